What follows belongs to an exercise in optimizing a design on an open flow for small area and a short achievable clock period; a production flow would make more cautious choices.
Only simulation tests tie the RTL to the original design; equivalence was not proved.
The runs stand in the order in which they began. Some may have run side by side, so a run need not build on the results above it, and the first need not be the original design.
Not every run is shown, and edits may drop behaviour that the tests do not exercise.

File: design/flow/design.v
`timescale 1ns/100ps
module booth_enc(
	input  [32:0] b,
	output [16:0] neg,
	output [16:0] one,
	output [16:0] two
);
	genvar i;
	generate
		for (i = 0; i < 16; i = i + 1) begin : g_digit
			wire hi = b[2*i+1];
			wire md = b[2*i];
			wire lo = (i == 0) ? 1'b0 : b[(i == 0) ? 0 : 2*i-1];
			assign neg[i] = hi;
			assign one[i] = md ^ lo;
			assign two[i] = (hi & ~md & ~lo) | (~hi & md & lo);
		end
	endgenerate
	assign neg[16] = 1'b0;
	assign one[16] = b[31] & ~b[32];
	assign two[16] = 1'b0;
endmodule
module mult(
	input  [32:0] a_q,
	input  [16:0] neg_q,
	input  [16:0] one_q,
	input  [16:0] two_q,
	input         hi_q,
	output [39:0] x_n,
	output [39:0] y_n,
	output        cin_n
);
	wire pp1 = ((one_q[0] & a_q[0])) ^ neg_q[0];
	wire pp2 = ((one_q[0] & a_q[1]) | (two_q[0] & a_q[0])) ^ neg_q[0];
	wire pp3 = ((one_q[0] & a_q[2]) | (two_q[0] & a_q[1])) ^ neg_q[0];
	wire pp4 = ((one_q[0] & a_q[3]) | (two_q[0] & a_q[2])) ^ neg_q[0];
	wire pp5 = ((one_q[0] & a_q[4]) | (two_q[0] & a_q[3])) ^ neg_q[0];
	wire pp6 = ((one_q[0] & a_q[5]) | (two_q[0] & a_q[4])) ^ neg_q[0];
	wire pp7 = ((one_q[0] & a_q[6]) | (two_q[0] & a_q[5])) ^ neg_q[0];
	wire pp8 = ((one_q[0] & a_q[7]) | (two_q[0] & a_q[6])) ^ neg_q[0];
	wire pp9 = ((one_q[0] & a_q[8]) | (two_q[0] & a_q[7])) ^ neg_q[0];
	wire pp10 = ((one_q[0] & a_q[9]) | (two_q[0] & a_q[8])) ^ neg_q[0];
	wire pp11 = ((one_q[0] & a_q[10]) | (two_q[0] & a_q[9])) ^ neg_q[0];
	wire pp12 = ((one_q[0] & a_q[11]) | (two_q[0] & a_q[10])) ^ neg_q[0];
	wire pp13 = ((one_q[0] & a_q[12]) | (two_q[0] & a_q[11])) ^ neg_q[0];
	wire pp14 = ((one_q[0] & a_q[13]) | (two_q[0] & a_q[12])) ^ neg_q[0];
	wire pp15 = ((one_q[0] & a_q[14]) | (two_q[0] & a_q[13])) ^ neg_q[0];
	wire pp16 = ((one_q[0] & a_q[15]) | (two_q[0] & a_q[14])) ^ neg_q[0];
	wire pp17 = ((one_q[0] & a_q[16]) | (two_q[0] & a_q[15])) ^ neg_q[0];
	wire pp18 = ((one_q[0] & a_q[17]) | (two_q[0] & a_q[16])) ^ neg_q[0];
	wire pp19 = ((one_q[0] & a_q[18]) | (two_q[0] & a_q[17])) ^ neg_q[0];
	wire pp20 = ((one_q[0] & a_q[19]) | (two_q[0] & a_q[18])) ^ neg_q[0];
	wire pp21 = ((one_q[0] & a_q[20]) | (two_q[0] & a_q[19])) ^ neg_q[0];
	wire pp22 = ((one_q[0] & a_q[21]) | (two_q[0] & a_q[20])) ^ neg_q[0];
	wire pp23 = ((one_q[0] & a_q[22]) | (two_q[0] & a_q[21])) ^ neg_q[0];
	wire pp24 = ((one_q[0] & a_q[23]) | (two_q[0] & a_q[22])) ^ neg_q[0];
	wire pp25 = ((one_q[0] & a_q[24]) | (two_q[0] & a_q[23])) ^ neg_q[0];
	wire pp26 = ((one_q[0] & a_q[25]) | (two_q[0] & a_q[24])) ^ neg_q[0];
	wire pp27 = ((one_q[0] & a_q[26]) | (two_q[0] & a_q[25])) ^ neg_q[0];
	wire pp28 = ((one_q[0] & a_q[27]) | (two_q[0] & a_q[26])) ^ neg_q[0];
	wire pp29 = ((one_q[0] & a_q[28]) | (two_q[0] & a_q[27])) ^ neg_q[0];
	wire pp30 = ((one_q[0] & a_q[29]) | (two_q[0] & a_q[28])) ^ neg_q[0];
	wire pp31 = ((one_q[0] & a_q[30]) | (two_q[0] & a_q[29])) ^ neg_q[0];
	wire pp32 = ((one_q[0] & a_q[31]) | (two_q[0] & a_q[30])) ^ neg_q[0];
	wire pp33 = ((one_q[0] & a_q[32]) | (two_q[0] & a_q[31])) ^ neg_q[0];
	wire pp34 = ~(((one_q[0] & a_q[32]) | (two_q[0] & a_q[32])) ^ neg_q[0]);
	wire pp35 = ((one_q[1] & a_q[0])) ^ neg_q[1];
	wire pp36 = ((one_q[1] & a_q[1]) | (two_q[1] & a_q[0])) ^ neg_q[1];
	wire pp37 = ((one_q[1] & a_q[2]) | (two_q[1] & a_q[1])) ^ neg_q[1];
	wire pp38 = ((one_q[1] & a_q[3]) | (two_q[1] & a_q[2])) ^ neg_q[1];
	wire pp39 = ((one_q[1] & a_q[4]) | (two_q[1] & a_q[3])) ^ neg_q[1];
	wire pp40 = ((one_q[1] & a_q[5]) | (two_q[1] & a_q[4])) ^ neg_q[1];
	wire pp41 = ((one_q[1] & a_q[6]) | (two_q[1] & a_q[5])) ^ neg_q[1];
	wire pp42 = ((one_q[1] & a_q[7]) | (two_q[1] & a_q[6])) ^ neg_q[1];
	wire pp43 = ((one_q[1] & a_q[8]) | (two_q[1] & a_q[7])) ^ neg_q[1];
	wire pp44 = ((one_q[1] & a_q[9]) | (two_q[1] & a_q[8])) ^ neg_q[1];
	wire pp45 = ((one_q[1] & a_q[10]) | (two_q[1] & a_q[9])) ^ neg_q[1];
	wire pp46 = ((one_q[1] & a_q[11]) | (two_q[1] & a_q[10])) ^ neg_q[1];
	wire pp47 = ((one_q[1] & a_q[12]) | (two_q[1] & a_q[11])) ^ neg_q[1];
	wire pp48 = ((one_q[1] & a_q[13]) | (two_q[1] & a_q[12])) ^ neg_q[1];
	wire pp49 = ((one_q[1] & a_q[14]) | (two_q[1] & a_q[13])) ^ neg_q[1];
	wire pp50 = ((one_q[1] & a_q[15]) | (two_q[1] & a_q[14])) ^ neg_q[1];
	wire pp51 = ((one_q[1] & a_q[16]) | (two_q[1] & a_q[15])) ^ neg_q[1];
	wire pp52 = ((one_q[1] & a_q[17]) | (two_q[1] & a_q[16])) ^ neg_q[1];
	wire pp53 = ((one_q[1] & a_q[18]) | (two_q[1] & a_q[17])) ^ neg_q[1];
	wire pp54 = ((one_q[1] & a_q[19]) | (two_q[1] & a_q[18])) ^ neg_q[1];
	wire pp55 = ((one_q[1] & a_q[20]) | (two_q[1] & a_q[19])) ^ neg_q[1];
	wire pp56 = ((one_q[1] & a_q[21]) | (two_q[1] & a_q[20])) ^ neg_q[1];
	wire pp57 = ((one_q[1] & a_q[22]) | (two_q[1] & a_q[21])) ^ neg_q[1];
	wire pp58 = ((one_q[1] & a_q[23]) | (two_q[1] & a_q[22])) ^ neg_q[1];
	wire pp59 = ((one_q[1] & a_q[24]) | (two_q[1] & a_q[23])) ^ neg_q[1];
	wire pp60 = ((one_q[1] & a_q[25]) | (two_q[1] & a_q[24])) ^ neg_q[1];
	wire pp61 = ((one_q[1] & a_q[26]) | (two_q[1] & a_q[25])) ^ neg_q[1];
	wire pp62 = ((one_q[1] & a_q[27]) | (two_q[1] & a_q[26])) ^ neg_q[1];
	wire pp63 = ((one_q[1] & a_q[28]) | (two_q[1] & a_q[27])) ^ neg_q[1];
	wire pp64 = ((one_q[1] & a_q[29]) | (two_q[1] & a_q[28])) ^ neg_q[1];
	wire pp65 = ((one_q[1] & a_q[30]) | (two_q[1] & a_q[29])) ^ neg_q[1];
	wire pp66 = ((one_q[1] & a_q[31]) | (two_q[1] & a_q[30])) ^ neg_q[1];
	wire pp67 = ((one_q[1] & a_q[32]) | (two_q[1] & a_q[31])) ^ neg_q[1];
	wire pp68 = ~(((one_q[1] & a_q[32]) | (two_q[1] & a_q[32])) ^ neg_q[1]);
	wire pp69 = ((one_q[2] & a_q[0])) ^ neg_q[2];
	wire pp70 = ((one_q[2] & a_q[1]) | (two_q[2] & a_q[0])) ^ neg_q[2];
	wire pp71 = ((one_q[2] & a_q[2]) | (two_q[2] & a_q[1])) ^ neg_q[2];
	wire pp72 = ((one_q[2] & a_q[3]) | (two_q[2] & a_q[2])) ^ neg_q[2];
	wire pp73 = ((one_q[2] & a_q[4]) | (two_q[2] & a_q[3])) ^ neg_q[2];
	wire pp74 = ((one_q[2] & a_q[5]) | (two_q[2] & a_q[4])) ^ neg_q[2];
	wire pp75 = ((one_q[2] & a_q[6]) | (two_q[2] & a_q[5])) ^ neg_q[2];
	wire pp76 = ((one_q[2] & a_q[7]) | (two_q[2] & a_q[6])) ^ neg_q[2];
	wire pp77 = ((one_q[2] & a_q[8]) | (two_q[2] & a_q[7])) ^ neg_q[2];
	wire pp78 = ((one_q[2] & a_q[9]) | (two_q[2] & a_q[8])) ^ neg_q[2];
	wire pp79 = ((one_q[2] & a_q[10]) | (two_q[2] & a_q[9])) ^ neg_q[2];
	wire pp80 = ((one_q[2] & a_q[11]) | (two_q[2] & a_q[10])) ^ neg_q[2];
	wire pp81 = ((one_q[2] & a_q[12]) | (two_q[2] & a_q[11])) ^ neg_q[2];
	wire pp82 = ((one_q[2] & a_q[13]) | (two_q[2] & a_q[12])) ^ neg_q[2];
	wire pp83 = ((one_q[2] & a_q[14]) | (two_q[2] & a_q[13])) ^ neg_q[2];
	wire pp84 = ((one_q[2] & a_q[15]) | (two_q[2] & a_q[14])) ^ neg_q[2];
	wire pp85 = ((one_q[2] & a_q[16]) | (two_q[2] & a_q[15])) ^ neg_q[2];
	wire pp86 = ((one_q[2] & a_q[17]) | (two_q[2] & a_q[16])) ^ neg_q[2];
	wire pp87 = ((one_q[2] & a_q[18]) | (two_q[2] & a_q[17])) ^ neg_q[2];
	wire pp88 = ((one_q[2] & a_q[19]) | (two_q[2] & a_q[18])) ^ neg_q[2];
	wire pp89 = ((one_q[2] & a_q[20]) | (two_q[2] & a_q[19])) ^ neg_q[2];
	wire pp90 = ((one_q[2] & a_q[21]) | (two_q[2] & a_q[20])) ^ neg_q[2];
	wire pp91 = ((one_q[2] & a_q[22]) | (two_q[2] & a_q[21])) ^ neg_q[2];
	wire pp92 = ((one_q[2] & a_q[23]) | (two_q[2] & a_q[22])) ^ neg_q[2];
	wire pp93 = ((one_q[2] & a_q[24]) | (two_q[2] & a_q[23])) ^ neg_q[2];
	wire pp94 = ((one_q[2] & a_q[25]) | (two_q[2] & a_q[24])) ^ neg_q[2];
	wire pp95 = ((one_q[2] & a_q[26]) | (two_q[2] & a_q[25])) ^ neg_q[2];
	wire pp96 = ((one_q[2] & a_q[27]) | (two_q[2] & a_q[26])) ^ neg_q[2];
	wire pp97 = ((one_q[2] & a_q[28]) | (two_q[2] & a_q[27])) ^ neg_q[2];
	wire pp98 = ((one_q[2] & a_q[29]) | (two_q[2] & a_q[28])) ^ neg_q[2];
	wire pp99 = ((one_q[2] & a_q[30]) | (two_q[2] & a_q[29])) ^ neg_q[2];
	wire pp100 = ((one_q[2] & a_q[31]) | (two_q[2] & a_q[30])) ^ neg_q[2];
	wire pp101 = ((one_q[2] & a_q[32]) | (two_q[2] & a_q[31])) ^ neg_q[2];
	wire pp102 = ~(((one_q[2] & a_q[32]) | (two_q[2] & a_q[32])) ^ neg_q[2]);
	wire pp103 = ((one_q[3] & a_q[0])) ^ neg_q[3];
	wire pp104 = ((one_q[3] & a_q[1]) | (two_q[3] & a_q[0])) ^ neg_q[3];
	wire pp105 = ((one_q[3] & a_q[2]) | (two_q[3] & a_q[1])) ^ neg_q[3];
	wire pp106 = ((one_q[3] & a_q[3]) | (two_q[3] & a_q[2])) ^ neg_q[3];
	wire pp107 = ((one_q[3] & a_q[4]) | (two_q[3] & a_q[3])) ^ neg_q[3];
	wire pp108 = ((one_q[3] & a_q[5]) | (two_q[3] & a_q[4])) ^ neg_q[3];
	wire pp109 = ((one_q[3] & a_q[6]) | (two_q[3] & a_q[5])) ^ neg_q[3];
	wire pp110 = ((one_q[3] & a_q[7]) | (two_q[3] & a_q[6])) ^ neg_q[3];
	wire pp111 = ((one_q[3] & a_q[8]) | (two_q[3] & a_q[7])) ^ neg_q[3];
	wire pp112 = ((one_q[3] & a_q[9]) | (two_q[3] & a_q[8])) ^ neg_q[3];
	wire pp113 = ((one_q[3] & a_q[10]) | (two_q[3] & a_q[9])) ^ neg_q[3];
	wire pp114 = ((one_q[3] & a_q[11]) | (two_q[3] & a_q[10])) ^ neg_q[3];
	wire pp115 = ((one_q[3] & a_q[12]) | (two_q[3] & a_q[11])) ^ neg_q[3];
	wire pp116 = ((one_q[3] & a_q[13]) | (two_q[3] & a_q[12])) ^ neg_q[3];
	wire pp117 = ((one_q[3] & a_q[14]) | (two_q[3] & a_q[13])) ^ neg_q[3];
	wire pp118 = ((one_q[3] & a_q[15]) | (two_q[3] & a_q[14])) ^ neg_q[3];
	wire pp119 = ((one_q[3] & a_q[16]) | (two_q[3] & a_q[15])) ^ neg_q[3];
	wire pp120 = ((one_q[3] & a_q[17]) | (two_q[3] & a_q[16])) ^ neg_q[3];
	wire pp121 = ((one_q[3] & a_q[18]) | (two_q[3] & a_q[17])) ^ neg_q[3];
	wire pp122 = ((one_q[3] & a_q[19]) | (two_q[3] & a_q[18])) ^ neg_q[3];
	wire pp123 = ((one_q[3] & a_q[20]) | (two_q[3] & a_q[19])) ^ neg_q[3];
	wire pp124 = ((one_q[3] & a_q[21]) | (two_q[3] & a_q[20])) ^ neg_q[3];
	wire pp125 = ((one_q[3] & a_q[22]) | (two_q[3] & a_q[21])) ^ neg_q[3];
	wire pp126 = ((one_q[3] & a_q[23]) | (two_q[3] & a_q[22])) ^ neg_q[3];
	wire pp127 = ((one_q[3] & a_q[24]) | (two_q[3] & a_q[23])) ^ neg_q[3];
	wire pp128 = ((one_q[3] & a_q[25]) | (two_q[3] & a_q[24])) ^ neg_q[3];
	wire pp129 = ((one_q[3] & a_q[26]) | (two_q[3] & a_q[25])) ^ neg_q[3];
	wire pp130 = ((one_q[3] & a_q[27]) | (two_q[3] & a_q[26])) ^ neg_q[3];
	wire pp131 = ((one_q[3] & a_q[28]) | (two_q[3] & a_q[27])) ^ neg_q[3];
	wire pp132 = ((one_q[3] & a_q[29]) | (two_q[3] & a_q[28])) ^ neg_q[3];
	wire pp133 = ((one_q[3] & a_q[30]) | (two_q[3] & a_q[29])) ^ neg_q[3];
	wire pp134 = ((one_q[3] & a_q[31]) | (two_q[3] & a_q[30])) ^ neg_q[3];
	wire pp135 = ((one_q[3] & a_q[32]) | (two_q[3] & a_q[31])) ^ neg_q[3];
	wire pp136 = ~(((one_q[3] & a_q[32]) | (two_q[3] & a_q[32])) ^ neg_q[3]);
	wire pp137 = ((one_q[4] & a_q[0])) ^ neg_q[4];
	wire pp138 = ((one_q[4] & a_q[1]) | (two_q[4] & a_q[0])) ^ neg_q[4];
	wire pp139 = ((one_q[4] & a_q[2]) | (two_q[4] & a_q[1])) ^ neg_q[4];
	wire pp140 = ((one_q[4] & a_q[3]) | (two_q[4] & a_q[2])) ^ neg_q[4];
	wire pp141 = ((one_q[4] & a_q[4]) | (two_q[4] & a_q[3])) ^ neg_q[4];
	wire pp142 = ((one_q[4] & a_q[5]) | (two_q[4] & a_q[4])) ^ neg_q[4];
	wire pp143 = ((one_q[4] & a_q[6]) | (two_q[4] & a_q[5])) ^ neg_q[4];
	wire pp144 = ((one_q[4] & a_q[7]) | (two_q[4] & a_q[6])) ^ neg_q[4];
	wire pp145 = ((one_q[4] & a_q[8]) | (two_q[4] & a_q[7])) ^ neg_q[4];
	wire pp146 = ((one_q[4] & a_q[9]) | (two_q[4] & a_q[8])) ^ neg_q[4];
	wire pp147 = ((one_q[4] & a_q[10]) | (two_q[4] & a_q[9])) ^ neg_q[4];
	wire pp148 = ((one_q[4] & a_q[11]) | (two_q[4] & a_q[10])) ^ neg_q[4];
	wire pp149 = ((one_q[4] & a_q[12]) | (two_q[4] & a_q[11])) ^ neg_q[4];
	wire pp150 = ((one_q[4] & a_q[13]) | (two_q[4] & a_q[12])) ^ neg_q[4];
	wire pp151 = ((one_q[4] & a_q[14]) | (two_q[4] & a_q[13])) ^ neg_q[4];
	wire pp152 = ((one_q[4] & a_q[15]) | (two_q[4] & a_q[14])) ^ neg_q[4];
	wire pp153 = ((one_q[4] & a_q[16]) | (two_q[4] & a_q[15])) ^ neg_q[4];
	wire pp154 = ((one_q[4] & a_q[17]) | (two_q[4] & a_q[16])) ^ neg_q[4];
	wire pp155 = ((one_q[4] & a_q[18]) | (two_q[4] & a_q[17])) ^ neg_q[4];
	wire pp156 = ((one_q[4] & a_q[19]) | (two_q[4] & a_q[18])) ^ neg_q[4];
	wire pp157 = ((one_q[4] & a_q[20]) | (two_q[4] & a_q[19])) ^ neg_q[4];
	wire pp158 = ((one_q[4] & a_q[21]) | (two_q[4] & a_q[20])) ^ neg_q[4];
	wire pp159 = ((one_q[4] & a_q[22]) | (two_q[4] & a_q[21])) ^ neg_q[4];
	wire pp160 = ((one_q[4] & a_q[23]) | (two_q[4] & a_q[22])) ^ neg_q[4];
	wire pp161 = ((one_q[4] & a_q[24]) | (two_q[4] & a_q[23])) ^ neg_q[4];
	wire pp162 = ((one_q[4] & a_q[25]) | (two_q[4] & a_q[24])) ^ neg_q[4];
	wire pp163 = ((one_q[4] & a_q[26]) | (two_q[4] & a_q[25])) ^ neg_q[4];
	wire pp164 = ((one_q[4] & a_q[27]) | (two_q[4] & a_q[26])) ^ neg_q[4];
	wire pp165 = ((one_q[4] & a_q[28]) | (two_q[4] & a_q[27])) ^ neg_q[4];
	wire pp166 = ((one_q[4] & a_q[29]) | (two_q[4] & a_q[28])) ^ neg_q[4];
	wire pp167 = ((one_q[4] & a_q[30]) | (two_q[4] & a_q[29])) ^ neg_q[4];
	wire pp168 = ((one_q[4] & a_q[31]) | (two_q[4] & a_q[30])) ^ neg_q[4];
	wire pp169 = ((one_q[4] & a_q[32]) | (two_q[4] & a_q[31])) ^ neg_q[4];
	wire pp170 = ~(((one_q[4] & a_q[32]) | (two_q[4] & a_q[32])) ^ neg_q[4]);
	wire pp171 = ((one_q[5] & a_q[0])) ^ neg_q[5];
	wire pp172 = ((one_q[5] & a_q[1]) | (two_q[5] & a_q[0])) ^ neg_q[5];
	wire pp173 = ((one_q[5] & a_q[2]) | (two_q[5] & a_q[1])) ^ neg_q[5];
	wire pp174 = ((one_q[5] & a_q[3]) | (two_q[5] & a_q[2])) ^ neg_q[5];
	wire pp175 = ((one_q[5] & a_q[4]) | (two_q[5] & a_q[3])) ^ neg_q[5];
	wire pp176 = ((one_q[5] & a_q[5]) | (two_q[5] & a_q[4])) ^ neg_q[5];
	wire pp177 = ((one_q[5] & a_q[6]) | (two_q[5] & a_q[5])) ^ neg_q[5];
	wire pp178 = ((one_q[5] & a_q[7]) | (two_q[5] & a_q[6])) ^ neg_q[5];
	wire pp179 = ((one_q[5] & a_q[8]) | (two_q[5] & a_q[7])) ^ neg_q[5];
	wire pp180 = ((one_q[5] & a_q[9]) | (two_q[5] & a_q[8])) ^ neg_q[5];
	wire pp181 = ((one_q[5] & a_q[10]) | (two_q[5] & a_q[9])) ^ neg_q[5];
	wire pp182 = ((one_q[5] & a_q[11]) | (two_q[5] & a_q[10])) ^ neg_q[5];
	wire pp183 = ((one_q[5] & a_q[12]) | (two_q[5] & a_q[11])) ^ neg_q[5];
	wire pp184 = ((one_q[5] & a_q[13]) | (two_q[5] & a_q[12])) ^ neg_q[5];
	wire pp185 = ((one_q[5] & a_q[14]) | (two_q[5] & a_q[13])) ^ neg_q[5];
	wire pp186 = ((one_q[5] & a_q[15]) | (two_q[5] & a_q[14])) ^ neg_q[5];
	wire pp187 = ((one_q[5] & a_q[16]) | (two_q[5] & a_q[15])) ^ neg_q[5];
	wire pp188 = ((one_q[5] & a_q[17]) | (two_q[5] & a_q[16])) ^ neg_q[5];
	wire pp189 = ((one_q[5] & a_q[18]) | (two_q[5] & a_q[17])) ^ neg_q[5];
	wire pp190 = ((one_q[5] & a_q[19]) | (two_q[5] & a_q[18])) ^ neg_q[5];
	wire pp191 = ((one_q[5] & a_q[20]) | (two_q[5] & a_q[19])) ^ neg_q[5];
	wire pp192 = ((one_q[5] & a_q[21]) | (two_q[5] & a_q[20])) ^ neg_q[5];
	wire pp193 = ((one_q[5] & a_q[22]) | (two_q[5] & a_q[21])) ^ neg_q[5];
	wire pp194 = ((one_q[5] & a_q[23]) | (two_q[5] & a_q[22])) ^ neg_q[5];
	wire pp195 = ((one_q[5] & a_q[24]) | (two_q[5] & a_q[23])) ^ neg_q[5];
	wire pp196 = ((one_q[5] & a_q[25]) | (two_q[5] & a_q[24])) ^ neg_q[5];
	wire pp197 = ((one_q[5] & a_q[26]) | (two_q[5] & a_q[25])) ^ neg_q[5];
	wire pp198 = ((one_q[5] & a_q[27]) | (two_q[5] & a_q[26])) ^ neg_q[5];
	wire pp199 = ((one_q[5] & a_q[28]) | (two_q[5] & a_q[27])) ^ neg_q[5];
	wire pp200 = ((one_q[5] & a_q[29]) | (two_q[5] & a_q[28])) ^ neg_q[5];
	wire pp201 = ((one_q[5] & a_q[30]) | (two_q[5] & a_q[29])) ^ neg_q[5];
	wire pp202 = ((one_q[5] & a_q[31]) | (two_q[5] & a_q[30])) ^ neg_q[5];
	wire pp203 = ((one_q[5] & a_q[32]) | (two_q[5] & a_q[31])) ^ neg_q[5];
	wire pp204 = ~(((one_q[5] & a_q[32]) | (two_q[5] & a_q[32])) ^ neg_q[5]);
	wire pp205 = ((one_q[6] & a_q[0])) ^ neg_q[6];
	wire pp206 = ((one_q[6] & a_q[1]) | (two_q[6] & a_q[0])) ^ neg_q[6];
	wire pp207 = ((one_q[6] & a_q[2]) | (two_q[6] & a_q[1])) ^ neg_q[6];
	wire pp208 = ((one_q[6] & a_q[3]) | (two_q[6] & a_q[2])) ^ neg_q[6];
	wire pp209 = ((one_q[6] & a_q[4]) | (two_q[6] & a_q[3])) ^ neg_q[6];
	wire pp210 = ((one_q[6] & a_q[5]) | (two_q[6] & a_q[4])) ^ neg_q[6];
	wire pp211 = ((one_q[6] & a_q[6]) | (two_q[6] & a_q[5])) ^ neg_q[6];
	wire pp212 = ((one_q[6] & a_q[7]) | (two_q[6] & a_q[6])) ^ neg_q[6];
	wire pp213 = ((one_q[6] & a_q[8]) | (two_q[6] & a_q[7])) ^ neg_q[6];
	wire pp214 = ((one_q[6] & a_q[9]) | (two_q[6] & a_q[8])) ^ neg_q[6];
	wire pp215 = ((one_q[6] & a_q[10]) | (two_q[6] & a_q[9])) ^ neg_q[6];
	wire pp216 = ((one_q[6] & a_q[11]) | (two_q[6] & a_q[10])) ^ neg_q[6];
	wire pp217 = ((one_q[6] & a_q[12]) | (two_q[6] & a_q[11])) ^ neg_q[6];
	wire pp218 = ((one_q[6] & a_q[13]) | (two_q[6] & a_q[12])) ^ neg_q[6];
	wire pp219 = ((one_q[6] & a_q[14]) | (two_q[6] & a_q[13])) ^ neg_q[6];
	wire pp220 = ((one_q[6] & a_q[15]) | (two_q[6] & a_q[14])) ^ neg_q[6];
	wire pp221 = ((one_q[6] & a_q[16]) | (two_q[6] & a_q[15])) ^ neg_q[6];
	wire pp222 = ((one_q[6] & a_q[17]) | (two_q[6] & a_q[16])) ^ neg_q[6];
	wire pp223 = ((one_q[6] & a_q[18]) | (two_q[6] & a_q[17])) ^ neg_q[6];
	wire pp224 = ((one_q[6] & a_q[19]) | (two_q[6] & a_q[18])) ^ neg_q[6];
	wire pp225 = ((one_q[6] & a_q[20]) | (two_q[6] & a_q[19])) ^ neg_q[6];
	wire pp226 = ((one_q[6] & a_q[21]) | (two_q[6] & a_q[20])) ^ neg_q[6];
	wire pp227 = ((one_q[6] & a_q[22]) | (two_q[6] & a_q[21])) ^ neg_q[6];
	wire pp228 = ((one_q[6] & a_q[23]) | (two_q[6] & a_q[22])) ^ neg_q[6];
	wire pp229 = ((one_q[6] & a_q[24]) | (two_q[6] & a_q[23])) ^ neg_q[6];
	wire pp230 = ((one_q[6] & a_q[25]) | (two_q[6] & a_q[24])) ^ neg_q[6];
	wire pp231 = ((one_q[6] & a_q[26]) | (two_q[6] & a_q[25])) ^ neg_q[6];
	wire pp232 = ((one_q[6] & a_q[27]) | (two_q[6] & a_q[26])) ^ neg_q[6];
	wire pp233 = ((one_q[6] & a_q[28]) | (two_q[6] & a_q[27])) ^ neg_q[6];
	wire pp234 = ((one_q[6] & a_q[29]) | (two_q[6] & a_q[28])) ^ neg_q[6];
	wire pp235 = ((one_q[6] & a_q[30]) | (two_q[6] & a_q[29])) ^ neg_q[6];
	wire pp236 = ((one_q[6] & a_q[31]) | (two_q[6] & a_q[30])) ^ neg_q[6];
	wire pp237 = ((one_q[6] & a_q[32]) | (two_q[6] & a_q[31])) ^ neg_q[6];
	wire pp238 = ~(((one_q[6] & a_q[32]) | (two_q[6] & a_q[32])) ^ neg_q[6]);
	wire pp239 = ((one_q[7] & a_q[0])) ^ neg_q[7];
	wire pp240 = ((one_q[7] & a_q[1]) | (two_q[7] & a_q[0])) ^ neg_q[7];
	wire pp241 = ((one_q[7] & a_q[2]) | (two_q[7] & a_q[1])) ^ neg_q[7];
	wire pp242 = ((one_q[7] & a_q[3]) | (two_q[7] & a_q[2])) ^ neg_q[7];
	wire pp243 = ((one_q[7] & a_q[4]) | (two_q[7] & a_q[3])) ^ neg_q[7];
	wire pp244 = ((one_q[7] & a_q[5]) | (two_q[7] & a_q[4])) ^ neg_q[7];
	wire pp245 = ((one_q[7] & a_q[6]) | (two_q[7] & a_q[5])) ^ neg_q[7];
	wire pp246 = ((one_q[7] & a_q[7]) | (two_q[7] & a_q[6])) ^ neg_q[7];
	wire pp247 = ((one_q[7] & a_q[8]) | (two_q[7] & a_q[7])) ^ neg_q[7];
	wire pp248 = ((one_q[7] & a_q[9]) | (two_q[7] & a_q[8])) ^ neg_q[7];
	wire pp249 = ((one_q[7] & a_q[10]) | (two_q[7] & a_q[9])) ^ neg_q[7];
	wire pp250 = ((one_q[7] & a_q[11]) | (two_q[7] & a_q[10])) ^ neg_q[7];
	wire pp251 = ((one_q[7] & a_q[12]) | (two_q[7] & a_q[11])) ^ neg_q[7];
	wire pp252 = ((one_q[7] & a_q[13]) | (two_q[7] & a_q[12])) ^ neg_q[7];
	wire pp253 = ((one_q[7] & a_q[14]) | (two_q[7] & a_q[13])) ^ neg_q[7];
	wire pp254 = ((one_q[7] & a_q[15]) | (two_q[7] & a_q[14])) ^ neg_q[7];
	wire pp255 = ((one_q[7] & a_q[16]) | (two_q[7] & a_q[15])) ^ neg_q[7];
	wire pp256 = ((one_q[7] & a_q[17]) | (two_q[7] & a_q[16])) ^ neg_q[7];
	wire pp257 = ((one_q[7] & a_q[18]) | (two_q[7] & a_q[17])) ^ neg_q[7];
	wire pp258 = ((one_q[7] & a_q[19]) | (two_q[7] & a_q[18])) ^ neg_q[7];
	wire pp259 = ((one_q[7] & a_q[20]) | (two_q[7] & a_q[19])) ^ neg_q[7];
	wire pp260 = ((one_q[7] & a_q[21]) | (two_q[7] & a_q[20])) ^ neg_q[7];
	wire pp261 = ((one_q[7] & a_q[22]) | (two_q[7] & a_q[21])) ^ neg_q[7];
	wire pp262 = ((one_q[7] & a_q[23]) | (two_q[7] & a_q[22])) ^ neg_q[7];
	wire pp263 = ((one_q[7] & a_q[24]) | (two_q[7] & a_q[23])) ^ neg_q[7];
	wire pp264 = ((one_q[7] & a_q[25]) | (two_q[7] & a_q[24])) ^ neg_q[7];
	wire pp265 = ((one_q[7] & a_q[26]) | (two_q[7] & a_q[25])) ^ neg_q[7];
	wire pp266 = ((one_q[7] & a_q[27]) | (two_q[7] & a_q[26])) ^ neg_q[7];
	wire pp267 = ((one_q[7] & a_q[28]) | (two_q[7] & a_q[27])) ^ neg_q[7];
	wire pp268 = ((one_q[7] & a_q[29]) | (two_q[7] & a_q[28])) ^ neg_q[7];
	wire pp269 = ((one_q[7] & a_q[30]) | (two_q[7] & a_q[29])) ^ neg_q[7];
	wire pp270 = ((one_q[7] & a_q[31]) | (two_q[7] & a_q[30])) ^ neg_q[7];
	wire pp271 = ((one_q[7] & a_q[32]) | (two_q[7] & a_q[31])) ^ neg_q[7];
	wire pp272 = ~(((one_q[7] & a_q[32]) | (two_q[7] & a_q[32])) ^ neg_q[7]);
	wire pp273 = ((one_q[8] & a_q[0])) ^ neg_q[8];
	wire pp274 = ((one_q[8] & a_q[1]) | (two_q[8] & a_q[0])) ^ neg_q[8];
	wire pp275 = ((one_q[8] & a_q[2]) | (two_q[8] & a_q[1])) ^ neg_q[8];
	wire pp276 = ((one_q[8] & a_q[3]) | (two_q[8] & a_q[2])) ^ neg_q[8];
	wire pp277 = ((one_q[8] & a_q[4]) | (two_q[8] & a_q[3])) ^ neg_q[8];
	wire pp278 = ((one_q[8] & a_q[5]) | (two_q[8] & a_q[4])) ^ neg_q[8];
	wire pp279 = ((one_q[8] & a_q[6]) | (two_q[8] & a_q[5])) ^ neg_q[8];
	wire pp280 = ((one_q[8] & a_q[7]) | (two_q[8] & a_q[6])) ^ neg_q[8];
	wire pp281 = ((one_q[8] & a_q[8]) | (two_q[8] & a_q[7])) ^ neg_q[8];
	wire pp282 = ((one_q[8] & a_q[9]) | (two_q[8] & a_q[8])) ^ neg_q[8];
	wire pp283 = ((one_q[8] & a_q[10]) | (two_q[8] & a_q[9])) ^ neg_q[8];
	wire pp284 = ((one_q[8] & a_q[11]) | (two_q[8] & a_q[10])) ^ neg_q[8];
	wire pp285 = ((one_q[8] & a_q[12]) | (two_q[8] & a_q[11])) ^ neg_q[8];
	wire pp286 = ((one_q[8] & a_q[13]) | (two_q[8] & a_q[12])) ^ neg_q[8];
	wire pp287 = ((one_q[8] & a_q[14]) | (two_q[8] & a_q[13])) ^ neg_q[8];
	wire pp288 = ((one_q[8] & a_q[15]) | (two_q[8] & a_q[14])) ^ neg_q[8];
	wire pp289 = ((one_q[8] & a_q[16]) | (two_q[8] & a_q[15])) ^ neg_q[8];
	wire pp290 = ((one_q[8] & a_q[17]) | (two_q[8] & a_q[16])) ^ neg_q[8];
	wire pp291 = ((one_q[8] & a_q[18]) | (two_q[8] & a_q[17])) ^ neg_q[8];
	wire pp292 = ((one_q[8] & a_q[19]) | (two_q[8] & a_q[18])) ^ neg_q[8];
	wire pp293 = ((one_q[8] & a_q[20]) | (two_q[8] & a_q[19])) ^ neg_q[8];
	wire pp294 = ((one_q[8] & a_q[21]) | (two_q[8] & a_q[20])) ^ neg_q[8];
	wire pp295 = ((one_q[8] & a_q[22]) | (two_q[8] & a_q[21])) ^ neg_q[8];
	wire pp296 = ((one_q[8] & a_q[23]) | (two_q[8] & a_q[22])) ^ neg_q[8];
	wire pp297 = ((one_q[8] & a_q[24]) | (two_q[8] & a_q[23])) ^ neg_q[8];
	wire pp298 = ((one_q[8] & a_q[25]) | (two_q[8] & a_q[24])) ^ neg_q[8];
	wire pp299 = ((one_q[8] & a_q[26]) | (two_q[8] & a_q[25])) ^ neg_q[8];
	wire pp300 = ((one_q[8] & a_q[27]) | (two_q[8] & a_q[26])) ^ neg_q[8];
	wire pp301 = ((one_q[8] & a_q[28]) | (two_q[8] & a_q[27])) ^ neg_q[8];
	wire pp302 = ((one_q[8] & a_q[29]) | (two_q[8] & a_q[28])) ^ neg_q[8];
	wire pp303 = ((one_q[8] & a_q[30]) | (two_q[8] & a_q[29])) ^ neg_q[8];
	wire pp304 = ((one_q[8] & a_q[31]) | (two_q[8] & a_q[30])) ^ neg_q[8];
	wire pp305 = ((one_q[8] & a_q[32]) | (two_q[8] & a_q[31])) ^ neg_q[8];
	wire pp306 = ~(((one_q[8] & a_q[32]) | (two_q[8] & a_q[32])) ^ neg_q[8]);
	wire pp307 = ((one_q[9] & a_q[0])) ^ neg_q[9];
	wire pp308 = ((one_q[9] & a_q[1]) | (two_q[9] & a_q[0])) ^ neg_q[9];
	wire pp309 = ((one_q[9] & a_q[2]) | (two_q[9] & a_q[1])) ^ neg_q[9];
	wire pp310 = ((one_q[9] & a_q[3]) | (two_q[9] & a_q[2])) ^ neg_q[9];
	wire pp311 = ((one_q[9] & a_q[4]) | (two_q[9] & a_q[3])) ^ neg_q[9];
	wire pp312 = ((one_q[9] & a_q[5]) | (two_q[9] & a_q[4])) ^ neg_q[9];
	wire pp313 = ((one_q[9] & a_q[6]) | (two_q[9] & a_q[5])) ^ neg_q[9];
	wire pp314 = ((one_q[9] & a_q[7]) | (two_q[9] & a_q[6])) ^ neg_q[9];
	wire pp315 = ((one_q[9] & a_q[8]) | (two_q[9] & a_q[7])) ^ neg_q[9];
	wire pp316 = ((one_q[9] & a_q[9]) | (two_q[9] & a_q[8])) ^ neg_q[9];
	wire pp317 = ((one_q[9] & a_q[10]) | (two_q[9] & a_q[9])) ^ neg_q[9];
	wire pp318 = ((one_q[9] & a_q[11]) | (two_q[9] & a_q[10])) ^ neg_q[9];
	wire pp319 = ((one_q[9] & a_q[12]) | (two_q[9] & a_q[11])) ^ neg_q[9];
	wire pp320 = ((one_q[9] & a_q[13]) | (two_q[9] & a_q[12])) ^ neg_q[9];
	wire pp321 = ((one_q[9] & a_q[14]) | (two_q[9] & a_q[13])) ^ neg_q[9];
	wire pp322 = ((one_q[9] & a_q[15]) | (two_q[9] & a_q[14])) ^ neg_q[9];
	wire pp323 = ((one_q[9] & a_q[16]) | (two_q[9] & a_q[15])) ^ neg_q[9];
	wire pp324 = ((one_q[9] & a_q[17]) | (two_q[9] & a_q[16])) ^ neg_q[9];
	wire pp325 = ((one_q[9] & a_q[18]) | (two_q[9] & a_q[17])) ^ neg_q[9];
	wire pp326 = ((one_q[9] & a_q[19]) | (two_q[9] & a_q[18])) ^ neg_q[9];
	wire pp327 = ((one_q[9] & a_q[20]) | (two_q[9] & a_q[19])) ^ neg_q[9];
	wire pp328 = ((one_q[9] & a_q[21]) | (two_q[9] & a_q[20])) ^ neg_q[9];
	wire pp329 = ((one_q[9] & a_q[22]) | (two_q[9] & a_q[21])) ^ neg_q[9];
	wire pp330 = ((one_q[9] & a_q[23]) | (two_q[9] & a_q[22])) ^ neg_q[9];
	wire pp331 = ((one_q[9] & a_q[24]) | (two_q[9] & a_q[23])) ^ neg_q[9];
	wire pp332 = ((one_q[9] & a_q[25]) | (two_q[9] & a_q[24])) ^ neg_q[9];
	wire pp333 = ((one_q[9] & a_q[26]) | (two_q[9] & a_q[25])) ^ neg_q[9];
	wire pp334 = ((one_q[9] & a_q[27]) | (two_q[9] & a_q[26])) ^ neg_q[9];
	wire pp335 = ((one_q[9] & a_q[28]) | (two_q[9] & a_q[27])) ^ neg_q[9];
	wire pp336 = ((one_q[9] & a_q[29]) | (two_q[9] & a_q[28])) ^ neg_q[9];
	wire pp337 = ((one_q[9] & a_q[30]) | (two_q[9] & a_q[29])) ^ neg_q[9];
	wire pp338 = ((one_q[9] & a_q[31]) | (two_q[9] & a_q[30])) ^ neg_q[9];
	wire pp339 = ((one_q[9] & a_q[32]) | (two_q[9] & a_q[31])) ^ neg_q[9];
	wire pp340 = ~(((one_q[9] & a_q[32]) | (two_q[9] & a_q[32])) ^ neg_q[9]);
	wire pp341 = ((one_q[10] & a_q[0])) ^ neg_q[10];
	wire pp342 = ((one_q[10] & a_q[1]) | (two_q[10] & a_q[0])) ^ neg_q[10];
	wire pp343 = ((one_q[10] & a_q[2]) | (two_q[10] & a_q[1])) ^ neg_q[10];
	wire pp344 = ((one_q[10] & a_q[3]) | (two_q[10] & a_q[2])) ^ neg_q[10];
	wire pp345 = ((one_q[10] & a_q[4]) | (two_q[10] & a_q[3])) ^ neg_q[10];
	wire pp346 = ((one_q[10] & a_q[5]) | (two_q[10] & a_q[4])) ^ neg_q[10];
	wire pp347 = ((one_q[10] & a_q[6]) | (two_q[10] & a_q[5])) ^ neg_q[10];
	wire pp348 = ((one_q[10] & a_q[7]) | (two_q[10] & a_q[6])) ^ neg_q[10];
	wire pp349 = ((one_q[10] & a_q[8]) | (two_q[10] & a_q[7])) ^ neg_q[10];
	wire pp350 = ((one_q[10] & a_q[9]) | (two_q[10] & a_q[8])) ^ neg_q[10];
	wire pp351 = ((one_q[10] & a_q[10]) | (two_q[10] & a_q[9])) ^ neg_q[10];
	wire pp352 = ((one_q[10] & a_q[11]) | (two_q[10] & a_q[10])) ^ neg_q[10];
	wire pp353 = ((one_q[10] & a_q[12]) | (two_q[10] & a_q[11])) ^ neg_q[10];
	wire pp354 = ((one_q[10] & a_q[13]) | (two_q[10] & a_q[12])) ^ neg_q[10];
	wire pp355 = ((one_q[10] & a_q[14]) | (two_q[10] & a_q[13])) ^ neg_q[10];
	wire pp356 = ((one_q[10] & a_q[15]) | (two_q[10] & a_q[14])) ^ neg_q[10];
	wire pp357 = ((one_q[10] & a_q[16]) | (two_q[10] & a_q[15])) ^ neg_q[10];
	wire pp358 = ((one_q[10] & a_q[17]) | (two_q[10] & a_q[16])) ^ neg_q[10];
	wire pp359 = ((one_q[10] & a_q[18]) | (two_q[10] & a_q[17])) ^ neg_q[10];
	wire pp360 = ((one_q[10] & a_q[19]) | (two_q[10] & a_q[18])) ^ neg_q[10];
	wire pp361 = ((one_q[10] & a_q[20]) | (two_q[10] & a_q[19])) ^ neg_q[10];
	wire pp362 = ((one_q[10] & a_q[21]) | (two_q[10] & a_q[20])) ^ neg_q[10];
	wire pp363 = ((one_q[10] & a_q[22]) | (two_q[10] & a_q[21])) ^ neg_q[10];
	wire pp364 = ((one_q[10] & a_q[23]) | (two_q[10] & a_q[22])) ^ neg_q[10];
	wire pp365 = ((one_q[10] & a_q[24]) | (two_q[10] & a_q[23])) ^ neg_q[10];
	wire pp366 = ((one_q[10] & a_q[25]) | (two_q[10] & a_q[24])) ^ neg_q[10];
	wire pp367 = ((one_q[10] & a_q[26]) | (two_q[10] & a_q[25])) ^ neg_q[10];
	wire pp368 = ((one_q[10] & a_q[27]) | (two_q[10] & a_q[26])) ^ neg_q[10];
	wire pp369 = ((one_q[10] & a_q[28]) | (two_q[10] & a_q[27])) ^ neg_q[10];
	wire pp370 = ((one_q[10] & a_q[29]) | (two_q[10] & a_q[28])) ^ neg_q[10];
	wire pp371 = ((one_q[10] & a_q[30]) | (two_q[10] & a_q[29])) ^ neg_q[10];
	wire pp372 = ((one_q[10] & a_q[31]) | (two_q[10] & a_q[30])) ^ neg_q[10];
	wire pp373 = ((one_q[10] & a_q[32]) | (two_q[10] & a_q[31])) ^ neg_q[10];
	wire pp374 = ~(((one_q[10] & a_q[32]) | (two_q[10] & a_q[32])) ^ neg_q[10]);
	wire pp375 = ((one_q[11] & a_q[0])) ^ neg_q[11];
	wire pp376 = ((one_q[11] & a_q[1]) | (two_q[11] & a_q[0])) ^ neg_q[11];
	wire pp377 = ((one_q[11] & a_q[2]) | (two_q[11] & a_q[1])) ^ neg_q[11];
	wire pp378 = ((one_q[11] & a_q[3]) | (two_q[11] & a_q[2])) ^ neg_q[11];
	wire pp379 = ((one_q[11] & a_q[4]) | (two_q[11] & a_q[3])) ^ neg_q[11];
	wire pp380 = ((one_q[11] & a_q[5]) | (two_q[11] & a_q[4])) ^ neg_q[11];
	wire pp381 = ((one_q[11] & a_q[6]) | (two_q[11] & a_q[5])) ^ neg_q[11];
	wire pp382 = ((one_q[11] & a_q[7]) | (two_q[11] & a_q[6])) ^ neg_q[11];
	wire pp383 = ((one_q[11] & a_q[8]) | (two_q[11] & a_q[7])) ^ neg_q[11];
	wire pp384 = ((one_q[11] & a_q[9]) | (two_q[11] & a_q[8])) ^ neg_q[11];
	wire pp385 = ((one_q[11] & a_q[10]) | (two_q[11] & a_q[9])) ^ neg_q[11];
	wire pp386 = ((one_q[11] & a_q[11]) | (two_q[11] & a_q[10])) ^ neg_q[11];
	wire pp387 = ((one_q[11] & a_q[12]) | (two_q[11] & a_q[11])) ^ neg_q[11];
	wire pp388 = ((one_q[11] & a_q[13]) | (two_q[11] & a_q[12])) ^ neg_q[11];
	wire pp389 = ((one_q[11] & a_q[14]) | (two_q[11] & a_q[13])) ^ neg_q[11];
	wire pp390 = ((one_q[11] & a_q[15]) | (two_q[11] & a_q[14])) ^ neg_q[11];
	wire pp391 = ((one_q[11] & a_q[16]) | (two_q[11] & a_q[15])) ^ neg_q[11];
	wire pp392 = ((one_q[11] & a_q[17]) | (two_q[11] & a_q[16])) ^ neg_q[11];
	wire pp393 = ((one_q[11] & a_q[18]) | (two_q[11] & a_q[17])) ^ neg_q[11];
	wire pp394 = ((one_q[11] & a_q[19]) | (two_q[11] & a_q[18])) ^ neg_q[11];
	wire pp395 = ((one_q[11] & a_q[20]) | (two_q[11] & a_q[19])) ^ neg_q[11];
	wire pp396 = ((one_q[11] & a_q[21]) | (two_q[11] & a_q[20])) ^ neg_q[11];
	wire pp397 = ((one_q[11] & a_q[22]) | (two_q[11] & a_q[21])) ^ neg_q[11];
	wire pp398 = ((one_q[11] & a_q[23]) | (two_q[11] & a_q[22])) ^ neg_q[11];
	wire pp399 = ((one_q[11] & a_q[24]) | (two_q[11] & a_q[23])) ^ neg_q[11];
	wire pp400 = ((one_q[11] & a_q[25]) | (two_q[11] & a_q[24])) ^ neg_q[11];
	wire pp401 = ((one_q[11] & a_q[26]) | (two_q[11] & a_q[25])) ^ neg_q[11];
	wire pp402 = ((one_q[11] & a_q[27]) | (two_q[11] & a_q[26])) ^ neg_q[11];
	wire pp403 = ((one_q[11] & a_q[28]) | (two_q[11] & a_q[27])) ^ neg_q[11];
	wire pp404 = ((one_q[11] & a_q[29]) | (two_q[11] & a_q[28])) ^ neg_q[11];
	wire pp405 = ((one_q[11] & a_q[30]) | (two_q[11] & a_q[29])) ^ neg_q[11];
	wire pp406 = ((one_q[11] & a_q[31]) | (two_q[11] & a_q[30])) ^ neg_q[11];
	wire pp407 = ((one_q[11] & a_q[32]) | (two_q[11] & a_q[31])) ^ neg_q[11];
	wire pp408 = ~(((one_q[11] & a_q[32]) | (two_q[11] & a_q[32])) ^ neg_q[11]);
	wire pp409 = ((one_q[12] & a_q[0])) ^ neg_q[12];
	wire pp410 = ((one_q[12] & a_q[1]) | (two_q[12] & a_q[0])) ^ neg_q[12];
	wire pp411 = ((one_q[12] & a_q[2]) | (two_q[12] & a_q[1])) ^ neg_q[12];
	wire pp412 = ((one_q[12] & a_q[3]) | (two_q[12] & a_q[2])) ^ neg_q[12];
	wire pp413 = ((one_q[12] & a_q[4]) | (two_q[12] & a_q[3])) ^ neg_q[12];
	wire pp414 = ((one_q[12] & a_q[5]) | (two_q[12] & a_q[4])) ^ neg_q[12];
	wire pp415 = ((one_q[12] & a_q[6]) | (two_q[12] & a_q[5])) ^ neg_q[12];
	wire pp416 = ((one_q[12] & a_q[7]) | (two_q[12] & a_q[6])) ^ neg_q[12];
	wire pp417 = ((one_q[12] & a_q[8]) | (two_q[12] & a_q[7])) ^ neg_q[12];
	wire pp418 = ((one_q[12] & a_q[9]) | (two_q[12] & a_q[8])) ^ neg_q[12];
	wire pp419 = ((one_q[12] & a_q[10]) | (two_q[12] & a_q[9])) ^ neg_q[12];
	wire pp420 = ((one_q[12] & a_q[11]) | (two_q[12] & a_q[10])) ^ neg_q[12];
	wire pp421 = ((one_q[12] & a_q[12]) | (two_q[12] & a_q[11])) ^ neg_q[12];
	wire pp422 = ((one_q[12] & a_q[13]) | (two_q[12] & a_q[12])) ^ neg_q[12];
	wire pp423 = ((one_q[12] & a_q[14]) | (two_q[12] & a_q[13])) ^ neg_q[12];
	wire pp424 = ((one_q[12] & a_q[15]) | (two_q[12] & a_q[14])) ^ neg_q[12];
	wire pp425 = ((one_q[12] & a_q[16]) | (two_q[12] & a_q[15])) ^ neg_q[12];
	wire pp426 = ((one_q[12] & a_q[17]) | (two_q[12] & a_q[16])) ^ neg_q[12];
	wire pp427 = ((one_q[12] & a_q[18]) | (two_q[12] & a_q[17])) ^ neg_q[12];
	wire pp428 = ((one_q[12] & a_q[19]) | (two_q[12] & a_q[18])) ^ neg_q[12];
	wire pp429 = ((one_q[12] & a_q[20]) | (two_q[12] & a_q[19])) ^ neg_q[12];
	wire pp430 = ((one_q[12] & a_q[21]) | (two_q[12] & a_q[20])) ^ neg_q[12];
	wire pp431 = ((one_q[12] & a_q[22]) | (two_q[12] & a_q[21])) ^ neg_q[12];
	wire pp432 = ((one_q[12] & a_q[23]) | (two_q[12] & a_q[22])) ^ neg_q[12];
	wire pp433 = ((one_q[12] & a_q[24]) | (two_q[12] & a_q[23])) ^ neg_q[12];
	wire pp434 = ((one_q[12] & a_q[25]) | (two_q[12] & a_q[24])) ^ neg_q[12];
	wire pp435 = ((one_q[12] & a_q[26]) | (two_q[12] & a_q[25])) ^ neg_q[12];
	wire pp436 = ((one_q[12] & a_q[27]) | (two_q[12] & a_q[26])) ^ neg_q[12];
	wire pp437 = ((one_q[12] & a_q[28]) | (two_q[12] & a_q[27])) ^ neg_q[12];
	wire pp438 = ((one_q[12] & a_q[29]) | (two_q[12] & a_q[28])) ^ neg_q[12];
	wire pp439 = ((one_q[12] & a_q[30]) | (two_q[12] & a_q[29])) ^ neg_q[12];
	wire pp440 = ((one_q[12] & a_q[31]) | (two_q[12] & a_q[30])) ^ neg_q[12];
	wire pp441 = ((one_q[12] & a_q[32]) | (two_q[12] & a_q[31])) ^ neg_q[12];
	wire pp442 = ~(((one_q[12] & a_q[32]) | (two_q[12] & a_q[32])) ^ neg_q[12]);
	wire pp443 = ((one_q[13] & a_q[0])) ^ neg_q[13];
	wire pp444 = ((one_q[13] & a_q[1]) | (two_q[13] & a_q[0])) ^ neg_q[13];
	wire pp445 = ((one_q[13] & a_q[2]) | (two_q[13] & a_q[1])) ^ neg_q[13];
	wire pp446 = ((one_q[13] & a_q[3]) | (two_q[13] & a_q[2])) ^ neg_q[13];
	wire pp447 = ((one_q[13] & a_q[4]) | (two_q[13] & a_q[3])) ^ neg_q[13];
	wire pp448 = ((one_q[13] & a_q[5]) | (two_q[13] & a_q[4])) ^ neg_q[13];
	wire pp449 = ((one_q[13] & a_q[6]) | (two_q[13] & a_q[5])) ^ neg_q[13];
	wire pp450 = ((one_q[13] & a_q[7]) | (two_q[13] & a_q[6])) ^ neg_q[13];
	wire pp451 = ((one_q[13] & a_q[8]) | (two_q[13] & a_q[7])) ^ neg_q[13];
	wire pp452 = ((one_q[13] & a_q[9]) | (two_q[13] & a_q[8])) ^ neg_q[13];
	wire pp453 = ((one_q[13] & a_q[10]) | (two_q[13] & a_q[9])) ^ neg_q[13];
	wire pp454 = ((one_q[13] & a_q[11]) | (two_q[13] & a_q[10])) ^ neg_q[13];
	wire pp455 = ((one_q[13] & a_q[12]) | (two_q[13] & a_q[11])) ^ neg_q[13];
	wire pp456 = ((one_q[13] & a_q[13]) | (two_q[13] & a_q[12])) ^ neg_q[13];
	wire pp457 = ((one_q[13] & a_q[14]) | (two_q[13] & a_q[13])) ^ neg_q[13];
	wire pp458 = ((one_q[13] & a_q[15]) | (two_q[13] & a_q[14])) ^ neg_q[13];
	wire pp459 = ((one_q[13] & a_q[16]) | (two_q[13] & a_q[15])) ^ neg_q[13];
	wire pp460 = ((one_q[13] & a_q[17]) | (two_q[13] & a_q[16])) ^ neg_q[13];
	wire pp461 = ((one_q[13] & a_q[18]) | (two_q[13] & a_q[17])) ^ neg_q[13];
	wire pp462 = ((one_q[13] & a_q[19]) | (two_q[13] & a_q[18])) ^ neg_q[13];
	wire pp463 = ((one_q[13] & a_q[20]) | (two_q[13] & a_q[19])) ^ neg_q[13];
	wire pp464 = ((one_q[13] & a_q[21]) | (two_q[13] & a_q[20])) ^ neg_q[13];
	wire pp465 = ((one_q[13] & a_q[22]) | (two_q[13] & a_q[21])) ^ neg_q[13];
	wire pp466 = ((one_q[13] & a_q[23]) | (two_q[13] & a_q[22])) ^ neg_q[13];
	wire pp467 = ((one_q[13] & a_q[24]) | (two_q[13] & a_q[23])) ^ neg_q[13];
	wire pp468 = ((one_q[13] & a_q[25]) | (two_q[13] & a_q[24])) ^ neg_q[13];
	wire pp469 = ((one_q[13] & a_q[26]) | (two_q[13] & a_q[25])) ^ neg_q[13];
	wire pp470 = ((one_q[13] & a_q[27]) | (two_q[13] & a_q[26])) ^ neg_q[13];
	wire pp471 = ((one_q[13] & a_q[28]) | (two_q[13] & a_q[27])) ^ neg_q[13];
	wire pp472 = ((one_q[13] & a_q[29]) | (two_q[13] & a_q[28])) ^ neg_q[13];
	wire pp473 = ((one_q[13] & a_q[30]) | (two_q[13] & a_q[29])) ^ neg_q[13];
	wire pp474 = ((one_q[13] & a_q[31]) | (two_q[13] & a_q[30])) ^ neg_q[13];
	wire pp475 = ((one_q[13] & a_q[32]) | (two_q[13] & a_q[31])) ^ neg_q[13];
	wire pp476 = ~(((one_q[13] & a_q[32]) | (two_q[13] & a_q[32])) ^ neg_q[13]);
	wire pp477 = ((one_q[14] & a_q[0])) ^ neg_q[14];
	wire pp478 = ((one_q[14] & a_q[1]) | (two_q[14] & a_q[0])) ^ neg_q[14];
	wire pp479 = ((one_q[14] & a_q[2]) | (two_q[14] & a_q[1])) ^ neg_q[14];
	wire pp480 = ((one_q[14] & a_q[3]) | (two_q[14] & a_q[2])) ^ neg_q[14];
	wire pp481 = ((one_q[14] & a_q[4]) | (two_q[14] & a_q[3])) ^ neg_q[14];
	wire pp482 = ((one_q[14] & a_q[5]) | (two_q[14] & a_q[4])) ^ neg_q[14];
	wire pp483 = ((one_q[14] & a_q[6]) | (two_q[14] & a_q[5])) ^ neg_q[14];
	wire pp484 = ((one_q[14] & a_q[7]) | (two_q[14] & a_q[6])) ^ neg_q[14];
	wire pp485 = ((one_q[14] & a_q[8]) | (two_q[14] & a_q[7])) ^ neg_q[14];
	wire pp486 = ((one_q[14] & a_q[9]) | (two_q[14] & a_q[8])) ^ neg_q[14];
	wire pp487 = ((one_q[14] & a_q[10]) | (two_q[14] & a_q[9])) ^ neg_q[14];
	wire pp488 = ((one_q[14] & a_q[11]) | (two_q[14] & a_q[10])) ^ neg_q[14];
	wire pp489 = ((one_q[14] & a_q[12]) | (two_q[14] & a_q[11])) ^ neg_q[14];
	wire pp490 = ((one_q[14] & a_q[13]) | (two_q[14] & a_q[12])) ^ neg_q[14];
	wire pp491 = ((one_q[14] & a_q[14]) | (two_q[14] & a_q[13])) ^ neg_q[14];
	wire pp492 = ((one_q[14] & a_q[15]) | (two_q[14] & a_q[14])) ^ neg_q[14];
	wire pp493 = ((one_q[14] & a_q[16]) | (two_q[14] & a_q[15])) ^ neg_q[14];
	wire pp494 = ((one_q[14] & a_q[17]) | (two_q[14] & a_q[16])) ^ neg_q[14];
	wire pp495 = ((one_q[14] & a_q[18]) | (two_q[14] & a_q[17])) ^ neg_q[14];
	wire pp496 = ((one_q[14] & a_q[19]) | (two_q[14] & a_q[18])) ^ neg_q[14];
	wire pp497 = ((one_q[14] & a_q[20]) | (two_q[14] & a_q[19])) ^ neg_q[14];
	wire pp498 = ((one_q[14] & a_q[21]) | (two_q[14] & a_q[20])) ^ neg_q[14];
	wire pp499 = ((one_q[14] & a_q[22]) | (two_q[14] & a_q[21])) ^ neg_q[14];
	wire pp500 = ((one_q[14] & a_q[23]) | (two_q[14] & a_q[22])) ^ neg_q[14];
	wire pp501 = ((one_q[14] & a_q[24]) | (two_q[14] & a_q[23])) ^ neg_q[14];
	wire pp502 = ((one_q[14] & a_q[25]) | (two_q[14] & a_q[24])) ^ neg_q[14];
	wire pp503 = ((one_q[14] & a_q[26]) | (two_q[14] & a_q[25])) ^ neg_q[14];
	wire pp504 = ((one_q[14] & a_q[27]) | (two_q[14] & a_q[26])) ^ neg_q[14];
	wire pp505 = ((one_q[14] & a_q[28]) | (two_q[14] & a_q[27])) ^ neg_q[14];
	wire pp506 = ((one_q[14] & a_q[29]) | (two_q[14] & a_q[28])) ^ neg_q[14];
	wire pp507 = ((one_q[14] & a_q[30]) | (two_q[14] & a_q[29])) ^ neg_q[14];
	wire pp508 = ((one_q[14] & a_q[31]) | (two_q[14] & a_q[30])) ^ neg_q[14];
	wire pp509 = ((one_q[14] & a_q[32]) | (two_q[14] & a_q[31])) ^ neg_q[14];
	wire pp510 = ~(((one_q[14] & a_q[32]) | (two_q[14] & a_q[32])) ^ neg_q[14]);
	wire pp511 = ((one_q[15] & a_q[0])) ^ neg_q[15];
	wire pp512 = ((one_q[15] & a_q[1]) | (two_q[15] & a_q[0])) ^ neg_q[15];
	wire pp513 = ((one_q[15] & a_q[2]) | (two_q[15] & a_q[1])) ^ neg_q[15];
	wire pp514 = ((one_q[15] & a_q[3]) | (two_q[15] & a_q[2])) ^ neg_q[15];
	wire pp515 = ((one_q[15] & a_q[4]) | (two_q[15] & a_q[3])) ^ neg_q[15];
	wire pp516 = ((one_q[15] & a_q[5]) | (two_q[15] & a_q[4])) ^ neg_q[15];
	wire pp517 = ((one_q[15] & a_q[6]) | (two_q[15] & a_q[5])) ^ neg_q[15];
	wire pp518 = ((one_q[15] & a_q[7]) | (two_q[15] & a_q[6])) ^ neg_q[15];
	wire pp519 = ((one_q[15] & a_q[8]) | (two_q[15] & a_q[7])) ^ neg_q[15];
	wire pp520 = ((one_q[15] & a_q[9]) | (two_q[15] & a_q[8])) ^ neg_q[15];
	wire pp521 = ((one_q[15] & a_q[10]) | (two_q[15] & a_q[9])) ^ neg_q[15];
	wire pp522 = ((one_q[15] & a_q[11]) | (two_q[15] & a_q[10])) ^ neg_q[15];
	wire pp523 = ((one_q[15] & a_q[12]) | (two_q[15] & a_q[11])) ^ neg_q[15];
	wire pp524 = ((one_q[15] & a_q[13]) | (two_q[15] & a_q[12])) ^ neg_q[15];
	wire pp525 = ((one_q[15] & a_q[14]) | (two_q[15] & a_q[13])) ^ neg_q[15];
	wire pp526 = ((one_q[15] & a_q[15]) | (two_q[15] & a_q[14])) ^ neg_q[15];
	wire pp527 = ((one_q[15] & a_q[16]) | (two_q[15] & a_q[15])) ^ neg_q[15];
	wire pp528 = ((one_q[15] & a_q[17]) | (two_q[15] & a_q[16])) ^ neg_q[15];
	wire pp529 = ((one_q[15] & a_q[18]) | (two_q[15] & a_q[17])) ^ neg_q[15];
	wire pp530 = ((one_q[15] & a_q[19]) | (two_q[15] & a_q[18])) ^ neg_q[15];
	wire pp531 = ((one_q[15] & a_q[20]) | (two_q[15] & a_q[19])) ^ neg_q[15];
	wire pp532 = ((one_q[15] & a_q[21]) | (two_q[15] & a_q[20])) ^ neg_q[15];
	wire pp533 = ((one_q[15] & a_q[22]) | (two_q[15] & a_q[21])) ^ neg_q[15];
	wire pp534 = ((one_q[15] & a_q[23]) | (two_q[15] & a_q[22])) ^ neg_q[15];
	wire pp535 = ((one_q[15] & a_q[24]) | (two_q[15] & a_q[23])) ^ neg_q[15];
	wire pp536 = ((one_q[15] & a_q[25]) | (two_q[15] & a_q[24])) ^ neg_q[15];
	wire pp537 = ((one_q[15] & a_q[26]) | (two_q[15] & a_q[25])) ^ neg_q[15];
	wire pp538 = ((one_q[15] & a_q[27]) | (two_q[15] & a_q[26])) ^ neg_q[15];
	wire pp539 = ((one_q[15] & a_q[28]) | (two_q[15] & a_q[27])) ^ neg_q[15];
	wire pp540 = ((one_q[15] & a_q[29]) | (two_q[15] & a_q[28])) ^ neg_q[15];
	wire pp541 = ((one_q[15] & a_q[30]) | (two_q[15] & a_q[29])) ^ neg_q[15];
	wire pp542 = ((one_q[15] & a_q[31]) | (two_q[15] & a_q[30])) ^ neg_q[15];
	wire pp543 = ((one_q[15] & a_q[32]) | (two_q[15] & a_q[31])) ^ neg_q[15];
	wire pp544 = ~(((one_q[15] & a_q[32]) | (two_q[15] & a_q[32])) ^ neg_q[15]);
	wire pp545 = one_q[16] & a_q[0];
	wire pp546 = one_q[16] & a_q[1];
	wire pp547 = one_q[16] & a_q[2];
	wire pp548 = one_q[16] & a_q[3];
	wire pp549 = one_q[16] & a_q[4];
	wire pp550 = one_q[16] & a_q[5];
	wire pp551 = one_q[16] & a_q[6];
	wire pp552 = one_q[16] & a_q[7];
	wire pp553 = one_q[16] & a_q[8];
	wire pp554 = one_q[16] & a_q[9];
	wire pp555 = one_q[16] & a_q[10];
	wire pp556 = one_q[16] & a_q[11];
	wire pp557 = one_q[16] & a_q[12];
	wire pp558 = one_q[16] & a_q[13];
	wire pp559 = one_q[16] & a_q[14];
	wire pp560 = one_q[16] & a_q[15];
	wire pp561 = one_q[16] & a_q[16];
	wire pp562 = one_q[16] & a_q[17];
	wire pp563 = one_q[16] & a_q[18];
	wire pp564 = one_q[16] & a_q[19];
	wire pp565 = one_q[16] & a_q[20];
	wire pp566 = one_q[16] & a_q[21];
	wire pp567 = one_q[16] & a_q[22];
	wire pp568 = one_q[16] & a_q[23];
	wire pp569 = one_q[16] & a_q[24];
	wire pp570 = one_q[16] & a_q[25];
	wire pp571 = one_q[16] & a_q[26];
	wire pp572 = one_q[16] & a_q[27];
	wire pp573 = one_q[16] & a_q[28];
	wire pp574 = one_q[16] & a_q[29];
	wire pp575 = one_q[16] & a_q[30];
	wire pp576 = one_q[16] & a_q[31];
	wire s577 = neg_q[1] ^ pp3 ^ pp35;
	wire c578 = (neg_q[1] & pp3) | (neg_q[1] & pp35) | (pp3 & pp35);
	wire s579 = pp4 ^ pp36 ^ c578;
	wire c580 = (pp4 & pp36) | (pp4 & c578) | (pp36 & c578);
	wire s581 = neg_q[2] ^ pp5 ^ pp37;
	wire c582 = (neg_q[2] & pp5) | (neg_q[2] & pp37) | (pp5 & pp37);
	wire s583 = pp69 ^ s581 ^ c580;
	wire c584 = (pp69 & s581) | (pp69 & c580) | (s581 & c580);
	wire s585 = pp6 ^ pp38 ^ pp70;
	wire c586 = (pp6 & pp38) | (pp6 & pp70) | (pp38 & pp70);
	wire s587 = c582 ^ s585 ^ c584;
	wire c588 = (c582 & s585) | (c582 & c584) | (s585 & c584);
	wire s589 = neg_q[3] ^ pp7 ^ pp39;
	wire c590 = (neg_q[3] & pp7) | (neg_q[3] & pp39) | (pp7 & pp39);
	wire s591 = pp71 ^ pp103 ^ c586;
	wire c592 = (pp71 & pp103) | (pp71 & c586) | (pp103 & c586);
	wire s593 = s589 ^ s591 ^ c588;
	wire c594 = (s589 & s591) | (s589 & c588) | (s591 & c588);
	wire s595 = pp8 ^ pp40 ^ pp72;
	wire c596 = (pp8 & pp40) | (pp8 & pp72) | (pp40 & pp72);
	wire s597 = pp104 ^ c590 ^ s595;
	wire c598 = (pp104 & c590) | (pp104 & s595) | (c590 & s595);
	wire s599 = c592 ^ s597;
	wire c600 = c592 & s597;
	wire s601 = neg_q[4] ^ pp9 ^ pp41;
	wire c602 = (neg_q[4] & pp9) | (neg_q[4] & pp41) | (pp9 & pp41);
	wire s603 = pp73 ^ pp105 ^ pp137;
	wire c604 = (pp73 & pp105) | (pp73 & pp137) | (pp105 & pp137);
	wire s605 = c596 ^ s601 ^ s603;
	wire c606 = (c596 & s601) | (c596 & s603) | (s601 & s603);
	wire s607 = c598 ^ s605 ^ c600;
	wire c608 = (c598 & s605) | (c598 & c600) | (s605 & c600);
	wire s609 = pp10 ^ pp42 ^ pp74;
	wire c610 = (pp10 & pp42) | (pp10 & pp74) | (pp42 & pp74);
	wire s611 = pp106 ^ pp138 ^ c602;
	wire c612 = (pp106 & pp138) | (pp106 & c602) | (pp138 & c602);
	wire s613 = c604 ^ s609 ^ c606;
	wire c614 = (c604 & s609) | (c604 & c606) | (s609 & c606);
	wire s615 = s611 ^ s613 ^ c608;
	wire c616 = (s611 & s613) | (s611 & c608) | (s613 & c608);
	wire s617 = neg_q[5] ^ pp11 ^ pp43;
	wire c618 = (neg_q[5] & pp11) | (neg_q[5] & pp43) | (pp11 & pp43);
	wire s619 = pp75 ^ pp107 ^ pp139;
	wire c620 = (pp75 & pp107) | (pp75 & pp139) | (pp107 & pp139);
	wire s621 = pp171 ^ c610 ^ s617;
	wire c622 = (pp171 & c610) | (pp171 & s617) | (c610 & s617);
	wire s623 = s619 ^ c612 ^ s621;
	wire c624 = (s619 & c612) | (s619 & s621) | (c612 & s621);
	wire s625 = c614 ^ s623;
	wire c626 = c614 & s623;
	wire s627 = pp12 ^ pp44 ^ pp76;
	wire c628 = (pp12 & pp44) | (pp12 & pp76) | (pp44 & pp76);
	wire s629 = pp108 ^ pp140 ^ pp172;
	wire c630 = (pp108 & pp140) | (pp108 & pp172) | (pp140 & pp172);
	wire s631 = c618 ^ c620 ^ s627;
	wire c632 = (c618 & c620) | (c618 & s627) | (c620 & s627);
	wire s633 = s629 ^ c622 ^ s631;
	wire c634 = (s629 & c622) | (s629 & s631) | (c622 & s631);
	wire s635 = c624 ^ s633 ^ c626;
	wire c636 = (c624 & s633) | (c624 & c626) | (s633 & c626);
	wire s637 = neg_q[6] ^ pp13 ^ pp45;
	wire c638 = (neg_q[6] & pp13) | (neg_q[6] & pp45) | (pp13 & pp45);
	wire s639 = pp77 ^ pp109 ^ pp141;
	wire c640 = (pp77 & pp109) | (pp77 & pp141) | (pp109 & pp141);
	wire s641 = pp173 ^ pp205 ^ c628;
	wire c642 = (pp173 & pp205) | (pp173 & c628) | (pp205 & c628);
	wire s643 = c630 ^ s637 ^ s639;
	wire c644 = (c630 & s637) | (c630 & s639) | (s637 & s639);
	wire s645 = c632 ^ s641 ^ s643;
	wire c646 = (c632 & s641) | (c632 & s643) | (s641 & s643);
	wire s647 = c634 ^ s645;
	wire c648 = c634 & s645;
	wire s649 = pp14 ^ pp46 ^ pp78;
	wire c650 = (pp14 & pp46) | (pp14 & pp78) | (pp46 & pp78);
	wire s651 = pp110 ^ pp142 ^ pp174;
	wire c652 = (pp110 & pp142) | (pp110 & pp174) | (pp142 & pp174);
	wire s653 = pp206 ^ c638 ^ c640;
	wire c654 = (pp206 & c638) | (pp206 & c640) | (c638 & c640);
	wire s655 = s649 ^ s651 ^ c642;
	wire c656 = (s649 & s651) | (s649 & c642) | (s651 & c642);
	wire s657 = c644 ^ s653 ^ s655;
	wire c658 = (c644 & s653) | (c644 & s655) | (s653 & s655);
	wire s659 = c646 ^ c648 ^ s657;
	wire c660 = (c646 & c648) | (c646 & s657) | (c648 & s657);
	wire s661 = neg_q[7] ^ pp15 ^ pp47;
	wire c662 = (neg_q[7] & pp15) | (neg_q[7] & pp47) | (pp15 & pp47);
	wire s663 = pp79 ^ pp111 ^ pp143;
	wire c664 = (pp79 & pp111) | (pp79 & pp143) | (pp111 & pp143);
	wire s665 = pp175 ^ pp207 ^ pp239;
	wire c666 = (pp175 & pp207) | (pp175 & pp239) | (pp207 & pp239);
	wire s667 = c650 ^ c652 ^ s661;
	wire c668 = (c650 & c652) | (c650 & s661) | (c652 & s661);
	wire s669 = s663 ^ s665 ^ c654;
	wire c670 = (s663 & s665) | (s663 & c654) | (s665 & c654);
	wire s671 = s667 ^ c656 ^ s669;
	wire c672 = (s667 & c656) | (s667 & s669) | (c656 & s669);
	wire s673 = c658 ^ s671;
	wire c674 = c658 & s671;
	wire s675 = pp16 ^ pp48 ^ pp80;
	wire c676 = (pp16 & pp48) | (pp16 & pp80) | (pp48 & pp80);
	wire s677 = pp112 ^ pp144 ^ pp176;
	wire c678 = (pp112 & pp144) | (pp112 & pp176) | (pp144 & pp176);
	wire s679 = pp208 ^ pp240 ^ c662;
	wire c680 = (pp208 & pp240) | (pp208 & c662) | (pp240 & c662);
	wire s681 = c664 ^ c666 ^ s675;
	wire c682 = (c664 & c666) | (c664 & s675) | (c666 & s675);
	wire s683 = s677 ^ c668 ^ s679;
	wire c684 = (s677 & c668) | (s677 & s679) | (c668 & s679);
	wire s685 = s681 ^ c670 ^ s683;
	wire c686 = (s681 & c670) | (s681 & s683) | (c670 & s683);
	wire s687 = c672 ^ s685;
	wire c688 = c672 & s685;
	wire s689 = neg_q[8] ^ pp17 ^ pp49;
	wire c690 = (neg_q[8] & pp17) | (neg_q[8] & pp49) | (pp17 & pp49);
	wire s691 = pp81 ^ pp113 ^ pp145;
	wire c692 = (pp81 & pp113) | (pp81 & pp145) | (pp113 & pp145);
	wire s693 = pp177 ^ pp209 ^ pp241;
	wire c694 = (pp177 & pp209) | (pp177 & pp241) | (pp209 & pp241);
	wire s695 = pp273 ^ c676 ^ c678;
	wire c696 = (pp273 & c676) | (pp273 & c678) | (c676 & c678);
	wire s697 = s689 ^ s691 ^ s693;
	wire c698 = (s689 & s691) | (s689 & s693) | (s691 & s693);
	wire s699 = c680 ^ c682 ^ s695;
	wire c700 = (c680 & c682) | (c680 & s695) | (c682 & s695);
	wire s701 = s697 ^ c684 ^ s699;
	wire c702 = (s697 & c684) | (s697 & s699) | (c684 & s699);
	wire s703 = c686 ^ s701;
	wire c704 = c686 & s701;
	wire s705 = pp18 ^ pp50 ^ pp82;
	wire c706 = (pp18 & pp50) | (pp18 & pp82) | (pp50 & pp82);
	wire s707 = pp114 ^ pp146 ^ pp178;
	wire c708 = (pp114 & pp146) | (pp114 & pp178) | (pp146 & pp178);
	wire s709 = pp210 ^ pp242 ^ pp274;
	wire c710 = (pp210 & pp242) | (pp210 & pp274) | (pp242 & pp274);
	wire s711 = c690 ^ c692 ^ c694;
	wire c712 = (c690 & c692) | (c690 & c694) | (c692 & c694);
	wire s713 = s705 ^ s707 ^ s709;
	wire c714 = (s705 & s707) | (s705 & s709) | (s707 & s709);
	wire s715 = c696 ^ c698 ^ s711;
	wire c716 = (c696 & c698) | (c696 & s711) | (c698 & s711);
	wire s717 = s713 ^ c700 ^ s715;
	wire c718 = (s713 & c700) | (s713 & s715) | (c700 & s715);
	wire s719 = c702 ^ s717;
	wire c720 = c702 & s717;
	wire s721 = neg_q[9] ^ pp19 ^ pp51;
	wire c722 = (neg_q[9] & pp19) | (neg_q[9] & pp51) | (pp19 & pp51);
	wire s723 = pp83 ^ pp115 ^ pp147;
	wire c724 = (pp83 & pp115) | (pp83 & pp147) | (pp115 & pp147);
	wire s725 = pp179 ^ pp211 ^ pp243;
	wire c726 = (pp179 & pp211) | (pp179 & pp243) | (pp211 & pp243);
	wire s727 = pp275 ^ pp307 ^ c706;
	wire c728 = (pp275 & pp307) | (pp275 & c706) | (pp307 & c706);
	wire s729 = c708 ^ c710 ^ s721;
	wire c730 = (c708 & c710) | (c708 & s721) | (c710 & s721);
	wire s731 = s723 ^ s725 ^ c712;
	wire c732 = (s723 & s725) | (s723 & c712) | (s725 & c712);
	wire s733 = c714 ^ s727 ^ s729;
	wire c734 = (c714 & s727) | (c714 & s729) | (s727 & s729);
	wire s735 = c716 ^ s731 ^ s733;
	wire c736 = (c716 & s731) | (c716 & s733) | (s731 & s733);
	wire s737 = c718 ^ s735;
	wire c738 = c718 & s735;
	wire s739 = pp20 ^ pp52 ^ pp84;
	wire c740 = (pp20 & pp52) | (pp20 & pp84) | (pp52 & pp84);
	wire s741 = pp116 ^ pp148 ^ pp180;
	wire c742 = (pp116 & pp148) | (pp116 & pp180) | (pp148 & pp180);
	wire s743 = pp212 ^ pp244 ^ pp276;
	wire c744 = (pp212 & pp244) | (pp212 & pp276) | (pp244 & pp276);
	wire s745 = pp308 ^ c722 ^ c724;
	wire c746 = (pp308 & c722) | (pp308 & c724) | (c722 & c724);
	wire s747 = c726 ^ s739 ^ s741;
	wire c748 = (c726 & s739) | (c726 & s741) | (s739 & s741);
	wire s749 = s743 ^ c728 ^ c730;
	wire c750 = (s743 & c728) | (s743 & c730) | (c728 & c730);
	wire s751 = s745 ^ s747 ^ c732;
	wire c752 = (s745 & s747) | (s745 & c732) | (s747 & c732);
	wire s753 = c734 ^ s749 ^ s751;
	wire c754 = (c734 & s749) | (c734 & s751) | (s749 & s751);
	wire s755 = c736 ^ c738;
	wire c756 = c736 & c738;
	wire s757 = neg_q[10] ^ pp21 ^ pp53;
	wire c758 = (neg_q[10] & pp21) | (neg_q[10] & pp53) | (pp21 & pp53);
	wire s759 = pp85 ^ pp117 ^ pp149;
	wire c760 = (pp85 & pp117) | (pp85 & pp149) | (pp117 & pp149);
	wire s761 = pp181 ^ pp213 ^ pp245;
	wire c762 = (pp181 & pp213) | (pp181 & pp245) | (pp213 & pp245);
	wire s763 = pp277 ^ pp309 ^ pp341;
	wire c764 = (pp277 & pp309) | (pp277 & pp341) | (pp309 & pp341);
	wire s765 = c740 ^ c742 ^ c744;
	wire c766 = (c740 & c742) | (c740 & c744) | (c742 & c744);
	wire s767 = s757 ^ s759 ^ s761;
	wire c768 = (s757 & s759) | (s757 & s761) | (s759 & s761);
	wire s769 = s763 ^ c746 ^ c748;
	wire c770 = (s763 & c746) | (s763 & c748) | (c746 & c748);
	wire s771 = s765 ^ s767 ^ c750;
	wire c772 = (s765 & s767) | (s765 & c750) | (s767 & c750);
	wire s773 = s769 ^ c752 ^ s771;
	wire c774 = (s769 & c752) | (s769 & s771) | (c752 & s771);
	wire s775 = c754 ^ s773;
	wire c776 = c754 & s773;
	wire s777 = pp22 ^ pp54 ^ pp86;
	wire c778 = (pp22 & pp54) | (pp22 & pp86) | (pp54 & pp86);
	wire s779 = pp118 ^ pp150 ^ pp182;
	wire c780 = (pp118 & pp150) | (pp118 & pp182) | (pp150 & pp182);
	wire s781 = pp214 ^ pp246 ^ pp278;
	wire c782 = (pp214 & pp246) | (pp214 & pp278) | (pp246 & pp278);
	wire s783 = pp310 ^ pp342 ^ c758;
	wire c784 = (pp310 & pp342) | (pp310 & c758) | (pp342 & c758);
	wire s785 = c760 ^ c762 ^ c764;
	wire c786 = (c760 & c762) | (c760 & c764) | (c762 & c764);
	wire s787 = s777 ^ s779 ^ s781;
	wire c788 = (s777 & s779) | (s777 & s781) | (s779 & s781);
	wire s789 = c766 ^ c768 ^ s783;
	wire c790 = (c766 & c768) | (c766 & s783) | (c768 & s783);
	wire s791 = s785 ^ s787 ^ c770;
	wire c792 = (s785 & s787) | (s785 & c770) | (s787 & c770);
	wire s793 = s789 ^ c772 ^ s791;
	wire c794 = (s789 & c772) | (s789 & s791) | (c772 & s791);
	wire s795 = c774 ^ s793;
	wire c796 = c774 & s793;
	wire s797 = neg_q[11] ^ pp23 ^ pp55;
	wire c798 = (neg_q[11] & pp23) | (neg_q[11] & pp55) | (pp23 & pp55);
	wire s799 = pp87 ^ pp119 ^ pp151;
	wire c800 = (pp87 & pp119) | (pp87 & pp151) | (pp119 & pp151);
	wire s801 = pp183 ^ pp215 ^ pp247;
	wire c802 = (pp183 & pp215) | (pp183 & pp247) | (pp215 & pp247);
	wire s803 = pp279 ^ pp311 ^ pp343;
	wire c804 = (pp279 & pp311) | (pp279 & pp343) | (pp311 & pp343);
	wire s805 = pp375 ^ c778 ^ c780;
	wire c806 = (pp375 & c778) | (pp375 & c780) | (c778 & c780);
	wire s807 = c782 ^ s797 ^ s799;
	wire c808 = (c782 & s797) | (c782 & s799) | (s797 & s799);
	wire s809 = s801 ^ s803 ^ c784;
	wire c810 = (s801 & s803) | (s801 & c784) | (s803 & c784);
	wire s811 = c786 ^ c788 ^ s805;
	wire c812 = (c786 & c788) | (c786 & s805) | (c788 & s805);
	wire s813 = s807 ^ c790 ^ s809;
	wire c814 = (s807 & c790) | (s807 & s809) | (c790 & s809);
	wire s815 = s811 ^ c792 ^ s813;
	wire c816 = (s811 & c792) | (s811 & s813) | (c792 & s813);
	wire s817 = c794 ^ s815;
	wire c818 = c794 & s815;
	wire s819 = pp24 ^ pp56 ^ pp88;
	wire c820 = (pp24 & pp56) | (pp24 & pp88) | (pp56 & pp88);
	wire s821 = pp120 ^ pp152 ^ pp184;
	wire c822 = (pp120 & pp152) | (pp120 & pp184) | (pp152 & pp184);
	wire s823 = pp216 ^ pp248 ^ pp280;
	wire c824 = (pp216 & pp248) | (pp216 & pp280) | (pp248 & pp280);
	wire s825 = pp312 ^ pp344 ^ pp376;
	wire c826 = (pp312 & pp344) | (pp312 & pp376) | (pp344 & pp376);
	wire s827 = c798 ^ c800 ^ c802;
	wire c828 = (c798 & c800) | (c798 & c802) | (c800 & c802);
	wire s829 = c804 ^ s819 ^ s821;
	wire c830 = (c804 & s819) | (c804 & s821) | (s819 & s821);
	wire s831 = s823 ^ s825 ^ c806;
	wire c832 = (s823 & s825) | (s823 & c806) | (s825 & c806);
	wire s833 = c808 ^ s827 ^ s829;
	wire c834 = (c808 & s827) | (c808 & s829) | (s827 & s829);
	wire s835 = c810 ^ c812 ^ s831;
	wire c836 = (c810 & c812) | (c810 & s831) | (c812 & s831);
	wire s837 = s833 ^ c814 ^ s835;
	wire c838 = (s833 & c814) | (s833 & s835) | (c814 & s835);
	wire s839 = c816 ^ s837;
	wire c840 = c816 & s837;
	wire s841 = neg_q[12] ^ pp25 ^ pp57;
	wire c842 = (neg_q[12] & pp25) | (neg_q[12] & pp57) | (pp25 & pp57);
	wire s843 = pp89 ^ pp121 ^ pp153;
	wire c844 = (pp89 & pp121) | (pp89 & pp153) | (pp121 & pp153);
	wire s845 = pp185 ^ pp217 ^ pp249;
	wire c846 = (pp185 & pp217) | (pp185 & pp249) | (pp217 & pp249);
	wire s847 = pp281 ^ pp313 ^ pp345;
	wire c848 = (pp281 & pp313) | (pp281 & pp345) | (pp313 & pp345);
	wire s849 = pp377 ^ pp409 ^ c820;
	wire c850 = (pp377 & pp409) | (pp377 & c820) | (pp409 & c820);
	wire s851 = c822 ^ c824 ^ c826;
	wire c852 = (c822 & c824) | (c822 & c826) | (c824 & c826);
	wire s853 = s841 ^ s843 ^ s845;
	wire c854 = (s841 & s843) | (s841 & s845) | (s843 & s845);
	wire s855 = s847 ^ c828 ^ c830;
	wire c856 = (s847 & c828) | (s847 & c830) | (c828 & c830);
	wire s857 = s849 ^ s851 ^ s853;
	wire c858 = (s849 & s851) | (s849 & s853) | (s851 & s853);
	wire s859 = c832 ^ c834 ^ s855;
	wire c860 = (c832 & c834) | (c832 & s855) | (c834 & s855);
	wire s861 = s857 ^ c836 ^ s859;
	wire c862 = (s857 & c836) | (s857 & s859) | (c836 & s859);
	wire s863 = c838 ^ s861;
	wire c864 = c838 & s861;
	wire s865 = pp26 ^ pp58 ^ pp90;
	wire c866 = (pp26 & pp58) | (pp26 & pp90) | (pp58 & pp90);
	wire s867 = pp122 ^ pp154 ^ pp186;
	wire c868 = (pp122 & pp154) | (pp122 & pp186) | (pp154 & pp186);
	wire s869 = pp218 ^ pp250 ^ pp282;
	wire c870 = (pp218 & pp250) | (pp218 & pp282) | (pp250 & pp282);
	wire s871 = pp314 ^ pp346 ^ pp378;
	wire c872 = (pp314 & pp346) | (pp314 & pp378) | (pp346 & pp378);
	wire s873 = pp410 ^ c842 ^ c844;
	wire c874 = (pp410 & c842) | (pp410 & c844) | (c842 & c844);
	wire s875 = c846 ^ c848 ^ s865;
	wire c876 = (c846 & c848) | (c846 & s865) | (c848 & s865);
	wire s877 = s867 ^ s869 ^ s871;
	wire c878 = (s867 & s869) | (s867 & s871) | (s869 & s871);
	wire s879 = c850 ^ c852 ^ c854;
	wire c880 = (c850 & c852) | (c850 & c854) | (c852 & c854);
	wire s881 = s873 ^ s875 ^ s877;
	wire c882 = (s873 & s875) | (s873 & s877) | (s875 & s877);
	wire s883 = c856 ^ c858 ^ s879;
	wire c884 = (c856 & c858) | (c856 & s879) | (c858 & s879);
	wire s885 = s881 ^ c860 ^ s883;
	wire c886 = (s881 & c860) | (s881 & s883) | (c860 & s883);
	wire s887 = c862 ^ s885;
	wire c888 = c862 & s885;
	wire s889 = neg_q[13] ^ pp27 ^ pp59;
	wire c890 = (neg_q[13] & pp27) | (neg_q[13] & pp59) | (pp27 & pp59);
	wire s891 = pp91 ^ pp123 ^ pp155;
	wire c892 = (pp91 & pp123) | (pp91 & pp155) | (pp123 & pp155);
	wire s893 = pp187 ^ pp219 ^ pp251;
	wire c894 = (pp187 & pp219) | (pp187 & pp251) | (pp219 & pp251);
	wire s895 = pp283 ^ pp315 ^ pp347;
	wire c896 = (pp283 & pp315) | (pp283 & pp347) | (pp315 & pp347);
	wire s897 = pp379 ^ pp411 ^ pp443;
	wire c898 = (pp379 & pp411) | (pp379 & pp443) | (pp411 & pp443);
	wire s899 = c866 ^ c868 ^ c870;
	wire c900 = (c866 & c868) | (c866 & c870) | (c868 & c870);
	wire s901 = c872 ^ s889 ^ s891;
	wire c902 = (c872 & s889) | (c872 & s891) | (s889 & s891);
	wire s903 = s893 ^ s895 ^ s897;
	wire c904 = (s893 & s895) | (s893 & s897) | (s895 & s897);
	wire s905 = c874 ^ c876 ^ c878;
	wire c906 = (c874 & c876) | (c874 & c878) | (c876 & c878);
	wire s907 = s899 ^ s901 ^ s903;
	wire c908 = (s899 & s901) | (s899 & s903) | (s901 & s903);
	wire s909 = c880 ^ c882 ^ s905;
	wire c910 = (c880 & c882) | (c880 & s905) | (c882 & s905);
	wire s911 = s907 ^ c884 ^ s909;
	wire c912 = (s907 & c884) | (s907 & s909) | (c884 & s909);
	wire s913 = c886 ^ s911;
	wire c914 = c886 & s911;
	wire s915 = pp28 ^ pp60 ^ pp92;
	wire c916 = (pp28 & pp60) | (pp28 & pp92) | (pp60 & pp92);
	wire s917 = pp124 ^ pp156 ^ pp188;
	wire c918 = (pp124 & pp156) | (pp124 & pp188) | (pp156 & pp188);
	wire s919 = pp220 ^ pp252 ^ pp284;
	wire c920 = (pp220 & pp252) | (pp220 & pp284) | (pp252 & pp284);
	wire s921 = pp316 ^ pp348 ^ pp380;
	wire c922 = (pp316 & pp348) | (pp316 & pp380) | (pp348 & pp380);
	wire s923 = pp412 ^ pp444 ^ c890;
	wire c924 = (pp412 & pp444) | (pp412 & c890) | (pp444 & c890);
	wire s925 = c892 ^ c894 ^ c896;
	wire c926 = (c892 & c894) | (c892 & c896) | (c894 & c896);
	wire s927 = c898 ^ s915 ^ s917;
	wire c928 = (c898 & s915) | (c898 & s917) | (s915 & s917);
	wire s929 = s919 ^ s921 ^ c900;
	wire c930 = (s919 & s921) | (s919 & c900) | (s921 & c900);
	wire s931 = c902 ^ c904 ^ s923;
	wire c932 = (c902 & c904) | (c902 & s923) | (c904 & s923);
	wire s933 = s925 ^ s927 ^ c906;
	wire c934 = (s925 & s927) | (s925 & c906) | (s927 & c906);
	wire s935 = s929 ^ c908 ^ s931;
	wire c936 = (s929 & c908) | (s929 & s931) | (c908 & s931);
	wire s937 = c910 ^ s933 ^ s935;
	wire c938 = (c910 & s933) | (c910 & s935) | (s933 & s935);
	wire s939 = c912 ^ s937;
	wire c940 = c912 & s937;
	wire s941 = neg_q[14] ^ pp29 ^ pp61;
	wire c942 = (neg_q[14] & pp29) | (neg_q[14] & pp61) | (pp29 & pp61);
	wire s943 = pp93 ^ pp125 ^ pp157;
	wire c944 = (pp93 & pp125) | (pp93 & pp157) | (pp125 & pp157);
	wire s945 = pp189 ^ pp221 ^ pp253;
	wire c946 = (pp189 & pp221) | (pp189 & pp253) | (pp221 & pp253);
	wire s947 = pp285 ^ pp317 ^ pp349;
	wire c948 = (pp285 & pp317) | (pp285 & pp349) | (pp317 & pp349);
	wire s949 = pp381 ^ pp413 ^ pp445;
	wire c950 = (pp381 & pp413) | (pp381 & pp445) | (pp413 & pp445);
	wire s951 = pp477 ^ c916 ^ c918;
	wire c952 = (pp477 & c916) | (pp477 & c918) | (c916 & c918);
	wire s953 = c920 ^ c922 ^ s941;
	wire c954 = (c920 & c922) | (c920 & s941) | (c922 & s941);
	wire s955 = s943 ^ s945 ^ s947;
	wire c956 = (s943 & s945) | (s943 & s947) | (s945 & s947);
	wire s957 = s949 ^ c924 ^ c926;
	wire c958 = (s949 & c924) | (s949 & c926) | (c924 & c926);
	wire s959 = c928 ^ s951 ^ s953;
	wire c960 = (c928 & s951) | (c928 & s953) | (s951 & s953);
	wire s961 = s955 ^ c930 ^ c932;
	wire c962 = (s955 & c930) | (s955 & c932) | (c930 & c932);
	wire s963 = s957 ^ s959 ^ c934;
	wire c964 = (s957 & s959) | (s957 & c934) | (s959 & c934);
	wire s965 = c936 ^ s961 ^ s963;
	wire c966 = (c936 & s961) | (c936 & s963) | (s961 & s963);
	wire s967 = c938 ^ c940;
	wire c968 = c938 & c940;
	wire s969 = pp30 ^ pp62 ^ pp94;
	wire c970 = (pp30 & pp62) | (pp30 & pp94) | (pp62 & pp94);
	wire s971 = pp126 ^ pp158 ^ pp190;
	wire c972 = (pp126 & pp158) | (pp126 & pp190) | (pp158 & pp190);
	wire s973 = pp222 ^ pp254 ^ pp286;
	wire c974 = (pp222 & pp254) | (pp222 & pp286) | (pp254 & pp286);
	wire s975 = pp318 ^ pp350 ^ pp382;
	wire c976 = (pp318 & pp350) | (pp318 & pp382) | (pp350 & pp382);
	wire s977 = pp414 ^ pp446 ^ pp478;
	wire c978 = (pp414 & pp446) | (pp414 & pp478) | (pp446 & pp478);
	wire s979 = c942 ^ c944 ^ c946;
	wire c980 = (c942 & c944) | (c942 & c946) | (c944 & c946);
	wire s981 = c948 ^ c950 ^ s969;
	wire c982 = (c948 & c950) | (c948 & s969) | (c950 & s969);
	wire s983 = s971 ^ s973 ^ s975;
	wire c984 = (s971 & s973) | (s971 & s975) | (s973 & s975);
	wire s985 = s977 ^ c952 ^ c954;
	wire c986 = (s977 & c952) | (s977 & c954) | (c952 & c954);
	wire s987 = c956 ^ s979 ^ s981;
	wire c988 = (c956 & s979) | (c956 & s981) | (s979 & s981);
	wire s989 = s983 ^ c958 ^ c960;
	wire c990 = (s983 & c958) | (s983 & c960) | (c958 & c960);
	wire s991 = s985 ^ s987 ^ c962;
	wire c992 = (s985 & s987) | (s985 & c962) | (s987 & c962);
	wire s993 = s989 ^ c964 ^ s991;
	wire c994 = (s989 & c964) | (s989 & s991) | (c964 & s991);
	wire s995 = c966 ^ s993;
	wire c996 = c966 & s993;
	wire s997 = neg_q[15] ^ pp31 ^ pp63;
	wire c998 = (neg_q[15] & pp31) | (neg_q[15] & pp63) | (pp31 & pp63);
	wire s999 = pp95 ^ pp127 ^ pp159;
	wire c1000 = (pp95 & pp127) | (pp95 & pp159) | (pp127 & pp159);
	wire s1001 = pp191 ^ pp223 ^ pp255;
	wire c1002 = (pp191 & pp223) | (pp191 & pp255) | (pp223 & pp255);
	wire s1003 = pp287 ^ pp319 ^ pp351;
	wire c1004 = (pp287 & pp319) | (pp287 & pp351) | (pp319 & pp351);
	wire s1005 = pp383 ^ pp415 ^ pp447;
	wire c1006 = (pp383 & pp415) | (pp383 & pp447) | (pp415 & pp447);
	wire s1007 = pp479 ^ pp511 ^ c970;
	wire c1008 = (pp479 & pp511) | (pp479 & c970) | (pp511 & c970);
	wire s1009 = c972 ^ c974 ^ c976;
	wire c1010 = (c972 & c974) | (c972 & c976) | (c974 & c976);
	wire s1011 = c978 ^ s997 ^ s999;
	wire c1012 = (c978 & s997) | (c978 & s999) | (s997 & s999);
	wire s1013 = s1001 ^ s1003 ^ s1005;
	wire c1014 = (s1001 & s1003) | (s1001 & s1005) | (s1003 & s1005);
	wire s1015 = c980 ^ c982 ^ c984;
	wire c1016 = (c980 & c982) | (c980 & c984) | (c982 & c984);
	wire s1017 = s1007 ^ s1009 ^ s1011;
	wire c1018 = (s1007 & s1009) | (s1007 & s1011) | (s1009 & s1011);
	wire s1019 = s1013 ^ c986 ^ c988;
	wire c1020 = (s1013 & c986) | (s1013 & c988) | (c986 & c988);
	wire s1021 = s1015 ^ s1017 ^ c990;
	wire c1022 = (s1015 & s1017) | (s1015 & c990) | (s1017 & c990);
	wire s1023 = s1019 ^ c992 ^ s1021;
	wire c1024 = (s1019 & c992) | (s1019 & s1021) | (c992 & s1021);
	wire s1025 = c994 ^ s1023;
	wire c1026 = c994 & s1023;
	wire s1027 = pp32 ^ pp64 ^ pp96;
	wire c1028 = (pp32 & pp64) | (pp32 & pp96) | (pp64 & pp96);
	wire s1029 = pp128 ^ pp160 ^ pp192;
	wire c1030 = (pp128 & pp160) | (pp128 & pp192) | (pp160 & pp192);
	wire s1031 = pp224 ^ pp256 ^ pp288;
	wire c1032 = (pp224 & pp256) | (pp224 & pp288) | (pp256 & pp288);
	wire s1033 = pp320 ^ pp352 ^ pp384;
	wire c1034 = (pp320 & pp352) | (pp320 & pp384) | (pp352 & pp384);
	wire s1035 = pp416 ^ pp448 ^ pp480;
	wire c1036 = (pp416 & pp448) | (pp416 & pp480) | (pp448 & pp480);
	wire s1037 = pp512 ^ c998 ^ c1000;
	wire c1038 = (pp512 & c998) | (pp512 & c1000) | (c998 & c1000);
	wire s1039 = c1002 ^ c1004 ^ c1006;
	wire c1040 = (c1002 & c1004) | (c1002 & c1006) | (c1004 & c1006);
	wire s1041 = s1027 ^ s1029 ^ s1031;
	wire c1042 = (s1027 & s1029) | (s1027 & s1031) | (s1029 & s1031);
	wire s1043 = s1033 ^ s1035 ^ c1008;
	wire c1044 = (s1033 & s1035) | (s1033 & c1008) | (s1035 & c1008);
	wire s1045 = c1010 ^ c1012 ^ c1014;
	wire c1046 = (c1010 & c1012) | (c1010 & c1014) | (c1012 & c1014);
	wire s1047 = s1037 ^ s1039 ^ s1041;
	wire c1048 = (s1037 & s1039) | (s1037 & s1041) | (s1039 & s1041);
	wire s1049 = c1016 ^ s1043 ^ c1018;
	wire c1050 = (c1016 & s1043) | (c1016 & c1018) | (s1043 & c1018);
	wire s1051 = s1045 ^ s1047 ^ c1020;
	wire c1052 = (s1045 & s1047) | (s1045 & c1020) | (s1047 & c1020);
	wire s1053 = s1049 ^ c1022 ^ s1051;
	wire c1054 = (s1049 & c1022) | (s1049 & s1051) | (c1022 & s1051);
	wire s1055 = c1024 ^ s1053;
	wire c1056 = c1024 & s1053;
	wire s1057 = pp33 ^ pp65 ^ pp97;
	wire c1058 = (pp33 & pp65) | (pp33 & pp97) | (pp65 & pp97);
	wire s1059 = pp129 ^ pp161 ^ pp193;
	wire c1060 = (pp129 & pp161) | (pp129 & pp193) | (pp161 & pp193);
	wire s1061 = pp225 ^ pp257 ^ pp289;
	wire c1062 = (pp225 & pp257) | (pp225 & pp289) | (pp257 & pp289);
	wire s1063 = pp321 ^ pp353 ^ pp385;
	wire c1064 = (pp321 & pp353) | (pp321 & pp385) | (pp353 & pp385);
	wire s1065 = pp417 ^ pp449 ^ pp481;
	wire c1066 = (pp417 & pp449) | (pp417 & pp481) | (pp449 & pp481);
	wire s1067 = pp513 ^ pp545 ^ c1028;
	wire c1068 = (pp513 & pp545) | (pp513 & c1028) | (pp545 & c1028);
	wire s1069 = c1030 ^ c1032 ^ c1034;
	wire c1070 = (c1030 & c1032) | (c1030 & c1034) | (c1032 & c1034);
	wire s1071 = c1036 ^ s1057 ^ s1059;
	wire c1072 = (c1036 & s1057) | (c1036 & s1059) | (s1057 & s1059);
	wire s1073 = s1061 ^ s1063 ^ s1065;
	wire c1074 = (s1061 & s1063) | (s1061 & s1065) | (s1063 & s1065);
	wire s1075 = c1038 ^ c1040 ^ c1042;
	wire c1076 = (c1038 & c1040) | (c1038 & c1042) | (c1040 & c1042);
	wire s1077 = s1067 ^ s1069 ^ s1071;
	wire c1078 = (s1067 & s1069) | (s1067 & s1071) | (s1069 & s1071);
	wire s1079 = s1073 ^ c1044 ^ c1046;
	wire c1080 = (s1073 & c1044) | (s1073 & c1046) | (c1044 & c1046);
	wire s1081 = c1048 ^ s1075 ^ s1077;
	wire c1082 = (c1048 & s1075) | (c1048 & s1077) | (s1075 & s1077);
	wire s1083 = c1050 ^ s1079 ^ s1081;
	wire c1084 = (c1050 & s1079) | (c1050 & s1081) | (s1079 & s1081);
	wire s1085 = c1052 ^ s1083 ^ c1054;
	wire c1086 = (c1052 & s1083) | (c1052 & c1054) | (s1083 & c1054);
	wire s1087 = 1'b1 ^ pp34 ^ pp66;
	wire c1088 = (1'b1 & pp34) | (1'b1 & pp66) | (pp34 & pp66);
	wire s1089 = pp98 ^ pp130 ^ pp162;
	wire c1090 = (pp98 & pp130) | (pp98 & pp162) | (pp130 & pp162);
	wire s1091 = pp194 ^ pp226 ^ pp258;
	wire c1092 = (pp194 & pp226) | (pp194 & pp258) | (pp226 & pp258);
	wire s1093 = pp290 ^ pp322 ^ pp354;
	wire c1094 = (pp290 & pp322) | (pp290 & pp354) | (pp322 & pp354);
	wire s1095 = pp386 ^ pp418 ^ pp450;
	wire c1096 = (pp386 & pp418) | (pp386 & pp450) | (pp418 & pp450);
	wire s1097 = pp482 ^ pp514 ^ pp546;
	wire c1098 = (pp482 & pp514) | (pp482 & pp546) | (pp514 & pp546);
	wire s1099 = c1058 ^ c1060 ^ c1062;
	wire c1100 = (c1058 & c1060) | (c1058 & c1062) | (c1060 & c1062);
	wire s1101 = c1064 ^ c1066 ^ s1087;
	wire c1102 = (c1064 & c1066) | (c1064 & s1087) | (c1066 & s1087);
	wire s1103 = s1089 ^ s1091 ^ s1093;
	wire c1104 = (s1089 & s1091) | (s1089 & s1093) | (s1091 & s1093);
	wire s1105 = s1095 ^ s1097 ^ c1068;
	wire c1106 = (s1095 & s1097) | (s1095 & c1068) | (s1097 & c1068);
	wire s1107 = c1070 ^ c1072 ^ c1074;
	wire c1108 = (c1070 & c1072) | (c1070 & c1074) | (c1072 & c1074);
	wire s1109 = s1099 ^ s1101 ^ s1103;
	wire c1110 = (s1099 & s1101) | (s1099 & s1103) | (s1101 & s1103);
	wire s1111 = c1076 ^ s1105 ^ c1078;
	wire c1112 = (c1076 & s1105) | (c1076 & c1078) | (s1105 & c1078);
	wire s1113 = s1107 ^ s1109 ^ c1080;
	wire c1114 = (s1107 & s1109) | (s1107 & c1080) | (s1109 & c1080);
	wire s1115 = c1082 ^ s1111 ^ s1113;
	wire c1116 = (c1082 & s1111) | (c1082 & s1113) | (s1111 & s1113);
	wire s1117 = c1084 ^ s1115;
	wire c1118 = c1084 & s1115;
	wire s1119 = 1'b1 ^ pp67 ^ pp99;
	wire c1120 = (1'b1 & pp67) | (1'b1 & pp99) | (pp67 & pp99);
	wire s1121 = pp131 ^ pp163 ^ pp195;
	wire c1122 = (pp131 & pp163) | (pp131 & pp195) | (pp163 & pp195);
	wire s1123 = pp227 ^ pp259 ^ pp291;
	wire c1124 = (pp227 & pp259) | (pp227 & pp291) | (pp259 & pp291);
	wire s1125 = pp323 ^ pp355 ^ pp387;
	wire c1126 = (pp323 & pp355) | (pp323 & pp387) | (pp355 & pp387);
	wire s1127 = pp419 ^ pp451 ^ pp483;
	wire c1128 = (pp419 & pp451) | (pp419 & pp483) | (pp451 & pp483);
	wire s1129 = pp515 ^ pp547 ^ c1088;
	wire c1130 = (pp515 & pp547) | (pp515 & c1088) | (pp547 & c1088);
	wire s1131 = c1090 ^ c1092 ^ c1094;
	wire c1132 = (c1090 & c1092) | (c1090 & c1094) | (c1092 & c1094);
	wire s1133 = c1096 ^ c1098 ^ s1119;
	wire c1134 = (c1096 & c1098) | (c1096 & s1119) | (c1098 & s1119);
	wire s1135 = s1121 ^ s1123 ^ s1125;
	wire c1136 = (s1121 & s1123) | (s1121 & s1125) | (s1123 & s1125);
	wire s1137 = s1127 ^ c1100 ^ c1102;
	wire c1138 = (s1127 & c1100) | (s1127 & c1102) | (c1100 & c1102);
	wire s1139 = c1104 ^ s1129 ^ s1131;
	wire c1140 = (c1104 & s1129) | (c1104 & s1131) | (s1129 & s1131);
	wire s1141 = s1133 ^ s1135 ^ c1106;
	wire c1142 = (s1133 & s1135) | (s1133 & c1106) | (s1135 & c1106);
	wire s1143 = c1108 ^ c1110 ^ s1137;
	wire c1144 = (c1108 & c1110) | (c1108 & s1137) | (c1110 & s1137);
	wire s1145 = s1139 ^ s1141 ^ c1112;
	wire c1146 = (s1139 & s1141) | (s1139 & c1112) | (s1141 & c1112);
	wire s1147 = s1143 ^ c1114 ^ s1145;
	wire c1148 = (s1143 & c1114) | (s1143 & s1145) | (c1114 & s1145);
	wire s1149 = c1116 ^ s1147;
	wire c1150 = c1116 & s1147;
	wire s1151 = pp68 ^ pp100 ^ pp132;
	wire c1152 = (pp68 & pp100) | (pp68 & pp132) | (pp100 & pp132);
	wire s1153 = pp164 ^ pp196 ^ pp228;
	wire c1154 = (pp164 & pp196) | (pp164 & pp228) | (pp196 & pp228);
	wire s1155 = pp260 ^ pp292 ^ pp324;
	wire c1156 = (pp260 & pp292) | (pp260 & pp324) | (pp292 & pp324);
	wire s1157 = pp356 ^ pp388 ^ pp420;
	wire c1158 = (pp356 & pp388) | (pp356 & pp420) | (pp388 & pp420);
	wire s1159 = pp452 ^ pp484 ^ pp516;
	wire c1160 = (pp452 & pp484) | (pp452 & pp516) | (pp484 & pp516);
	wire s1161 = pp548 ^ c1120 ^ c1122;
	wire c1162 = (pp548 & c1120) | (pp548 & c1122) | (c1120 & c1122);
	wire s1163 = c1124 ^ c1126 ^ c1128;
	wire c1164 = (c1124 & c1126) | (c1124 & c1128) | (c1126 & c1128);
	wire s1165 = s1151 ^ s1153 ^ s1155;
	wire c1166 = (s1151 & s1153) | (s1151 & s1155) | (s1153 & s1155);
	wire s1167 = s1157 ^ s1159 ^ c1130;
	wire c1168 = (s1157 & s1159) | (s1157 & c1130) | (s1159 & c1130);
	wire s1169 = c1132 ^ c1134 ^ c1136;
	wire c1170 = (c1132 & c1134) | (c1132 & c1136) | (c1134 & c1136);
	wire s1171 = s1161 ^ s1163 ^ s1165;
	wire c1172 = (s1161 & s1163) | (s1161 & s1165) | (s1163 & s1165);
	wire s1173 = c1138 ^ c1140 ^ s1167;
	wire c1174 = (c1138 & c1140) | (c1138 & s1167) | (c1140 & s1167);
	wire s1175 = s1169 ^ s1171 ^ c1142;
	wire c1176 = (s1169 & s1171) | (s1169 & c1142) | (s1171 & c1142);
	wire s1177 = c1144 ^ s1173 ^ s1175;
	wire c1178 = (c1144 & s1173) | (c1144 & s1175) | (s1173 & s1175);
	wire s1179 = c1146 ^ s1177 ^ c1148;
	wire c1180 = (c1146 & s1177) | (c1146 & c1148) | (s1177 & c1148);
	wire s1181 = 1'b1 ^ pp101 ^ pp133;
	wire c1182 = (1'b1 & pp101) | (1'b1 & pp133) | (pp101 & pp133);
	wire s1183 = pp165 ^ pp197 ^ pp229;
	wire c1184 = (pp165 & pp197) | (pp165 & pp229) | (pp197 & pp229);
	wire s1185 = pp261 ^ pp293 ^ pp325;
	wire c1186 = (pp261 & pp293) | (pp261 & pp325) | (pp293 & pp325);
	wire s1187 = pp357 ^ pp389 ^ pp421;
	wire c1188 = (pp357 & pp389) | (pp357 & pp421) | (pp389 & pp421);
	wire s1189 = pp453 ^ pp485 ^ pp517;
	wire c1190 = (pp453 & pp485) | (pp453 & pp517) | (pp485 & pp517);
	wire s1191 = pp549 ^ c1152 ^ c1154;
	wire c1192 = (pp549 & c1152) | (pp549 & c1154) | (c1152 & c1154);
	wire s1193 = c1156 ^ c1158 ^ c1160;
	wire c1194 = (c1156 & c1158) | (c1156 & c1160) | (c1158 & c1160);
	wire s1195 = s1181 ^ s1183 ^ s1185;
	wire c1196 = (s1181 & s1183) | (s1181 & s1185) | (s1183 & s1185);
	wire s1197 = s1187 ^ s1189 ^ c1162;
	wire c1198 = (s1187 & s1189) | (s1187 & c1162) | (s1189 & c1162);
	wire s1199 = c1164 ^ c1166 ^ s1191;
	wire c1200 = (c1164 & c1166) | (c1164 & s1191) | (c1166 & s1191);
	wire s1201 = s1193 ^ s1195 ^ c1168;
	wire c1202 = (s1193 & s1195) | (s1193 & c1168) | (s1195 & c1168);
	wire s1203 = c1170 ^ s1197 ^ c1172;
	wire c1204 = (c1170 & s1197) | (c1170 & c1172) | (s1197 & c1172);
	wire s1205 = s1199 ^ c1174 ^ s1201;
	wire c1206 = (s1199 & c1174) | (s1199 & s1201) | (c1174 & s1201);
	wire s1207 = s1203 ^ c1176 ^ s1205;
	wire c1208 = (s1203 & c1176) | (s1203 & s1205) | (c1176 & s1205);
	wire s1209 = c1178 ^ s1207;
	wire c1210 = c1178 & s1207;
	wire s1211 = pp102 ^ pp134 ^ pp166;
	wire c1212 = (pp102 & pp134) | (pp102 & pp166) | (pp134 & pp166);
	wire s1213 = pp198 ^ pp230 ^ pp262;
	wire c1214 = (pp198 & pp230) | (pp198 & pp262) | (pp230 & pp262);
	wire s1215 = pp294 ^ pp326 ^ pp358;
	wire c1216 = (pp294 & pp326) | (pp294 & pp358) | (pp326 & pp358);
	wire s1217 = pp390 ^ pp422 ^ pp454;
	wire c1218 = (pp390 & pp422) | (pp390 & pp454) | (pp422 & pp454);
	wire s1219 = pp486 ^ pp518 ^ pp550;
	wire c1220 = (pp486 & pp518) | (pp486 & pp550) | (pp518 & pp550);
	wire s1221 = c1182 ^ c1184 ^ c1186;
	wire c1222 = (c1182 & c1184) | (c1182 & c1186) | (c1184 & c1186);
	wire s1223 = c1188 ^ c1190 ^ s1211;
	wire c1224 = (c1188 & c1190) | (c1188 & s1211) | (c1190 & s1211);
	wire s1225 = s1213 ^ s1215 ^ s1217;
	wire c1226 = (s1213 & s1215) | (s1213 & s1217) | (s1215 & s1217);
	wire s1227 = s1219 ^ c1192 ^ c1194;
	wire c1228 = (s1219 & c1192) | (s1219 & c1194) | (c1192 & c1194);
	wire s1229 = c1196 ^ s1221 ^ s1223;
	wire c1230 = (c1196 & s1221) | (c1196 & s1223) | (s1221 & s1223);
	wire s1231 = s1225 ^ c1198 ^ c1200;
	wire c1232 = (s1225 & c1198) | (s1225 & c1200) | (c1198 & c1200);
	wire s1233 = s1227 ^ s1229 ^ c1202;
	wire c1234 = (s1227 & s1229) | (s1227 & c1202) | (s1229 & c1202);
	wire s1235 = c1204 ^ s1231 ^ c1206;
	wire c1236 = (c1204 & s1231) | (c1204 & c1206) | (s1231 & c1206);
	wire s1237 = s1233 ^ c1208 ^ s1235;
	wire c1238 = (s1233 & c1208) | (s1233 & s1235) | (c1208 & s1235);
	wire s1239 = 1'b1 ^ pp135 ^ pp167;
	wire c1240 = (1'b1 & pp135) | (1'b1 & pp167) | (pp135 & pp167);
	wire s1241 = pp199 ^ pp231 ^ pp263;
	wire c1242 = (pp199 & pp231) | (pp199 & pp263) | (pp231 & pp263);
	wire s1243 = pp295 ^ pp327 ^ pp359;
	wire c1244 = (pp295 & pp327) | (pp295 & pp359) | (pp327 & pp359);
	wire s1245 = pp391 ^ pp423 ^ pp455;
	wire c1246 = (pp391 & pp423) | (pp391 & pp455) | (pp423 & pp455);
	wire s1247 = pp487 ^ pp519 ^ pp551;
	wire c1248 = (pp487 & pp519) | (pp487 & pp551) | (pp519 & pp551);
	wire s1249 = c1212 ^ c1214 ^ c1216;
	wire c1250 = (c1212 & c1214) | (c1212 & c1216) | (c1214 & c1216);
	wire s1251 = c1218 ^ c1220 ^ s1239;
	wire c1252 = (c1218 & c1220) | (c1218 & s1239) | (c1220 & s1239);
	wire s1253 = s1241 ^ s1243 ^ s1245;
	wire c1254 = (s1241 & s1243) | (s1241 & s1245) | (s1243 & s1245);
	wire s1255 = s1247 ^ c1222 ^ c1224;
	wire c1256 = (s1247 & c1222) | (s1247 & c1224) | (c1222 & c1224);
	wire s1257 = c1226 ^ s1249 ^ s1251;
	wire c1258 = (c1226 & s1249) | (c1226 & s1251) | (s1249 & s1251);
	wire s1259 = s1253 ^ c1228 ^ c1230;
	wire c1260 = (s1253 & c1228) | (s1253 & c1230) | (c1228 & c1230);
	wire s1261 = s1255 ^ s1257 ^ c1232;
	wire c1262 = (s1255 & s1257) | (s1255 & c1232) | (s1257 & c1232);
	wire s1263 = s1259 ^ c1234 ^ s1261;
	wire c1264 = (s1259 & c1234) | (s1259 & s1261) | (c1234 & s1261);
	wire s1265 = c1236 ^ s1263;
	wire c1266 = c1236 & s1263;
	wire s1267 = pp136 ^ pp168 ^ pp200;
	wire c1268 = (pp136 & pp168) | (pp136 & pp200) | (pp168 & pp200);
	wire s1269 = pp232 ^ pp264 ^ pp296;
	wire c1270 = (pp232 & pp264) | (pp232 & pp296) | (pp264 & pp296);
	wire s1271 = pp328 ^ pp360 ^ pp392;
	wire c1272 = (pp328 & pp360) | (pp328 & pp392) | (pp360 & pp392);
	wire s1273 = pp424 ^ pp456 ^ pp488;
	wire c1274 = (pp424 & pp456) | (pp424 & pp488) | (pp456 & pp488);
	wire s1275 = pp520 ^ pp552 ^ c1240;
	wire c1276 = (pp520 & pp552) | (pp520 & c1240) | (pp552 & c1240);
	wire s1277 = c1242 ^ c1244 ^ c1246;
	wire c1278 = (c1242 & c1244) | (c1242 & c1246) | (c1244 & c1246);
	wire s1279 = c1248 ^ s1267 ^ s1269;
	wire c1280 = (c1248 & s1267) | (c1248 & s1269) | (s1267 & s1269);
	wire s1281 = s1271 ^ s1273 ^ c1250;
	wire c1282 = (s1271 & s1273) | (s1271 & c1250) | (s1273 & c1250);
	wire s1283 = c1252 ^ c1254 ^ s1275;
	wire c1284 = (c1252 & c1254) | (c1252 & s1275) | (c1254 & s1275);
	wire s1285 = s1277 ^ s1279 ^ c1256;
	wire c1286 = (s1277 & s1279) | (s1277 & c1256) | (s1279 & c1256);
	wire s1287 = s1281 ^ c1258 ^ s1283;
	wire c1288 = (s1281 & c1258) | (s1281 & s1283) | (c1258 & s1283);
	wire s1289 = c1260 ^ s1285 ^ s1287;
	wire c1290 = (c1260 & s1285) | (c1260 & s1287) | (s1285 & s1287);
	wire s1291 = c1262 ^ s1289 ^ c1264;
	wire c1292 = (c1262 & s1289) | (c1262 & c1264) | (s1289 & c1264);
	wire s1293 = 1'b1 ^ pp169 ^ pp201;
	wire c1294 = (1'b1 & pp169) | (1'b1 & pp201) | (pp169 & pp201);
	wire s1295 = pp233 ^ pp265 ^ pp297;
	wire c1296 = (pp233 & pp265) | (pp233 & pp297) | (pp265 & pp297);
	wire s1297 = pp329 ^ pp361 ^ pp393;
	wire c1298 = (pp329 & pp361) | (pp329 & pp393) | (pp361 & pp393);
	wire s1299 = pp425 ^ pp457 ^ pp489;
	wire c1300 = (pp425 & pp457) | (pp425 & pp489) | (pp457 & pp489);
	wire s1301 = pp521 ^ pp553 ^ c1268;
	wire c1302 = (pp521 & pp553) | (pp521 & c1268) | (pp553 & c1268);
	wire s1303 = c1270 ^ c1272 ^ c1274;
	wire c1304 = (c1270 & c1272) | (c1270 & c1274) | (c1272 & c1274);
	wire s1305 = s1293 ^ s1295 ^ s1297;
	wire c1306 = (s1293 & s1295) | (s1293 & s1297) | (s1295 & s1297);
	wire s1307 = s1299 ^ c1276 ^ c1278;
	wire c1308 = (s1299 & c1276) | (s1299 & c1278) | (c1276 & c1278);
	wire s1309 = c1280 ^ s1301 ^ s1303;
	wire c1310 = (c1280 & s1301) | (c1280 & s1303) | (s1301 & s1303);
	wire s1311 = s1305 ^ c1282 ^ c1284;
	wire c1312 = (s1305 & c1282) | (s1305 & c1284) | (c1282 & c1284);
	wire s1313 = s1307 ^ s1309 ^ c1286;
	wire c1314 = (s1307 & s1309) | (s1307 & c1286) | (s1309 & c1286);
	wire s1315 = c1288 ^ s1311 ^ s1313;
	wire c1316 = (c1288 & s1311) | (c1288 & s1313) | (s1311 & s1313);
	wire s1317 = c1290 ^ s1315;
	wire c1318 = c1290 & s1315;
	wire s1319 = pp170 ^ pp202 ^ pp234;
	wire c1320 = (pp170 & pp202) | (pp170 & pp234) | (pp202 & pp234);
	wire s1321 = pp266 ^ pp298 ^ pp330;
	wire c1322 = (pp266 & pp298) | (pp266 & pp330) | (pp298 & pp330);
	wire s1323 = pp362 ^ pp394 ^ pp426;
	wire c1324 = (pp362 & pp394) | (pp362 & pp426) | (pp394 & pp426);
	wire s1325 = pp458 ^ pp490 ^ pp522;
	wire c1326 = (pp458 & pp490) | (pp458 & pp522) | (pp490 & pp522);
	wire s1327 = pp554 ^ c1294 ^ c1296;
	wire c1328 = (pp554 & c1294) | (pp554 & c1296) | (c1294 & c1296);
	wire s1329 = c1298 ^ c1300 ^ s1319;
	wire c1330 = (c1298 & c1300) | (c1298 & s1319) | (c1300 & s1319);
	wire s1331 = s1321 ^ s1323 ^ s1325;
	wire c1332 = (s1321 & s1323) | (s1321 & s1325) | (s1323 & s1325);
	wire s1333 = c1302 ^ c1304 ^ c1306;
	wire c1334 = (c1302 & c1304) | (c1302 & c1306) | (c1304 & c1306);
	wire s1335 = s1327 ^ s1329 ^ s1331;
	wire c1336 = (s1327 & s1329) | (s1327 & s1331) | (s1329 & s1331);
	wire s1337 = c1308 ^ c1310 ^ s1333;
	wire c1338 = (c1308 & c1310) | (c1308 & s1333) | (c1310 & s1333);
	wire s1339 = s1335 ^ c1312 ^ s1337;
	wire c1340 = (s1335 & c1312) | (s1335 & s1337) | (c1312 & s1337);
	wire s1341 = c1314 ^ s1339 ^ c1316;
	wire c1342 = (c1314 & s1339) | (c1314 & c1316) | (s1339 & c1316);
	wire s1343 = 1'b1 ^ pp203 ^ pp235;
	wire c1344 = (1'b1 & pp203) | (1'b1 & pp235) | (pp203 & pp235);
	wire s1345 = pp267 ^ pp299 ^ pp331;
	wire c1346 = (pp267 & pp299) | (pp267 & pp331) | (pp299 & pp331);
	wire s1347 = pp363 ^ pp395 ^ pp427;
	wire c1348 = (pp363 & pp395) | (pp363 & pp427) | (pp395 & pp427);
	wire s1349 = pp459 ^ pp491 ^ pp523;
	wire c1350 = (pp459 & pp491) | (pp459 & pp523) | (pp491 & pp523);
	wire s1351 = pp555 ^ c1320 ^ c1322;
	wire c1352 = (pp555 & c1320) | (pp555 & c1322) | (c1320 & c1322);
	wire s1353 = c1324 ^ c1326 ^ s1343;
	wire c1354 = (c1324 & c1326) | (c1324 & s1343) | (c1326 & s1343);
	wire s1355 = s1345 ^ s1347 ^ s1349;
	wire c1356 = (s1345 & s1347) | (s1345 & s1349) | (s1347 & s1349);
	wire s1357 = c1328 ^ c1330 ^ c1332;
	wire c1358 = (c1328 & c1330) | (c1328 & c1332) | (c1330 & c1332);
	wire s1359 = s1351 ^ s1353 ^ s1355;
	wire c1360 = (s1351 & s1353) | (s1351 & s1355) | (s1353 & s1355);
	wire s1361 = c1334 ^ c1336 ^ s1357;
	wire c1362 = (c1334 & c1336) | (c1334 & s1357) | (c1336 & s1357);
	wire s1363 = s1359 ^ c1338 ^ s1361;
	wire c1364 = (s1359 & c1338) | (s1359 & s1361) | (c1338 & s1361);
	wire s1365 = c1340 ^ s1363;
	wire c1366 = c1340 & s1363;
	wire s1367 = pp204 ^ pp236 ^ pp268;
	wire c1368 = (pp204 & pp236) | (pp204 & pp268) | (pp236 & pp268);
	wire s1369 = pp300 ^ pp332 ^ pp364;
	wire c1370 = (pp300 & pp332) | (pp300 & pp364) | (pp332 & pp364);
	wire s1371 = pp396 ^ pp428 ^ pp460;
	wire c1372 = (pp396 & pp428) | (pp396 & pp460) | (pp428 & pp460);
	wire s1373 = pp492 ^ pp524 ^ pp556;
	wire c1374 = (pp492 & pp524) | (pp492 & pp556) | (pp524 & pp556);
	wire s1375 = c1344 ^ c1346 ^ c1348;
	wire c1376 = (c1344 & c1346) | (c1344 & c1348) | (c1346 & c1348);
	wire s1377 = c1350 ^ s1367 ^ s1369;
	wire c1378 = (c1350 & s1367) | (c1350 & s1369) | (s1367 & s1369);
	wire s1379 = s1371 ^ s1373 ^ c1352;
	wire c1380 = (s1371 & s1373) | (s1371 & c1352) | (s1373 & c1352);
	wire s1381 = c1354 ^ c1356 ^ s1375;
	wire c1382 = (c1354 & c1356) | (c1354 & s1375) | (c1356 & s1375);
	wire s1383 = s1377 ^ c1358 ^ s1379;
	wire c1384 = (s1377 & c1358) | (s1377 & s1379) | (c1358 & s1379);
	wire s1385 = c1360 ^ s1381 ^ c1362;
	wire c1386 = (c1360 & s1381) | (c1360 & c1362) | (s1381 & c1362);
	wire s1387 = s1383 ^ c1364 ^ s1385;
	wire c1388 = (s1383 & c1364) | (s1383 & s1385) | (c1364 & s1385);
	wire s1389 = 1'b1 ^ pp237 ^ pp269;
	wire c1390 = (1'b1 & pp237) | (1'b1 & pp269) | (pp237 & pp269);
	wire s1391 = pp301 ^ pp333 ^ pp365;
	wire c1392 = (pp301 & pp333) | (pp301 & pp365) | (pp333 & pp365);
	wire s1393 = pp397 ^ pp429 ^ pp461;
	wire c1394 = (pp397 & pp429) | (pp397 & pp461) | (pp429 & pp461);
	wire s1395 = pp493 ^ pp525 ^ pp557;
	wire c1396 = (pp493 & pp525) | (pp493 & pp557) | (pp525 & pp557);
	wire s1397 = c1368 ^ c1370 ^ c1372;
	wire c1398 = (c1368 & c1370) | (c1368 & c1372) | (c1370 & c1372);
	wire s1399 = c1374 ^ s1389 ^ s1391;
	wire c1400 = (c1374 & s1389) | (c1374 & s1391) | (s1389 & s1391);
	wire s1401 = s1393 ^ s1395 ^ c1376;
	wire c1402 = (s1393 & s1395) | (s1393 & c1376) | (s1395 & c1376);
	wire s1403 = c1378 ^ s1397 ^ s1399;
	wire c1404 = (c1378 & s1397) | (c1378 & s1399) | (s1397 & s1399);
	wire s1405 = c1380 ^ c1382 ^ s1401;
	wire c1406 = (c1380 & c1382) | (c1380 & s1401) | (c1382 & s1401);
	wire s1407 = s1403 ^ c1384 ^ s1405;
	wire c1408 = (s1403 & c1384) | (s1403 & s1405) | (c1384 & s1405);
	wire s1409 = c1386 ^ s1407;
	wire c1410 = c1386 & s1407;
	wire s1411 = pp238 ^ pp270 ^ pp302;
	wire c1412 = (pp238 & pp270) | (pp238 & pp302) | (pp270 & pp302);
	wire s1413 = pp334 ^ pp366 ^ pp398;
	wire c1414 = (pp334 & pp366) | (pp334 & pp398) | (pp366 & pp398);
	wire s1415 = pp430 ^ pp462 ^ pp494;
	wire c1416 = (pp430 & pp462) | (pp430 & pp494) | (pp462 & pp494);
	wire s1417 = pp526 ^ pp558 ^ c1390;
	wire c1418 = (pp526 & pp558) | (pp526 & c1390) | (pp558 & c1390);
	wire s1419 = c1392 ^ c1394 ^ c1396;
	wire c1420 = (c1392 & c1394) | (c1392 & c1396) | (c1394 & c1396);
	wire s1421 = s1411 ^ s1413 ^ s1415;
	wire c1422 = (s1411 & s1413) | (s1411 & s1415) | (s1413 & s1415);
	wire s1423 = c1398 ^ c1400 ^ s1417;
	wire c1424 = (c1398 & c1400) | (c1398 & s1417) | (c1400 & s1417);
	wire s1425 = s1419 ^ s1421 ^ c1402;
	wire c1426 = (s1419 & s1421) | (s1419 & c1402) | (s1421 & c1402);
	wire s1427 = c1404 ^ s1423 ^ c1406;
	wire c1428 = (c1404 & s1423) | (c1404 & c1406) | (s1423 & c1406);
	wire s1429 = s1425 ^ c1408 ^ s1427;
	wire c1430 = (s1425 & c1408) | (s1425 & s1427) | (c1408 & s1427);
	wire s1431 = 1'b1 ^ pp271 ^ pp303;
	wire c1432 = (1'b1 & pp271) | (1'b1 & pp303) | (pp271 & pp303);
	wire s1433 = pp335 ^ pp367 ^ pp399;
	wire c1434 = (pp335 & pp367) | (pp335 & pp399) | (pp367 & pp399);
	wire s1435 = pp431 ^ pp463 ^ pp495;
	wire c1436 = (pp431 & pp463) | (pp431 & pp495) | (pp463 & pp495);
	wire s1437 = pp527 ^ pp559 ^ c1412;
	wire c1438 = (pp527 & pp559) | (pp527 & c1412) | (pp559 & c1412);
	wire s1439 = c1414 ^ c1416 ^ s1431;
	wire c1440 = (c1414 & c1416) | (c1414 & s1431) | (c1416 & s1431);
	wire s1441 = s1433 ^ s1435 ^ c1418;
	wire c1442 = (s1433 & s1435) | (s1433 & c1418) | (s1435 & c1418);
	wire s1443 = c1420 ^ c1422 ^ s1437;
	wire c1444 = (c1420 & c1422) | (c1420 & s1437) | (c1422 & s1437);
	wire s1445 = s1439 ^ c1424 ^ s1441;
	wire c1446 = (s1439 & c1424) | (s1439 & s1441) | (c1424 & s1441);
	wire s1447 = s1443 ^ c1426 ^ s1445;
	wire c1448 = (s1443 & c1426) | (s1443 & s1445) | (c1426 & s1445);
	wire s1449 = c1428 ^ s1447;
	wire c1450 = c1428 & s1447;
	wire s1451 = pp272 ^ pp304 ^ pp336;
	wire c1452 = (pp272 & pp304) | (pp272 & pp336) | (pp304 & pp336);
	wire s1453 = pp368 ^ pp400 ^ pp432;
	wire c1454 = (pp368 & pp400) | (pp368 & pp432) | (pp400 & pp432);
	wire s1455 = pp464 ^ pp496 ^ pp528;
	wire c1456 = (pp464 & pp496) | (pp464 & pp528) | (pp496 & pp528);
	wire s1457 = pp560 ^ c1432 ^ c1434;
	wire c1458 = (pp560 & c1432) | (pp560 & c1434) | (c1432 & c1434);
	wire s1459 = c1436 ^ s1451 ^ s1453;
	wire c1460 = (c1436 & s1451) | (c1436 & s1453) | (s1451 & s1453);
	wire s1461 = s1455 ^ c1438 ^ c1440;
	wire c1462 = (s1455 & c1438) | (s1455 & c1440) | (c1438 & c1440);
	wire s1463 = s1457 ^ s1459 ^ c1442;
	wire c1464 = (s1457 & s1459) | (s1457 & c1442) | (s1459 & c1442);
	wire s1465 = c1444 ^ s1461 ^ c1446;
	wire c1466 = (c1444 & s1461) | (c1444 & c1446) | (s1461 & c1446);
	wire s1467 = s1463 ^ c1448 ^ s1465;
	wire c1468 = (s1463 & c1448) | (s1463 & s1465) | (c1448 & s1465);
	wire s1469 = 1'b1 ^ pp305 ^ pp337;
	wire c1470 = (1'b1 & pp305) | (1'b1 & pp337) | (pp305 & pp337);
	wire s1471 = pp369 ^ pp401 ^ pp433;
	wire c1472 = (pp369 & pp401) | (pp369 & pp433) | (pp401 & pp433);
	wire s1473 = pp465 ^ pp497 ^ pp529;
	wire c1474 = (pp465 & pp497) | (pp465 & pp529) | (pp497 & pp529);
	wire s1475 = pp561 ^ c1452 ^ c1454;
	wire c1476 = (pp561 & c1452) | (pp561 & c1454) | (c1452 & c1454);
	wire s1477 = c1456 ^ s1469 ^ s1471;
	wire c1478 = (c1456 & s1469) | (c1456 & s1471) | (s1469 & s1471);
	wire s1479 = s1473 ^ c1458 ^ c1460;
	wire c1480 = (s1473 & c1458) | (s1473 & c1460) | (c1458 & c1460);
	wire s1481 = s1475 ^ s1477 ^ c1462;
	wire c1482 = (s1475 & s1477) | (s1475 & c1462) | (s1477 & c1462);
	wire s1483 = s1479 ^ c1464 ^ s1481;
	wire c1484 = (s1479 & c1464) | (s1479 & s1481) | (c1464 & s1481);
	wire s1485 = c1466 ^ s1483;
	wire c1486 = c1466 & s1483;
	wire s1487 = pp306 ^ pp338 ^ pp370;
	wire c1488 = (pp306 & pp338) | (pp306 & pp370) | (pp338 & pp370);
	wire s1489 = pp402 ^ pp434 ^ pp466;
	wire c1490 = (pp402 & pp434) | (pp402 & pp466) | (pp434 & pp466);
	wire s1491 = pp498 ^ pp530 ^ pp562;
	wire c1492 = (pp498 & pp530) | (pp498 & pp562) | (pp530 & pp562);
	wire s1493 = c1470 ^ c1472 ^ c1474;
	wire c1494 = (c1470 & c1472) | (c1470 & c1474) | (c1472 & c1474);
	wire s1495 = s1487 ^ s1489 ^ s1491;
	wire c1496 = (s1487 & s1489) | (s1487 & s1491) | (s1489 & s1491);
	wire s1497 = c1476 ^ c1478 ^ s1493;
	wire c1498 = (c1476 & c1478) | (c1476 & s1493) | (c1478 & s1493);
	wire s1499 = s1495 ^ c1480 ^ s1497;
	wire c1500 = (s1495 & c1480) | (s1495 & s1497) | (c1480 & s1497);
	wire s1501 = c1482 ^ s1499 ^ c1484;
	wire c1502 = (c1482 & s1499) | (c1482 & c1484) | (s1499 & c1484);
	wire s1503 = 1'b1 ^ pp339 ^ pp371;
	wire c1504 = (1'b1 & pp339) | (1'b1 & pp371) | (pp339 & pp371);
	wire s1505 = pp403 ^ pp435 ^ pp467;
	wire c1506 = (pp403 & pp435) | (pp403 & pp467) | (pp435 & pp467);
	wire s1507 = pp499 ^ pp531 ^ pp563;
	wire c1508 = (pp499 & pp531) | (pp499 & pp563) | (pp531 & pp563);
	wire s1509 = c1488 ^ c1490 ^ c1492;
	wire c1510 = (c1488 & c1490) | (c1488 & c1492) | (c1490 & c1492);
	wire s1511 = s1503 ^ s1505 ^ s1507;
	wire c1512 = (s1503 & s1505) | (s1503 & s1507) | (s1505 & s1507);
	wire s1513 = c1494 ^ c1496 ^ s1509;
	wire c1514 = (c1494 & c1496) | (c1494 & s1509) | (c1496 & s1509);
	wire s1515 = s1511 ^ c1498 ^ s1513;
	wire c1516 = (s1511 & c1498) | (s1511 & s1513) | (c1498 & s1513);
	wire s1517 = c1500 ^ s1515;
	wire c1518 = c1500 & s1515;
	wire s1519 = pp340 ^ pp372 ^ pp404;
	wire c1520 = (pp340 & pp372) | (pp340 & pp404) | (pp372 & pp404);
	wire s1521 = pp436 ^ pp468 ^ pp500;
	wire c1522 = (pp436 & pp468) | (pp436 & pp500) | (pp468 & pp500);
	wire s1523 = pp532 ^ pp564 ^ c1504;
	wire c1524 = (pp532 & pp564) | (pp532 & c1504) | (pp564 & c1504);
	wire s1525 = c1506 ^ c1508 ^ s1519;
	wire c1526 = (c1506 & c1508) | (c1506 & s1519) | (c1508 & s1519);
	wire s1527 = s1521 ^ c1510 ^ c1512;
	wire c1528 = (s1521 & c1510) | (s1521 & c1512) | (c1510 & c1512);
	wire s1529 = s1523 ^ s1525 ^ c1514;
	wire c1530 = (s1523 & s1525) | (s1523 & c1514) | (s1525 & c1514);
	wire s1531 = s1527 ^ c1516 ^ s1529;
	wire c1532 = (s1527 & c1516) | (s1527 & s1529) | (c1516 & s1529);
	wire s1533 = 1'b1 ^ pp373 ^ pp405;
	wire c1534 = (1'b1 & pp373) | (1'b1 & pp405) | (pp373 & pp405);
	wire s1535 = pp437 ^ pp469 ^ pp501;
	wire c1536 = (pp437 & pp469) | (pp437 & pp501) | (pp469 & pp501);
	wire s1537 = pp533 ^ pp565 ^ c1520;
	wire c1538 = (pp533 & pp565) | (pp533 & c1520) | (pp565 & c1520);
	wire s1539 = c1522 ^ s1533 ^ s1535;
	wire c1540 = (c1522 & s1533) | (c1522 & s1535) | (s1533 & s1535);
	wire s1541 = c1524 ^ c1526 ^ s1537;
	wire c1542 = (c1524 & c1526) | (c1524 & s1537) | (c1526 & s1537);
	wire s1543 = s1539 ^ c1528 ^ s1541;
	wire c1544 = (s1539 & c1528) | (s1539 & s1541) | (c1528 & s1541);
	wire s1545 = c1530 ^ s1543;
	wire c1546 = c1530 & s1543;
	wire s1547 = pp374 ^ pp406 ^ pp438;
	wire c1548 = (pp374 & pp406) | (pp374 & pp438) | (pp406 & pp438);
	wire s1549 = pp470 ^ pp502 ^ pp534;
	wire c1550 = (pp470 & pp502) | (pp470 & pp534) | (pp502 & pp534);
	wire s1551 = pp566 ^ c1534 ^ c1536;
	wire c1552 = (pp566 & c1534) | (pp566 & c1536) | (c1534 & c1536);
	wire s1553 = s1547 ^ s1549 ^ c1538;
	wire c1554 = (s1547 & s1549) | (s1547 & c1538) | (s1549 & c1538);
	wire s1555 = c1540 ^ s1551 ^ c1542;
	wire c1556 = (c1540 & s1551) | (c1540 & c1542) | (s1551 & c1542);
	wire s1557 = s1553 ^ c1544 ^ s1555;
	wire c1558 = (s1553 & c1544) | (s1553 & s1555) | (c1544 & s1555);
	wire s1559 = 1'b1 ^ pp407 ^ pp439;
	wire c1560 = (1'b1 & pp407) | (1'b1 & pp439) | (pp407 & pp439);
	wire s1561 = pp471 ^ pp503 ^ pp535;
	wire c1562 = (pp471 & pp503) | (pp471 & pp535) | (pp503 & pp535);
	wire s1563 = pp567 ^ c1548 ^ c1550;
	wire c1564 = (pp567 & c1548) | (pp567 & c1550) | (c1548 & c1550);
	wire s1565 = s1559 ^ s1561 ^ c1552;
	wire c1566 = (s1559 & s1561) | (s1559 & c1552) | (s1561 & c1552);
	wire s1567 = s1563 ^ c1554 ^ s1565;
	wire c1568 = (s1563 & c1554) | (s1563 & s1565) | (c1554 & s1565);
	wire s1569 = c1556 ^ s1567;
	wire c1570 = c1556 & s1567;
	wire s1571 = pp408 ^ pp440 ^ pp472;
	wire c1572 = (pp408 & pp440) | (pp408 & pp472) | (pp440 & pp472);
	wire s1573 = pp504 ^ pp536 ^ pp568;
	wire c1574 = (pp504 & pp536) | (pp504 & pp568) | (pp536 & pp568);
	wire s1575 = c1560 ^ c1562 ^ s1571;
	wire c1576 = (c1560 & c1562) | (c1560 & s1571) | (c1562 & s1571);
	wire s1577 = s1573 ^ c1564 ^ s1575;
	wire c1578 = (s1573 & c1564) | (s1573 & s1575) | (c1564 & s1575);
	wire s1579 = c1566 ^ s1577 ^ c1568;
	wire c1580 = (c1566 & s1577) | (c1566 & c1568) | (s1577 & c1568);
	wire s1581 = 1'b1 ^ pp441 ^ pp473;
	wire c1582 = (1'b1 & pp441) | (1'b1 & pp473) | (pp441 & pp473);
	wire s1583 = pp505 ^ pp537 ^ pp569;
	wire c1584 = (pp505 & pp537) | (pp505 & pp569) | (pp537 & pp569);
	wire s1585 = c1572 ^ c1574 ^ s1581;
	wire c1586 = (c1572 & c1574) | (c1572 & s1581) | (c1574 & s1581);
	wire s1587 = s1583 ^ c1576 ^ s1585;
	wire c1588 = (s1583 & c1576) | (s1583 & s1585) | (c1576 & s1585);
	wire s1589 = c1578 ^ s1587;
	wire c1590 = c1578 & s1587;
	wire s1591 = pp442 ^ pp474 ^ pp506;
	wire c1592 = (pp442 & pp474) | (pp442 & pp506) | (pp474 & pp506);
	wire s1593 = pp538 ^ pp570 ^ c1582;
	wire c1594 = (pp538 & pp570) | (pp538 & c1582) | (pp570 & c1582);
	wire s1595 = c1584 ^ s1591 ^ c1586;
	wire c1596 = (c1584 & s1591) | (c1584 & c1586) | (s1591 & c1586);
	wire s1597 = s1593 ^ c1588 ^ s1595;
	wire c1598 = (s1593 & c1588) | (s1593 & s1595) | (c1588 & s1595);
	wire s1599 = 1'b1 ^ pp475 ^ pp507;
	wire c1600 = (1'b1 & pp475) | (1'b1 & pp507) | (pp475 & pp507);
	wire s1601 = pp539 ^ pp571 ^ c1592;
	wire c1602 = (pp539 & pp571) | (pp539 & c1592) | (pp571 & c1592);
	wire s1603 = s1599 ^ c1594 ^ s1601;
	wire c1604 = (s1599 & c1594) | (s1599 & s1601) | (c1594 & s1601);
	wire s1605 = c1596 ^ s1603 ^ c1598;
	wire c1606 = (c1596 & s1603) | (c1596 & c1598) | (s1603 & c1598);
	wire s1607 = pp476 ^ pp508 ^ pp540;
	wire c1608 = (pp476 & pp508) | (pp476 & pp540) | (pp508 & pp540);
	wire s1609 = pp572 ^ c1600 ^ s1607;
	wire c1610 = (pp572 & c1600) | (pp572 & s1607) | (c1600 & s1607);
	wire s1611 = c1602 ^ s1609 ^ c1604;
	wire c1612 = (c1602 & s1609) | (c1602 & c1604) | (s1609 & c1604);
	wire s1613 = 1'b1 ^ pp509 ^ pp541;
	wire c1614 = (1'b1 & pp509) | (1'b1 & pp541) | (pp509 & pp541);
	wire s1615 = pp573 ^ c1608 ^ s1613;
	wire c1616 = (pp573 & c1608) | (pp573 & s1613) | (c1608 & s1613);
	wire s1617 = c1610 ^ s1615 ^ c1612;
	wire c1618 = (c1610 & s1615) | (c1610 & c1612) | (s1615 & c1612);
	wire s1619 = pp510 ^ pp542 ^ pp574;
	wire c1620 = (pp510 & pp542) | (pp510 & pp574) | (pp542 & pp574);
	wire s1621 = c1614 ^ s1619 ^ c1616;
	wire c1622 = (c1614 & s1619) | (c1614 & c1616) | (s1619 & c1616);
	wire s1623 = 1'b1 ^ pp543 ^ pp575;
	wire c1624 = (1'b1 & pp543) | (1'b1 & pp575) | (pp543 & pp575);
	wire s1625 = c1620 ^ s1623 ^ c1622;
	wire c1626 = (c1620 & s1623) | (c1620 & c1622) | (s1623 & c1622);
	wire s1627 = pp544 ^ pp576 ^ c1624;
	wire c1628 = (pp544 & pp576) | (pp544 & c1624) | (pp576 & c1624);
	wire [63:0] px = {c1626, s1625, c1618, s1617, c1606, s1605, c1590, c1580, c1570, c1558, c1546, c1532, c1518, c1502, c1486, c1468, c1450, c1430, c1410, c1388, c1366, c1342, c1318, c1292, c1266, c1238, c1210, c1180, c1150, c1118, c1086, c1056, c1026, c996, c968, s965, c914, c888, c864, c840, c818, c796, c776, c756, s753, c720, c704, c688, c674, c660, s659, c636, s635, c616, s615, s607, c594, s593, s587, s583, s579, s577, pp2, pp1};
	wire [63:0] py = {s1627, 1'b0, s1621, 1'b0, s1611, 1'b0, s1597, s1589, s1579, s1569, s1557, s1545, s1531, s1517, s1501, s1485, s1467, s1449, s1429, s1409, s1387, s1365, s1341, s1317, s1291, s1265, s1237, s1209, s1179, s1149, s1117, s1085, s1055, s1025, s995, s967, s939, s913, s887, s863, s839, s817, s795, s775, s755, s737, s719, s703, s687, s673, 1'b0, s647, 1'b0, s625, 1'b0, 1'b0, s599, 1'b0, 1'b0, 1'b0, 1'b0, 1'b0, 1'b0, neg_q[0]};
	wire [24:0] low_sum = {1'b0, px[23:0]} + {1'b0, py[23:0]};
	assign cin_n = hi_q & low_sum[24];
	assign x_n = hi_q ? px[63:24] : {px[31:0], 8'b0};
	assign y_n = hi_q ? py[63:24] : {py[31:0], 8'b0};
endmodule
`timescale 1ns/100ps
module mult_top(
	input 							clk,
	input							rst_n,
	input							pipe_flush,
	input 			[32-1:0] 	mcand,
	input 			[32-1:0] 	mplier,
	input 			[4:0]	 		func,
	output logic 	[32-1:0] 	result
);
	localparam [4:0] ALU_MUL    = 5'h0a;
	localparam [4:0] ALU_MULH   = 5'h0b;
	localparam [4:0] ALU_MULHSU = 5'h0c;
	localparam [4:0] ALU_MULHU  = 5'h0d;
	wire is_mul   = (func == ALU_MUL) | (func == ALU_MULH) | (func == ALU_MULHSU) | (func == ALU_MULHU);
	wire a_signed = (func != ALU_MULHU);
	wire b_signed = (func == ALU_MUL) | (func == ALU_MULH);
	wire want_hi  = (func != ALU_MUL);
	wire [32:0] a_ext = {mcand[31] & a_signed, mcand};
	wire [32:0] b_ext = {mplier[31] & b_signed, mplier};
	wire [16:0] neg, one, two;
	booth_enc u_booth(.b(b_ext), .neg(neg), .one(one), .two(two));
	logic        valid_d0, hi_d0;
	logic [32:0] a_d0;
	logic [16:0] neg_d0, one_d0, two_d0;
	wire [39:0] x_n, y_n;
	wire        cin_n;
	mult u_mult(.a_q(a_d0), .neg_q(neg_d0), .one_q(one_d0), .two_q(two_d0), .hi_q(hi_d0),
		.x_n(x_n), .y_n(y_n), .cin_n(cin_n));
	logic        valid_d1;
	logic [39:0] x_d1, y_d1;
	logic        cin_d1;
	always @(posedge clk or negedge rst_n) begin
		if (~rst_n) begin
			valid_d0 <= 1'b0;
			valid_d1 <= 1'b0;
		end else if (pipe_flush) begin
			valid_d0 <= 1'b0;
			valid_d1 <= 1'b0;
		end else begin
			valid_d0 <= is_mul;
			valid_d1 <= valid_d0;
		end
	end
	always @(posedge clk) begin
		a_d0   <= a_ext;
		neg_d0 <= neg;
		one_d0 <= one;
		two_d0 <= two;
		hi_d0  <= want_hi;
		x_d1   <= x_n;
		y_d1   <= y_n;
		cin_d1 <= cin_n;
	end
	wire [39:0] sum = x_d1 + y_d1 + {39'b0, cin_d1};
	assign result = valid_d1 ? sum[39:8] : 32'hfacebeec;
endmodule
File: design/flow/run.sh
#!/bin/bash
# synth_recipe.tcl (not shown) runs the flow's synth.tcl, then flattens the netlist and writes it again
# the make line also repeats each setting of config.mk as NAME=value (left out here)
make -C /OpenROAD-flow-scripts/flow DESIGN_CONFIG=/design/flow/config.mk WORK_HOME=/design/flow/orfs CLKGATE_MAP_FILE= SYNTH_SCRIPT=/design/flow/synth_recipe.tcl finish
File: design/flow/config.mk
export PLATFORM = sky130hd
export DESIGN_NAME = mult_top
export DESIGN_NICKNAME = mult_top
export VERILOG_FILES = /design/flow/design.v
export SDC_FILE = /design/flow/constraint.sdc
export NUM_CORES = 4
export LEC_CHECK = 0
export ABC_AREA = 1
export CAP_MARGIN = 20
export CORE_MARGIN = 2
export CORE_UTILIZATION = 40
export SLEW_MARGIN = 20
File: design/flow/constraint.sdc
create_clock -name core_clock -period 13.0 [get_ports {clk}]
set_input_delay 2.6000 -clock core_clock [delete_from_list [all_inputs] [get_ports {clk}]]
set_output_delay 2.6000 -clock core_clock [all_outputs]
set_load 0.01 [all_outputs]
==> impl_metrics.toml, run 1 <==
[place]
placed_area_um2 = 30920
port-buffer-count = 103
gp_congestion = 0.9867
pre_cts_ws_ns = 7.014
hpwl_um = 79370

[global_route]
grt_max_degree = 95
antenna_found_initial = 2
track_usage = 0.3122
grt_pass1_wl_um = 170700
grt_pass1_vias = 26080
grt-ovfl-total = 0

[floorplan]
core_area_um2 = 71850
ios = 104
rows = 98
fp.dieH_um = 274.0
die_w_um = 274.0
dieArea_um2 = 75050
floorplan.initialDensity = 0.4057

[finish]
multi_input_area_um2 = 22190
fillers = 7202
final_area_um2 = 31510
finalNetCount = 4082
ff_latch_area_um2 = 3336
area_growth_pct = 8.087
drive_gt1_frac = 0.05252

[synthesis]
synthCells = 3496
yosysSeqAreaShare = 0.1143
syn_area_um2 = 29150
synth_area_leader_cell = "fa_1"
synth.avg_cell_area_um2 = 8.338
synth_area_leaders = "fa_1, xor2_1, dfxtp_1, o22ai_1, inv_1"
ys_ff_latch = 166
synthArstFlopShare = 0.01205
syn_nets = 4145
synth-edff-count = 0
ys_types = 42
synth_top_area_share = 0.3255
yosys_warnings = 1
synth_ff_type = "dfxtp_1"

[sta]
rsz0062_at_grt = "false"
fin_crit_ns = 6.065
drv_slew = 0
fin_skew_ns = 0.02415
relSlewSlack = 0.3186
period_share = 0.4666
final.setup.tns_ns = 0
hold_viol = 0
fin_ws_ns = 6.935
worstMarginPinSlew_ns = 1.021
setup_violations = 0
max_freq_mhz = 164.9

[worst_setup_path]
crit_chain = "clkinv_1 -> buf_4 -> xor2_1 -> fa_1 -> fa_1 -> fa_1 -> fa_1 -> fa_1 -> inv_1 -> ha_1 -> ha_1 -> nand2_1 -> inv_1 -> nand3_1 -> nor3_1 -> and3_1 -> nand2_1 -> a21oi_1"
r2r_setup_slack_ns = 6.93
max_stage_delay_ns = 0.83
timing.rr.end = "cin_d1"
arrival_ns = 6.50
worst-setup-path-type = "reg2reg"
cp_data_required_time_ns = 13.44
cp-end-kind = "flip-flop"
cpMostUsedCell = "fa_1"
reg2reg_from = "neg_d0[3]"
critPathMaxFanout = 14
ff2ff_path_depth = 18
start_kind = "flip-flop"
critPathSlowestCell = "dfxtp_1"

[clock_tree]
htreeDepth = 4
clk_pin_slew_worst_paths_ns = 0.09
post_cts_buffers = 0
cts_buffers = 17
clk_latency_ns = 0.52
cts_root_buf = "clkbuf_16"
cts.repair.resized = 0
holdBufCountCts = 0
clock_sink_count = 166
cts_tree = "done"
cts_buffer_depth = 2

[detailed_routing]
wl_per_cell_um = 26.39
vias_per_cell = 5.839
route.detailed.drc = 0
wl_um = 116100
dr.first_iter.drc_count = 3148
first_pass_iters = 8
dr_total_vias = 25680
final_antenna_net_count = 0

[hold_path]
min_to = "valid_d1"
min_from = "valid_d0"
hold_depth = 2
hold_class = "reg2reg"

[status]
status = "complete, no violations"

[flow_run]
maxCapViolCount = 0
## worst max-delay path, delay by kind of cell, from the launching register on
family / cells / cell delay (ns)
buffers and inverters: 4 / 1.27
XOR/XNOR: 1 / 0.29
AO/OA/AOI/OAI: 1 / 0.13
AND/OR/NAND/NOR: 5 / 0.55
adder cells (fa/ha/maj): 7 / 2.91
flip-flops: 1 / 0.83
## final cells by class
class,instances,share of cell area
Multi-Input combinational cell,2385,0.7043
Sequential cell,166,0.1059
Inverter,673,0.08018
Timing Repair Buffer,190,0.05345
Tap cell,950,0.03773
Clock buffer,21,0.01461
Clock inverter,11,0.003733
Antenna cell,2,0.0001588
## worst max-delay path by stage
stage,startpoint,to,slack [ns],cells past startpoint
finish,neg_d0[3],cin_d1,6.93,18
CTS,neg_d0[3],cin_d1,6.96,18
detailed placement,neg_d0[3],cin_d1,7.01,18
global route,neg_d0[3],cin_d1,6.62,18
global placement,neg_d0[3],cin_d1,7.07,18
floorplan,neg_d0[3],cin_d1,8.32,19
## metrics by stage
step | utilization | hold WS (ns) | std cells
after floorplan | - | 0.4340 | 3496
after global placement | 0.4304 | 0.4537 | 4364
after detailed placement | 0.4304 | 0.4643 | 4364
after CTS | 0.4384 | 0.4768 | 4396
after global routing | 0.4384 | 0.4928 | 4396
final | 0.4385 | 0.4710 | 4398
## cells in the mapped netlist, drive strengths merged (14+ instances only)
| master | instances |
|---|---|
| o22ai | 512 |
| fa | 474 |
| mux2 | 14 |
| nor2 | 114 |
| o21ai | 77 |
| clkbuf | 214 |
| buf | 58 |
| xor2 | 545 |
| a21oi | 82 |
| nand3 | 47 |
| dfxtp | 164 |
| ha | 103 |
| nand2 | 373 |
| inv | 668 |
## kinds of logic (layout without fill, tap and decap cells)
logic type      after synthesis  count (layout)  share of synthesized area
compound gates              689             689                     0.1424
xor+xnor                    549             549                     0.1654
fa+ha+maj                   577             577                     0.3697
buf+inv                     945             895                     0.1244
flops                       166             166                     0.1143
mux                          14              14                   0.005408
other cells                   0               2                          0
simple gates                556             556                    0.07825
## flip-flops by register name, summed over array words and instances, names as in the netlist
| name | cells |
|---|---|
| two_d0 | 16 |
| valid_d0 | 1 |
| one_d0 | 17 |
| a_d0 | 33 |
| neg_d0 | 16 |
| x_d1 | 40 |
| valid_d1 | 1 |
| y_d1 | 40 |
| hi_d0 | 1 |
| cin_d1 | 1 |
## per-layer routing
layer  vias to the layer above  part of all wire  global-route usage
li1                      10900                 -                   -
met3                       495              0.14              0.1053
met4                         0             0.072              0.1935
met2                      1917              0.42              0.4623
met1                     12370              0.37              0.3913
met5                         -                 0                   0
## cell usage in the layout, fill, tap and decap left out, drive strengths merged, types with 3 or more instances in the layout
master	netlist	final
nor2	114	114
xnor2	3	3
o21ai	77	77
inv	668	666
fa	474	474
clkbuf	214	21
clkdlybuf4s50	0	103
nor3	4	4
clkinv	5	16
nand3b	4	4
nor4	3	3
a21oi	82	82
nand3	47	47
buf	58	87
mux2	14	14
nand4	6	6
o21a	9	9
a21o	5	5
dfxtp	164	164
ha	103	103
nand2	373	373
xor2	545	545
or2	3	3
o22ai	512	512
Power of run 1 is not shown: the default activity estimate is doubtful for this run.
## Run 2: large edit since run 1, in outline
design/flow/design.v: 1724 -> 1176 lines; modules unchanged: 0
  booth_enc: edited, 21 -> 28 lines
  mult: edited, 1645 -> 1084 lines, shown in part
  mult_top: edited, 56 -> 62 lines
==> module booth_enc as of run 2 <==
module booth_enc(
	input  [32:0] a,
	input  [32:0] b,
	output [34:1] t,
	output [10:0] neg,
	output [10:0] s1,
	output [10:0] s2,
	output [10:0] s3,
	output [10:0] s4
);
	wire [34:0] a3 = {{2{a[32]}}, a} + {a[32], a, 1'b0};
	assign t = a3[34:1];
	wire [33:0] bx = {b, 1'b0};    
	genvar i;
	generate
		for (i = 0; i < 11; i = i + 1) begin : g_digit
			wire x  = bx[3*i+3];
			wire y2 = bx[3*i+2] ^ x;
			wire y1 = bx[3*i+1] ^ x;
			wire y0 = bx[3*i]   ^ x;
			assign neg[i] = x;
			assign s1[i] = ~y2 & (y1 ^ y0);
			assign s2[i] = (~y2 & y1 & y0) | (y2 & ~y1 & ~y0);
			assign s3[i] = y2 & (y1 ^ y0);
			assign s4[i] = y2 & y1 & y0;
		end
	endgenerate
endmodule
==> module mult, changes in run 2, first 38 of 2721 lines <==
@@ -2,1644 +2,1083 @@
 	input  [32:0] a_q,
-	input  [16:0] neg_q,
-	input  [16:0] one_q,
-	input  [16:0] two_q,
+	input  [34:1] t_q,
+	input  [10:0] neg_q,
+	input  [10:0] s1_q,
+	input  [10:0] s2_q,
+	input  [10:0] s3_q,
+	input  [10:0] s4_q,
 	input         hi_q,
-	output [39:0] x_n,
-	output [39:0] y_n,
+	output [43:0] x_n,
+	output [43:0] y_n,
 	output        cin_n
 );
-	wire pp1 = ((one_q[0] & a_q[0])) ^ neg_q[0];
-	wire pp2 = ((one_q[0] & a_q[1]) | (two_q[0] & a_q[0])) ^ neg_q[0];
-	wire pp3 = ((one_q[0] & a_q[2]) | (two_q[0] & a_q[1])) ^ neg_q[0];
-	wire pp4 = ((one_q[0] & a_q[3]) | (two_q[0] & a_q[2])) ^ neg_q[0];
-	wire pp5 = ((one_q[0] & a_q[4]) | (two_q[0] & a_q[3])) ^ neg_q[0];
-	wire pp6 = ((one_q[0] & a_q[5]) | (two_q[0] & a_q[4])) ^ neg_q[0];
-	wire pp7 = ((one_q[0] & a_q[6]) | (two_q[0] & a_q[5])) ^ neg_q[0];
-	wire pp8 = ((one_q[0] & a_q[7]) | (two_q[0] & a_q[6])) ^ neg_q[0];
-	wire pp9 = ((one_q[0] & a_q[8]) | (two_q[0] & a_q[7])) ^ neg_q[0];
-	wire pp10 = ((one_q[0] & a_q[9]) | (two_q[0] & a_q[8])) ^ neg_q[0];
-	wire pp11 = ((one_q[0] & a_q[10]) | (two_q[0] & a_q[9])) ^ neg_q[0];
-	wire pp12 = ((one_q[0] & a_q[11]) | (two_q[0] & a_q[10])) ^ neg_q[0];
-	wire pp13 = ((one_q[0] & a_q[12]) | (two_q[0] & a_q[11])) ^ neg_q[0];
-	wire pp14 = ((one_q[0] & a_q[13]) | (two_q[0] & a_q[12])) ^ neg_q[0];
-	wire pp15 = ((one_q[0] & a_q[14]) | (two_q[0] & a_q[13])) ^ neg_q[0];
-	wire pp16 = ((one_q[0] & a_q[15]) | (two_q[0] & a_q[14])) ^ neg_q[0];
-	wire pp17 = ((one_q[0] & a_q[16]) | (two_q[0] & a_q[15])) ^ neg_q[0];
-	wire pp18 = ((one_q[0] & a_q[17]) | (two_q[0] & a_q[16])) ^ neg_q[0];
-	wire pp19 = ((one_q[0] & a_q[18]) | (two_q[0] & a_q[17])) ^ neg_q[0];
-	wire pp20 = ((one_q[0] & a_q[19]) | (two_q[0] & a_q[18])) ^ neg_q[0];
==> module mult_top as of run 2 <==
module mult_top(
	input 							clk,
	input							rst_n,
	input							pipe_flush,
	input 			[32-1:0] 	mcand,
	input 			[32-1:0] 	mplier,
	input 			[4:0]	 		func,
	output logic 	[32-1:0] 	result
);
	localparam [4:0] ALU_MUL    = 5'h0a;
	localparam [4:0] ALU_MULH   = 5'h0b;
	localparam [4:0] ALU_MULHSU = 5'h0c;
	localparam [4:0] ALU_MULHU  = 5'h0d;
	wire is_mul   = (func == ALU_MUL) | (func == ALU_MULH) | (func == ALU_MULHSU) | (func == ALU_MULHU);
	wire a_signed = (func != ALU_MULHU);
	wire b_signed = (func == ALU_MUL) | (func == ALU_MULH);
	wire want_hi  = (func != ALU_MUL);
	wire [32:0] a_ext = {mcand[31] & a_signed, mcand};
	wire [32:0] b_ext = {mplier[31] & b_signed, mplier};
	wire [34:1] a3;
	wire [10:0] neg, s1, s2, s3, s4;
	booth_enc u_booth(.a(a_ext), .b(b_ext), .t(a3), .neg(neg), .s1(s1), .s2(s2), .s3(s3), .s4(s4));
	logic        valid_d0, hi_d0;
	logic [32:0] a_d0;
	logic [34:1] a3_d0;
	logic [10:0] neg_d0, s1_d0, s2_d0, s3_d0, s4_d0;
	wire [43:0] x_n, y_n;
	wire        cin_n;
	mult u_mult(.a_q(a_d0), .t_q(a3_d0), .neg_q(neg_d0),
		.s1_q(s1_d0), .s2_q(s2_d0), .s3_q(s3_d0), .s4_q(s4_d0), .hi_q(hi_d0),
		.x_n(x_n), .y_n(y_n), .cin_n(cin_n));
	logic        valid_d1;
	logic [43:0] x_d1, y_d1;
	logic        cin_d1;
	always @(posedge clk or negedge rst_n) begin
		if (~rst_n) begin
			valid_d0 <= 1'b0;
			valid_d1 <= 1'b0;
		end else if (pipe_flush) begin
			valid_d0 <= 1'b0;
			valid_d1 <= 1'b0;
		end else begin
			valid_d0 <= is_mul;
			valid_d1 <= valid_d0;
		end
	end
	always @(posedge clk) begin
		a_d0   <= a_ext;
		a3_d0  <= a3;
		neg_d0 <= neg;
		s1_d0  <= s1;
		s2_d0  <= s2;
		s3_d0  <= s3;
		s4_d0  <= s4;
		hi_d0  <= want_hi;
		x_d1   <= x_n;
		y_d1   <= y_n;
		cin_d1 <= cin_n;
	end
	wire [43:0] sum = x_d1 + y_d1 + {43'b0, cin_d1};
	assign result = valid_d1 ? sum[43:12] : 32'hfacebeec;
endmodule
==> run 2 against run 1 <==
Register-to-register slack improved by 0.24 ns. Still clean on timing, DRC and antenna. Count of clock-buffer cells in the layout increased by 15. Maximum frequency increased by 4.1%. Critical path depth decreased by 5. Sequential share of layout area increased by 3.0 points. Synthesized cell count increased by 6.5%. Sequential cell count increased by 47. Setup slack improved by 0.24 ns. Final area decreased by 0.12%.
==> impl_metrics.toml, run 2 <==
[finish]
post-route-util = 0.4336
fillers = 7456
diodes = 0
fin_cells = 4578
finalNetCount = 4092
ff_latch_area_um2 = 4284
reg_top3 = "x_d1: 44 flops, y_d1: 44 flops"
layout_commonest_cell = "inv_1"
area_growth_pct = 7.671
final_cell_mix = "inv_1, nand2_1, xor2_1"
drive_gt1_frac = 0.05609
multi_input_area_um2 = 21280

[worst_setup_path]
cp_data_required_time_ns = 13.30
worst-setup-path-type = "reg2reg"
cp-end-kind = "flip-flop"
critPathMaxFanout = 26
arrival_ns = 6.12
startpoint = "neg_d0[5]"
reg2reg_from = "neg_d0[5]"
start_kind = "flip-flop"

[global_route]
grt_pass1_vias = 28820
track_usage = 0.3526
grt_pass1_wl_um = 195000
grt_max_degree = 55
antenna_found_initial = 3
grt-ovfl-total = 0

[place]
place_inst = 4532
gp_congestion = 1.034
port-buffer-count = 103
hpwl_um = 95210

[detailed_routing]
vias_per_cell = 6.401
dr.first_iter.drc_count = 5183
route.detailed.drc = 0
wl_per_cell_um = 29.34
final_antenna_net_count = 0
first_pass_iters = 14
wl_um = 134300
dr_total_vias = 29310

[status]
status = "complete, no violations"

[floorplan]
fp.dieH_um = 274.3
rows = 99
ios = 104
core_area_um2 = 72590
floorplan.initialDensity = 0.4027
dieArea_um2 = 75250
die_w_um = 274.3

[clock_tree]
post_cts_buffers = 0
clk_latency_ns = 0.59
holdBufCountCts = 0
clk_pin_slew_worst_paths_ns = 0.06
htreeDepth = 1
cts_buffers = 24
cts_tree = "done"
clock_sink_count = 213
cts_root_buf = "clkbuf_16"
cts_buffer_depth = 3
cts.repair.resized = 0

[synthesis]
synth_top_area_share = 0.1966
ys_types = 49
synthArstFlopShare = 0.009390
synth.avg_cell_area_um2 = 7.849
ys_ff_latch = 213
syn_nets = 4215
yosys_warnings = 1
synth_area_leader_cell = "fa_1"
yosysMostFrequentCell = "inv_1"
synth_ff_type = "dfxtp_1"
synth-edff-count = 0
yosysSeqAreaShare = 0.1462
syn_area_um2 = 29230
yosys-top-cells-count = "inv_1, nand2_1, xor2_1, a221oi_1, o22ai_1"
synthCells = 3724
synth_area_leaders = "fa_1, dfxtp_1, xor2_1, a221oi_1, o22ai_1"

[flow_run]
maxCapViolCount = 0

[sta]
max_freq_mhz = 171.7
setup_violations = 0
hold_viol = 0
period_share = 0.4480
relSlewSlack = 0.2192
worstMarginPinSlew_ns = 1.171
final.setup.tns_ns = 0
drv_slew = 0
fin_skew_ns = 0.02797
rsz0062_at_grt = "false"
fin_crit_ns = 5.825

[hold_path]
hold_class = "reg2reg"
min_from = "valid_d0"
==> run 2: metrics by stage <==
step | setup slack (ns) | instance area, um^2 | hold slack [ns]
floorplan | 8.839 | 29230 | 0.4340
global placement | 7.612 | 30640 | 0.4393
detailed placement | 7.577 | 30640 | 0.4677
CTS | 7.270 | 31450 | 0.4808
global route | 7.021 | 31470 | 0.5217
finish | 7.175 | 31470 | 0.4730
==> run 2: cells by family (layout without fill, tap and decap cells) <==
kind of cell	after synthesis	count (layout)	share of synthesized area
AO/OA/AOI/OAI	983	983	0.2351
flip-flops	213	213	0.1462
AND/OR/NAND/NOR	746	746	0.1090
XOR/XNOR	436	436	0.1307
adder cells (fa/ha/maj)	419	419	0.2531
buffers and inverters	927	822	0.1259
==> run 2: layout make-up <==
class / instances / area share
multi-input cells: 2584 / 0.6762
flip-flops and latches: 213 / 0.1361
well taps: 959 / 0.03813
clock inverters: 8 / 0.004453
repair buffers: 191 / 0.05359
clock buffers: 36 / 0.02147
inverters: 587 / 0.07005
==> run 2: worst max-delay path: stages, from the launching register on <==
cell	delay, ns
dfxtp_1	0.30
buf_4	0.48
inv_1	0.59
xor2_1	1.07
fa_1	0.36
inv_1	0.07
fa_1	0.52
inv_1	0.05
fa_1	0.48
inv_1	0.04
ha_1	0.18
fa_1	0.47
nand2_1	0.37
o21ai_0	0.47
==> run 2: routing by layer <==
layer  GRT usage  share of wire
met3      0.1455           0.15
met1      0.4284           0.36
met2      0.5121           0.40
met5    0.003209        0.00020
met4      0.2267          0.084
==> run 2: final timing paths <==
check	end	slack, ns	cells past startpoint
min reg2reg	valid_d1	0.47	2
max	x_d1[31]	7.18	13
max reg2reg	x_d1[31]	7.18	13
min	valid_d1	0.47	2
max in group asynchronous	valid_d1	10.69	1
min in group asynchronous	valid_d0	2.19	1
Power of run 2 is not shown: the default activity estimate is doubtful for this run.
==> run 3: changes to the inputs <==
--- a/design/flow/config.mk
+++ b/design/flow/config.mk
@@ -10,3 +10,4 @@
 export CORE_MARGIN = 2
-export CORE_UTILIZATION = 40
+export CORE_UTILIZATION = 30
+export PLACE_DENSITY = 0.45
 export SLEW_MARGIN = 20
==> run 3 against run 2 <==
Synthesized cell count unchanged. Largest cell class unchanged. Maximum frequency shrank 0.19%. Sequential cell count stayed put. Critical path depth shrank 4. Register-to-register slack improved by 0.25 ns. Die area increased by 33%. Global-route usage decreased by 6.1 points. Still clean. Clock skew up 0.0032 ns. Utilization down 10 points. Cell count increased by 7.1%.
==> impl_metrics.toml, run 3 <==
[detailed_routing]
wl_per_cell_um = 30.24
vias_per_cell = 5.935
wl_um = 148200
route.detailed.drc = 0
dr_total_vias = 29100
first_pass_iters = 8
final_antenna_net_count = 0
dr.first_iter.drc_count = 4181

[sta]
drv_slew = 0
rsz0062_at_grt = "false"
final.setup.tns_ns = 0
setup_violations = 0
relSlewSlack = 0.2665
fin_crit_ns = 5.835
worstMarginPinSlew_ns = 1.099
hold_viol = 0
max_freq_mhz = 171.4
period_share = 0.4489
fin_skew_ns = 0.03122

[worst_setup_path]
worst-setup-path-type = "reg2out"
cp_data_required_time_ns = 10.40
arrival_ns = 3.24
critPathMaxFanout = 5
ff2ff_path_depth = 22
cp-end-kind = "output pin"
start_kind = "flip-flop"
r2r_setup_slack_ns = 7.43

[clock_tree]
clock_sink_count = 213
clk_pin_slew_worst_paths_ns = 0.06
holdBufCountCts = 0
htreeDepth = 1
cts.repair.resized = 0
cts_tree = "done"
cts_buffers = 26
cts_buffer_depth = 3
clk_latency_ns = 0.60
post_cts_buffers = 0
cts_root_buf = "clkbuf_16"

[global_route]
track_usage = 0.2917
antenna_found_initial = 5
grt_pass1_wl_um = 211100
grt_max_degree = 76
grt-ovfl-total = 0
grt_pass1_vias = 28740

[synthesis]
synth_area_leader_cell = "fa_1"
synthArstFlopShare = 0.009390
ys_types = 49
synth_top_area_share = 0.1966
synth_area_leaders = "fa_1, dfxtp_1, xor2_1, a221oi_1, o22ai_1"
syn_area_um2 = 29230
synth-edff-count = 0
yosys-top-cells-count = "inv_1, nand2_1, xor2_1, a221oi_1, o22ai_1"
yosysMostFrequentCell = "inv_1"
yosysSeqAreaShare = 0.1462
ys_ff_latch = 213
synth_ff_type = "dfxtp_1"
yosys_warnings = 1
synthCells = 3724
syn_nets = 4215
synth.avg_cell_area_um2 = 7.849

[status]
status = "complete, no violations"

[place]
port-buffer-count = 103
place_inst = 4855
gp_congestion = 0.9950
hpwl_um = 105600

[floorplan]
die_w_um = 316.1
ios = 104
rows = 114
floorplan.initialDensity = 0.3027
core_area_um2 = 96570
fp.dieH_um = 316.1
dieArea_um2 = 99940

[finish]
fillers = 10410
finalNetCount = 4098
drive_gt1_frac = 0.05957
post-route-util = 0.3307
layout_commonest_cell = "inv_1"
area_growth_pct = 9.264
multi_input_area_um2 = 21270
reg_top3 = "x_d1: 44 flops, y_d1: 44 flops"
diodes = 0
ff_latch_area_um2 = 4287
final_cell_mix = "inv_1, nand2_1, xor2_1"
fin_cells = 4902

[hold_path]
hold_depth = 2
hold_class = "reg2reg"

[flow_run]
maxCapViolCount = 0
-- run 3: changes by cell type in the layout (fill, tap and decap cells not counted), moves of 2 or more --
cell | before | now
clkbuf_16 | 24 | 26
clkinvlp_4 | 0 | 4
inv_1 | 567 | 564
dfxtp_2 | 8 | 10
buf_4 | 86 | 92
dfxtp_1 | 203 | 201
clkbuf_1 | 9 | 5
buf_2 | 2 | 0
clkinv_1 | 8 | 10
clkinv_2 | 2 | 4
-- run 3: per-stage QoR --
step                area [um^2]  hold WS [ns]  setup slack, ns
floorplan                 29230        0.4340            8.839
CTS                       31940        0.4610            7.129
global route              31940        0.4918            7.002
detailed placement        31080        0.4491            7.610
global placement          31080        0.4416            7.606
finish                    31940        0.4552            7.165
-- run 3: cells by family (layout without fill, tap and decap cells) --
kind of cell / after synthesis / after routing / share of synthesized area
adder cells (fa/ha/maj): 419 / 419 / 0.2531
buffers and inverters: 927 / 829 / 0.1259
AND/OR/NAND/NOR: 746 / 746 / 0.1090
AO/OA/AOI/OAI: 983 / 983 / 0.2351
XOR/XNOR: 436 / 436 / 0.1307
flip-flops: 213 / 213 / 0.1462
-- run 3: cell type report --
class                      count  area share
sequential                   213      0.1342
timing repair buffer         195     0.05391
inverter                     587     0.06903
clock inverter                14    0.004897
clock buffer                  33     0.02182
multi-input combinational   2584      0.6661
tap                         1276     0.04999
-- run 3: layer usage --
layer  up-vias  global-route usage  part of all wire
li1      12450                   -                 -
met1     13950              0.3720              0.40
met2      2177              0.4419              0.42
met3       514             0.09163              0.12
met4        10              0.1502             0.066
met5         -                   0           0.00047
-- run 3: worst max-delay path, stage by stage, from the launching register on --
cell and delay, ns:
dfxtp_1 0.30, ha_1 0.38, a21oi_1 0.37, o21ai_0 0.23, a21oi_1 0.37, nand2_1 0.10, nand2_1 0.10, nand4_1 0.10
nand3_1 0.15, clkdlybuf4s50_1 0.55
-- run 3: worst paths after layout --
check                             end      from
min in group asynchronous    valid_d1     rst_n
setup / recovery           result[27]  x_d1[20]
hold / removal               valid_d1  valid_d0
hold reg to reg              valid_d1  valid_d0
setup reg to reg               cin_d1  a_d0[12]
max in group asynchronous    valid_d0     rst_n
Power of run 3 is not shown: the default activity estimate is doubtful for this run.
==> run 4: changes to the inputs <==
==> design/flow/flow/run.sh (new file) <==
#!/bin/bash
# Layout flow: the standard ORFS flow (standard.sh, standard synthesis
# unchanged), with two changes made through ORFS's own variables:
#  - input and output ports are buffered with buf_2 (BUFFER_PORTS_ARGS);
#  - after the placement resize step, the drivers of high-fanout nets are
#    given a stronger drive strength of the same cell (flow/upsize.tcl,
#    run as ORFS's POST_RESIZE_TCL hook).
# Each make run's full output goes to a log file in the work folder; ORFS's
# per-step logs are under orfs/logs/.
set -euo pipefail
W=$(pwd)
bash standard.sh synth > "$W/log_synth.txt" 2>&1
bash standard.sh "BUFFER_PORTS_ARGS=-buffer_cell sky130_fd_sc_hd__buf_2" \
  POST_RESIZE_TCL="$W/flow/upsize.tcl" finish > "$W/log_layout.txt" 2>&1
==> design/flow/flow/upsize.tcl (new file) <==
# Upsize the drivers of high-fanout nets (drive strength only; same cell function).
set lib_cells {}
foreach lc [get_lib_cells */*] { dict set lib_cells [get_name $lc] 1 }
set n 0
foreach inst [get_cells *] {
  set master [get_property $inst ref_name]
  if {![regexp {^(sky130_fd_sc_hd__[a-z0-9]+)_([0-9]+)$} $master -> base drv]} { continue }
  if {[string match "*tapvpwrvgnd*" $master] || [string match "*clkbuf*" $master] && 0} { continue }
  set fo 0
  foreach pin [get_pins -of_objects $inst -filter "direction == output"] {
    set net [get_nets -quiet -of_objects $pin]
    if {$net eq ""} { continue }
    set c [llength [get_pins -quiet -of_objects $net -filter "direction == input"]]
    if {$c > $fo} { set fo $c }
  }
  set want ""
  if {$fo >= 14} { set want 4 } elseif {$fo >= 6} { set want 2 }
  if {$want ne "" && $drv < $want && [dict exists $lib_cells ${base}_$want]} {
    replace_cell $inst ${base}_$want
    incr n
  }
}
puts "upsize.tcl: resized $n instances"
==> design/flow/standard.sh (new file) <==
#!/bin/bash
# synth_recipe.tcl (not shown) runs the flow's synth.tcl, then flattens the netlist and writes it again
# the make line also repeats each setting of config.mk as NAME=value (left out here)
make -C /OpenROAD-flow-scripts/flow DESIGN_CONFIG=/design/flow/config.mk WORK_HOME=/design/flow/orfs CLKGATE_MAP_FILE= SYNTH_SCRIPT=/design/flow/synth_recipe.tcl "${@:-finish}"
removed: design/flow/run.sh
==> run 4 against run 3 <==
Final area down 1.4%. Sequential cell count unchanged. Utilization down 0.48 points. Via count down 0.84%. Largest cell class unchanged. Worst hold slack better by 0.0024 ns. Critical path type unchanged. Global-route usage down 0.36 points.
==> impl_metrics.toml, run 4 <==
[global_route]
track_usage = 0.2881
grt_util_met2 = 0.4271
antenna_found_initial = 4
grt-ovfl-total = 0
met1_usage = 0.3699
top_usage_layer = "met2"
grt_pass1_wl_um = 209100
met3_usage = 0.09581
grt_pass1_vias = 28530
grt_max_degree = 95

[status]
status = "complete, no violations"

[floorplan]
floorplan.initialDensity = 0.3027
die_w_um = 316.1
ios = 104
fp.dieH_um = 316.1
core_area_um2 = 96570
dieArea_um2 = 99940
rows = 114

[clock_tree]
clk_pin_slew_worst_paths_ns = 0.06
cts_buffer_depth = 3
clk_latency_ns = 0.60
cts_root_buf = "clkbuf_16"
cts_buffers = 27
cts_tree = "done"
holdBufCountCts = 0
htreeDepth = 1
cts.repair.resized = 0
clock_sink_count = 213
post_cts_buffers = 0

[synthesis]
syn_area_um2 = 29230
synthCells = 3724
ys_ff_latch = 213
synth.avg_cell_area_um2 = 7.849
synth_area_leaders = "fa_1, dfxtp_1, xor2_1, a221oi_1, o22ai_1"
yosysSeqAreaShare = 0.1462
yosysMostFrequentCell = "inv_1"
synth_ff_type = "dfxtp_1"
synthArstFlopShare = 0.009390
synth_top_area_share = 0.1966
synth-edff-count = 0
syn_nets = 4215
ys_types = 49
yosys-top-cells-count = "inv_1, nand2_1, xor2_1, a221oi_1, o22ai_1"
yosys_warnings = 1
synth_area_leader_cell = "fa_1"

[detailed_routing]
wl_um = 146000
dr_total_vias = 28850
wl_per_cell_um = 29.79
first_pass_iters = 9
final_antenna_net_count = 0
route.detailed.drc = 0
dr.first_iter.drc_count = 3957
vias_per_cell = 5.888

[sta]
max_freq_mhz = 178.0
final.setup.tns_ns = 0
setup_violations = 0
hold_viol = 0
worstMarginPinSlew_ns = 0.9457
rsz0062_at_grt = "false"
fin_skew_ns = 0.01914
relSlewSlack = 0.3695
period_share = 0.4321
fin_crit_ns = 5.617
drv_slew = 0

[finish]
reg_top3 = "x_d1: 44 flops, y_d1: 44 flops"
layout_commonest_cell = "inv_1"
final_cell_mix = "inv_1, nand2_1, xor2_1"
drive_gt1_frac = 0.1134
fin_cells = 4900
finalNetCount = 4093
area_growth_pct = 7.693

[worst_setup_path]
critPathMaxFanout = 4
cp_data_required_time_ns = 10.40
start_kind = "flip-flop"
r2r_setup_slack_ns = 7.79
cp-end-kind = "output pin"
crit_end = "result[23]"
worst-setup-path-type = "reg2out"
startpoint = "x_d1[18]"
timing.rr.end = "cin_d1"
ff2ff_path_depth = 22
arrival_ns = 3.02
reg2reg_from = "s1_d0[0]"

[place]
place_inst = 4848
gp_congestion = 0.9979
hpwl_um = 105000
port-buffer-count = 103

[hold_path]
hold_class = "reg2reg"
min_from = "valid_d0"

[flow_run]
maxCapViolCount = 0
-- run 4: routing by layer --
metal / up-vias / part of all wire
li1: 12450 / -
met1: 13760 / 0.39
met2: 2119 / 0.41
met3: 526 / 0.13
met4: 2 / 0.069
met5: - / 0.000082
-- run 4: how the worst min path moves through the flow --
stage,end,slack [ns],cells past startpoint
2_1_floorplan,valid_d1,0.43,2
3_3_place_gp,valid_d1,0.45,2
3_5_place_dp,valid_d1,0.44,2
4_1_cts,valid_d1,0.46,2
5_1_grt,valid_d1,0.48,2
6_report,valid_d1,0.46,2
-- run 4: cells by family after synthesis --
group / Yosys count / share of synthesized area
AOI/OAI and AO/OA: 983 / 0.2351
buffers and inverters: 927 / 0.1259
and+or+nand+nor: 746 / 0.1090
xor gates and xnor gates: 436 / 0.1307
adders and majority gates: 419 / 0.2531
DFF: 213 / 0.1462
-- run 4: stage by stage --
stage	instance area [um^2]	setup WS, ns	util	hold slack, ns
floorplan	29230	8.839	-	0.4340
global placement	30520	7.425	0.3160	0.4467
detailed placement	30600	7.975	0.3169	0.4450
CTS	31470	7.424	0.3259	0.4598
global route	31470	7.246	0.3259	0.4773
finish	31480	7.383	0.3260	0.4576
-- run 4: area by class of cell --
cell class | instances | area (um^2)
Fill cell | 10450 | 65090
Multi-Input combinational cell | 2584 | 21300
Sequential cell | 213 | 4330
Inverter | 587 | 2222
Tap cell | 1276 | 1597
Timing Repair Buffer | 189 | 1159
Clock buffer | 37 | 723.2
Clock inverter | 13 | 147.6
Antenna cell | 1 | 2.502
-- run 4: worst max-delay path: stages, from the launching register on --
cell      delay [ns]
dfxtp_1         0.31
ha_1            0.37
a21oi_1         0.36
o21ai_0         0.30
inv_1           0.11
nand2_1         0.09
nand3b_1        0.28
nand2_1         0.19
nand2_1         0.06
nand2_1         0.06
nand3_1         0.10
buf_2           0.18
Power of run 4 is not shown: the default activity estimate is doubtful for this run.
==> run 5: changes to the inputs <==
--- a/design/flow/design.v
+++ b/design/flow/design.v
@@ -38,5 +38,5 @@
 	input         hi_q,
-	output [43:0] x_n,
-	output [43:0] y_n,
-	output        cin_n
+	output [31:0] s0_n,
+	output [15:0] g_n,
+	output [2:0] c_n
 );
@@ -1108,6 +1108,178 @@
 	wire [63:0] py = {1'b0, 1'b0, s1059, 1'b0, 1'b0, s1049, s1045, 1'b0, s1033, s1027, 1'b0, s1011, 1'b0, s993, s983, s973, s961, s949, s937, s923, s909, s895, s879, s863, s847, s829, s811, s793, s773, s753, s733, s713, s693, s673, s653, s635, s617, s599, s583, s567, s551, s537, s523, s509, s497, 1'b0, s473, 1'b0, s453, 1'b0, 1'b0, s427, 1'b0, 1'b0, 1'b0, s401, 1'b0, 1'b0, 1'b0, 1'b0, 1'b0, 1'b0, 1'b0, neg_q[0]};
+	wire [31:0] xs = hi_q ? px[63:32] : px[31:0];
+	wire [31:0] ys = hi_q ? py[63:32] : py[31:0];
 	wire [20:0] low_sum = {1'b0, px[19:0]} + {1'b0, py[19:0]};
-	assign cin_n = hi_q & low_sum[20];
-	assign x_n = hi_q ? px[63:20] : {px[31:0], 12'b0};
-	assign y_n = hi_q ? py[63:20] : {py[31:0], 12'b0};
+	wire [12:0] mid_sum = {1'b0, px[31:20]} + {1'b0, py[31:20]};
+	wire mid_p = &(px[31:20] ^ py[31:20]);
+	assign c_n = {hi_q & mid_sum[12], hi_q & mid_p, low_sum[20]};
+	wire [2:0] bs0 = {1'b0, xs[1:0]} + {1'b0, ys[1:0]};
+	assign s0_n[1:0] = bs0[1:0];
+	assign g_n[0] = bs0[2];
+	wire [2:0] bs1 = {1'b0, xs[3:2]} + {1'b0, ys[3:2]};
+	assign s0_n[3:2] = bs1[1:0];
+	assign g_n[1] = bs1[2];
+	wire [2:0] bs2 = {1'b0, xs[5:4]} + {1'b0, ys[5:4]};
+	assign s0_n[5:4] = bs2[1:0];
+	assign g_n[2] = bs2[2];
+	wire [2:0] bs3 = {1'b0, xs[7:6]} + {1'b0, ys[7:6]};
+	assign s0_n[7:6] = bs3[1:0];
+	assign g_n[3] = bs3[2];
+	wire [2:0] bs4 = {1'b0, xs[9:8]} + {1'b0, ys[9:8]};
+	assign s0_n[9:8] = bs4[1:0];
+	assign g_n[4] = bs4[2];
+	wire [2:0] bs5 = {1'b0, xs[11:10]} + {1'b0, ys[11:10]};
+	assign s0_n[11:10] = bs5[1:0];
+	assign g_n[5] = bs5[2];
+	wire [2:0] bs6 = {1'b0, xs[13:12]} + {1'b0, ys[13:12]};
+	assign s0_n[13:12] = bs6[1:0];
+	assign g_n[6] = bs6[2];
+	wire [2:0] bs7 = {1'b0, xs[15:14]} + {1'b0, ys[15:14]};
+	assign s0_n[15:14] = bs7[1:0];
+	assign g_n[7] = bs7[2];
+	wire [2:0] bs8 = {1'b0, xs[17:16]} + {1'b0, ys[17:16]};
+	assign s0_n[17:16] = bs8[1:0];
+	assign g_n[8] = bs8[2];
+	wire [2:0] bs9 = {1'b0, xs[19:18]} + {1'b0, ys[19:18]};
+	assign s0_n[19:18] = bs9[1:0];
+	assign g_n[9] = bs9[2];
+	wire [2:0] bs10 = {1'b0, xs[21:20]} + {1'b0, ys[21:20]};
+	assign s0_n[21:20] = bs10[1:0];
+	assign g_n[10] = bs10[2];
+	wire [2:0] bs11 = {1'b0, xs[23:22]} + {1'b0, ys[23:22]};
+	assign s0_n[23:22] = bs11[1:0];
+	assign g_n[11] = bs11[2];
+	wire [2:0] bs12 = {1'b0, xs[25:24]} + {1'b0, ys[25:24]};
+	assign s0_n[25:24] = bs12[1:0];
+	assign g_n[12] = bs12[2];
+	wire [2:0] bs13 = {1'b0, xs[27:26]} + {1'b0, ys[27:26]};
+	assign s0_n[27:26] = bs13[1:0];
+	assign g_n[13] = bs13[2];
+	wire [2:0] bs14 = {1'b0, xs[29:28]} + {1'b0, ys[29:28]};
+	assign s0_n[29:28] = bs14[1:0];
+	assign g_n[14] = bs14[2];
+	wire [2:0] bs15 = {1'b0, xs[31:30]} + {1'b0, ys[31:30]};
+	assign s0_n[31:30] = bs15[1:0];
+	assign g_n[15] = bs15[2];
+endmodule
+module mult_res(
+	input  [31:0] s0_q,
+	input  [15:0] g_q,
+	input  [2:0] c_q,
+	output [31:0] sum
+);
+	wire c_in = c_q[2] | (c_q[1] & c_q[0]);
+	wire p0 = &s0_q[1:0];
+	wire p1 = &s0_q[3:2];
+	wire p2 = &s0_q[5:4];
+	wire p3 = &s0_q[7:6];
+	wire p4 = &s0_q[9:8];
+	wire p5 = &s0_q[11:10];
+	wire p6 = &s0_q[13:12];
+	wire p7 = &s0_q[15:14];
+	wire p8 = &s0_q[17:16];
+	wire p9 = &s0_q[19:18];
+	wire p10 = &s0_q[21:20];
+	wire p11 = &s0_q[23:22];
+	wire p12 = &s0_q[25:24];
+	wire p13 = &s0_q[27:26];
+	wire p14 = &s0_q[29:28];
+	wire p15 = &s0_q[31:30];
+	wire pg0_1 = g_q[0] | (p0 & c_in);
+	wire pg0_3 = g_q[2] | (p2 & g_q[1]);
+	wire pp0_3 = p2 & p1;
+	wire pg0_5 = g_q[4] | (p4 & g_q[3]);
+	wire pp0_5 = p4 & p3;
+	wire pg0_7 = g_q[6] | (p6 & g_q[5]);
+	wire pp0_7 = p6 & p5;
+	wire pg0_9 = g_q[8] | (p8 & g_q[7]);
+	wire pp0_9 = p8 & p7;
+	wire pg0_11 = g_q[10] | (p10 & g_q[9]);
+	wire pp0_11 = p10 & p9;
+	wire pg0_13 = g_q[12] | (p12 & g_q[11]);
+	wire pp0_13 = p12 & p11;
+	wire pg0_15 = g_q[14] | (p14 & g_q[13]);
+	wire pp0_15 = p14 & p13;
+	wire pg1_2 = g_q[1] | (p1 & pg0_1);
+	wire pg1_3 = pg0_3 | (pp0_3 & pg0_1);
+	wire pg1_6 = g_q[5] | (p5 & pg0_5);
+	wire pp1_6 = p5 & pp0_5;
+	wire pg1_7 = pg0_7 | (pp0_7 & pg0_5);
+	wire pp1_7 = pp0_7 & pp0_5;
+	wire pg1_10 = g_q[9] | (p9 & pg0_9);
+	wire pp1_10 = p9 & pp0_9;
+	wire pg1_11 = pg0_11 | (pp0_11 & pg0_9);
+	wire pp1_11 = pp0_11 & pp0_9;
+	wire pg1_14 = g_q[13] | (p13 & pg0_13);
+	wire pp1_14 = p13 & pp0_13;
+	wire pg1_15 = pg0_15 | (pp0_15 & pg0_13);
+	wire pp1_15 = pp0_15 & pp0_13;
+	wire pg2_4 = g_q[3] | (p3 & pg1_3);
+	wire pg2_5 = pg0_5 | (pp0_5 & pg1_3);
+	wire pg2_6 = pg1_6 | (pp1_6 & pg1_3);
+	wire pg2_7 = pg1_7 | (pp1_7 & pg1_3);
+	wire pg2_12 = g_q[11] | (p11 & pg1_11);
+	wire pp2_12 = p11 & pp1_11;
+	wire pg2_13 = pg0_13 | (pp0_13 & pg1_11);
+	wire pp2_13 = pp0_13 & pp1_11;
+	wire pg2_14 = pg1_14 | (pp1_14 & pg1_11);
+	wire pp2_14 = pp1_14 & pp1_11;
+	wire pg2_15 = pg1_15 | (pp1_15 & pg1_11);
+	wire pp2_15 = pp1_15 & pp1_11;
+	wire pg3_8 = g_q[7] | (p7 & pg2_7);
+	wire pg3_9 = pg0_9 | (pp0_9 & pg2_7);
+	wire pg3_10 = pg1_10 | (pp1_10 & pg2_7);
+	wire pg3_11 = pg1_11 | (pp1_11 & pg2_7);
+	wire pg3_12 = pg2_12 | (pp2_12 & pg2_7);
+	wire pg3_13 = pg2_13 | (pp2_13 & pg2_7);
+	wire pg3_14 = pg2_14 | (pp2_14 & pg2_7);
+	wire pg3_15 = pg2_15 | (pp2_15 & pg2_7);
+	wire pg4_16 = g_q[15] | (p15 & pg3_15);
+	wire cb0 = c_in;
+	wire cb1 = pg0_1;
+	wire cb2 = pg1_2;
+	wire cb3 = pg1_3;
+	wire cb4 = pg2_4;
+	wire cb5 = pg2_5;
+	wire cb6 = pg2_6;
+	wire cb7 = pg2_7;
+	wire cb8 = pg3_8;
+	wire cb9 = pg3_9;
+	wire cb10 = pg3_10;
+	wire cb11 = pg3_11;
+	wire cb12 = pg3_12;
+	wire cb13 = pg3_13;
+	wire cb14 = pg3_14;
+	wire cb15 = pg3_15;
+	assign sum[0] = s0_q[0] ^ cb0;
+	assign sum[1] = s0_q[1] ^ (cb0 & (&s0_q[0:0]));
+	assign sum[2] = s0_q[2] ^ cb1;
+	assign sum[3] = s0_q[3] ^ (cb1 & (&s0_q[2:2]));
+	assign sum[4] = s0_q[4] ^ cb2;
+	assign sum[5] = s0_q[5] ^ (cb2 & (&s0_q[4:4]));
+	assign sum[6] = s0_q[6] ^ cb3;
+	assign sum[7] = s0_q[7] ^ (cb3 & (&s0_q[6:6]));
+	assign sum[8] = s0_q[8] ^ cb4;
+	assign sum[9] = s0_q[9] ^ (cb4 & (&s0_q[8:8]));
+	assign sum[10] = s0_q[10] ^ cb5;
+	assign sum[11] = s0_q[11] ^ (cb5 & (&s0_q[10:10]));
+	assign sum[12] = s0_q[12] ^ cb6;
+	assign sum[13] = s0_q[13] ^ (cb6 & (&s0_q[12:12]));
+	assign sum[14] = s0_q[14] ^ cb7;
+	assign sum[15] = s0_q[15] ^ (cb7 & (&s0_q[14:14]));
+	assign sum[16] = s0_q[16] ^ cb8;
+	assign sum[17] = s0_q[17] ^ (cb8 & (&s0_q[16:16]));
+	assign sum[18] = s0_q[18] ^ cb9;
+	assign sum[19] = s0_q[19] ^ (cb9 & (&s0_q[18:18]));
+	assign sum[20] = s0_q[20] ^ cb10;
+	assign sum[21] = s0_q[21] ^ (cb10 & (&s0_q[20:20]));
+	assign sum[22] = s0_q[22] ^ cb11;
+	assign sum[23] = s0_q[23] ^ (cb11 & (&s0_q[22:22]));
+	assign sum[24] = s0_q[24] ^ cb12;
+	assign sum[25] = s0_q[25] ^ (cb12 & (&s0_q[24:24]));
+	assign sum[26] = s0_q[26] ^ cb13;
+	assign sum[27] = s0_q[27] ^ (cb13 & (&s0_q[26:26]));
+	assign sum[28] = s0_q[28] ^ cb14;
+	assign sum[29] = s0_q[29] ^ (cb14 & (&s0_q[28:28]));
+	assign sum[30] = s0_q[30] ^ cb15;
+	assign sum[31] = s0_q[31] ^ (cb15 & (&s0_q[30:30]));
 endmodule
@@ -1140,10 +1312,12 @@
 	logic [10:0] neg_d0, s1_d0, s2_d0, s3_d0, s4_d0;
-	wire [43:0] x_n, y_n;
-	wire        cin_n;
+	wire [31:0] s0_n;
+	wire [15:0] g_n;
+	wire [2:0] c_n;
 	mult u_mult(.a_q(a_d0), .t_q(a3_d0), .neg_q(neg_d0),
 		.s1_q(s1_d0), .s2_q(s2_d0), .s3_q(s3_d0), .s4_q(s4_d0), .hi_q(hi_d0),
-		.x_n(x_n), .y_n(y_n), .cin_n(cin_n));
+		.s0_n(s0_n), .g_n(g_n), .c_n(c_n));
 	logic        valid_d1;
-	logic [43:0] x_d1, y_d1;
-	logic        cin_d1;
+	logic [31:0] s0_d1;
+	logic [15:0] g_d1;
+	logic [2:0] c_d1;
 	always @(posedge clk or negedge rst_n) begin
@@ -1169,8 +1343,9 @@
 		hi_d0  <= want_hi;
-		x_d1   <= x_n;
-		y_d1   <= y_n;
-		cin_d1 <= cin_n;
+		s0_d1  <= s0_n;
+		g_d1   <= g_n;
+		c_d1   <= c_n;
 	end
-	wire [43:0] sum = x_d1 + y_d1 + {43'b0, cin_d1};
-	assign result = valid_d1 ? sum[43:12] : 32'hfacebeec;
+	wire [31:0] sum;
+	mult_res u_res(.s0_q(s0_d1), .g_q(g_d1), .c_q(c_d1), .sum(sum));
+	assign result = valid_d1 ? sum : 32'hfacebeec;
 endmodule
--- a/design/flow/flow/run.sh
+++ b/design/flow/flow/run.sh
@@ -5,3 +5,4 @@
 #  - after the placement resize step, the drivers of high-fanout nets are
-#    given a stronger drive strength of the same cell (flow/upsize.tcl,
+#    and of nets whose slew is over 0.45 ns are given a stronger drive
+#    strength of the same cell (flow/upsize.tcl,
 #    run as ORFS's POST_RESIZE_TCL hook).
==> design/flow/flow/upsize.tcl (replaced) <==
# Upsize (drive strength only, same function and footprint family) the drivers
# of high-fanout or slow-slewing nets.
set lib_cells {}
foreach lc [get_lib_cells */*] { dict set lib_cells [get_name $lc] 1 }
proc next_size {master lib_cells} {
  if {![regexp {^(sky130_fd_sc_hd__[a-z0-9]+)_([0-9]+)$} $master -> base drv]} { return "" }
  foreach d {1 2 4} {
    if {$d > $drv && [dict exists $lib_cells ${base}_$d]} { return ${base}_$d }
  }
  return ""
}
set total 0
for {set pass 0} {$pass < 3} {incr pass} {
  set n 0
  foreach inst [get_cells *] {
    set master [get_property $inst ref_name]
    if {[string match "*tap*" $master] || [string match "*fill*" $master] || [string match "*clkbuf*" $master] || [string match "*conb*" $master]} { continue }
    set worst 0.0
    set fo 0
    foreach pin [get_pins -of_objects $inst -filter "direction == output"] {
      set s [get_property $pin slew_max]
      if {$s > $worst} { set worst $s }
      set net [get_nets -quiet -of_objects $pin]
      if {$net ne ""} {
        set c [llength [get_pins -quiet -of_objects $net -filter "direction == input"]]
        if {$c > $fo} { set fo $c }
      }
    }
    set want 0
    if {$fo >= 14} { set want 4 } elseif {$fo >= 6} { set want 2 }
    regexp {_([0-9]+)$} $master -> drv
    if {$drv < $want || $worst > 0.45} {
      set nm [next_size $master $lib_cells]
      if {$nm ne ""} { replace_cell $inst $nm; incr n }
    }
  }
  incr total $n
  puts "upsize pass $pass: resized $n instances"
  if {$n == 0} { break }
}
puts "upsize: resized $total instances in all"
==> run 5 against run 4 <==
Final area is 4.0% lower. Synthesized area is 3.8% lower. Sequential cell count is 39 lower. Critical path type is now reg2reg. Highest routed layer unchanged.
==> impl_metrics.toml, run 5 <==
[sta]
setup_violations = 0
max_freq_mhz = 189.7
drv_slew = 0
fin_skew_ns = 0.01850
final.setup.tns_ns = 0
worstMarginPinSlew_ns = 0.6644
hold_viol = 0
relSlewSlack = 0.5570
period_share = 0.4056
rsz0062_at_grt = "false"
fin_crit_ns = 5.272

[synthesis]
synth_area_leader_cell = "fa_1"
synthArstFlopShare = 0.01149
synth.area.mux_share = 0.001424
yosysMostFrequentCell = "o22ai_1"
synth_top_area_share = 0.2151
yosys.area_share.xor_xnor = 0.1374
synth_ff_type = "dfxtp_1"
synth_fa_ha_area_frac = 0.2743
syn_nets = 4332
synth_compound_area_frac = 0.1790
ys_types = 44
synth_top_family_by_area = "adder cells"
syn_area_um2 = 28110
synth_area_leaders = "fa_1, o22ai_1, dfxtp_1, xor2_1, inv_1"
yosys-top-cells-count = "o22ai_1, inv_1, nand2_1, nor2_1, xor2_1"
yosysSeqAreaShare = 0.1243
ys_ff_latch = 174
yosys_warnings = 1
synthCells = 3825
synth-edff-count = 0
synth.avg_cell_area_um2 = 7.349
synthSimpleGateAreaFrac = 0.1464

[clock_tree]
htreeDepth = 4
cts_tree = "done"
cts_root_buf = "clkbuf_16"
cts.repair.resized = 0
clk_latency_ns = 0.52
post_cts_buffers = 0
clk_pin_slew_worst_paths_ns = 0.08
holdBufCountCts = 0
cts_buffer_depth = 2
cts_buffers = 17
clock_sink_count = 174

[detailed_routing]
wl_um = 133300
route.detailed.drc = 0
first_pass_iters = 7
wl_per_cell_um = 26.73
dr_total_vias = 27420
final_antenna_net_count = 0
vias_per_cell = 5.501
dr.first_iter.drc_count = 3491

[global_route]
antenna_found_initial = 4
grt-ovfl-total = 0
track_usage = 0.2752
grt_pass1_wl_um = 190800
grt_max_degree = 61
grt_pass1_vias = 26340

[status]
status = "complete, no violations"

[floorplan]
ios = 104
rows = 112
fp.dieH_um = 310.1
floorplan.initialDensity = 0.3021
die_w_um = 310.1
dieArea_um2 = 96160
core_area_um2 = 93050

[finish]
drive_gt1_frac = 0.09759
area_growth_pct = 7.549
reg_top3 = "a3_d0: 33 flops, a_d0: 33 flops, s0_d1: 32 flops"
finalNetCount = 4224
layout_commonest_cell = "o22ai_1"
final_cell_mix = "o22ai_1, inv_1, nand2_1"

[worst_setup_path]
arrival_ns = 5.67
cp_data_required_time_ns = 13.40
cp-end-kind = "flip-flop"
critPathMaxFanout = 24
start_kind = "flip-flop"
worst-setup-path-type = "reg2reg"

[place]
gp_congestion = 0.9622
port-buffer-count = 103
hpwl_um = 94750

[hold_path]
hold_class = "reg2reg"

[flow_run]
maxCapViolCount = 0
run 5: cell count changes in the layout (fill, tap and decap cells not counted), moves of 46 or more:
cell      delta
a21oi_1     -85
a221oi_1   -339
inv_1       +53
inv_2       -46
nand2_1     +55
nor2_1     +282
o22ai_1    +318
run 5: cell type report:
type,instances,area (um^2)
antenna,1,2.502
inverter,608,2336
sequential,174,3505
fill,10220,62820
multi-input combinational,2719,20980
timing repair buffer,197,1221
clock buffer,18,450.4
tap,1254,1569
clock inverter,14,163.9
run 5: path summary, 6_finish.rpt:
check / startpoint / endpoint / slack [ns] / cells after the start
worst max-delay path: neg_d0[4] / s0_d1[3] / 7.73 / 15
worst min-delay path: valid_d0 / valid_d1 / 0.47 / 2
worst max register to register: neg_d0[4] / s0_d1[3] / 7.73 / 15
worst min register to register: valid_d0 / valid_d1 / 0.47 / 2
max in group asynchronous: rst_n / valid_d1 / 11.05 / 1
min in group asynchronous: rst_n / valid_d0 / 1.85 / 1
run 5: metrics by stage:
stage          hold slack [ns]  setup WS [ns]  area (um^2)  std cells    util
2_1_floorplan           0.4340          8.457        28110       3825       -
3_3_place_gp            0.4409          7.495        29330       4952  0.3152
3_5_place_dp            0.4478          7.828        29610       4952  0.3183
4_1_cts                 0.4665          7.649        30230       4984  0.3249
5_1_grt                 0.4841          7.570        30230       4985  0.3249
6_report                0.4655          7.728        30230       4985  0.3249
run 5: cells by family (layout without fill, tap and decap cells):
group | after synthesis | in the layout
simple gates | 1029 | 1029
buf+inv | 932 | 837
compound gates | 810 | 810
xor+xnor | 441 | 441
fa+ha+maj | 435 | 435
flops | 174 | 174
mux | 4 | 4
other cells | 0 | 1
run 5: layer usage:
layer	vias up	track usage	wire (um)
met5	-	0	47
met4	6	0.1405	7791
met3	337	0.08711	16150
met2	1746	0.3932	54060
met1	13150	0.3703	55200
li1	12180	-	-
run 5: worst max-delay path: stages (launching register included):
cell	delay, ns
dfxtp_1	0.31
buf_4	0.43
clkinv_2	0.46
xor2_1	0.51
fa_1	0.26
inv_1	0.08
fa_1	0.47
fa_1	0.48
fa_1	0.50
fa_1	0.38
inv_1	0.08
fa_1	0.41
nand2_1	0.08
inv_1	0.06
ha_1	0.20
fa_1	0.42
Power of run 5 is not shown: the default activity estimate is doubtful for this run.
==> run 6: changes to the inputs <==
--- a/design/flow/design.v
+++ b/design/flow/design.v
@@ -1110,6 +1110,6 @@
 	wire [31:0] ys = hi_q ? py[63:32] : py[31:0];
-	wire [20:0] low_sum = {1'b0, px[19:0]} + {1'b0, py[19:0]};
-	wire [12:0] mid_sum = {1'b0, px[31:20]} + {1'b0, py[31:20]};
-	wire mid_p = &(px[31:20] ^ py[31:20]);
-	assign c_n = {hi_q & mid_sum[12], hi_q & mid_p, low_sum[20]};
+	wire [16:0] low_sum = {1'b0, px[15:0]} + {1'b0, py[15:0]};
+	wire [16:0] mid_sum = {1'b0, px[31:16]} + {1'b0, py[31:16]};
+	wire mid_p = &(px[31:16] ^ py[31:16]);
+	assign c_n = {hi_q & mid_sum[16], hi_q & mid_p, low_sum[16]};
 	wire [2:0] bs0 = {1'b0, xs[1:0]} + {1'b0, ys[1:0]};
==> design/flow/flow/run.sh (replaced) <==
#!/bin/bash
set -euo pipefail
W=$(pwd)
bash standard.sh synth > "$W/log_synth.txt" 2>&1
bash standard.sh "BUFFER_PORTS_ARGS=-buffer_cell sky130_fd_sc_hd__buf_2" \
  POST_RESIZE_TCL="$W/flow/upsize.tcl" SETUP_SLACK_MARGIN=7.75 finish > "$W/log_layout.txt" 2>&1
==> run 6 against run 5 <==
Die area barely moved. Via count increased by 0.62%. Non-clock buffer count increased by 4. First-iteration DRC count decreased by 1.6%. Register-to-register slack improved by 0.08 ns. Setup slack gained 0.076 ns. Clock skew increased by 0.0037 ns. Synthesized area is essentially flat. Sequential share of layout area about the same. Utilization about the same.
==> impl_metrics.toml, run 6 <==
[status]
status = "complete, no violations"

[hold_path]
hold_depth = 2
hold_class = "reg2reg"
min_to = "valid_d1"
min_from = "valid_d0"

[worst_setup_path]
worst-setup-path-type = "reg2reg"
reg2reg_from = "s2_d0[4]"
critPathMaxFanout = 32
arrival_ns = 5.58
cp-end-kind = "flip-flop"
timing.rr.end = "s0_d1[9]"
ff2ff_path_depth = 18
start_kind = "flip-flop"
cp_data_required_time_ns = 13.38
r2r_setup_slack_ns = 7.80

[sta]
hold_viol = 0
fin_skew_ns = 0.02217
setup_violations = 0
final.setup.tns_ns = 0
period_share = 0.3997
worstMarginPinSlew_ns = 0.6603
max_freq_mhz = 192.4
drv_slew = 0
relSlewSlack = 0.5598
fin_crit_ns = 5.196
rsz0062_at_grt = "true"

[synthesis]
synth_ff_type = "dfxtp_1"
synthArstFlopShare = 0.01149
synth_top_area_share = 0.2151
synth-edff-count = 0
synthCells = 3809
synth_area_leaders = "fa_1, o22ai_1, xor2_1, dfxtp_1, inv_1"
syn_nets = 4316
synth.avg_cell_area_um2 = 7.377
synth_area_leader_cell = "fa_1"
yosysSeqAreaShare = 0.1243
yosys_warnings = 1
yosysMostFrequentCell = "o22ai_1"
yosys-top-cells-count = "o22ai_1, inv_1, nand2_1, nor2_1, xor2_1"
syn_area_um2 = 28100
ys_types = 48
ys_ff_latch = 174

[finish]
fillers = 10150
final_area_um2 = 30240
final_cell_mix = "o22ai_1, inv_1, nand2_1"
diodes = 0
layout_commonest_cell = "o22ai_1"
finalNetCount = 4213
drive_gt1_frac = 0.09841
reg_top3 = "a3_d0: 33 flops, a_d0: 33 flops, s0_d1: 32 flops"
area_growth_pct = 7.614

[detailed_routing]
wl_per_cell_um = 26.95
wl_um = 134000
dr_total_vias = 27590
wl_met3_um = 16110
route.detailed.drc = 0
route.top_layer_used = "met5"
dr.first_iter.drc_count = 3436
vias_per_cell = 5.549
wl_met1_um = 53880
final_antenna_net_count = 0
first_pass_iters = 6
met2_length_um = 55030

[global_route]
grt-ovfl-total = 0
grt_max_degree = 63
antenna_found_initial = 2
grt_pass1_wl_um = 193600
track_usage = 0.2784
grt_pass1_vias = 27080

[place]
placed_area_um2 = 29540
hpwl_um = 94990
gp_congestion = 0.9800
port-buffer-count = 103

[flow_run]
maxCapViolCount = 0

[clock_tree]
cts.repair.resized = 2
cts_buffers = 17
cts_root_buf = "clkbuf_16"
htreeDepth = 4
holdBufCountCts = 0
post_cts_buffers = 0
cts_tree = "done"
clk_pin_slew_worst_paths_ns = 0.09
clk_latency_ns = 0.52
cts_buffer_depth = 2
clock_sink_count = 174

[floorplan]
fp.dieH_um = 310.1
die_w_um = 310.1
ios = 104
dieArea_um2 = 96130
core_area_um2 = 93050
floorplan.initialDensity = 0.3020
rows = 112
==> run 6: worst max path at each step <==
stage	start	slack, ns	to
floorplan	a_d0[30]	8.43	s0_d1[9]
global placement	neg_d0[2]	7.65	s0_d1[3]
detailed placement	neg_d0[6]	7.77	s0_d1[9]
CTS	c_d1[0]	7.75	result[28]
global route	neg_d0[1]	7.70	s0_d1[9]
finish	s2_d0[4]	7.80	s0_d1[9]
==> run 6: per-stage QoR <==
stage	setup slack (ns)	std cells	util	hold WS, ns
floorplan	8.426	3809	-	0.4340
global placement	7.646	4940	0.3154	0.4412
detailed placement	7.769	4941	0.3174	0.4465
CTS	7.753	4973	0.3244	0.4762
global route	7.702	4973	0.3250	0.5125
finish	7.804	4973	0.3250	0.4656
==> run 6: layer usage <==
layer | track usage | vias to the layer above
met1 | 0.3599 | 13150
met2 | 0.4053 | 1849
li1 | - | 12190
met5 | 0 | -
met4 | 0.1665 | 4
met3 | 0.08643 | 396
==> run 6: critical path, stage by stage, from the launching register on <==
cell	delay, ns
dfxtp_1	0.39
inv_1	0.08
buf_4	0.40
o22ai_1	0.13
nor2_1	0.19
xor2_1	0.13
fa_1	0.56
inv_1	0.07
fa_1	0.39
fa_1	0.39
fa_1	0.50
inv_1	0.05
fa_1	0.36
inv_1	0.08
fa_1	0.50
nand2_1	0.12
nand2_1	0.07
ha_1	0.21
fa_1	0.42
==> run 6: cells by family after synthesis <==
group                    Yosys count  synth area share
multiplexers                       4          0.001425
adder cells (fa/ha/maj)          435            0.2744
AO/OA/AOI/OAI                    821            0.1814
XOR/XNOR                         442            0.1378
AND/OR/NAND/NOR                 1016            0.1454
buffers and inverters            917            0.1353
flip-flops                       174            0.1243
==> run 6: final cells by class <==
| type | instances | area (um^2) | share of cell area |
|---|---|---|---|
| clock buffers | 17 | 425.4 | 0.01407 |
| clock inverters | 15 | 211.5 | 0.006992 |
| inverters | 594 | 2306 | 0.07625 |
| multi-input cells | 2718 | 20920 | 0.6918 |
| flip-flops and latches | 174 | 3506 | 0.1159 |
| well taps | 1254 | 1569 | 0.05188 |
| repair buffers | 201 | 1301 | 0.04303 |
Power of run 6 is not shown: default switching activity piles up to over one toggle a cycle in this logic, so the estimate is an artifact.
==> run 7: changes to the inputs <==
==> design/flow/flow/run.sh (replaced) <==
#!/bin/bash
# Layout flow: the standard ORFS flow (standard.sh, standard synthesis
# unchanged), with these changes made through ORFS's own variables and step
# hooks:
#  - after floorplan, full adders whose polarity leaves inverters between
#    them are flipped (a full adder inverted at all three inputs gives both
#    outputs inverted), which removes those inverters without changing the
#    logic (flow/faflip.tcl, ORFS's POST_FLOORPLAN_TCL hook);
#  - input and output ports are buffered with buf_2 (BUFFER_PORTS_ARGS);
#  - after the placement resize step, the drivers of high-fanout nets and of
#    nets whose slew is over 0.45 ns get a stronger drive strength of the
#    same cell (flow/upsize.tcl, ORFS's POST_RESIZE_TCL hook);
set -euo pipefail
W=$(pwd)
bash standard.sh synth > "$W/log_synth.txt" 2>&1
bash standard.sh "BUFFER_PORTS_ARGS=-buffer_cell sky130_fd_sc_hd__buf_2" \
  POST_FLOORPLAN_TCL="$W/flow/faflip.tcl" \
  POST_RESIZE_TCL="$W/flow/upsize.tcl" SETUP_SLACK_MARGIN=7.9 finish > "$W/log_layout.txt" 2>&1
==> design/flow/flow/faflip.tcl (new file) <==
# Full-adder polarity: a full adder is self-dual (inverting its three inputs
# inverts both outputs). Synthesis leaves many inverters between full adders;
# flipping a full adder's polarity where that removes more inverters than it
# adds keeps the logic the same and saves those inverters.
set db [ord::get_db]
set block [ord::get_db_block]
set ::inv_master [$db findMaster sky130_fd_sc_hd__inv_1]
set ::faflip_n 0

proc is_inv {inst} {
  set m [[$inst getMaster] getName]
  return [regexp {^sky130_fd_sc_hd__(clk)?inv_[0-9]+$} $m]
}
proc is_fa {inst} {
  return [regexp {^sky130_fd_sc_hd__fa_[0-9]+$} [[$inst getMaster] getName]]
}
proc out_iterm {inst} {
  foreach it [$inst getITerms] { if {[$it isOutputSignal]} { return $it } }
  return ""
}
proc in_iterm {inst} {
  foreach it [$inst getITerms] { if {[$it isInputSignal]} { return $it } }
  return ""
}
proc net_driver {net} {
  foreach it [$net getITerms] { if {[$it isOutputSignal]} { return [$it getInst] } }
  return ""
}
proc net_loads {net} {
  set l {}
  foreach it [$net getITerms] { if {[$it isInputSignal]} { lappend l $it } }
  return $l
}
proc has_bterm {net} { return [expr {[llength [$net getBTerms]] > 0}] }

# gain of flipping fa: inverters removed minus inverters added
proc flip_gain {fa} {
  set g 0
  foreach p {A B CIN} {
    set net [[$fa findITerm $p] getNet]
    set d [net_driver $net]
    if {$d ne "" && [is_inv $d]} {
      set in [[in_iterm $d] getNet]
      # inverter removable if the fa is its only load
      if {[llength [net_loads $net]] == 1 && ![has_bterm $net]} { incr g } 
      # else no inverter added or removed
    } else { incr g -1 }
  }
  foreach p {SUM COUT} {
    set net [[$fa findITerm $p] getNet]
    if {$net eq "NULL" || $net eq ""} { continue }
    if {[has_bterm $net]} { incr g -1; continue }
    set ninv 0; set nother 0
    foreach l [net_loads $net] {
      set li [$l getInst]
      if {[is_inv $li] && ![has_bterm [[out_iterm $li] getNet]]} { incr ninv } else { incr nother }
    }
    incr g $ninv
    if {$nother > 0} { incr g -1 }
  }
  return $g
}

proc new_inv {block src_net} {

  incr ::faflip_n
  set name "faflip_inv_$::faflip_n"
  set inst [odb::dbInst_create $block $::inv_master $name]
  set net [odb::dbNet_create $block "faflip_net_$::faflip_n"]
  [$inst findITerm A] connect $src_net
  [$inst findITerm Y] connect $net
  return $net
}

proc do_flip {block fa} {
  # inputs
  foreach p {A B CIN} {
    set it [$fa findITerm $p]
    set net [$it getNet]
    set d [net_driver $net]
    if {$d ne "" && [is_inv $d]} {
      set src [[in_iterm $d] getNet]
      $it disconnect
      $it connect $src
      if {[llength [net_loads $net]] == 0 && ![has_bterm $net]} {
        odb::dbInst_destroy $d
        odb::dbNet_destroy $net
      }
    } else {
      set nn [new_inv $block $net]
      $it disconnect
      $it connect $nn
    }
  }
  # outputs: the pin now carries the complement
  foreach p {SUM COUT} {
    set it [$fa findITerm $p]
    set net [$it getNet]
    if {$net eq "NULL" || $net eq ""} { continue }
    set others {}
    set invs {}
    foreach l [net_loads $net] {
      set li [$l getInst]
      if {[is_inv $li] && ![has_bterm [[out_iterm $li] getNet]]} { lappend invs $li } else { lappend others $l }
    }
    if {[has_bterm $net]} {
      # keep the port net carrying the old value: move the fa output to a new net
      set nn [odb::dbNet_create $block "faflip_onet_[incr ::faflip_n]"]
      $it disconnect
      $it connect $nn
      set inst [odb::dbInst_create $block $::inv_master "faflip_inv_[incr ::faflip_n]"]
      [$inst findITerm A] connect $nn
      [$inst findITerm Y] connect $net
      continue
    }
    # loads that were inverters now read the fa output directly
    foreach li $invs {
      set onet [[out_iterm $li] getNet]
      foreach l [net_loads $onet] { $l disconnect; $l connect $net }
      odb::dbInst_destroy $li
      odb::dbNet_destroy $onet
    }
    if {[llength $others] > 0} {
      set nn [new_inv $block $net]
      foreach l $others { $l disconnect; $l connect $nn }
    }
  }
}

set before 0
foreach inst [$block getInsts] { if {[is_inv $inst]} { incr before } }
set total 0
for {set pass 0} {$pass < 6} {incr pass} {
  set n 0
  foreach inst [$block getInsts] {
    if {![is_fa $inst]} { continue }
    if {[flip_gain $inst] > 0} { do_flip $block $inst; incr n }
  }
  incr total $n
  if {$n == 0} { break }
}
set after 0
foreach inst [$block getInsts] { if {[is_inv $inst]} { incr after } }
puts "faflip: flipped $total full adders; inverters $before -> $after"
==> run 7 against run 6 <==
Count of clock-buffer cells in the layout unchanged. Still clean on timing, DRC and antenna. Die area is the same. Global-route usage fell by 0.055 points. Sequential cell count unchanged. Critical endpoint is now s0_d1[1]. Synthesized cell count did not move. Clock skew up 0.0068 ns.
==> impl_metrics.toml, run 7 <==
[status]
status = "complete, no violations"

[synthesis]
synth_area_leader_cell = "fa_1"
synthArstFlopShare = 0.01149
syn_nets = 4316
synth.avg_cell_area_um2 = 7.377
yosysSeqAreaShare = 0.1243
synthCells = 3809
ys_ff_latch = 174
synth_top_area_share = 0.2151
yosys_warnings = 1
yosysMostFrequentCell = "o22ai_1"
ys_types = 48
yosys-top-cells-count = "o22ai_1, inv_1, nand2_1, nor2_1, xor2_1"
syn_area_um2 = 28100
synth_ff_type = "dfxtp_1"
synth_area_leaders = "fa_1, o22ai_1, xor2_1, dfxtp_1, inv_1"
synth-edff-count = 0

[finish]
post-route-util = 0.3271
area_growth_pct = 8.317
reg_top3 = "a3_d0: 33 flops, a_d0: 33 flops, s0_d1: 32 flops"
final_area_um2 = 30440
ff_latch_area_um2 = 3521
multi_input_area_um2 = 21000
fillers = 10080
finalNetCount = 4115
drive_gt1_frac = 0.1118
final_cell_mix = "o22ai_1, nand2_1, nor2_1"
layout_commonest_cell = "o22ai_1"

[worst_setup_path]
crit_chain = "buf_12 -> inv_1 -> buf_4 -> xor2_1 -> fa_1 -> inv_1 -> fa_1 -> fa_1 -> fa_1 -> fa_1 -> inv_1 -> ha_1 -> nand2_1 -> o21ai_0 -> ha_1 -> fa_1"
max_stage_delay_ns = 0.50
arrival_ns = 5.38
cp_data_required_time_ns = 13.38
startpoint = "neg_d0[4]"
worst-setup-path-type = "reg2reg"
critPathSlowestCell = "fa_1"
cpMostUsedCell = "fa_1"
cp-end-kind = "flip-flop"
start_kind = "flip-flop"
critPathMaxFanout = 13
reg2reg_from = "neg_d0[4]"

[clock_tree]
clock_sink_count = 174
cts_buffers = 17
clk_pin_slew_worst_paths_ns = 0.10
cts_root_buf = "clkbuf_16"
cts_buffer_depth = 2
clk_latency_ns = 0.52
htreeDepth = 4
cts_tree = "done"

[floorplan]
rows = 112
die_w_um = 310.1
dieArea_um2 = 96130
ios = 104
core_area_um2 = 93050
floorplan.initialDensity = 0.3020
fp.dieH_um = 310.1

[detailed_routing]
dr_total_vias = 27470
final_antenna_net_count = 0
vias_per_cell = 5.626
route.detailed.drc = 0
dr.first_iter.drc_count = 3750
first_pass_iters = 8
wl_um = 134600
wl_per_cell_um = 27.57

[sta]
drv_slew = 0
max_freq_mhz = 200.0
final.setup.tns_ns = 0
rsz0062_at_grt = "true"
setup_violations = 0
worstMarginPinSlew_ns = 0.7031
fin_crit_ns = 5.001
hold_slack_ns = 0.4894
hold_viol = 0
period_share = 0.3847
fin_skew_ns = 0.02893
relSlewSlack = 0.5312

[global_route]
grt_pass1_wl_um = 192700
track_usage = 0.2778
grt-ovfl-total = 0
grt_pass1_vias = 26660
grt_max_degree = 63
antenna_found_initial = 8

[place]
hpwl_um = 91810
placed_area_um2 = 29190
gp_congestion = 0.9746
port-buffer-count = 103

[hold_path]
hold_class = "reg2reg"
min_from = "valid_d0"

[flow_run]
maxCapViolCount = 0
-- run 7: cell counts after synthesis --
Identical to the previous run, type by type.
-- run 7: worst max-delay path, delay by kind of cell, from the launching register on --
| kind | cells | cell delay, ns |
|---|---|---|
| fa+ha+maj | 8 | 3.26 |
| buf+inv | 5 | 0.75 |
| compound gates | 1 | 0.10 |
| xor+xnor | 1 | 0.22 |
| flops | 1 | 0.43 |
| simple gates | 1 | 0.06 |
-- run 7: repair_timing --
item | in CTS | in global routing
hold buffers | 0 | 0
resized for setup | 12 | 155
gates cloned | 0 | 1
setup endpoints to repair | 11 | 21
setup buffers | 0 | 9
pin swaps | 0 | 1
-- run 7: cell type report --
type	count	share of cell area
Sequential cell	174	0.1157
Clock buffer	17	0.01398
Multi-Input combinational cell	2718	0.6899
Clock inverter	15	0.006084
Antenna cell	7	0.0005755
Inverter	476	0.06162
Tap cell	1254	0.05155
Timing Repair Buffer	221	0.06063
-- run 7: final timing paths --
path / to / slack (ns) / cells past startpoint
setup / recovery: s0_d1[1] / 8.00 / 16
setup reg to reg: s0_d1[1] / 8.00 / 16
max in group asynchronous: valid_d1 / 11.04 / 1
min in group asynchronous: valid_d0 / 1.84 / 1
hold reg to reg: valid_d1 / 0.49 / 2
hold / removal: valid_d1 / 0.49 / 2
-- run 7: cells by family (layout without fill, tap and decap cells) --
kind of cell,after synthesis,after routing,synth area share
buffers and inverters,917,729,0.1353
muxes,4,4,0.001425
adders and majority gates,435,435,0.2744
xor gates and xnor gates,442,442,0.1378
DFF,174,174,0.1243
other,0,7,0
AOI/OAI and AO/OA,821,821,0.1814
and+or+nand+nor,1016,1016,0.1454
-- run 7: per-layer routing --
layer | global-route usage | vias to the layer above | routed length [um]
met4 | 0.1584 | 10 | 8608
met3 | 0.1152 | 468 | 18790
met1 | 0.3506 | 13090 | 52600
met2 | 0.3965 | 1891 | 54550
li1 | - | 12010 | -
met5 | 0 | - | 65
-- run 7: per-stage QoR --
step                cells  setup slack [ns]
finish               4882             8.000
global route         4875             7.866
detailed placement   4833             7.717
global placement     4833             7.507
floorplan            3809             8.426
CTS                  4865             7.901
Power of run 7 is not shown: the default activity estimate is doubtful for this run.
==> run 8: changes to the inputs <==
--- a/design/flow/config.mk
+++ b/design/flow/config.mk
@@ -11,3 +11,3 @@
 export CORE_UTILIZATION = 30
-export PLACE_DENSITY = 0.45
+export PLACE_DENSITY = 0.6
 export SLEW_MARGIN = 20
==> run 8 against run 7 <==
Utilization shrank 0.31 points. Via count grew 1.2%. Wire length shrank 7.8%. Setup slack lost 0.016 ns. Clock skew shrank 0.0077 ns. Register-to-register slack lost 0.02 ns. Die area is the same. Still clean. First-iteration DRC count grew 18%.
==> impl_metrics.toml, run 8 <==
[synthesis]
yosysSeqAreaShare = 0.1243
synth_ff_type = "dfxtp_1"
synth-edff-count = 0
synth_area_leader_cell = "fa_1"
synth_top_area_share = 0.2151
synthCells = 3809
synth.avg_cell_area_um2 = 7.377
syn_nets = 4316
ys_ff_latch = 174
yosysMostFrequentCell = "o22ai_1"
synth_area_leaders = "fa_1, o22ai_1, xor2_1, dfxtp_1, inv_1"
yosys_warnings = 1
synthArstFlopShare = 0.01149
yosys-top-cells-count = "o22ai_1, inv_1, nand2_1, nor2_1, xor2_1"
ys_types = 48
syn_area_um2 = 28100

[sta]
final.setup.tns_ns = 0
fin_skew_ns = 0.02121
hold_slack_ns = 0.4648
drv_slew = 0
max_freq_mhz = 199.4
relSlewSlack = 0.4787
worstMarginPinSlew_ns = 0.7793
fin_crit_ns = 5.016
hold_viol = 0
period_share = 0.3859
setup_violations = 0
rsz0062_at_grt = "true"

[worst_setup_path]
cp_data_required_time_ns = 13.38
r2r_setup_slack_ns = 7.98
arrival_ns = 5.39
cp-end-kind = "flip-flop"
ff2ff_path_depth = 16
start_kind = "flip-flop"
timing.rr.end = "s0_d1[3]"
worst-setup-path-type = "reg2reg"
reg2reg_from = "neg_d0[10]"
critPathMaxFanout = 23

[finish]
layout_commonest_cell = "o22ai_1"
fin_cells = 4863
area_growth_pct = 7.302
reg_top3 = "a3_d0: 33 flops, a_d0: 33 flops, s0_d1: 32 flops"
fillers = 9992
finalNetCount = 4102
drive_gt1_frac = 0.1053
ff_latch_area_um2 = 3513
final_cell_mix = "o22ai_1, nand2_1, nor2_1"
multi_input_area_um2 = 20980

[clock_tree]
cts_buffer_depth = 2
cts_buffers = 17
clk_latency_ns = 0.51
clock_sink_count = 174
clk_pin_slew_worst_paths_ns = 0.07
htreeDepth = 4
cts_tree = "done"
holdBufCountCts = 0
cts_root_buf = "clkbuf_16"

[floorplan]
floorplan.initialDensity = 0.3020
die_w_um = 310.1
dieArea_um2 = 96130
core_area_um2 = 93050
ios = 104
rows = 112
fp.dieH_um = 310.1

[hold_path]
hold_class = "reg2reg"
hold_depth = 2
min_to = "valid_d1"
min_from = "valid_d0"

[global_route]
grt-ovfl-total = 0
grt_pass1_wl_um = 181000
grt_pass1_vias = 26740
track_usage = 0.2556
antenna_found_initial = 1
grt_max_degree = 64

[detailed_routing]
wl_um = 124100
vias_per_cell = 5.717
final_antenna_net_count = 0
dr.first_iter.drc_count = 4420
wl_per_cell_um = 25.52
first_pass_iters = 10
route.detailed.drc = 0
dr_total_vias = 27800

[place]
port-buffer-count = 103
place_inst = 4826
gp_congestion = 1.035
hpwl_um = 84770

[status]
status = "complete, no violations"

[flow_run]
maxCapViolCount = 0
[run 8: cell types whose count changed in the layout (fill, tap and decap cells not counted), moves of 6 or more]
cell,delta
diode_2,-6
clkinv_1,-7
buf_6,+11
buf_12,-10
buf_4,-6
dfxtp_2,-9
dfxtp_1,+8
[run 8: how the worst max path moves through the flow]
stage | from | depth (start not counted) | end
6_report | neg_d0[10] | 16 | s0_d1[3]
5_1_grt | a_d0[27] | 17 | s0_d1[5]
4_1_cts | g_d1[3] | 9 | result[18]
3_5_place_dp | neg_d0[4] | 15 | s0_d1[1]
3_3_place_gp | neg_d0[0] | 15 | s0_d1[3]
2_1_floorplan | a_d0[30] | 19 | s0_d1[9]
[run 8: repair_timing]
item / 4_1_cts / 5_1_grt
buffers inserted: 0 / 3
gates resized for setup: 5 / 112
hold endpoints to repair: 0 / 0
cloned: 0 / 1
endpoints found under the setup margin: 5 / 26
pin swaps: 0 / 3
[run 8: cell type report]
class                      count  area share
antenna                        1  0.00008299
clock buffer                  19     0.01469
clock inverter                13    0.006390
inverter                     476     0.06187
multi-input combinational   2719      0.6957
sequential                   174      0.1165
tap                         1254     0.05204
timing repair buffer         207     0.05274
[run 8: logic make-up (layout without fill, tap and decap cells)]
| logic type | Yosys count | count (layout) | synth area share |
|---|---|---|---|
| AO/OA/AOI/OAI | 821 | 821 | 0.1814 |
| XOR/XNOR | 442 | 442 | 0.1378 |
| adder cells (fa/ha/maj) | 435 | 435 | 0.2744 |
| buffers and inverters | 917 | 715 | 0.1353 |
| flip-flops | 174 | 174 | 0.1243 |
| multiplexers | 4 | 4 | 0.001425 |
| other | 0 | 1 | 0 |
| AND/OR/NAND/NOR | 1016 | 1017 | 0.1454 |
[run 8: layer usage]
layer | global-route usage | vias to the layer above | wire [um]
met1 | 0.3065 | 12930 | 44770
met2 | 0.3712 | 2308 | 50180
li1 | - | 11990 | -
met4 | 0.1439 | 2 | 9321
met3 | 0.1241 | 574 | 19790
met5 | 0.004550 | - | 44
[run 8: critical path: stages, from the launching register on]
cell,delay [ns]
dfxtp_1,0.34
buf_6,0.37
clkinv_2,0.31
buf_4,0.29
xor2_1,0.22
fa_1,0.20
inv_1,0.10
fa_1,0.45
fa_1,0.47
fa_1,0.42
fa_1,0.49
inv_1,0.05
fa_1,0.43
nand2_1,0.08
inv_1,0.05
ha_1,0.20
fa_1,0.42
[run 8: through the flow]
step,utilization,instance area (um^2),setup slack (ns)
after floorplan,-,28100,8.426
after global placement,0.3110,28930,7.289
after global routing,0.3240,30150,7.885
after CTS,0.3196,29740,7.899
final,0.3241,30150,7.984
after detailed placement,0.3126,29090,7.919
Power of run 8 is not shown: the default activity estimate is doubtful for this run.

-- what the ideal ports hide --
The results above use ideal ports. As a check the final layouts listed here were re-extracted and re-timed, cells and wires unchanged. Step 1 assumes that a clkbuf_16 drives the clock port and a buf_2 every other input. Step 2, shift: input delay + t, output delay - t, t = (earliest + latest rising clock arrival at the registers) / 2. This alone moves slack from input paths to output paths. Slacks: ideal ports / drivers / drivers and shift; pairs: ideal ports / drivers.
| run | t (ns) | setup WS [ns] | pins driven straight from the clock port |
|---|---|---|---|
| run 1 | 0.568 | 6.935 / 6.935 / 6.935 | 1 |
| run 2 | 0.650 | 7.175 / 7.175 / 7.175 | 1 |
| run 3 | 0.653 | 7.165 / 7.100 / 7.426 | 1 |
| run 4 | 0.661 | 7.383 / 7.316 / 7.786 | 1 |
| run 5 | 0.577 | 7.728 / 7.728 / 7.728 | 1 |
| run 6 | 0.573 | 7.804 / 7.804 / 7.804 | 1 |
| run 7 | 0.577 | 7.999 / 7.978 / 7.999 | 1 |
| run 8 | 0.563 | 7.984 / 7.984 / 7.984 | 1 |
After both steps every run listed still meets setup and hold.
